Background: an optimization exercise with open tools, aiming at small area, a short achievable clock period and few clock cycles per item. Do not read the settings as production practice. Only simulation tests tie the RTL to the original design; equivalence was not proved. The runs stand in the order in which they began. Some may have run side by side, so a run need not build on the results above it, and the first need not be the original design. Not every run is shown, and edits may drop behaviour that the tests do not exercise.

### config.mk
export PLATFORM = sky130hd
export DESIGN_NAME = aesha_keccak
export DESIGN_NICKNAME = aesha_keccak
export VERILOG_FILES = /design/flow/design.v
export SDC_FILE = /design/flow/constraint.sdc
export NUM_CORES = 4
export LEC_CHECK = 0
export CAP_MARGIN = 40
export CORE_MARGIN = 2
export CORE_UTILIZATION = 35
export PLACE_DENSITY = 0.5
export SLEW_MARGIN = 40
### constraint.sdc
create_clock -name core_clock -period 5.5 [get_ports {i_clk}]
set_input_delay 1.1000 -clock core_clock [delete_from_list [all_inputs] [get_ports {i_clk}]]
set_output_delay 1.1000 -clock core_clock [all_outputs]
set_load 0.01 [all_outputs]
### run.sh
#!/bin/bash
# synth_recipe.tcl (not shown) runs the flow's synth.tcl, then flattens the netlist and writes it again
# the make line also repeats each setting of config.mk as NAME=value (left out here)
make -C /OpenROAD-flow-scripts/flow DESIGN_CONFIG=/design/flow/config.mk WORK_HOME=/design/flow/orfs CLKGATE_MAP_FILE= SYNTH_SCRIPT=/design/flow/synth_recipe.tcl finish
### design.v
module rot(input  logic [63:0] i_lane,
           input  logic [5:0 ] i_r,
           output logic [63:0] o_lane
           );
    always_comb begin
        o_lane = (i_lane << i_r) | (i_lane >> (64 - i_r));
    end
endmodule
module rc (input [4:0] t, output logic [63:0] rct);
	always_comb begin
		case (t)
			5'b00000: rct = 64'h0000000000000001;
			5'b00001: rct = 64'h0000000000008082;
			5'b00010: rct = 64'h800000000000808A;
			5'b00011: rct = 64'h8000000080008000;
			5'b00100: rct = 64'h000000000000808B;
			5'b00101: rct = 64'h0000000080000001;
			5'b00110: rct = 64'h8000000080008081;
			5'b00111: rct = 64'h8000000000008009;
			5'b01000: rct = 64'h000000000000008A;
			5'b01001: rct = 64'h0000000000000088;
			5'b01010: rct = 64'h0000000080008009;
			5'b01011: rct = 64'h000000008000000A;
			5'b01100: rct = 64'h000000008000808B;
			5'b01101: rct = 64'h800000000000008B;
			5'b01110: rct = 64'h8000000000008089;
			5'b01111: rct = 64'h8000000000008003;
			5'b10000: rct = 64'h8000000000008002;
			5'b10001: rct = 64'h8000000000000080;
			5'b10010: rct = 64'h000000000000800A;
			5'b10011: rct = 64'h800000008000000A;
			5'b10100: rct = 64'h8000000080008081;
			5'b10101: rct = 64'h8000000000008080;
			5'b10110: rct = 64'h0000000080000001;
			5'b10111: rct = 64'h8000000080008008;
			default: rct = 64'h0;
		endcase
	end
endmodule
module round_counter_k(input  logic       i_clk, i_reset, i_aes_or_keccak,
                       output logic [4:0] o_round
                      );
    always_ff @(posedge i_clk, negedge i_reset) begin
        if (!i_reset)              o_round <= 0;
        else if (o_round == 24)    o_round <= 0; 
        else if (i_aes_or_keccak)  o_round <= 0;
        else                       o_round <= o_round + 1; 
    end
endmodule
module xor_32_bits (
    input  wire  [0:4][31:0] i_data,
    output logic [31:0] o_data
);
    assign o_data[31:16] = i_data[0][31:16] ^ i_data[1][31:16] ^ i_data[2][31:16] ^ i_data[3][31:16] ^ i_data[4][31:16];
    assign o_data[15:0 ] = i_data[0][15:0 ] ^ i_data[1][15:0 ] ^ i_data[2][15:0 ] ^ i_data[3][15:0 ] ^ i_data[4][15:0 ];
endmodule
module n (
    input  wire  [0:3][0:4][31:0] A_in,
    input  wire  [0:4][31:0] i_K_col_5,
    output logic [0:3][31:0] C,
    output logic [31:0] C_5
);
    xor_32_bits xor1(.i_data(A_in[0]),    .o_data(C[0]));
    xor_32_bits xor2(.i_data(A_in[1]),    .o_data(C[1]));
    xor_32_bits xor3(.i_data(A_in[2]),    .o_data(C[2]));
    xor_32_bits xor4(.i_data(A_in[3]),    .o_data(C[3]));
    xor_32_bits xor5(.i_data(i_K_col_5),  .o_data(C_5));
endmodule
module xor_padding(input  wire  [0:3][31:0] i_data,
                   input  wire  [31:0] i_K_col_5,
                   input  wire  [0:4][31:0] i_C_shifted,
                   output logic [0:3][0:4][31:0] o_data,
                   output logic [0:4][31:0] o_K_col_5
                  );
    assign o_data[0][0] = i_data[0];
    assign o_data[0][1] = i_C_shifted[2];
    assign o_data[0][2] = 32'b0;
    assign o_data[0][3] = 32'b0;
    assign o_data[0][4] = 32'b0;
    assign o_data[1][0] = 32'b0;
    assign o_data[1][1] = 32'b0;
    assign o_data[1][2] = i_data[1];
    assign o_data[1][3] = i_C_shifted[3];
    assign o_data[1][4] = 32'b0;
    assign o_data[2][0] = 32'b0;
    assign o_data[2][1] = 32'b0;
    assign o_data[2][2] = 32'b0;
    assign o_data[2][3] = i_C_shifted[4];
    assign o_data[2][4] = i_data[2];
    assign o_data[3][0] = i_data[3];
    assign o_data[3][1] = i_C_shifted[0];
    assign o_data[3][2] = 32'b0;
    assign o_data[3][3] = 32'b0;
    assign o_data[3][4] = 32'b0;
    assign o_K_col_5[0] = i_C_shifted[1];
    assign o_K_col_5[1] = i_K_col_5;
    assign o_K_col_5[2] = 32'b0;
    assign o_K_col_5[3] = 32'b0;
    assign o_K_col_5[4] = 32'b0;
endmodule
module unified_xor_section(input  logic        i_aes_or_keccak,
                           input  wire  [0:3][0:4][31:0] i_A_1_state,
                           input  wire  [0:3][0:4][31:0] i_A_2_state,
                           input  wire  [0:4][0:4][31:0] i_K_state,
                           input  wire  [0:4][31:0] i_C_shifted,
                           output logic [0:4][31:0] o_C,
                           output logic [0:3][63:0] o_A_state,
                           output logic [0:4][31:0] D
                           );
logic [0:4][31:0] C;
logic [0:4][31:0] o_data;
logic [0:3][0:4][31:0] A_in_n_1;
logic [0:3][0:4][31:0] A_in_n_2;
logic [0:4][0:4][31:0] A_in_n_mid;
assign A_in_n_1 = (i_aes_or_keccak) ? i_A_1_state : i_K_state[0:3];
n n1(.A_in(A_in_n_1), .i_K_col_5(i_K_state[4]), .C(C[0:3]), .C_5(C[4]));
assign o_C[0] = C[0];
assign o_C[1] = C[1];
assign o_C[2] = C[2];
assign o_C[3] = C[3];
assign o_C[4] = C[4];
xor_padding xpad(.i_data(C[0:3]), .i_K_col_5(C[4]), .i_C_shifted(i_C_shifted), .o_data(A_in_n_mid[0:3]), .o_K_col_5(A_in_n_mid[4]));
assign A_in_n_2 = (i_aes_or_keccak) ? i_A_2_state : A_in_n_mid[0:3];
n n2(.A_in(A_in_n_2), .i_K_col_5(A_in_n_mid[4]), .C(o_data[0:3]), .C_5(o_data[4]));
   assign o_A_state[3] = (i_aes_or_keccak) ? {C[2]     , C[3]     } : 64'h0;
   assign o_A_state[2] = (i_aes_or_keccak) ? {C[0]     , C[1]     } : 64'h0;
   assign o_A_state[1] = (i_aes_or_keccak) ? {o_data[2], o_data[3]} : 64'h0;
   assign o_A_state[0] = (i_aes_or_keccak) ? {o_data[0], o_data[1]} : 64'h0;
   assign D[0] = (!i_aes_or_keccak) ? o_data[4] : 32'b0;
   assign D[1] = (!i_aes_or_keccak) ? o_data[0] : 32'b0;
   assign D[2] = (!i_aes_or_keccak) ? o_data[1] : 32'b0;
   assign D[3] = (!i_aes_or_keccak) ? o_data[2] : 32'b0;
   assign D[4] = (!i_aes_or_keccak) ? o_data[3] : 32'b0;
endmodule
module sixie (
  input  wire  [0:4][0:4][63:0] A_in,
  input  wire  [0:4][63:0] D,
  input  wire  [63:0] rc,
  output logic [0:4][0:4][63:0] A_out
);
localparam logic [149:0] rot_constants = {
    6'd0, 6'd36, 6'd3, 6'd41, 6'd18,
    6'd1, 6'd44, 6'd10, 6'd45, 6'd2,
    6'd62, 6'd6, 6'd43, 6'd15, 6'd61,
    6'd28, 6'd55, 6'd25, 6'd21, 6'd56,
    6'd27, 6'd20, 6'd39, 6'd8, 6'd14
};
genvar x, y;
generate
  for(x = 0; x < 5; x++) begin : gen_x
      for(y = 0; y < 5; y++) begin : gen_y
          logic [63:0] theta_3_0, theta_3_1, theta_3_2;
          logic [63:0] o_rot_0, o_rot_1, o_rot_2;
          assign theta_3_0 = A_in[(x + 3 * y) % 5][x] ^ D[(x + 3 * y) % 5];
          assign theta_3_1 = A_in[((x + 1) + 3 * y) % 5][(x + 1) % 5] ^ D[((x + 1) + 3 * y) % 5];
          assign theta_3_2 = A_in[((x + 2) + 3 * y) % 5][(x + 2) % 5] ^ D[((x + 2) + 3 * y) % 5];
          wire [5:0] rot_cons_0 = rot_constants[149 - 6 * (5 * ((x + 3 * y) % 5) + x) -: 6];
          wire [5:0] rot_cons_1 = rot_constants[149 - 6 * (5 * (((x + 1) + 3 * y) % 5) + (x + 1) % 5) -: 6];
          wire [5:0] rot_cons_2 = rot_constants[149 - 6 * (5 * (((x + 2) + 3 * y) % 5) + (x + 2) % 5) -: 6];
          rot rot0_ins(.i_lane(theta_3_0), .i_r(rot_cons_0), .o_lane(o_rot_0));
          rot rot1_ins(.i_lane(theta_3_1), .i_r(rot_cons_1), .o_lane(o_rot_1));
          rot rot2_ins(.i_lane(theta_3_2), .i_r(rot_cons_2), .o_lane(o_rot_2));
          wire [63:0] sixie_result = o_rot_0 ^ ((~o_rot_1) & o_rot_2);
          if (x == 0 && y == 0) begin : g_iota
              assign A_out[x][y] = sixie_result ^ rc;
          end
          else begin : g_pass
              assign A_out[x][y] = sixie_result;
          end
      end
  end
endgenerate
endmodule
module S_to_A (
	input  [1599:0] S,
	output [0:4][0:4][63:0] A
);
	assign A[0][0] = {S[1543:1536], S[1551:1544], S[1559:1552], S[1567:1560], S[1575:1568], S[1583:1576], S[1591:1584], S[1599:1592]};
	assign A[1][0] = {S[1479:1472], S[1487:1480], S[1495:1488], S[1503:1496], S[1511:1504], S[1519:1512], S[1527:1520], S[1535:1528]};
	assign A[2][0] = {S[1415:1408], S[1423:1416], S[1431:1424], S[1439:1432], S[1447:1440], S[1455:1448], S[1463:1456], S[1471:1464]};
	assign A[3][0] = {S[1351:1344], S[1359:1352], S[1367:1360], S[1375:1368], S[1383:1376], S[1391:1384], S[1399:1392], S[1407:1400]};
	assign A[4][0] = {S[1287:1280], S[1295:1288], S[1303:1296], S[1311:1304], S[1319:1312], S[1327:1320], S[1335:1328], S[1343:1336]};
	assign A[0][1] = {S[1223:1216], S[1231:1224], S[1239:1232], S[1247:1240], S[1255:1248], S[1263:1256], S[1271:1264], S[1279:1272]};
	assign A[1][1] = {S[1159:1152], S[1167:1160], S[1175:1168], S[1183:1176], S[1191:1184], S[1199:1192], S[1207:1200], S[1215:1208]};
	assign A[2][1] = {S[1095:1088], S[1103:1096], S[1111:1104], S[1119:1112], S[1127:1120], S[1135:1128], S[1143:1136], S[1151:1144]};
	assign A[3][1] = {S[1031:1024], S[1039:1032], S[1047:1040], S[1055:1048], S[1063:1056], S[1071:1064], S[1079:1072], S[1087:1080]};
	assign A[4][1] = {S[967:960]  , S[975:968]  , S[983:976]  , S[991:984]  , S[999:992]  , S[1007:1000], S[1015:1008], S[1023:1016]};
	assign A[0][2] = {S[903:896]  , S[911:904]  , S[919:912]  , S[927:920]  , S[935:928]  , S[943:936]  , S[951:944]  , S[959:952]  };
	assign A[1][2] = {S[839:832]  , S[847:840]  , S[855:848]  , S[863:856]  , S[871:864]  , S[879:872]  , S[887:880]  , S[895:888]  };
	assign A[2][2] = {S[775:768]  , S[783:776]  , S[791:784]  , S[799:792]  , S[807:800]  , S[815:808]  , S[823:816]  , S[831:824]  };
	assign A[3][2] = {S[711:704]  , S[719:712]  , S[727:720]  , S[735:728]  , S[743:736]  , S[751:744]  , S[759:752]  , S[767:760]  };
	assign A[4][2] = {S[647:640]  , S[655:648]  , S[663:656]  , S[671:664]  , S[679:672]  , S[687:680]  , S[695:688]  , S[703:696]  };
	assign A[0][3] = {S[583:576]  , S[591:584]  , S[599:592]  , S[607:600]  , S[615:608]  , S[623:616]  , S[631:624]  , S[639:632]  };
	assign A[1][3] = {S[519:512]  , S[527:520]  , S[535:528]  , S[543:536]  , S[551:544]  , S[559:552]  , S[567:560]  , S[575:568]  };
	assign A[2][3] = {S[455:448]  , S[463:456]  , S[471:464]  , S[479:472]  , S[487:480]  , S[495:488]  , S[503:496]  , S[511:504]  };
	assign A[3][3] = {S[391:384]  , S[399:392]  , S[407:400]  , S[415:408]  , S[423:416]  , S[431:424]  , S[439:432]  , S[447:440]  };
	assign A[4][3] = {S[327:320]  , S[335:328]  , S[343:336]  , S[351:344]  , S[359:352]  , S[367:360]  , S[375:368]  , S[383:376]  };
	assign A[0][4] = {S[263:256]  , S[271:264]  , S[279:272]  , S[287:280]  , S[295:288]  , S[303:296]  , S[311:304]  , S[319:312]  };
	assign A[1][4] = {S[199:192]  , S[207:200]  , S[215:208]  , S[223:216]  , S[231:224]  , S[239:232]  , S[247:240]  , S[255:248]  };
	assign A[2][4] = {S[135:128]  , S[143:136]  , S[151:144]  , S[159:152]  , S[167:160]  , S[175:168]  , S[183:176]  , S[191:184]  };
	assign A[3][4] = {S[71:64]    , S[79:72]    , S[87:80]    , S[95:88]    , S[103:96]   , S[111:104]  , S[119:112]  , S[127:120]  };
	assign A[4][4] = {S[7:0]      , S[15:8]     , S[23:16]    , S[31:24]    , S[39:32]    , S[47:40]    , S[55:48]    , S[63:56]    };
endmodule
module A_to_S (
	input  [0:4][0:4][63:0] A,
	output [1599:0] S
);
	assign {S[1543:1536], S[1551:1544], S[1559:1552], S[1567:1560], S[1575:1568], S[1583:1576], S[1591:1584], S[1599:1592]} = A[0][0];
	assign {S[1479:1472], S[1487:1480], S[1495:1488], S[1503:1496], S[1511:1504], S[1519:1512], S[1527:1520], S[1535:1528]} = A[1][0];
	assign {S[1415:1408], S[1423:1416], S[1431:1424], S[1439:1432], S[1447:1440], S[1455:1448], S[1463:1456], S[1471:1464]} = A[2][0];
	assign {S[1351:1344], S[1359:1352], S[1367:1360], S[1375:1368], S[1383:1376], S[1391:1384], S[1399:1392], S[1407:1400]} = A[3][0];
	assign {S[1287:1280], S[1295:1288], S[1303:1296], S[1311:1304], S[1319:1312], S[1327:1320], S[1335:1328], S[1343:1336]} = A[4][0];
	assign {S[1223:1216], S[1231:1224], S[1239:1232], S[1247:1240], S[1255:1248], S[1263:1256], S[1271:1264], S[1279:1272]} = A[0][1];
	assign {S[1159:1152], S[1167:1160], S[1175:1168], S[1183:1176], S[1191:1184], S[1199:1192], S[1207:1200], S[1215:1208]} = A[1][1];
	assign {S[1095:1088], S[1103:1096], S[1111:1104], S[1119:1112], S[1127:1120], S[1135:1128], S[1143:1136], S[1151:1144]} = A[2][1];
	assign {S[1031:1024], S[1039:1032], S[1047:1040], S[1055:1048], S[1063:1056], S[1071:1064], S[1079:1072], S[1087:1080]} = A[3][1];
	assign {S[967:960]  , S[975:968]  , S[983:976]  , S[991:984]  , S[999:992]  , S[1007:1000], S[1015:1008], S[1023:1016]} = A[4][1];
	assign {S[903:896]  , S[911:904]  , S[919:912]  , S[927:920]  , S[935:928]  , S[943:936]  , S[951:944]  , S[959:952]  } = A[0][2];
	assign {S[839:832]  , S[847:840]  , S[855:848]  , S[863:856]  , S[871:864]  , S[879:872]  , S[887:880]  , S[895:888]  } = A[1][2];
	assign {S[775:768]  , S[783:776]  , S[791:784]  , S[799:792]  , S[807:800]  , S[815:808]  , S[823:816]  , S[831:824]  } = A[2][2];
	assign {S[711:704]  , S[719:712]  , S[727:720]  , S[735:728]  , S[743:736]  , S[751:744]  , S[759:752]  , S[767:760]  } = A[3][2];
	assign {S[647:640]  , S[655:648]  , S[663:656]  , S[671:664]  , S[679:672]  , S[687:680]  , S[695:688]  , S[703:696]  } = A[4][2];
	assign {S[583:576]  , S[591:584]  , S[599:592]  , S[607:600]  , S[615:608]  , S[623:616]  , S[631:624]  , S[639:632]  } = A[0][3];
	assign {S[519:512]  , S[527:520]  , S[535:528]  , S[543:536]  , S[551:544]  , S[559:552]  , S[567:560]  , S[575:568]  } = A[1][3];
	assign {S[455:448]  , S[463:456]  , S[471:464]  , S[479:472]  , S[487:480]  , S[495:488]  , S[503:496]  , S[511:504]  } = A[2][3];
	assign {S[391:384]  , S[399:392]  , S[407:400]  , S[415:408]  , S[423:416]  , S[431:424]  , S[439:432]  , S[447:440]  } = A[3][3];
	assign {S[327:320]  , S[335:328]  , S[343:336]  , S[351:344]  , S[359:352]  , S[367:360]  , S[375:368]  , S[383:376]  } = A[4][3];
	assign {S[263:256]  , S[271:264]  , S[279:272]  , S[287:280]  , S[295:288]  , S[303:296]  , S[311:304]  , S[319:312]  } = A[0][4];
	assign {S[199:192]  , S[207:200]  , S[215:208]  , S[223:216]  , S[231:224]  , S[239:232]  , S[247:240]  , S[255:248]  } = A[1][4];
	assign {S[135:128]  , S[143:136]  , S[151:144]  , S[159:152]  , S[167:160]  , S[175:168]  , S[183:176]  , S[191:184]  } = A[2][4];
	assign {S[71:64]    , S[79:72]    , S[87:80]    , S[95:88]    , S[103:96]   , S[111:104]  , S[119:112]  , S[127:120]  } = A[3][4];
	assign {S[7:0]      , S[15:8]     , S[23:16]    , S[31:24]    , S[39:32]    , S[47:40]    , S[55:48]    , S[63:56]    } = A[4][4];
endmodule
module aesha_keccak(input  logic         i_clk,
                    input  logic         i_reset,    
                    input  logic         i_start,
                    input  logic [511:0] i_data,
                    output logic [511:0] o_data,
                    output logic         o_busy,
                    output logic         o_done
                   );
    logic         busy, done_k;
    logic [4:0]   round_k;
    logic [511:0] data_reg;
    logic [1599:0] S_in, S_out;
    logic [0:4][0:4][63:0] sha_in;
    logic [0:4][0:4][63:0] sha_in_sie;
    logic [0:1][0:4][0:4][31:0] sha_in_mid;
    logic [0:4][0:4][63:0] sha_mid_out;
    logic [0:4][0:4][63:0] sha_out;
    logic [63:0] round_constant;
    logic [0:1][0:4][31:0] D;
    logic [0:4][63:0] D_in;
    logic [0:3][0:4][31:0] A_zero;
    logic [0:1][0:3][63:0] A_unused;
    logic        ctrl_1;
    always_ff @(posedge i_clk or negedge i_reset) begin
        if (!i_reset)                  busy <= 1'b0;
        else if (!busy && i_start)     busy <= 1'b1;
        else if (busy && done_k)       busy <= 1'b0;
    end
    always_ff @(posedge i_clk) begin
        if (!busy && i_start) data_reg <= i_data;
    end
    round_counter_k round_counter_ins1(.i_clk(i_clk), .i_reset(i_reset), .i_aes_or_keccak(!busy), .o_round(round_k));
    assign ctrl_1 = (round_k == 0) ? 1'b0 : 1'b1;
    assign A_zero = '0;
    assign S_in = {data_reg, 8'h01, 48'h0, 8'h80, 1024'h0};
    S_to_A SA_ins(.S(S_in), .A(sha_in));
    always_comb begin
        for (int x = 0; x < 5; x++) begin
            for (int y = 0; y < 5; y++) begin
                sha_in_mid[0][x][y] = (ctrl_1 == 0) ? sha_in[x][y][63:32] : sha_out[x][y][63:32];
                sha_in_mid[1][x][y] = (ctrl_1 == 0) ? sha_in[x][y][31:0 ] : sha_out[x][y][31:0 ];
            end
        end
    end
    logic [0:4][63:0] C;
    logic [0:4][63:0] C_rot;
    logic [0:1][0:4][31:0] o_C;
    logic [0:1][0:4][31:0] i_C_shifted;
    assign C[0] = {o_C[0][0], o_C[1][0]};
    assign C[1] = {o_C[0][1], o_C[1][1]};
    assign C[2] = {o_C[0][2], o_C[1][2]};
    assign C[3] = {o_C[0][3], o_C[1][3]};
    assign C[4] = {o_C[0][4], o_C[1][4]};
    rot rot_ins0 (.i_lane(C[0]), .i_r(6'b1), .o_lane(C_rot[0]));
    rot rot_ins1 (.i_lane(C[1]), .i_r(6'b1), .o_lane(C_rot[1]));
    rot rot_ins2 (.i_lane(C[2]), .i_r(6'b1), .o_lane(C_rot[2]));
    rot rot_ins3 (.i_lane(C[3]), .i_r(6'b1), .o_lane(C_rot[3]));
    rot rot_ins4 (.i_lane(C[4]), .i_r(6'b1), .o_lane(C_rot[4]));
    always_comb begin
        for (int i = 0; i < 5; i++) begin
            i_C_shifted[0][i] = C_rot[i][63:32];
            i_C_shifted[1][i] = C_rot[i][31:0];
        end
    end
    unified_xor_section  uxs0_ins(.i_aes_or_keccak(1'b0),
                                  .i_A_1_state(A_zero),
                                  .i_A_2_state(A_zero),
                                  .i_K_state(sha_in_mid[0]),
                                  .i_C_shifted(i_C_shifted[0]),
                                  .o_C(o_C[0]),
                                  .o_A_state(A_unused[0]),
                                  .D(D[0])
                                 );
    unified_xor_section  uxs1_ins(.i_aes_or_keccak(1'b0),
                                  .i_A_1_state(A_zero),
                                  .i_A_2_state(A_zero),
                                  .i_K_state(sha_in_mid[1]),
                                  .i_C_shifted(i_C_shifted[1]),
                                  .o_C(o_C[1]),
                                  .o_A_state(A_unused[1]),
                                  .D(D[1])
                                 );
    rc rc_inst (.t(round_k), .rct(round_constant));
    assign D_in[0] = {D[0][0], D[1][0]};
    assign D_in[1] = {D[0][1], D[1][1]};
    assign D_in[2] = {D[0][2], D[1][2]};
    assign D_in[3] = {D[0][3], D[1][3]};
    assign D_in[4] = {D[0][4], D[1][4]};
    assign sha_in_sie = (round_k == 0) ? sha_in : sha_out;
    sixie sixie_ins(.A_in(sha_in_sie), .D(D_in), .rc(round_constant), .A_out(sha_mid_out));
    always_ff @(posedge i_clk, negedge i_reset) begin
        if (!i_reset) begin
            sha_out <= '0;
        end
        else if (round_k == 24 || !busy) begin
            sha_out <= '0;
        end
        else sha_out <= sha_mid_out;
    end
    A_to_S AS_ins(.A(sha_out), .S(S_out));
    assign done_k = busy && (round_k == 24);
    assign o_busy = busy;
    assign o_done = done_k;
    assign o_data = done_k ? S_out[1599:1088] : 512'h0;
endmodule
==> results of run 1 <==
==> stage by stage <==
step	worst slack [ns]	hold WS, ns	cell area [sq um]	std cells	util
6_report	0.0797	0.604	180000	22000	0.443
2_1_floorplan	-3.69	0.541	143000	14300	-
3_3_place_gp	0.598	0.573	167000	21200	0.412
4_1_cts	0.0225	0.0430	179000	21700	0.441
3_5_place_dp	0.383	0.579	169000	21200	0.417
5_1_grt	0.000556	0.643	179000	21700	0.442
==> cells by family (layout without fill, tap and decap cells) <==
family          count (synthesis)  in the layout
xor+xnor                     4683           4683
simple gates                 4124           4124
compound gates               2614           2614
flops                        2118           2118
buf+inv                       504           2521
mux                           216            216
fa+ha+maj                       7              7
other cells                     0            264
==> worst max-delay path by stage <==
stage                        to  slack [ns]  cells past startpoint                          start
finish              o_data[148]        0.08                     10  round_counter_ins1.o_round[1]
global route        o_data[409]      0.0006                     10  round_counter_ins1.o_round[1]
CTS                 o_data[111]        0.02                     10  round_counter_ins1.o_round[1]
detailed placement  o_data[148]        0.38                     10  round_counter_ins1.o_round[1]
global placement    o_data[471]        0.60                      9  round_counter_ins1.o_round[1]
floorplan           data_reg[0]       -3.69                      1                        i_start
==> cell usage after synthesis (2+ instances only) <==
library cell / number
xnor2_1: 3262
nor2_1: 1629
dfrtp_1: 1606
a21oi_1: 1573
xor2_1: 854
a21o_1: 602
and2_1: 574
and3_1: 541
nor3_1: 540
edfxtp_1: 512
clkbuf_1: 454
xnor3_1: 344
o21ai_0: 284
or3_1: 277
nand2_1: 237
xnor2_2: 211
nand2b_1: 196
mux2_2: 184
o21ai_1: 135
nor2b_1: 95
mux2i_1: 29
buf_1: 27
buf_2: 18
nand3_1: 18
nor3b_1: 13
ha_1: 7
o21a_1: 7
xnor2_4: 6
inv_1: 5
xor3_2: 5
o21bai_1: 3
a211o_1: 2
mux2i_2: 2
o221ai_1: 2
==> placed cells by master, fill, tap and decap left out, drive strengths merged, types with 541 or more instances in the layout <==
master / count
clkdlybuf4s50: 1027
and3: 541
a21oi: 1573
buf: 959
dfrtp: 1606
a21o: 602
and2: 574
nor2: 1630
xnor2: 3479
xor2: 854
==> timing repair <==
| item | 4_1_cts | 5_1_grt |
|---|---|---|
| gates resized for setup | 5 | 1 |
| cloned | 5 | 4 |
| endpoints found under the hold margin | 0 | 6 |
| endpoints found under the setup margin | 393 | 183 |
| setup buffers | 2 | 0 |
| hold buffers | 0 | 1 |
| pin swaps | 1 | 0 |
==> metal layers <==
layer	part of all wire	wire, um	vias to the layer above	track usage
li1	-	-	52000	-
met1	0.36	416000	67600	0.631
met2	0.38	436000	10500	0.709
met3	0.14	164000	2617	0.263
met4	0.12	138000	48	0.530
met5	0.00050	579	-	0
==> area by class of cell <==
cell class                      instances  area share
Multi-Input combinational cell      11600       0.491
Sequential cell                      2118       0.309
Timing Repair Buffer                 1995       0.106
Clock buffer                          395      0.0448
Tap cell                             5428      0.0377
Clock inverter                        126     0.00793
Antenna cell                          264     0.00367
Inverter                                5    0.000104
==> flow_metrics.env, run 1 <==
export IMPL_synth_top_area_cell="dfrtp_1"
export IMPL_period_share=0.986
export IMPL_synth_seq_area_share=0.390
export IMPL_synth_edff_count=512
export IMPL_cpPeakStageDelay_ns=0.54
export IMPL_start_util=0.351
export IMPL_synth_mux_area_frac=0.0169
export IMPL_firstDrtPassIters=8
export IMPL_die_area_sq_um=413000
export IMPL_io_buffers=1028
export IMPL_worst_setup_path_end_kind="output port"
export IMPL_grt_first_pass_wirelength_um=1400000
export IMPL_synth_distinct_cells=46
export IMPL_multiInputGateArea_sq_um=88400
export IMPL_vias=133000
export IMPL_die_h_um=642
export IMPL_register_area_sq_um=55600
export IMPL_slew_violations=0
export IMPL_setup_viol=0
export IMPL_synth_top_area_share=0.282
export IMPL_period_minus_slack_ns=5.42
export IMPL_worst_path_buf_inv=5
export IMPL_synth_area_top_cells="dfrtp_1 28%, xnor2_1 20%, edfxtp_1 11%"
export IMPL_overflow=0
export IMPL_synth_simple_area_share=0.143
export IMPL_hold_start="round_counter_ins1.o_round[0]"
export IMPL_synth_fa_ha_area_frac=0.000614
export IMPL_hold_end="round_counter_ins1.o_round[0]"
export IMPL_core_sq_um=406000
export IMPL_drtIter0Drc=22400
export IMPL_clock_fmax_mhz=184
export IMPL_synth_compound_area_share=0.103
export IMPL_grt_start_max_net_pins=150
export IMPL_synth_area_per_cell_sq_um=10.0
export IMPL_max_slew_margin=0.267
export IMPL_ys_flop_type="dfrtp_1"
export IMPL_synth_seq_cells=2118
export IMPL_drt_total_wl_um=1150000
export IMPL_worstHoldPathCells=1
export IMPL_worst_setup_path_start_kind="flop"
export IMPL_grt_pass1_vias=118000
export IMPL_cp_slowest_cell="clkdlybuf4s50_1"
export IMPL_clk_pin_slew_ns=0.06
export IMPL_rsz0062_at_grt="no"
export IMPL_ys_warnings_count=4
export IMPL_antenna_found_initial=230
export IMPL_status="complete, no violations"
export IMPL_fp_row_count=234
export IMPL_cap_violations=0
export IMPL_async_flop_share=0.758
export IMPL_io_pins=1029
export IMPL_reg2reg_to="sha_out[642]"
export IMPL_syn2layout_area_growth_pct=26.3
export IMPL_via_per_inst=6.04
export IMPL_place_congestion=1.16
export IMPL_synth_top_family_by_area="XOR/XNOR gates"
export IMPL_clock_path_buffers=4
export IMPL_path_delay_family="buffers and inverters"
export IMPL_cts_tree="yes"
export IMPL_final_layout_size_suffix_gt1_frac=0.145
export IMPL_remaining_drc_errors=0
export IMPL_fill_cells=39200
export IMPL_min_path_type="flop to flop"
export IMPL_synthCells=14300
export IMPL_cpMostUsedCell="buf_16"
export IMPL_skew_ns=0.0589
export IMPL_syn_area_sq_um=143000
export IMPL_dieWidth_um=642
export IMPL_hold_viol_final=0
export IMPL_largest_reg_flops=1600
export IMPL_clk_latency_ns=1.02
export IMPL_crit_required_ns=4.40
export IMPL_cts_htree_levels=5
export IMPL_worstSetupPathType="flop to output port"
export IMPL_ant_nets=0
export IMPL_arrival_ns=4.32
export IMPL_tightest_slew_ns=1.10
export IMPL_rr_worst_depth=11
export IMPL_synth_xor_area_share=0.333
export IMPL_reg2reg_from="round_counter_ins1.o_round[1]"
export IMPL_clockRootBuffer="clkbuf_16"
export IMPL_grtUsageTotal=0.542
export IMPL_synth_fp_nets=14800
export IMPL_cts_buffers=286
export IMPL_wire_per_inst_um=52.5
export IMPL_path_cells="inv_1 -> ha_1 -> nor2b_4 -> nand3_4 -> nor2_4 -> buf_12 -> buf_16 -> buf_16 -> and2_1 -> clkdlybuf4s50_1"
export IMPL_critPathMaxFanout=48
export IMPL_finalSetupTns_ns=0
export IMPL_numClockSinks=2118
export IMPL_dp_hpwl_um=1010000
export IMPL_layout_nets=16600
export IMPL_rrSetupSlack_ns=0.92
Testbench counts, summed over its fixed seeds: cycles 8,312, items 320.
Power of run 1 is not shown: default switching activity piles up to over one toggle a cycle in this logic, so the estimate is an artifact.
==> inputs of run 2 (changes only) <==
--- a/design.v
+++ b/design.v
@@ -239,100 +239,119 @@
                     output logic         o_busy,
                     output logic         o_done
                    );
-    logic         busy, done_k;
-    logic [4:0]   round_k;
-    logic [511:0] data_reg;
-    logic [1599:0] S_in, S_out;
-    logic [0:4][0:4][63:0] sha_in;
-    logic [0:4][0:4][63:0] sha_in_sie;
-    logic [0:1][0:4][0:4][31:0] sha_in_mid;
-    logic [0:4][0:4][63:0] sha_mid_out;
-    logic [0:4][0:4][63:0] sha_out;
-    logic [63:0] round_constant;
-    logic [0:1][0:4][31:0] D;
-    logic [0:4][63:0] D_in;
-    logic [0:3][0:4][31:0] A_zero;
-    logic [0:1][0:3][63:0] A_unused;
-    logic        ctrl_1;
+    localparam logic [149:0] ROT = {
+        6'd14, 6'd56, 6'd61, 6'd2,  6'd18,    
+        6'd8,  6'd21, 6'd15, 6'd45, 6'd41,    
+        6'd39, 6'd25, 6'd43, 6'd10, 6'd3,     
+        6'd20, 6'd55, 6'd6,  6'd44, 6'd36,    
+        6'd27, 6'd28, 6'd62, 6'd1,  6'd0      
+    };
+    logic        busy, done;
+    logic [4:0]  cnt;
+    logic        accept;
+    logic [24:0][63:0] a, a_in, a_nx;
+    logic [4:0][63:0]  c, d;
+    logic [24:0][63:0] b;
+    logic [63:0]       rc;
+    assign accept = i_start && !busy;
     always_ff @(posedge i_clk or negedge i_reset) begin
-        if (!i_reset)                  busy <= 1'b0;
-        else if (!busy && i_start)     busy <= 1'b1;
-        else if (busy && done_k)       busy <= 1'b0;
-    end
-    always_ff @(posedge i_clk) begin
-        if (!busy && i_start) data_reg <= i_data;
-    end
-    round_counter_k round_counter_ins1(.i_clk(i_clk), .i_reset(i_reset), .i_aes_or_keccak(!busy), .o_round(round_k));
-    assign ctrl_1 = (round_k == 0) ? 1'b0 : 1'b1;
-    assign A_zero = '0;
-    assign S_in = {data_reg, 8'h01, 48'h0, 8'h80, 1024'h0};
-    S_to_A SA_ins(.S(S_in), .A(sha_in));
-    always_comb begin
-        for (int x = 0; x < 5; x++) begin
-            for (int y = 0; y < 5; y++) begin
-                sha_in_mid[0][x][y] = (ctrl_1 == 0) ? sha_in[x][y][63:32] : sha_out[x][y][63:32];
-                sha_in_mid[1][x][y] = (ctrl_1 == 0) ? sha_in[x][y][31:0 ] : sha_out[x][y][31:0 ];
+        if (!i_reset) begin
+            busy <= 1'b0;
+            done <= 1'b0;
+            cnt  <= 5'd0;
+        end else begin
+            done <= busy && (cnt == 5'd23);
+            if (accept) begin
+                busy <= 1'b1;
+                cnt  <= 5'd0;
+            end else if (busy) begin
+                if (cnt == 5'd23) busy <= 1'b0;
+                cnt <= cnt + 5'd1;
             end
         end
     end
-    logic [0:4][63:0] C;
-    logic [0:4][63:0] C_rot;
-    logic [0:1][0:4][31:0] o_C;
-    logic [0:1][0:4][31:0] i_C_shifted;
-    assign C[0] = {o_C[0][0], o_C[1][0]};
-    assign C[1] = {o_C[0][1], o_C[1][1]};
-    assign C[2] = {o_C[0][2], o_C[1][2]};
-    assign C[3] = {o_C[0][3], o_C[1][3]};
-    assign C[4] = {o_C[0][4], o_C[1][4]};
-    rot rot_ins0 (.i_lane(C[0]), .i_r(6'b1), .o_lane(C_rot[0]));
-    rot rot_ins1 (.i_lane(C[1]), .i_r(6'b1), .o_lane(C_rot[1]));
-    rot rot_ins2 (.i_lane(C[2]), .i_r(6'b1), .o_lane(C_rot[2]));
-    rot rot_ins3 (.i_lane(C[3]), .i_r(6'b1), .o_lane(C_rot[3]));
-    rot rot_ins4 (.i_lane(C[4]), .i_r(6'b1), .o_lane(C_rot[4]));
-    always_comb begin
-        for (int i = 0; i < 5; i++) begin
-            i_C_shifted[0][i] = C_rot[i][63:32];
-            i_C_shifted[1][i] = C_rot[i][31:0];
+    genvar l, k, x, y;
+    generate
+        for (l = 0; l < 25; l++) begin : g_in
+            if (l < 8) begin : g_msg
+                for (k = 0; k < 8; k++) begin : g_byte
+                    assign a_in[l][8*k +: 8] = i_data[511 - 8*(8*l + k) -: 8];
+                end
+            end else if (l == 8) begin : g_pad
+                assign a_in[l] = 64'h8000000000000001;
+            end else begin : g_zero
+                assign a_in[l] = 64'h0;
+            end
         end
-    end
-    unified_xor_section  uxs0_ins(.i_aes_or_keccak(1'b0),
-                                  .i_A_1_state(A_zero),
-                                  .i_A_2_state(A_zero),
-                                  .i_K_state(sha_in_mid[0]),
-                                  .i_C_shifted(i_C_shifted[0]),
-                                  .o_C(o_C[0]),
-                                  .o_A_state(A_unused[0]),
-                                  .D(D[0])
-                                 );
-    unified_xor_section  uxs1_ins(.i_aes_or_keccak(1'b0),
-                                  .i_A_1_state(A_zero),
-                                  .i_A_2_state(A_zero),
-                                  .i_K_state(sha_in_mid[1]),
-                                  .i_C_shifted(i_C_shifted[1]),
-                                  .o_C(o_C[1]),
-                                  .o_A_state(A_unused[1]),
-                                  .D(D[1])
-                                 );
-    rc rc_inst (.t(round_k), .rct(round_constant));
-    assign D_in[0] = {D[0][0], D[1][0]};
-    assign D_in[1] = {D[0][1], D[1][1]};
-    assign D_in[2] = {D[0][2], D[1][2]};
-    assign D_in[3] = {D[0][3], D[1][3]};
-    assign D_in[4] = {D[0][4], D[1][4]};
-    assign sha_in_sie = (round_k == 0) ? sha_in : sha_out;
-    sixie sixie_ins(.A_in(sha_in_sie), .D(D_in), .rc(round_constant), .A_out(sha_mid_out));
-    always_ff @(posedge i_clk, negedge i_reset) begin
-        if (!i_reset) begin
-            sha_out <= '0;
+    endgenerate
+    generate
+        for (x = 0; x < 5; x++) begin : g_c
+            assign c[x] = a[x] ^ a[x+5] ^ a[x+10] ^ a[x+15] ^ a[x+20];
         end
-        else if (round_k == 24 || !busy) begin
-            sha_out <= '0;
+        for (x = 0; x < 5; x++) begin : g_d
+            assign d[x] = c[(x+4)%5] ^ {c[(x+1)%5][62:0], c[(x+1)%5][63]};
         end
-        else sha_out <= sha_mid_out;
+        for (x = 0; x < 5; x++) begin : g_rx
+            for (y = 0; y < 5; y++) begin : g_ry
+                localparam int R = ROT[6*(x+5*y) +: 6];
+                logic [63:0] t;
+                assign t = a[x+5*y] ^ d[x];
+                if (R == 0) begin : g_r0
+                    assign b[y + 5*((2*x+3*y)%5)] = t;
+                end else begin : g_rn
+                    assign b[y + 5*((2*x+3*y)%5)] = {t[63-R:0], t[63:64-R]};
+                end
+            end
+        end
+        for (x = 0; x < 5; x++) begin : g_chx
+            for (y = 0; y < 5; y++) begin : g_chy
+                if (x == 0 && y == 0) begin : g_iota
+                    assign a_nx[0] = b[0] ^ (~b[1] & b[2]) ^ rc;
+                end else begin : g_chi
+                    assign a_nx[x+5*y] = b[x+5*y] ^ (~b[(x+1)%5+5*y] & b[(x+2)%5+5*y]);
+                end
+            end
+        end
+    endgenerate
+    always_comb begin
+        case (cnt)
+            5'd0:  rc = 64'h0000000000000001;
+            5'd1:  rc = 64'h0000000000008082;
+            5'd2:  rc = 64'h800000000000808A;
+            5'd3:  rc = 64'h8000000080008000;
+            5'd4:  rc = 64'h000000000000808B;
+            5'd5:  rc = 64'h0000000080000001;
+            5'd6:  rc = 64'h8000000080008081;
+            5'd7:  rc = 64'h8000000000008009;
+            5'd8:  rc = 64'h000000000000008A;
+            5'd9:  rc = 64'h0000000000000088;
+            5'd10: rc = 64'h0000000080008009;
+            5'd11: rc = 64'h000000008000000A;
+            5'd12: rc = 64'h000000008000808B;
+            5'd13: rc = 64'h800000000000008B;
+            5'd14: rc = 64'h8000000000008089;
+            5'd15: rc = 64'h8000000000008003;
+            5'd16: rc = 64'h8000000000008002;
+            5'd17: rc = 64'h8000000000000080;
+            5'd18: rc = 64'h000000000000800A;
+            5'd19: rc = 64'h800000008000000A;
+            5'd20: rc = 64'h8000000080008081;
+            5'd21: rc = 64'h8000000000008080;
+            5'd22: rc = 64'h0000000080000001;
+            5'd23: rc = 64'h8000000080008008;
+            default: rc = 64'h0;
+        endcase
     end
-    A_to_S AS_ins(.A(sha_out), .S(S_out));
-    assign done_k = busy && (round_k == 24);
+    always_ff @(posedge i_clk) begin
+        a <= accept ? a_in : a_nx;
+    end
+    generate
+        for (l = 0; l < 8; l++) begin : g_out
+            for (k = 0; k < 8; k++) begin : g_obyte
+                assign o_data[511 - 8*(8*l + k) -: 8] = a[l][8*k +: 8];
+            end
+        end
+    endgenerate
     assign o_busy = busy;
-    assign o_done = done_k;
-    assign o_data = done_k ? S_out[1599:1088] : 512'h0;
+    assign o_done = done;
 endmodule
==> run 2 against run 1 <==
Against the previous run:
- flip-flop and latch count decreased by 511
- via count decreased by 35%
- first-iteration DRC count decreased by 47%
- cell count decreased by 27%
- core utilization decreased by 3.0 points
- hold slack got worse by 0.12 ns
- sequential share of layout area decreased by 8.7 points
- critical path type is now flop to flop
- highest routed layer unchanged
==> flow_metrics.env, run 2 <==
export IMPL_syn2layout_area_growth_pct=17.6
export IMPL_reg2reg_from="a[251]"
export IMPL_die_area_sq_um=359000
export IMPL_largest_reg_flops=1600
export IMPL_dp_hpwl_um=755000
export IMPL_grt_pass1_vias=80900
export IMPL_synth_fp_nets=10800
export IMPL_synth_edff_count=0
export IMPL_cpPeakStageDelay_ns=0.95
export IMPL_min_path_type="input port to async pin"
export IMPL_ys_top_cells_by_count="1856 x xnor2_1, 1848 x xnor3_1, 1600 x dfxtp_1"
export IMPL_drt_total_wl_um=861000
export IMPL_cts_setup_buffers=0
export IMPL_drtIter0Drc=11800
export IMPL_io_pins=1029
export IMPL_final_common_cell="xnor2_1"
export IMPL_pre_cts_slack_ns=1.52
export IMPL_synth_top_area_share=0.336
export IMPL_overflow=0
export IMPL_vias=86000
export IMPL_grt_busiest_layer="met2"
export IMPL_path_delay_family="XOR/XNOR gates"
export IMPL_antenna_found_initial=119
export IMPL_cts_buffers=217
export IMPL_grtUsageTotal=0.471
export IMPL_dieWidth_um=599
export IMPL_cp_slowest_cell="xnor3_1"
export IMPL_place_congestion=1.10
export IMPL_clockRootBuffer="clkbuf_16"
export IMPL_tightest_slew_ns=1.10
export IMPL_cts_htree_levels=4
export IMPL_period_share=0.714
export IMPL_final_layout_size_suffix_gt1_frac=0.101
export IMPL_use_met1=0.557
export IMPL_grt_start_max_net_pins=200
export IMPL_crit_required_ns=6.33
export IMPL_critPathMaxFanout=10
export IMPL_reg2reg_to="a[201]"
export IMPL_layout_nets=11500
export IMPL_die_h_um=599
export IMPL_layout_common_cells="1846 x xnor2_1, 1630 x xnor3_1, 1600 x dfxtp_1"
export IMPL_ctsResizeCount=0
export IMPL_clk_pin_slew_ns=0.06
export IMPL_period_minus_slack_ns=3.93
export IMPL_skew_ns=0.0539
export IMPL_synthCells=10300
export IMPL_clk_latency_ns=1.00
export IMPL_start_util=0.351
export IMPL_syn_area_sq_um=124000
export IMPL_use_met2=0.661
export IMPL_grt_first_pass_wirelength_um=1030000
export IMPL_post_route_cell_area_sq_um=146000
export IMPL_ys_warnings_count=1
export IMPL_worst_setup_path_end_kind="flop"
export IMPL_cpMostUsedCell="xnor3_1"
export IMPL_core_sq_um=352000
export IMPL_clock_fmax_mhz=254
export IMPL_finalSetupTns_ns=0
export IMPL_rr_worst_depth=6
export IMPL_register_area_sq_um=32200
export IMPL_firstDrtPassIters=5
export IMPL_arrival_ns=4.76
export IMPL_wire_per_inst_um=53.9
export IMPL_synth_seq_area_share=0.260
export IMPL_timing_critical_path_from="a[251]"
export IMPL_synth_area_top_cells="xnor3_1 34%, dfxtp_1 26%, xnor2_1 13%"
export IMPL_holdBufCountCts=0
export IMPL_fp_row_count=218
export IMPL_clock_path_buffers=4
export IMPL_status="complete, no violations"
export IMPL_synth_distinct_cells=41
export IMPL_rsz0062_at_grt="no"
export IMPL_setup_slack_ns=1.57
export IMPL_io_buffers=1028
export IMPL_cts_tree="yes"
export IMPL_synth_seq_cells=1607
export IMPL_worst_setup_path_start_kind="flop"
export IMPL_grtUsageMet3=0.162
export IMPL_remaining_drc_errors=0
export IMPL_via_per_inst=5.38
export IMPL_async_flop_share=0.00436
export IMPL_top_register="a"
export IMPL_cap_violations=0
export IMPL_synth_area_per_cell_sq_um=12.0
export IMPL_final_core_util=0.413
export IMPL_worstSetupPathType="flop to flop"
export IMPL_detailed_place_area_sq_um=137000
export IMPL_ys_flop_type="dfxtp_1"
export IMPL_fill_cells=33400
export IMPL_worst_path_buf_inv=0
export IMPL_ant_nets=0
export IMPL_rrSetupSlack_ns=1.57
export IMPL_synthMostInstantiatedCell="xnor2_1"
export IMPL_multiInputGateArea_sq_um=87600
export IMPL_hold_viol_final=0
export IMPL_slew_violations=0
export IMPL_numClockSinks=1607
export IMPL_synth_top_area_cell="xnor3_1"
export IMPL_max_slew_margin=0.264
export IMPL_path_cells="xnor3_1 -> xnor2_4 -> xnor3_1 -> nand2b_1 -> xnor2_2 -> o21ai_1"
export IMPL_setup_viol=0
-- run 2: changes by cell type after synthesis, moves of 512 or more --
cell,previous run,this run
nor3_1,540,1
dfxtp_1,0,1600
a21oi_1,1573,6
and3_1,541,0
edfxtp_1,512,0
nand2b_1,196,1396
buf_4,0,513
dfrtp_1,1606,7
a21o_1,602,0
xor2_1,854,72
xnor2_1,3262,1856
and2_1,574,1
xnor3_1,344,1848
-- run 2: cell families (layout without fill, tap and decap cells) --
family / Yosys count / count (layout) / synth area share
AO/OA/AOI/OAI: 532 / 532 / 0.0219
XOR/XNOR: 4170 / 4170 / 0.551
adder cells (fa/ha/maj): 6 / 6 / 0.000606
buffers and inverters: 756 / 1616 / 0.0385
flip-flops: 1607 / 1607 / 0.260
multiplexers: 8 / 8 / 0.000788
other: 0 / 91 / 0
AND/OR/NAND/NOR: 3220 / 3220 / 0.128
-- run 2: worst max-delay path by stage --
stage,endpoint,slack (ns),cells past startpoint
after floorplan,a[1000],2.67,7
after global placement,a[233],1.48,6
after detailed placement,a[362],1.52,7
after CTS,a[201],1.85,6
after global routing,a[525],1.89,6
final,a[201],1.57,6
-- run 2: area by class of cell --
| type | count | share of cell area |
|---|---|---|
| multi-input combinational | 7936 | 0.601 |
| sequential | 1607 | 0.221 |
| timing repair buffer | 1214 | 0.0825 |
| clock buffer | 311 | 0.0441 |
| tap | 4730 | 0.0406 |
| clock inverter | 87 | 0.00847 |
| antenna | 91 | 0.00156 |
| inverter | 4 | 0.000103 |
-- run 2: layer usage --
| layer | up-vias | share of wire | wire length [um] |
|---|---|---|---|
| li1 | 34600 | - | - |
| met1 | 44500 | 0.37 | 321000 |
| met2 | 5449 | 0.40 | 348000 |
| met3 | 1423 | 0.11 | 92700 |
| met4 | 40 | 0.12 | 99500 |
| met5 | - | 0.00075 | 650 |
-- run 2: stage by stage --
step / hold slack, ns / std cells
global route: 0.520 / 15900
global placement: 0.765 / 15500
finish: 0.487 / 16000
CTS: 0.491 / 15900
floorplan: 0.628 / 10300
detailed placement: 0.744 / 15500
Testbench counts for the RTL of run 2, summed over its fixed seeds: cycles 8,000, items 320.
Power of run 2 is left out for the same reason.
==> inputs of run 3 (changes only) <==
--- a/design.v
+++ b/design.v
@@ -284,31 +284,50 @@
             end
         end
     endgenerate
+    logic [4:0][63:0]  p01, p23, p0123;
+    logic [24:0][63:0] t;
+    logic [63:0]       ldv;
+    assign ldv = {64{accept}};
     generate
         for (x = 0; x < 5; x++) begin : g_c
-            assign c[x] = a[x] ^ a[x+5] ^ a[x+10] ^ a[x+15] ^ a[x+20];
+            kx2 u_p01  (.a(a[x]),     .b(a[x+5]),  .y(p01[x]));
+            kx2 u_p23  (.a(a[x+10]),  .b(a[x+15]), .y(p23[x]));
+            kx2 u_p0123(.a(p01[x]),   .b(p23[x]),  .y(p0123[x]));
+            kx2 u_c    (.a(p0123[x]), .b(a[x+20]), .y(c[x]));
         end
         for (x = 0; x < 5; x++) begin : g_d
-            assign d[x] = c[(x+4)%5] ^ {c[(x+1)%5][62:0], c[(x+1)%5][63]};
+            kx2 u_d(.a(c[(x+4)%5]), .b({c[(x+1)%5][62:0], c[(x+1)%5][63]}), .y(d[x]));
         end
         for (x = 0; x < 5; x++) begin : g_rx
             for (y = 0; y < 5; y++) begin : g_ry
                 localparam int R = ROT[6*(x+5*y) +: 6];
-                logic [63:0] t;
-                assign t = a[x+5*y] ^ d[x];
+                kx2 u_t(.a(a[x+5*y]), .b(d[x]), .y(t[x+5*y]));
                 if (R == 0) begin : g_r0
-                    assign b[y + 5*((2*x+3*y)%5)] = t;
+                    assign b[y + 5*((2*x+3*y)%5)] = t[x+5*y];
                 end else begin : g_rn
-                    assign b[y + 5*((2*x+3*y)%5)] = {t[63-R:0], t[63:64-R]};
+                    assign b[y + 5*((2*x+3*y)%5)] = {t[x+5*y][63-R:0], t[x+5*y][63:64-R]};
                 end
             end
         end
-        for (x = 0; x < 5; x++) begin : g_chx
-            for (y = 0; y < 5; y++) begin : g_chy
-                if (x == 0 && y == 0) begin : g_iota
-                    assign a_nx[0] = b[0] ^ (~b[1] & b[2]) ^ rc;
-                end else begin : g_chi
-                    assign a_nx[x+5*y] = b[x+5*y] ^ (~b[(x+1)%5+5*y] & b[(x+2)%5+5*y]);
+        for (l = 0; l < 25; l++) begin : g_chi
+            logic [63:0] b0, nb, xn, x1;
+            if (l == 0) begin : g_iota
+                assign b0 = b[0] ^ rc;
+            end else begin : g_pass
+                assign b0 = b[l];
+            end
+            kornb u_nb(.a(b[(l%5+2)%5 + 5*(l/5)]), .b(b[(l%5+1)%5 + 5*(l/5)]), .y(nb));
+            if (l < 8) begin : g_msg
+                kxn2 u_x (.a(b0), .b(nb), .y(x1));
+                kmux u_ld(.s(ldv), .a(x1), .b(a_in[l]), .y(a_nx[l]));
+            end else begin : g_clr
+                logic [63:0] z;
+                kx2  u_xn(.a(b0), .b(nb), .y(xn));
+                knor u_ld(.a(ldv), .b(xn), .y(z));
+                if (l == 8) begin : g_pad
+                    assign a_nx[l] = z | {accept, 62'h0, accept};
+                end else begin : g_zero
+                    assign a_nx[l] = z;
                 end
             end
         end
@@ -343,7 +362,7 @@
         endcase
     end
     always_ff @(posedge i_clk) begin
-        a <= accept ? a_in : a_nx;
+        a <= a_nx;
     end
     generate
         for (l = 0; l < 8; l++) begin : g_out
@@ -355,3 +374,20 @@
     assign o_busy = busy;
     assign o_done = done;
 endmodule
+module kx2(input  logic [63:0] a, b, output logic [63:0] y);
+    assign y = a ^ b;
+endmodule
+module kxn2(input  logic [63:0] a, b, output logic [63:0] y);
+    assign y = ~(a ^ b);
+endmodule
+module kornb(input  logic [63:0] a, b, output logic [63:0] y);
+    assign y = b | ~a;
+endmodule
+module knor(input  logic [63:0] a, b, output logic [63:0] y);
+    assign y = ~(a | b);
+endmodule
+module kmux(input  logic [63:0] s, a, b, output logic [63:0] y);
+    for (genvar i = 0; i < 64; i++) begin : g_bit
+        assign y[i] = s[i] ? b[i] : a[i];
+    end
+endmodule
--- a/config.mk
+++ b/config.mk
@@ -10,3 +10,4 @@
 export CORE_UTILIZATION = 35
 export PLACE_DENSITY = 0.5
 export SLEW_MARGIN = 40
+export SYNTH_HIERARCHICAL = 1
==> run 3 against run 2 <==
Against the previous run:
- non-clock buffer count up 260
- synthesized cell count down 0.84%
- wire length down 17%
- flip-flop and latch count unchanged
- sequential share of layout area up 2.6 points
- via count down 7.6%
- setup slack worse by 0.36 ns
- cell count down 3.7%
- largest cell class unchanged
==> flow_metrics.env, run 3 <==
export IMPL_status="complete, no violations"
export IMPL_worst_setup_path_end_kind="flop"
export IMPL_wire_per_inst_um=46.3
export IMPL_clock_path_buffers=4
export IMPL_synth_fp_nets=10700
export IMPL_io_buffers=1028
export IMPL_clockRootBuffer="clkbuf_16"
export IMPL_arrival_ns=5.07
export IMPL_async_flop_share=0.00436
export IMPL_clk_latency_ns=0.94
export IMPL_reg2reg_to="a[967]"
export IMPL_ctsResizeCount=0
export IMPL_rr_worst_depth=9
export IMPL_numClockSinks=1607
export IMPL_dr_wl_met3_um=77400
export IMPL_via_per_inst=5.16
export IMPL_max_slew_margin=0.289
export IMPL_reg2reg_from="a[701]"
export IMPL_die_area_sq_um=292000
export IMPL_critPathMaxFanout=5
export IMPL_overflow=0
export IMPL_rrSetupSlack_ns=1.21
export IMPL_synth_area_per_cell_sq_um=9.85
export IMPL_crit_required_ns=6.29
export IMPL_fp_row_count=196
export IMPL_syn_area_sq_um=101000
export IMPL_grt_start_max_net_pins=115
export IMPL_cap_violations=0
export IMPL_synthMostInstantiatedCell="xor2_1"
export IMPL_finalSetupTns_ns=0
export IMPL_grt_pass1_vias=76400
export IMPL_firstDrtPassIters=7
export IMPL_synthCells=10200
export IMPL_synth_distinct_cells=39
export IMPL_cpMostUsedCell="xor2_1"
export IMPL_synth_seq_area_share=0.320
export IMPL_path_delay_family="XOR/XNOR gates"
export IMPL_remaining_drc_errors=0
export IMPL_cpPeakStageDelay_ns=0.76
export IMPL_cts_tree="yes"
export IMPL_hold_viol_final=0
export IMPL_core_sq_um=285000
export IMPL_ys_warnings_count=7
export IMPL_setup_viol=0
export IMPL_ys_flop_type="dfxtp_1"
export IMPL_drt_met1_wl_um=281000
export IMPL_final_layout_size_suffix_gt1_frac=0.176
export IMPL_vias=79500
export IMPL_ant_nets=0
export IMPL_synth_area_top_cells="xor2_1 37%, dfxtp_1 32%, nand2b_1 10%"
export IMPL_cp_slowest_cell="xor2_1"
export IMPL_clock_fmax_mhz=233
export IMPL_rsz0062_at_grt="no"
export IMPL_grtUsageTotal=0.474
export IMPL_path_cells="xor2_1 -> xor2_1 -> xor2_1 -> xor2_1 -> buf_4 -> xor2_1 -> nand2b_1 -> xor2_1 -> nor2_1"
export IMPL_period_minus_slack_ns=4.29
export IMPL_tightest_slew_ns=1.06
export IMPL_fill_cells=27200
export IMPL_drtIter0Drc=10200
export IMPL_synth_top_area_share=0.374
export IMPL_clk_pin_slew_ns=0.06
export IMPL_holdBufCountCts=0
export IMPL_grt_first_pass_wirelength_um=872000
export IMPL_slew_violations=0
export IMPL_worstSetupPathType="flop to flop"
export IMPL_min_path_type="input port to async pin"
export IMPL_route_top_layer_used="met5"
export IMPL_start_util=0.352
export IMPL_dp_hpwl_um=636000
export IMPL_skew_ns=0.0401
export IMPL_io_pins=1029
export IMPL_largest_reg_flops=1600
export IMPL_synth_top_area_cell="xor2_1"
export IMPL_cts_htree_levels=4
export IMPL_place_congestion=1.12
export IMPL_die_h_um=540
export IMPL_worst_path_buf_inv=1
export IMPL_layout_common_cells="3577 x xor2_1, 1602 x nand2b_1, 1599 x dfxtp_1"
export IMPL_syn2layout_area_growth_pct=29.8
export IMPL_antenna_found_initial=88
export IMPL_wl_met2_um=285000
export IMPL_worst_setup_path_start_kind="flop"
export IMPL_dieWidth_um=540
export IMPL_synth_seq_cells=1607
export IMPL_layout_nets=11900
export IMPL_cts_setup_buffers=0
export IMPL_final_common_cell="xor2_1"
export IMPL_period_share=0.779
export IMPL_synth_edff_count=0
export IMPL_ys_top_cells_by_count="4291 x xor2_1, 1602 x nand2b_1, 1600 x dfxtp_1"
export IMPL_top_register="a"
export IMPL_drt_total_wl_um=713000
export IMPL_cts_buffers=210
==> run 3: cell types whose count changed after synthesis, moves of 6 or more <==
cell	delta
clkbuf_1	-237
mux2_4	+513
nand2_1	-572
nand2b_1	+206
nor2_1	-68
nor2b_1	-70
o21ai_0	+6
o21ai_1	-506
xnor2_1	-1338
xnor2_2	-81
xnor2_4	-241
xnor3_1	-1848
xor2_1	+4219
xor3_1	-67
==> run 3: cell families (layout without fill, tap and decap cells) <==
logic type | count (synthesis) | count (layout) | synth area share
AO/OA/AOI/OAI | 30 | 30 | 0.00197
XOR/XNOR | 4809 | 4809 | 0.419
buffers and inverters | 525 | 1868 | 0.0393
AND/OR/NAND/NOR | 2718 | 2718 | 0.142
adder cells (fa/ha/maj) | 8 | 8 | 0.000996
multiplexers | 515 | 515 | 0.0768
flip-flops | 1607 | 1607 | 0.320
other | 0 | 76 | 0
==> run 3: area by class of cell <==
class / count / area [sq um] / area share
tap: 3762 / 4710 / 0.0361
inverter: 6 / 26.3 / 0.000201
clock inverter: 99 / 1280 / 0.00978
clock buffer: 289 / 6050 / 0.0463
antenna: 76 / 190 / 0.00146
multi-input combinational: 8080 / 71900 / 0.551
sequential: 1607 / 32200 / 0.247
timing repair buffer: 1474 / 14100 / 0.108
==> run 3: Yosys stat by module (local to each module, per instance) <==
| module | copies in the design | area (sq um) |
|---|---|---|
| kxn2 | 8 | 561 |
| knor | 17 | 240 |
| kx2 | 67 | 561 |
| kmux | 8 | 961 |
| aesha_keccak | 1 | 36700 |
| kornb | 25 | 400 |
==> run 3: worst max path at each step <==
| stage | slack (ns) | to | from | cells past startpoint |
|---|---|---|---|---|
| 2_1_floorplan | -18.70 | a[0] | i_start | 3 |
| 4_1_cts | 1.35 | a[386] | a[341] | 8 |
| 3_3_place_gp | 0.11 | a[849] | a[328] | 7 |
| 6_report | 1.21 | a[967] | a[701] | 9 |
| 3_5_place_dp | 1.42 | a[386] | a[341] | 8 |
| 5_1_grt | 1.40 | a[481] | a[740] | 8 |
==> run 3: per-layer routing <==
metal | vias to the layer above | GRT usage
met1 | 40400 | 0.577
met2 | 4814 | 0.664
met5 | - | 0
met3 | 1278 | 0.175
met4 | 42 | 0.387
li1 | 32900 | -
==> run 3: per-stage QoR <==
stage                     setup WS, ns  utilization  hold slack [ns]  instances  area [sq um]
after floorplan                 -18.70            -            0.586      10200        101000
after global placement           0.109        0.410            0.578      14900        117000
after detailed placement          1.42        0.429            0.593      14900        123000
after CTS                         1.35        0.455            0.395      15300        130000
after global routing              1.40        0.457            0.468      15300        130000
final                             1.21        0.457            0.454      15400        131000
Testbench counts for the RTL of run 3, summed over its fixed seeds: cycles 8,000, items 320.
Power of run 3 is left out for the same reason.
==> inputs of run 4 (changes only) <==
--- a/config.mk
+++ b/config.mk
@@ -9,5 +9,6 @@
 export CORE_MARGIN = 2
 export CORE_UTILIZATION = 35
 export PLACE_DENSITY = 0.5
+export SETUP_SLACK_MARGIN = 2.0
 export SLEW_MARGIN = 40
 export SYNTH_HIERARCHICAL = 1
==> run 4 against run 3 <==
Against the previous run:
- clock skew is 0.0016 ns higher
- critical path type unchanged
- die area unchanged
- design area increased by 2.9%
- largest cell class unchanged
- wire length is 0.16% higher
- core utilization grew 1.3 points
- first-iteration DRC count increased by 3.6%
- via count grew 0.42%
- sequential share of layout area fell by 0.70 points
==> flow_metrics.env, run 4 <==
export IMPL_status="complete, no violations"
export IMPL_grt_first_pass_wirelength_um=874000
export IMPL_synth_seq_cells=1607
export IMPL_antenna_found_initial=79
export IMPL_synth_seq_area_share=0.320
export IMPL_drt_total_wl_um=714000
export IMPL_crit_required_ns=6.31
export IMPL_async_flop_share=0.00436
export IMPL_worst_path_buf_inv=0
export IMPL_min_path_type="input port to async pin"
export IMPL_grt_pass1_vias=76600
export IMPL_clock_path_buffers=4
export IMPL_layout_cells_non_filler=15400
export IMPL_via_per_inst=5.18
export IMPL_rr_worst_depth=8
export IMPL_cap_violations=0
export IMPL_final_common_cell="xor2_1"
export IMPL_cts_buffers=210
export IMPL_drtIter0Drc=10600
export IMPL_io_buffers=1028
export IMPL_cpPeakStageDelay_ns=0.73
export IMPL_finalSetupTns_ns=0
export IMPL_core_sq_um=285000
export IMPL_top_register="a"
export IMPL_dp_hpwl_um=636000
export IMPL_tightest_slew_ns=1.06
export IMPL_layout_nets=11900
export IMPL_clk_latency_ns=0.94
export IMPL_synthMostInstantiatedCell="xor2_1"
export IMPL_synth_top_area_cell="xor2_1"
export IMPL_overflow=0
export IMPL_synth_top_area_share=0.374
export IMPL_arrival_ns=4.57
export IMPL_skew_ns=0.0416
export IMPL_dieWidth_um=540
export IMPL_ys_warnings_count=7
export IMPL_clk_pin_slew_ns=0.07
export IMPL_io_pins=1029
export IMPL_wire_per_inst_um=46.3
export IMPL_grtUsageTotal=0.475
export IMPL_period_share=0.684
export IMPL_syn2layout_area_growth_pct=33.6
export IMPL_die_area_sq_um=292000
export IMPL_ant_nets=0
export IMPL_period_minus_slack_ns=3.76
export IMPL_firstDrtPassIters=6
export IMPL_clock_fmax_mhz=266
export IMPL_remaining_drc_errors=0
export IMPL_synth_distinct_cells=39
export IMPL_worstSetupPathType="flop to flop"
export IMPL_synth_edff_count=0
export IMPL_hold_viol_final=0
export IMPL_ys_top_cells_by_count="4291 x xor2_1, 1602 x nand2b_1, 1600 x dfxtp_1"
export IMPL_synth_fp_nets=10700
export IMPL_worst_setup_path_end_kind="flop"
export IMPL_rsz0062_at_grt="yes"
export IMPL_worst_path_stages=8
export IMPL_cts_tree="yes"
export IMPL_grt_start_max_net_pins=115
export IMPL_syn_area_sq_um=101000
export IMPL_path_delay_family="XOR/XNOR gates"
export IMPL_dp_cells=14900
export IMPL_final_layout_size_suffix_gt1_frac=0.205
export IMPL_worst_setup_path_start_kind="flop"
export IMPL_die_h_um=540
export IMPL_place_congestion=1.12
export IMPL_critPathMaxFanout=5
export IMPL_ys_flop_type="dfxtp_1"
export IMPL_start_util=0.352
export IMPL_fp_row_count=196
export IMPL_cp_slowest_cell="xor2_1"
export IMPL_slew_violations=0
export IMPL_synth_area_top_cells="xor2_1 37%, dfxtp_1 32%, nand2b_1 10%"
export IMPL_setup_viol=0
export IMPL_numClockSinks=1607
export IMPL_clockRootBuffer="clkbuf_16"
export IMPL_largest_reg_flops=1600
export IMPL_cpMostUsedCell="xor2_1"
export IMPL_path_cells="xor2_1 -> xor2_1 -> xor2_1 -> xor2_4 -> xor2_2 -> nand2b_1 -> xor2_1 -> nor2_1"
export IMPL_synthCells=10200
export IMPL_layout_common_cells="3277 x xor2_1, 1602 x nand2b_1, 1596 x dfxtp_1"
export IMPL_synth_area_per_cell_sq_um=9.85
export IMPL_vias=79800
export IMPL_max_slew_margin=0.296
export IMPL_cts_htree_levels=4
run 4: cell count changes in the layout (fill, tap and decap cells not counted), sizes merged:
cell | previous run | this run
buf | 446 | 458
dlygate4sd2 | 0 | 1
diode | 76 | 82
clkdlybuf4s50 | 1028 | 1027
run 4: metal layers:
layer  track usage  up-vias  part of all wire
li1              -    32700                 -
met1         0.591    40800              0.39
met2         0.664     5082              0.40
met3         0.157     1269              0.11
met4         0.392       22             0.098
met5             0        -           0.00023
run 4: cell type report:
class,count,area (sq um)
antenna,82,205
clock inverter,99,1280
tap,3762,4710
clock buffer,289,6050
timing repair buffer,1486,14400
inverter,6,26.3
fill,26800,151000
multi-input combinational,8080,75500
sequential,1607,32200
run 4: logic make-up (layout without fill, tap and decap cells):
| family | after synthesis | in the layout | share of synthesized area |
|---|---|---|---|
| xor+xnor | 4809 | 4809 | 0.419 |
| simple gates | 2718 | 2718 | 0.142 |
| flops | 1607 | 1607 | 0.320 |
| buf+inv | 525 | 1880 | 0.0393 |
| mux | 515 | 515 | 0.0768 |
| compound gates | 30 | 30 | 0.00197 |
| fa+ha+maj | 8 | 8 | 0.000996 |
| other cells | 0 | 82 | 0 |
run 4: final timing paths:
| path | startpoint | to | slack (ns) |
|---|---|---|---|
| worst max-delay path | a[1080] | a[1031] | 1.74 |
| worst min-delay path | i_reset | done | 0.46 |
| worst max register to register | a[1080] | a[1031] | 1.74 |
| worst min register to register | busy | cnt[1] | 0.61 |
| max in group asynchronous | i_reset | cnt[3] | 4.78 |
| min in group core_clock | busy | cnt[1] | 0.61 |
run 4: per-module statistics from Yosys (local to each module, per instance):
module | cells inside | area [sq um] | copies in the design | flip-flops and latches
knor | 64 | 240 | 17 | 0
kmux | 64 | 961 | 8 | 0
kornb | 64 | 400 | 25 | 0
kxn2 | 64 | 561 | 8 | 0
aesha_keccak | 2212 | 36700 | 1 | 1607
kx2 | 64 | 561 | 67 | 0
run 4: timing repair:
item | 4_1_cts | 5_1_grt
hold endpoints to repair | 0 | 0
pin swaps | 10 | 16
gates resized for setup | 288 | 170
setup buffers | 7 | 6
hold buffers | 0 | 0
setup endpoints to repair | 440 | 305
run 4: per-stage QoR:
step | hold WS (ns) | util | instance area [sq um] | setup slack (ns)
after global routing | 0.469 | 0.470 | 134000 | 1.89
final | 0.461 | 0.471 | 134000 | 1.74
after detailed placement | 0.593 | 0.429 | 123000 | 1.42
after floorplan | 0.586 | - | 101000 | -18.70
after CTS | 0.395 | 0.464 | 132000 | 1.80
after global placement | 0.578 | 0.410 | 117000 | 0.109
Power of run 4 is left out for the same reason.
==> inputs of run 5 (changes only) <==
--- a/design.v
+++ b/design.v
@@ -239,21 +239,15 @@
                     output logic         o_busy,
                     output logic         o_done
                    );
-    localparam logic [149:0] ROT = {
-        6'd14, 6'd56, 6'd61, 6'd2,  6'd18,    
-        6'd8,  6'd21, 6'd15, 6'd45, 6'd41,    
-        6'd39, 6'd25, 6'd43, 6'd10, 6'd3,     
-        6'd20, 6'd55, 6'd6,  6'd44, 6'd36,    
-        6'd27, 6'd28, 6'd62, 6'd1,  6'd0      
-    };
     logic        busy, done;
     logic [4:0]  cnt;
-    logic        accept;
+    logic        ld;
     logic [24:0][63:0] a, a_in, a_nx;
-    logic [4:0][63:0]  c, d;
-    logic [24:0][63:0] b;
+    logic [4:0][63:0]  p01, p23, p0123, c, d;
+    logic [24:0][63:0] t;       
+    logic [24:0][63:0] b;       
     logic [63:0]       rc;
-    assign accept = i_start && !busy;
+    logic [63:0]       ldv;
     always_ff @(posedge i_clk or negedge i_reset) begin
         if (!i_reset) begin
             busy <= 1'b0;
@@ -261,16 +255,18 @@
             cnt  <= 5'd0;
         end else begin
             done <= busy && (cnt == 5'd23);
-            if (accept) begin
-                busy <= 1'b1;
+            if (!busy) begin
+                busy <= i_start;
                 cnt  <= 5'd0;
-            end else if (busy) begin
+            end else begin
                 if (cnt == 5'd23) busy <= 1'b0;
                 cnt <= cnt + 5'd1;
             end
         end
     end
-    genvar l, k, x, y;
+    assign ld  = !busy;
+    assign ldv = {64{ld}};
+    genvar l, k;
     generate
         for (l = 0; l < 25; l++) begin : g_in
             if (l < 8) begin : g_msg
@@ -284,66 +280,171 @@
             end
         end
     endgenerate
-    logic [4:0][63:0]  p01, p23, p0123;
-    logic [24:0][63:0] t;
-    logic [63:0]       ldv;
-    assign ldv = {64{accept}};
-    generate
-        for (x = 0; x < 5; x++) begin : g_c
-            kx2 u_p01  (.a(a[x]),     .b(a[x+5]),  .y(p01[x]));
-            kx2 u_p23  (.a(a[x+10]),  .b(a[x+15]), .y(p23[x]));
-            kx2 u_p0123(.a(p01[x]),   .b(p23[x]),  .y(p0123[x]));
-            kx2 u_c    (.a(p0123[x]), .b(a[x+20]), .y(c[x]));
-        end
-        for (x = 0; x < 5; x++) begin : g_d
-            kx2 u_d(.a(c[(x+4)%5]), .b({c[(x+1)%5][62:0], c[(x+1)%5][63]}), .y(d[x]));
-        end
-        for (x = 0; x < 5; x++) begin : g_rx
-            for (y = 0; y < 5; y++) begin : g_ry
-                localparam int R = ROT[6*(x+5*y) +: 6];
-                kx2 u_t(.a(a[x+5*y]), .b(d[x]), .y(t[x+5*y]));
-                if (R == 0) begin : g_r0
-                    assign b[y + 5*((2*x+3*y)%5)] = t[x+5*y];
-                end else begin : g_rn
-                    assign b[y + 5*((2*x+3*y)%5)] = {t[x+5*y][63-R:0], t[x+5*y][63:64-R]};
-                end
-            end
-        end
-        for (l = 0; l < 25; l++) begin : g_chi
-            logic [63:0] b0, nb, xn, x1;
-            if (l == 0) begin : g_iota
-                assign b0 = b[0] ^ rc;
-            end else begin : g_pass
-                assign b0 = b[l];
-            end
-            kornb u_nb(.a(b[(l%5+2)%5 + 5*(l/5)]), .b(b[(l%5+1)%5 + 5*(l/5)]), .y(nb));
-            if (l < 8) begin : g_msg
-                kxn2 u_x (.a(b0), .b(nb), .y(x1));
-                kmux u_ld(.s(ldv), .a(x1), .b(a_in[l]), .y(a_nx[l]));
-            end else begin : g_clr
-                logic [63:0] z;
-                kx2  u_xn(.a(b0), .b(nb), .y(xn));
-                knor u_ld(.a(ldv), .b(xn), .y(z));
-                if (l == 8) begin : g_pad
-                    assign a_nx[l] = z | {accept, 62'h0, accept};
-                end else begin : g_zero
-                    assign a_nx[l] = z;
-                end
-            end
-        end
-    endgenerate
+    kx2 u_p01_0  (.a(a[0]), .b(a[5]), .y(p01[0]));
+    kx2 u_p23_0  (.a(a[10]), .b(a[15]), .y(p23[0]));
+    kx2 u_p0123_0(.a(p01[0]), .b(p23[0]), .y(p0123[0]));
+    kx2 u_c_0    (.a(p0123[0]), .b(a[20]), .y(c[0]));
+    kx2 u_p01_1  (.a(a[1]), .b(a[6]), .y(p01[1]));
+    kx2 u_p23_1  (.a(a[11]), .b(a[16]), .y(p23[1]));
+    kx2 u_p0123_1(.a(p01[1]), .b(p23[1]), .y(p0123[1]));
+    kx2 u_c_1    (.a(p0123[1]), .b(a[21]), .y(c[1]));
+    kx2 u_p01_2  (.a(a[2]), .b(a[7]), .y(p01[2]));
+    kx2 u_p23_2  (.a(a[12]), .b(a[17]), .y(p23[2]));
+    kx2 u_p0123_2(.a(p01[2]), .b(p23[2]), .y(p0123[2]));
+    kx2 u_c_2    (.a(p0123[2]), .b(a[22]), .y(c[2]));
+    kx2 u_p01_3  (.a(a[3]), .b(a[8]), .y(p01[3]));
+    kx2 u_p23_3  (.a(a[13]), .b(a[18]), .y(p23[3]));
+    kx2 u_p0123_3(.a(p01[3]), .b(p23[3]), .y(p0123[3]));
+    kx2 u_c_3    (.a(p0123[3]), .b(a[23]), .y(c[3]));
+    kx2 u_p01_4  (.a(a[4]), .b(a[9]), .y(p01[4]));
+    kx2 u_p23_4  (.a(a[14]), .b(a[19]), .y(p23[4]));
+    kx2 u_p0123_4(.a(p01[4]), .b(p23[4]), .y(p0123[4]));
+    kx2 u_c_4    (.a(p0123[4]), .b(a[24]), .y(c[4]));
+    kx2 u_d_0(.a(c[4]), .b({c[1][62:0], c[1][63]}), .y(d[0]));
+    kx2 u_d_1(.a(c[0]), .b({c[2][62:0], c[2][63]}), .y(d[1]));
+    kx2 u_d_2(.a(c[1]), .b({c[3][62:0], c[3][63]}), .y(d[2]));
+    kx2 u_d_3(.a(c[2]), .b({c[4][62:0], c[4][63]}), .y(d[3]));
+    kx2 u_d_4(.a(c[3]), .b({c[0][62:0], c[0][63]}), .y(d[4]));
+    kx2  u_t_0(.a(a[0]), .b(d[0]), .y(t[0]));
+    assign b[0] = t[0];
+    kxn2 u_t_5(.a(a[5]), .b(d[0]), .y(t[5]));
+    assign b[16] = {t[5][27:0], t[5][63:28]};
+    kx2  u_t_10(.a(a[10]), .b(d[0]), .y(t[10]));
+    assign b[7] = {t[10][60:0], t[10][63:61]};
+    kxn2 u_t_15(.a(a[15]), .b(d[0]), .y(t[15]));
+    assign b[23] = {t[15][22:0], t[15][63:23]};
+    kx2  u_t_20(.a(a[20]), .b(d[0]), .y(t[20]));
+    assign b[14] = {t[20][45:0], t[20][63:46]};
+    kx2  u_t_1(.a(a[1]), .b(d[1]), .y(t[1]));
+    assign b[10] = {t[1][62:0], t[1][63:63]};
+    kxn2 u_t_6(.a(a[6]), .b(d[1]), .y(t[6]));
+    assign b[1] = {t[6][19:0], t[6][63:20]};
+    kx2  u_t_11(.a(a[11]), .b(d[1]), .y(t[11]));
+    assign b[17] = {t[11][53:0], t[11][63:54]};
+    kxn2 u_t_16(.a(a[16]), .b(d[1]), .y(t[16]));
+    assign b[8] = {t[16][18:0], t[16][63:19]};
+    kx2  u_t_21(.a(a[21]), .b(d[1]), .y(t[21]));
+    assign b[24] = {t[21][61:0], t[21][63:62]};
+    kx2  u_t_2(.a(a[2]), .b(d[2]), .y(t[2]));
+    assign b[20] = {t[2][1:0], t[2][63:2]};
+    kxn2 u_t_7(.a(a[7]), .b(d[2]), .y(t[7]));
+    assign b[11] = {t[7][57:0], t[7][63:58]};
+    kx2  u_t_12(.a(a[12]), .b(d[2]), .y(t[12]));
+    assign b[2] = {t[12][20:0], t[12][63:21]};
+    kxn2 u_t_17(.a(a[17]), .b(d[2]), .y(t[17]));
+    assign b[18] = {t[17][48:0], t[17][63:49]};
+    kx2  u_t_22(.a(a[22]), .b(d[2]), .y(t[22]));
+    assign b[9] = {t[22][2:0], t[22][63:3]};
+    kx2  u_t_3(.a(a[3]), .b(d[3]), .y(t[3]));
+    assign b[5] = {t[3][35:0], t[3][63:36]};
+    kxn2 u_t_8(.a(a[8]), .b(d[3]), .y(t[8]));
+    assign b[21] = {t[8][8:0], t[8][63:9]};
+    kx2  u_t_13(.a(a[13]), .b(d[3]), .y(t[13]));
+    assign b[12] = {t[13][38:0], t[13][63:39]};
+    kxn2 u_t_18(.a(a[18]), .b(d[3]), .y(t[18]));
+    assign b[3] = {t[18][42:0], t[18][63:43]};
+    kx2  u_t_23(.a(a[23]), .b(d[3]), .y(t[23]));
+    assign b[19] = {t[23][7:0], t[23][63:8]};
+    kx2  u_t_4(.a(a[4]), .b(d[4]), .y(t[4]));
+    assign b[15] = {t[4][36:0], t[4][63:37]};
+    kxn2 u_t_9(.a(a[9]), .b(d[4]), .y(t[9]));
+    assign b[6] = {t[9][43:0], t[9][63:44]};
+    kx2  u_t_14(.a(a[14]), .b(d[4]), .y(t[14]));
+    assign b[22] = {t[14][24:0], t[14][63:25]};
+    kxn2 u_t_19(.a(a[19]), .b(d[4]), .y(t[19]));
+    assign b[13] = {t[19][55:0], t[19][63:56]};
+    kx2  u_t_24(.a(a[24]), .b(d[4]), .y(t[24]));
+    assign b[4] = {t[24][49:0], t[24][63:50]};
+    logic [63:0] b0;
+    assign b0 = b[0] ^ rc;
+    logic [63:0] g0; knand u_g0(.a(b[1]), .b(b[2]), .y(g0));
+    logic [63:0] z0; kxn2 u_z0(.a(b0), .b(g0), .y(z0));
+    kmux u_ld0(.s(ldv), .a(z0), .b(a_in[0]), .y(a_nx[0]));
+    logic [63:0] g1; knor  u_g1(.a(b[2]), .b(b[3]), .y(g1));
+    logic [63:0] z1; kxn2 u_z1(.a(b[1]), .b(g1), .y(z1));
+    kmux u_ld1(.s(ldv), .a(z1), .b(a_in[1]), .y(a_nx[1]));
+    logic [63:0] g2; knand u_g2(.a(b[3]), .b(b[4]), .y(g2));
+    logic [63:0] z2; kxn2 u_z2(.a(b[2]), .b(g2), .y(z2));
+    kmux u_ld2(.s(ldv), .a(z2), .b(a_in[2]), .y(a_nx[2]));
+    logic [63:0] g3; kornb u_g3(.a(b[0]), .b(b[4]), .y(g3));
+    logic [63:0] z3; kx2  u_z3(.a(b[3]), .b(g3), .y(z3));
+    kmux u_ld3(.s(ldv), .a(z3), .b(a_in[3]), .y(a_nx[3]));
+    logic [63:0] g4; knor  u_g4(.a(b[0]), .b(b[1]), .y(g4));
+    logic [63:0] z4; kx2  u_z4(.a(b[4]), .b(g4), .y(z4));
+    kmux u_ld4(.s(ldv), .a(z4), .b(a_in[4]), .y(a_nx[4]));
+    logic [63:0] g5; knand u_g5(.a(b[6]), .b(b[7]), .y(g5));
+    logic [63:0] z5; kxn2 u_z5(.a(b[5]), .b(g5), .y(z5));
+    kmux u_ld5(.s(ldv), .a(z5), .b(a_in[5]), .y(a_nx[5]));
+    logic [63:0] g6; knor  u_g6(.a(b[7]), .b(b[8]), .y(g6));
+    logic [63:0] z6; kxn2 u_z6(.a(b[6]), .b(g6), .y(z6));
+    kmux u_ld6(.s(ldv), .a(z6), .b(a_in[6]), .y(a_nx[6]));
+    logic [63:0] g7; knand u_g7(.a(b[8]), .b(b[9]), .y(g7));
+    logic [63:0] z7; kxn2 u_z7(.a(b[7]), .b(g7), .y(z7));
+    kmux u_ld7(.s(ldv), .a(z7), .b(a_in[7]), .y(a_nx[7]));
+    logic [63:0] g8; kornb u_g8(.a(b[5]), .b(b[9]), .y(g8));
+    logic [63:0] zn8; kxn2 u_z8(.a(b[8]), .b(g8), .y(zn8));
+    logic [63:0] y8; knor u_ld8(.a(ldv), .b(zn8), .y(y8));
+    assign a_nx[8] = y8 | {ld, 62'h0, ld};
+    logic [63:0] g9; knor  u_g9(.a(b[5]), .b(b[6]), .y(g9));
+    logic [63:0] zn9; kxn2 u_z9(.a(b[9]), .b(g9), .y(zn9));
+    knor u_ld9(.a(ldv), .b(zn9), .y(a_nx[9]));
+    logic [63:0] g10; knand u_g10(.a(b[11]), .b(b[12]), .y(g10));
+    logic [63:0] zn10; kx2  u_z10(.a(b[10]), .b(g10), .y(zn10));
+    knor u_ld10(.a(ldv), .b(zn10), .y(a_nx[10]));
+    logic [63:0] g11; knor  u_g11(.a(b[12]), .b(b[13]), .y(g11));
+    logic [63:0] zn11; kx2  u_z11(.a(b[11]), .b(g11), .y(zn11));
+    knor u_ld11(.a(ldv), .b(zn11), .y(a_nx[11]));
+    logic [63:0] g12; knand u_g12(.a(b[13]), .b(b[14]), .y(g12));
+    logic [63:0] zn12; kx2  u_z12(.a(b[12]), .b(g12), .y(zn12));
+    knor u_ld12(.a(ldv), .b(zn12), .y(a_nx[12]));
+    logic [63:0] g13; kornb u_g13(.a(b[10]), .b(b[14]), .y(g13));
+    logic [63:0] zn13; kxn2 u_z13(.a(b[13]), .b(g13), .y(zn13));
+    knor u_ld13(.a(ldv), .b(zn13), .y(a_nx[13]));
+    logic [63:0] g14; knor  u_g14(.a(b[10]), .b(b[11]), .y(g14));
+    logic [63:0] zn14; kxn2 u_z14(.a(b[14]), .b(g14), .y(zn14));
+    knor u_ld14(.a(ldv), .b(zn14), .y(a_nx[14]));
+    logic [63:0] g15; knand u_g15(.a(b[16]), .b(b[17]), .y(g15));
+    logic [63:0] zn15; kx2  u_z15(.a(b[15]), .b(g15), .y(zn15));
+    knor u_ld15(.a(ldv), .b(zn15), .y(a_nx[15]));
+    logic [63:0] g16; knor  u_g16(.a(b[17]), .b(b[18]), .y(g16));
+    logic [63:0] zn16; kx2  u_z16(.a(b[16]), .b(g16), .y(zn16));
+    knor u_ld16(.a(ldv), .b(zn16), .y(a_nx[16]));
+    logic [63:0] g17; knand u_g17(.a(b[18]), .b(b[19]), .y(g17));
+    logic [63:0] zn17; kx2  u_z17(.a(b[17]), .b(g17), .y(zn17));
+    knor u_ld17(.a(ldv), .b(zn17), .y(a_nx[17]));
+    logic [63:0] g18; kornb u_g18(.a(b[15]), .b(b[19]), .y(g18));
+    logic [63:0] zn18; kxn2 u_z18(.a(b[18]), .b(g18), .y(zn18));
+    knor u_ld18(.a(ldv), .b(zn18), .y(a_nx[18]));
+    logic [63:0] g19; knor  u_g19(.a(b[15]), .b(b[16]), .y(g19));
+    logic [63:0] zn19; kxn2 u_z19(.a(b[19]), .b(g19), .y(zn19));
+    knor u_ld19(.a(ldv), .b(zn19), .y(a_nx[19]));
+    logic [63:0] g20; knand u_g20(.a(b[21]), .b(b[22]), .y(g20));
+    logic [63:0] zn20; kx2  u_z20(.a(b[20]), .b(g20), .y(zn20));
+    knor u_ld20(.a(ldv), .b(zn20), .y(a_nx[20]));
+    logic [63:0] g21; knor  u_g21(.a(b[22]), .b(b[23]), .y(g21));
+    logic [63:0] zn21; kx2  u_z21(.a(b[21]), .b(g21), .y(zn21));
+    knor u_ld21(.a(ldv), .b(zn21), .y(a_nx[21]));
+    logic [63:0] g22; knand u_g22(.a(b[23]), .b(b[24]), .y(g22));
+    logic [63:0] zn22; kx2  u_z22(.a(b[22]), .b(g22), .y(zn22));
+    knor u_ld22(.a(ldv), .b(zn22), .y(a_nx[22]));
+    logic [63:0] g23; kornb u_g23(.a(b[20]), .b(b[24]), .y(g23));
+    logic [63:0] zn23; kxn2 u_z23(.a(b[23]), .b(g23), .y(zn23));
+    knor u_ld23(.a(ldv), .b(zn23), .y(a_nx[23]));
+    logic [63:0] g24; knor  u_g24(.a(b[20]), .b(b[21]), .y(g24));
+    logic [63:0] zn24; kxn2 u_z24(.a(b[24]), .b(g24), .y(zn24));
+    knor u_ld24(.a(ldv), .b(zn24), .y(a_nx[24]));
     always_comb begin
         case (cnt)
-            5'd0:  rc = 64'h0000000000000001;
-            5'd1:  rc = 64'h0000000000008082;
-            5'd2:  rc = 64'h800000000000808A;
-            5'd3:  rc = 64'h8000000080008000;
-            5'd4:  rc = 64'h000000000000808B;
-            5'd5:  rc = 64'h0000000080000001;
-            5'd6:  rc = 64'h8000000080008081;
-            5'd7:  rc = 64'h8000000000008009;
-            5'd8:  rc = 64'h000000000000008A;
-            5'd9:  rc = 64'h0000000000000088;
+            5'd0: rc = 64'h0000000000000001;
+            5'd1: rc = 64'h0000000000008082;
+            5'd2: rc = 64'h800000000000808A;
+            5'd3: rc = 64'h8000000080008000;
+            5'd4: rc = 64'h000000000000808B;
+            5'd5: rc = 64'h0000000080000001;
+            5'd6: rc = 64'h8000000080008081;
+            5'd7: rc = 64'h8000000000008009;
+            5'd8: rc = 64'h000000000000008A;
+            5'd9: rc = 64'h0000000000000088;
             5'd10: rc = 64'h0000000080008009;
             5'd11: rc = 64'h000000008000000A;
             5'd12: rc = 64'h000000008000808B;
@@ -380,12 +481,15 @@
 module kxn2(input  logic [63:0] a, b, output logic [63:0] y);
     assign y = ~(a ^ b);
 endmodule
-module kornb(input  logic [63:0] a, b, output logic [63:0] y);
-    assign y = b | ~a;
+module knand(input  logic [63:0] a, b, output logic [63:0] y);
+    assign y = ~(a & b);
 endmodule
 module knor(input  logic [63:0] a, b, output logic [63:0] y);
     assign y = ~(a | b);
 endmodule
+module kornb(input  logic [63:0] a, b, output logic [63:0] y);
+    assign y = b | ~a;
+endmodule
 module kmux(input  logic [63:0] s, a, b, output logic [63:0] y);
     for (genvar i = 0; i < 64; i++) begin : g_bit
         assign y[i] = s[i] ? b[i] : a[i];
--- a/config.mk
+++ b/config.mk
@@ -7,8 +7,8 @@
 export LEC_CHECK = 0
 export CAP_MARGIN = 40
 export CORE_MARGIN = 2
-export CORE_UTILIZATION = 35
-export PLACE_DENSITY = 0.5
+export CORE_UTILIZATION = 55
+export PLACE_DENSITY = 0.65
 export SETUP_SLACK_MARGIN = 2.0
 export SLEW_MARGIN = 40
 export SYNTH_HIERARCHICAL = 1
==> run 5 against run 4 <==
Against the previous run:
- still clean on timing, DRC and antenna
- cell count down 11%
- global-route usage up 15 points
- design area down 8.7%
- via count is 4.9% higher
- clock skew is 0.0071 ns higher
- die area down 38%
- register-to-register slack got worse by 0.32 ns
- synthesized area shrank 3.3%
- critical path depth up 1
- core utilization is 23 points higher
- highest routed layer unchanged
==> flow_metrics.env, run 5 <==
export IMPL_dp_hpwl_um=501000
export IMPL_antenna_found_initial=48
export IMPL_min_path_type="input port to async pin"
export IMPL_start_util=0.553
export IMPL_largest_reg_flops=1600
export IMPL_path_cells="xor2_1 -> xor2_1 -> xor2_1 -> xor2_1 -> buf_4 -> xor2_1 -> nand2b_1 -> xnor2_1 -> nor2_1"
export IMPL_reg2reg_to="a[1156]"
export IMPL_worst_setup_path_start_kind="flop"
export IMPL_clockRootBuffer="clkbuf_16"
export IMPL_grtUsageTotal=0.625
export IMPL_firstDrtPassIters=10
export IMPL_grt_first_pass_wirelength_um=734000
export IMPL_path_delay_family="XOR/XNOR gates"
export IMPL_clock_path_buffers=3
export IMPL_final_layout_size_suffix_gt1_frac=0.164
export IMPL_tightest_slew_ns=1.17
export IMPL_numClockSinks=1607
export IMPL_syn_area_sq_um=97300
export IMPL_period_share=0.742
export IMPL_io_buffers=1028
export IMPL_hold_viol_final=0
export IMPL_via_per_inst=6.11
export IMPL_syn2layout_area_growth_pct=26.1
export IMPL_rr_worst_depth=9
export IMPL_synth_seq_cells=1607
export IMPL_place_congestion=1.28
export IMPL_finalSetupTns_ns=0
export IMPL_setup_viol=0
export IMPL_slew_violations=0
export IMPL_critPathMaxFanout=5
export IMPL_cts_buffers=181
export IMPL_die_area_sq_um=180000
export IMPL_io_pins=1029
export IMPL_ys_flop_type="dfxtp_1"
export IMPL_cpMostUsedCell="xor2_1"
export IMPL_synth_edff_count=0
export IMPL_final_common_cell="xor2_1"
export IMPL_worst_path_buf_inv=1
export IMPL_crit_required_ns=6.24
export IMPL_drtIter0Drc=14100
export IMPL_synth_fp_nets=10700
export IMPL_clock_fmax_mhz=245
export IMPL_ys_warnings_count=7
export IMPL_remaining_drc_errors=0
export IMPL_synth_distinct_cells=35
export IMPL_dieWidth_um=425
export IMPL_fp_row_count=154
export IMPL_cts_htree_levels=4
export IMPL_reg2reg_from="a[233]"
export IMPL_arrival_ns=4.83
export IMPL_grt_pass1_vias=77400
export IMPL_core_sq_um=176000
export IMPL_cpPeakStageDelay_ns=0.77
export IMPL_timing_critical_path_from="a[233]"
export IMPL_rsz0062_at_grt="yes"
export IMPL_worstSetupPathType="flop to flop"
export IMPL_layout_nets=11700
export IMPL_cts_tree="yes"
export IMPL_synthMostInstantiatedCell="xor2_1"
export IMPL_clk_latency_ns=0.91
export IMPL_synth_top_area_cell="dfxtp_1"
export IMPL_skew_ns=0.0488
export IMPL_max_slew_margin=0.219
export IMPL_grt_start_max_net_pins=135
export IMPL_synthCells=10200
export IMPL_synth_seq_area_share=0.331
export IMPL_cap_violations=0
export IMPL_clk_pin_slew_ns=0.07
export IMPL_synth_top_area_share=0.329
export IMPL_synth_area_per_cell_sq_um=9.53
export IMPL_ys_top_cells_by_count="3269 x xor2_1, 1739 x nor2_1, 1600 x dfxtp_1"
export IMPL_async_flop_share=0.00436
export IMPL_worst_setup_path_end_kind="flop"
export IMPL_top_register="a"
export IMPL_status="complete, no violations"
export IMPL_cp_slowest_cell="xnor2_1"
export IMPL_synth_area_top_cells="dfxtp_1 33%, xor2_1 29%, xnor2_1 14%"
export IMPL_layout_common_cells="2719 x xor2_1, 1735 x nor2_1, 1599 x dfxtp_1"
export IMPL_die_h_um=425
export IMPL_period_minus_slack_ns=4.08
export IMPL_rrSetupSlack_ns=1.42
export IMPL_drt_total_wl_um=586000
export IMPL_ant_nets=0
export IMPL_wire_per_inst_um=42.7
export IMPL_overflow=0
export IMPL_vias=83800
-- run 5: cell count changes after synthesis, sizes merged, moves of 3 or more --
cell | before | now
nand2b | 1602 | 322
xnor2 | 518 | 1542
xor2 | 4291 | 3269
nor2 | 1093 | 1739
nand2 | 8 | 642
o21ai | 10 | 5
a21oi | 5 | 2
a22oi | 3 | 0
-- run 5: cells by family after synthesis --
logic type | Yosys count | share of synthesized area
mux | 517 | 0.0797
flops | 1607 | 0.331
compound gates | 16 | 0.00111
xor+xnor | 4811 | 0.433
fa+ha+maj | 8 | 0.00103
simple gates | 2721 | 0.114
buf+inv | 522 | 0.0401
-- run 5: area by class of cell --
type / instances / area, sq um
Multi-Input combinational cell: 8073 / 68500
Fill cell: 13400 / 53300
Sequential cell: 1607 / 32200
Timing Repair Buffer: 1294 / 12500
Clock buffer: 255 / 5300
Tap cell: 2340 / 2930
Clock inverter: 78 / 1060
Antenna cell: 49 / 123
Inverter: 5 / 22.5
-- run 5: worst max-delay path by stage --
| stage | slack [ns] | end | depth (start not counted) |
|---|---|---|---|
| after detailed placement | 1.66 | a[345] | 8 |
| after global placement | 1.17 | a[172] | 8 |
| after CTS | 1.93 | a[398] | 8 |
| after global routing | 1.78 | a[1584] | 9 |
| after floorplan | -17.97 | a[0] | 2 |
| final | 1.42 | a[1156] | 9 |
-- run 5: Yosys stat by module (local to each module, per instance) --
module | cells | flops+latches
aesha_keccak | 2202 | 1607
kmux | 64 | 0
knand | 64 | 0
knor | 64 | 0
kornb | 64 | 0
kx2 | 64 | 0
kxn2 | 64 | 0
-- run 5: stage by stage --
step	utilization	hold WS, ns	area, sq um	worst slack, ns	std cells
floorplan	-	0.546	97300	-17.97	10200
global placement	0.624	0.624	110000	1.17	13300
detailed placement	0.645	0.633	114000	1.66	13300
CTS	0.685	0.468	121000	1.93	13600
global route	0.697	0.516	123000	1.78	13700
finish	0.697	0.469	123000	1.42	13700
-- run 5: layer usage --
| layer | vias up | track usage | wire length (um) |
|---|---|---|---|
| met4 | 42 | 0.664 | 80600 |
| met5 | - | 0.0439 | 2320 |
| met3 | 2705 | 0.388 | 103000 |
| met2 | 7986 | 0.820 | 216000 |
| li1 | 32500 | - | - |
| met1 | 40500 | 0.648 | 184000 |
-- run 5: timing repair --
action | in CTS | in global routing
pin swaps | 0 | 8
setup buffers | 0 | 2
hold buffers | 0 | 0
setup endpoints to repair | 133 | 237
gates resized for setup | 79 | 142
Testbench counts for the RTL of run 5, summed over its fixed seeds: cycles 8,000, items 320.
Power of run 5 is left out for the same reason.
==> inputs of run 6 (changes only) <==
==> config.mk (replaced) <==
export PLATFORM = sky130hd
export DESIGN_NAME = aesha_keccak
export DESIGN_NICKNAME = aesha_keccak
export VERILOG_FILES = /design/flow/design.v
export SDC_FILE = /design/flow/constraint.sdc
export NUM_CORES = 4
export LEC_CHECK = 0
export CAP_MARGIN = 10
export CORE_MARGIN = 2
export CORE_UTILIZATION = 60
export CTS_BUF_LIST = sky130_fd_sc_hd__clkbuf_8
export CTS_CLUSTER_DIAMETER = 100
export CTS_CLUSTER_SIZE = 30
export PLACE_DENSITY = 0.7
export SETUP_SLACK_MARGIN = 2.3
export SLEW_MARGIN = 10
export SYNTH_HIERARCHICAL = 1
==> run 6 against run 5 <==
Against the previous run:
- the flow now stops in global routing (5_1_grt)
- synthesized area unchanged
- synthesized cell count unchanged
==> flow_metrics.env, run 6 <==
export IMPL_io_pins=1029
export IMPL_cts_buffers=61
export IMPL_lastStage="global routing (5_1_grt)"
export IMPL_status="stopped before the end"
export IMPL_ys_top_cells_by_count="3269 x xor2_1, 1739 x nor2_1, 1600 x dfxtp_1"
export IMPL_fp_row_count=147
export IMPL_synth_seq_area_share=0.331
export IMPL_start_util=0.605
export IMPL_ys_warnings_count=7
export IMPL_synth_top_area_share=0.329
export IMPL_synth_area_top_cells="dfxtp_1 33%, xor2_1 29%, xnor2_1 14%"
export IMPL_overflow=43
export IMPL_ys_flop_type="dfxtp_1"
export IMPL_crit_endpoint="a[1199]$_DFF_P_/D"
export IMPL_detailed_place_area_sq_um=109000
export IMPL_synth_fp_nets=10700
export IMPL_synth_top_area_cell="dfxtp_1"
export IMPL_numClockSinks=1607
export IMPL_dieWidth_um=407
export IMPL_clock_path_buffers=3
export IMPL_synth_edff_count=0
export IMPL_clockRootBuffer="clkbuf_8"
export IMPL_synth_area_per_cell_sq_um=9.53
export IMPL_worst_endpoint_kind="register input"
export IMPL_holdBufCountCts=0
export IMPL_place_congestion=1.34
export IMPL_synth_seq_cells=1607
export IMPL_synthMostInstantiatedCell="xor2_1"
export IMPL_tool_error="[ERROR GRT-0232] Routing congestion too high. Check the congestion heatmap in the GUI."
export IMPL_grtUsageTotal=0.716
export IMPL_grt_start_max_net_pins=139
export IMPL_dp_hpwl_um=480000
export IMPL_cts_htree_levels=2
export IMPL_io_buffers=1028
export IMPL_async_flop_share=0.00436
export IMPL_synthCells=10200
export IMPL_synth_distinct_cells=35
export IMPL_die_h_um=407
export IMPL_syn_area_sq_um=97300
-- run 6: cell counts after synthesis --
Identical to the previous run, type by type.
-- run 6: worst max-delay path by stage --
stage | from | endpoint | slack [ns]
global placement | a[237] | a[187] | 1.21
floorplan | busy | a[0] | -17.97
detailed placement | a[97] | a[421] | 1.53
CTS | a[347] | a[860] | 2.01
-- run 6: kinds of logic after synthesis --
| family | count (synthesis) | synth area share |
|---|---|---|
| and+or+nand+nor | 2721 | 0.114 |
| buffers and inverters | 522 | 0.0401 |
| AOI/OAI and AO/OA | 16 | 0.00111 |
| DFF | 1607 | 0.331 |
| adders and majority gates | 8 | 0.00103 |
| xor gates and xnor gates | 4811 | 0.433 |
| muxes | 517 | 0.0797 |
-- run 6: timing repair --
| action | CTS |
|---|---|
| resized for setup | 1031 |
| buffers inserted | 9 |
| cloned | 0 |
| pin swaps | 23 |
| endpoints found under the setup margin | 1234 |
-- run 6: metrics by stage --
stage | hold slack (ns) | cells | util | setup WS, ns
detailed placement | 0.604 | 13100 | 0.679 | 1.53
CTS | 0.363 | 13200 | 0.731 | 2.01
global placement | 0.601 | 13100 | 0.678 | 1.21
floorplan | 0.546 | 10200 | - | -17.97
-- run 6: per-module statistics from Yosys, one instance, submodules excluded --
module	cells	cell area, sq um	flip-flops and latches	copies in the design
aesha_keccak	2202	36600	1607	1
kmux	64	961	0	8
kx2	64	561	0	51
kxn2	64	561	0	24
kornb	64	400	0	5
knand	64	240	0	10
knor	64	240	0	27
-- run 6: per-layer routing --
layer / GRT overflow / track usage
met3: 0 / 0.556
met1: 0 / 0.718
met4: 16 / 0.703
met2: 27 / 0.886
met5: 0 / 0.282
==> inputs of run 7 (changes only) <==
==> flow/run.sh (new file) <==
#!/bin/bash
# The standard ORFS layout (standard.sh), with faster, smaller port buffers
# (buffer_ports -buffer_cell) and sizing not tied to cell footprints.
set -euo pipefail
bash standard.sh \
  "BUFFER_PORTS_ARGS=-buffer_cell sky130_fd_sc_hd__buf_2" \
  MATCH_CELL_FOOTPRINT=0 \
  finish > standard_sh.log 2>&1
==> standard.sh (new file) <==
#!/bin/bash
# synth_recipe.tcl (not shown) runs the flow's synth.tcl, then flattens the netlist and writes it again
# the make line also repeats each setting of config.mk as NAME=value (left out here)
make -C /OpenROAD-flow-scripts/flow DESIGN_CONFIG=/design/flow/config.mk WORK_HOME=/design/flow/orfs CLKGATE_MAP_FILE= SYNTH_SCRIPT=/design/flow/synth_recipe.tcl "${@:-finish}"
==> config.mk (replaced) <==
export PLATFORM = sky130hd
export DESIGN_NAME = aesha_keccak
export DESIGN_NICKNAME = aesha_keccak
export VERILOG_FILES = /design/flow/design.v
export SDC_FILE = /design/flow/constraint.sdc
export NUM_CORES = 4
export LEC_CHECK = 0
export CAP_MARGIN = 20
export CORE_MARGIN = 2
export CORE_UTILIZATION = 50
export CTS_BUF_LIST = sky130_fd_sc_hd__clkbuf_16
export CTS_CLUSTER_DIAMETER = 60
export CTS_CLUSTER_SIZE = 20
export PLACE_DENSITY = 0.6
export SETUP_SLACK_MARGIN = 2.5
export SLEW_MARGIN = 20
export SYNTH_HIERARCHICAL = 1
removed: run.sh
==> run 7 against run 6 <==
Against the previous run:
- now clean on timing, DRC and antenna
- synthesized cell count unchanged
- synthesized area unchanged
==> flow_metrics.env, run 7 <==
export IMPL_status="complete, no violations"
export IMPL_fp_row_count=161
export IMPL_vias=87600
export IMPL_final_layout_size_suffix_gt1_frac=0.384
export IMPL_core_sq_um=193000
export IMPL_cap_violations=0
export IMPL_synth_seq_cells=1607
export IMPL_cts_tree="yes"
export IMPL_reg2reg_to="a[349]"
export IMPL_hold_viol_final=0
export IMPL_clockRootBuffer="clkbuf_16"
export IMPL_worst_setup_path_end_kind="flop"
export IMPL_syn_area_sq_um=97300
export IMPL_period_minus_slack_ns=3.38
export IMPL_skew_ns=0.0456
export IMPL_holdBufCountCts=0
export IMPL_die_h_um=445
export IMPL_clk_pin_slew_ns=0.08
export IMPL_min_path_type="input port to async pin"
export IMPL_cts_buffers=159
export IMPL_start_util=0.504
export IMPL_rsz0062_at_grt="yes"
export IMPL_max_slew_margin=0.235
export IMPL_synth_edff_count=0
export IMPL_cpMostUsedCell="xor2_2"
export IMPL_slew_violations=0
export IMPL_ys_flop_type="dfxtp_1"
export IMPL_synth_area_top_cells="dfxtp_1 33%, xor2_1 29%, xnor2_1 14%"
export IMPL_rrSetupSlack_ns=2.12
export IMPL_top_register="a"
export IMPL_clock_fmax_mhz=296
export IMPL_ys_warnings_count=7
export IMPL_path_cells="xor2_1 -> xor2_1 -> xor2_2 -> xor2_2 -> buf_4 -> xor2_2 -> xnor2_1 -> mux2_4"
export IMPL_syn2layout_area_growth_pct=43.3
export IMPL_grt_first_pass_wirelength_um=776000
export IMPL_worstSetupPathType="flop to flop"
export IMPL_place_congestion=1.23
export IMPL_rr_worst_depth=8
export IMPL_synth_fp_nets=10700
export IMPL_layout_common_cells="1991 x xor2_1, 1712 x nor2_1, 1527 x dfxtp_1"
export IMPL_critPathMaxFanout=3
export IMPL_numClockSinks=1607
export IMPL_dp_hpwl_um=531000
export IMPL_overflow=0
export IMPL_clock_path_buffers=3
export IMPL_layout_nets=12400
export IMPL_crit_required_ns=6.29
export IMPL_drtIter0Drc=14000
export IMPL_grtUsageTotal=0.608
export IMPL_setup_viol=0
export IMPL_cts_htree_levels=4
export IMPL_clk_latency_ns=0.91
export IMPL_fill_cells=13600
export IMPL_synth_distinct_cells=35
export IMPL_synth_top_area_share=0.329
export IMPL_io_pins=1029
export IMPL_tightest_slew_ns=1.15
export IMPL_ant_nets=0
export IMPL_worst_setup_path_start_kind="flop"
export IMPL_io_buffers=1028
export IMPL_cp_slowest_cell="xor2_2"
export IMPL_synthMostInstantiatedCell="xor2_1"
export IMPL_wire_per_inst_um=43.3
export IMPL_drt_total_wl_um=634000
export IMPL_finalSetupTns_ns=0
export IMPL_synthCells=10200
export IMPL_ys_top_cells_by_count="3269 x xor2_1, 1739 x nor2_1, 1600 x dfxtp_1"
export IMPL_grt_pass1_vias=79200
export IMPL_firstDrtPassIters=9
export IMPL_via_per_inst=5.99
export IMPL_dieWidth_um=445
export IMPL_remaining_drc_errors=0
export IMPL_grt_start_max_net_pins=145
export IMPL_cpPeakStageDelay_ns=0.77
export IMPL_die_area_sq_um=198000
export IMPL_synth_area_per_cell_sq_um=9.53
export IMPL_period_share=0.615
export IMPL_arrival_ns=4.17
export IMPL_largest_reg_flops=1600
export IMPL_final_common_cell="xor2_1"
export IMPL_synth_seq_area_share=0.331
export IMPL_antenna_found_initial=53
export IMPL_reg2reg_from="a[1089]"
export IMPL_async_flop_share=0.00436
export IMPL_synth_top_area_cell="dfxtp_1"
## run 7: routing by layer
metal	up-vias	GRT usage	part of all wire
met1	42700	0.646	0.31
li1	33600	-	-
met4	30	0.637	0.14
met5	-	0.0327	0.0015
met3	2946	0.354	0.17
met2	8425	0.803	0.37
## run 7: logic make-up (layout without fill, tap and decap cells)
logic type / count (synthesis) / after routing / synth area share
AND/OR/NAND/NOR: 2721 / 2721 / 0.114
flip-flops: 1607 / 1607 / 0.331
other: 0 / 52 / 0
buffers and inverters: 522 / 2368 / 0.0401
XOR/XNOR: 4811 / 4811 / 0.433
multiplexers: 517 / 517 / 0.0797
AO/OA/AOI/OAI: 16 / 16 / 0.00111
adder cells (fa/ha/maj): 8 / 8 / 0.00103
## run 7: metrics by stage
stage	area, sq um	util	cells	hold WS, ns	setup WS [ns]
2_1_floorplan	97300	-	10200	0.546	-17.97
3_3_place_gp	105000	0.546	13600	0.629	0.854
3_5_place_dp	106000	0.548	13600	0.642	1.34
4_1_cts	130000	0.672	14100	0.0591	2.15
5_1_grt	139000	0.722	14600	0.0833	2.24
6_report	139000	0.722	14600	0.0620	2.12
## run 7: worst max-delay path by stage
stage            start  endpoint  slack, ns
2_1_floorplan     busy      a[0]     -17.97
3_3_place_gp    a[173]     a[66]       0.85
3_5_place_dp    a[358]    a[245]       1.34
4_1_cts         a[290]    a[357]       2.15
5_1_grt         a[129]    a[349]       2.24
6_report       a[1089]    a[349]       2.12
## run 7: per-module statistics from Yosys (local to each module, per instance)
module,flops+latches,cells,area (sq um)
kmux,0,64,961
aesha_keccak,1607,2202,36600
kxn2,0,64,561
knor,0,64,240
kx2,0,64,561
kornb,0,64,400
knand,0,64,240
## run 7: cell type report
| class | instances | area (sq um) | share of cell area |
|---|---|---|---|
| Antenna cell | 52 | 130 | 0.000933 |
| Clock buffer | 165 | 4130 | 0.0296 |
| Tap cell | 2526 | 3160 | 0.0227 |
| Clock inverter | 126 | 1210 | 0.00870 |
| Sequential cell | 1607 | 32300 | 0.232 |
| Inverter | 5 | 22.5 | 0.000162 |
| Multi-Input combinational cell | 8073 | 82700 | 0.593 |
| Timing Repair Buffer | 2072 | 15700 | 0.113 |
## run 7: timing repair
item	CTS	global route
gates resized for setup	1848	527
pin swaps	160	233
buffers inserted	259	465
hold endpoints to repair	0	0
endpoints found under the setup margin	1543	1176
## run 7: critical path, delay by kind of cell (launching register included)
kind	cells	cell delay [ns]
XOR/XNOR	6	2.22
buffers and inverters	1	0.21
flip-flops	1	0.50
multiplexers	1	0.32
Power of run 7 is left out for the same reason.
==> inputs of run 8 (changes only) <==
--- a/config.mk
+++ b/config.mk
@@ -12,6 +12,6 @@
 export CTS_CLUSTER_DIAMETER = 60
 export CTS_CLUSTER_SIZE = 20
 export PLACE_DENSITY = 0.6
-export SETUP_SLACK_MARGIN = 2.5
+export SETUP_SLACK_MARGIN = 2.0
 export SLEW_MARGIN = 20
 export SYNTH_HIERARCHICAL = 1
==> run 8 against run 7 <==
Against the previous run:
- hold slack better by 0.0071 ns
- design area is 17% lower
- setup slack got worse by 0.43 ns
- first-iteration DRC count decreased by 6.9%
- clock skew is 0.0044 ns higher
- flip-flop and latch count stayed put
- via count down 6.6%
- global-route usage is 1.6 points lower
- fmax down 11%
- still clean
- largest cell class unchanged
- cell count decreased by 5.0%
- wire length decreased by 4.2%
- critical path depth stayed put
==> flow_metrics.env, run 8 <==
export IMPL_status="complete, no violations"
export IMPL_syn2layout_area_growth_pct=18.8
export IMPL_io_pins=1029
export IMPL_synth_distinct_cells=35
export IMPL_layout_common_cells="2794 x xor2_1, 1735 x nor2_1, 1598 x dfxtp_1"
export IMPL_cpPeakStageDelay_ns=0.62
export IMPL_core_sq_um=193000
export IMPL_synth_seq_area_share=0.331
export IMPL_vias=81900
export IMPL_ys_flop_type="dfxtp_1"
export IMPL_numClockSinks=1607
export IMPL_clockRootBuffer="clkbuf_16"
export IMPL_skew_ns=0.0500
export IMPL_syn_area_sq_um=97300
export IMPL_reg2reg_from="a[87]"
export IMPL_min_path_type="input port to async pin"
export IMPL_synth_top_area_share=0.329
export IMPL_setup_viol=0
export IMPL_synth_area_top_cells="dfxtp_1 33%, xor2_1 29%, xnor2_1 14%"
export IMPL_path_cells="xor2_1 -> xor2_1 -> xor2_2 -> xor2_2 -> xor2_1 -> nand2_1 -> xnor2_1 -> mux2_4"
export IMPL_clk_pin_slew_ns=0.08
export IMPL_io_buffers=1028
export IMPL_largest_reg_flops=1600
export IMPL_critPathMaxFanout=5
export IMPL_synth_edff_count=0
export IMPL_clock_path_buffers=3
export IMPL_path_delay_family="XOR/XNOR gates"
export IMPL_ys_top_cells_by_count="3269 x xor2_1, 1739 x nor2_1, 1600 x dfxtp_1"
export IMPL_dp_hpwl_um=531000
export IMPL_cpMostUsedCell="xor2_1"
export IMPL_finalSetupTns_ns=0
export IMPL_place_congestion=1.23
export IMPL_cap_violations=0
export IMPL_cts_htree_levels=4
export IMPL_top_register="a"
export IMPL_async_flop_share=0.00436
export IMPL_synth_area_per_cell_sq_um=9.53
export IMPL_clock_fmax_mhz=262
export IMPL_rsz0062_at_grt="yes"
export IMPL_worst_setup_path_start_kind="flop"
export IMPL_via_per_inst=5.89
export IMPL_period_minus_slack_ns=3.81
export IMPL_dieWidth_um=445
export IMPL_tightest_slew_ns=1.41
export IMPL_synth_fp_nets=10700
export IMPL_remaining_drc_errors=0
export IMPL_final_common_cell="xor2_1"
export IMPL_crit_required_ns=6.27
export IMPL_fp_row_count=161
export IMPL_final_layout_size_suffix_gt1_frac=0.246
export IMPL_synth_seq_cells=1607
export IMPL_firstDrtPassIters=8
export IMPL_grt_pass1_vias=75700
export IMPL_timing_critical_path_from="a[87]"
export IMPL_drt_total_wl_um=607000
export IMPL_grt_first_pass_wirelength_um=756000
export IMPL_overflow=0
export IMPL_max_slew_margin=0.0529
export IMPL_cp_slowest_cell="xor2_2"
export IMPL_grtUsageTotal=0.592
export IMPL_synth_top_area_cell="dfxtp_1"
export IMPL_slew_violations=0
export IMPL_cts_tree="yes"
export IMPL_start_util=0.504
export IMPL_hold_viol_final=0
export IMPL_arrival_ns=4.59
export IMPL_grt_start_max_net_pins=145
export IMPL_antenna_found_initial=61
export IMPL_worst_path_buf_inv=0
export IMPL_synthCells=10200
export IMPL_worst_setup_path_end_kind="flop"
export IMPL_period_share=0.694
export IMPL_die_area_sq_um=198000
export IMPL_worstSetupPathType="flop to flop"
export IMPL_ant_nets=0
export IMPL_clk_latency_ns=0.89
export IMPL_cts_buffers=159
export IMPL_wire_per_inst_um=43.7
export IMPL_drtIter0Drc=13000
export IMPL_die_h_um=445
export IMPL_synthMostInstantiatedCell="xor2_1"
export IMPL_layout_nets=11700
export IMPL_ys_warnings_count=7
[run 8: changes by cell type in the layout (fill, tap and decap cells not counted), sizes merged]
cell	change
diode	-14
buf	-721
[run 8: cells by family (layout without fill, tap and decap cells)]
group                    count (synthesis)  in the layout  share of synthesized area
XOR/XNOR                              4811           4811                      0.433
AND/OR/NAND/NOR                       2721           2721                      0.114
flip-flops                            1607           1607                      0.331
buffers and inverters                  522           1647                     0.0401
multiplexers                           517            517                     0.0797
AO/OA/AOI/OAI                           16             16                    0.00111
adder cells (fa/ha/maj)                  8              8                    0.00103
other                                    0             38                          0
[run 8: timing repair]
item                                    CTS  global route
hold buffers                              0             0
pin swaps                                 0             4
resized for setup                       257           259
endpoints found under the setup margin  397           411
gates cloned                              0             0
buffers inserted                          0             2
hold endpoints to repair                  0             0
[run 8: path summary, 6_finish.rpt]
path | end | slack [ns] | cells after the start
worst min-delay path | busy | 0.07 | 1
worst max-delay path | a[468] | 1.69 | 8
worst max register to register | a[468] | 1.69 | 8
min in group core_clock | a[298] | 0.43 | 2
worst min register to register | cnt[0] | 0.67 | 1
max in group asynchronous | busy | 5.26 | 1
[run 8: layout make-up]
class,instances,area [sq um]
fill,16700,77500
inverter,5,22.5
antenna,38,95.1
tap,2526,3160
timing repair buffer,1351,7750
sequential,1607,32200
clock buffer,165,4130
clock inverter,126,1210
multi-input combinational,8073,66900
[run 8: per-module statistics from Yosys (local to each module, per instance)]
module        cells  flops+latches  times used  cell area, sq um
knand            64              0          10               240
kmux             64              0           8               961
kornb            64              0           5               400
aesha_keccak   2202           1607           1             36600
kx2              64              0          51               561
kxn2             64              0          24               561
knor             64              0          27               240
[run 8: through the flow]
stage / hold WS [ns] / cell area (sq um) / utilization / cells / setup WS, ns
3_5_place_dp: 0.642 / 106000 / 0.548 / 13600 / 1.34
4_1_cts: 0.0591 / 113000 / 0.586 / 13900 / 1.75
2_1_floorplan: 0.546 / 97300 / - / 10200 / -17.97
3_3_place_gp: 0.629 / 105000 / 0.546 / 13600 / 0.854
5_1_grt: 0.0836 / 115000 / 0.598 / 13900 / 1.89
6_report: 0.0690 / 116000 / 0.599 / 13900 / 1.69
[run 8: per-layer routing]
layer | GRT usage | part of all wire | routed length [um] | vias to the layer above
li1 | - | - | - | 32600
met2 | 0.788 | 0.38 | 228000 | 7141
met4 | 0.608 | 0.13 | 79300 | 32
met5 | 0.0212 | 0.0028 | 1690 | -
met3 | 0.312 | 0.16 | 95100 | 2125
met1 | 0.649 | 0.33 | 203000 | 39900
[run 8: worst register-to-register path, stage by stage (launching register included)]
cell and delay, ns:
dfxtp_1 0.49, xor2_1 0.48, xor2_1 0.28, xor2_2 0.60, xor2_2 0.62, xor2_1 0.63, nand2_1 0.15, xnor2_1 0.17
mux2_4 0.29
Power of run 8 is left out for the same reason.
==> inputs of run 9 (changes only) <==
--- a/config.mk
+++ b/config.mk
@@ -7,11 +7,11 @@
 export LEC_CHECK = 0
 export CAP_MARGIN = 20
 export CORE_MARGIN = 2
-export CORE_UTILIZATION = 50
+export CORE_UTILIZATION = 40
 export CTS_BUF_LIST = sky130_fd_sc_hd__clkbuf_16
 export CTS_CLUSTER_DIAMETER = 60
 export CTS_CLUSTER_SIZE = 20
-export PLACE_DENSITY = 0.6
+export PLACE_DENSITY = 0.5
 export SETUP_SLACK_MARGIN = 2.0
 export SLEW_MARGIN = 20
 export SYNTH_HIERARCHICAL = 1
==> run 9 against run 8 <==
Against the previous run:
- synthesized area unchanged
- clock skew decreased by 0.0094 ns
- register-to-register slack improved by 0.04 ns
- count of clock-buffer cells in the layout increased by 18
- design area increased by 4.0%
- synthesized cell count unchanged
- critical path type unchanged
- largest cell class unchanged
- highest routed layer unchanged
==> flow_metrics.env, run 9 <==
export IMPL_synth_top_area_share=0.329
export IMPL_grt_first_pass_wirelength_um=820000
export IMPL_critPathMaxFanout=5
export IMPL_synth_distinct_cells=35
export IMPL_top_register="a"
export IMPL_crit_required_ns=6.23
export IMPL_ys_flop_type="dfxtp_1"
export IMPL_layout_nets=11800
export IMPL_syn2layout_area_growth_pct=23.5
export IMPL_grtUsageTotal=0.520
export IMPL_clock_fmax_mhz=265
export IMPL_remaining_drc_errors=0
export IMPL_start_util=0.401
export IMPL_clock_path_buffers=3
export IMPL_grt_pass1_vias=75600
export IMPL_place_congestion=1.17
export IMPL_finalSetupTns_ns=0
export IMPL_final_common_cell="xor2_1"
export IMPL_synth_edff_count=0
export IMPL_synth_seq_area_share=0.331
export IMPL_vias=80900
export IMPL_core_sq_um=243000
export IMPL_io_pins=1029
export IMPL_io_buffers=1028
export IMPL_synth_fp_nets=10700
export IMPL_largest_reg_flops=1600
export IMPL_synth_seq_cells=1607
export IMPL_synth_area_top_cells="dfxtp_1 33%, xor2_1 29%, xnor2_1 14%"
export IMPL_async_flop_share=0.00436
export IMPL_synthCells=10200
export IMPL_period_minus_slack_ns=3.78
export IMPL_drt_total_wl_um=665000
export IMPL_tightest_slew_ns=1.34
export IMPL_holdBufCountCts=0
export IMPL_cts_buffers=177
export IMPL_setup_viol=0
export IMPL_die_area_sq_um=247000
export IMPL_overflow=0
export IMPL_cap_violations=0
export IMPL_wire_per_inst_um=45.3
export IMPL_post_route_cell_area_sq_um=120000
export IMPL_dieWidth_um=497
export IMPL_pre_cts_slack_ns=1.28
export IMPL_period_share=0.687
export IMPL_worst_setup_path_start_kind="flop"
export IMPL_clk_pin_slew_ns=0.08
export IMPL_cts_htree_levels=4
export IMPL_slew_violations=0
export IMPL_hold_viol_final=0
export IMPL_final_layout_size_suffix_gt1_frac=0.270
export IMPL_numClockSinks=1607
export IMPL_via_per_inst=5.51
export IMPL_ys_top_cells_by_count="3269 x xor2_1, 1739 x nor2_1, 1600 x dfxtp_1"
export IMPL_antenna_found_initial=56
export IMPL_min_path_type="input port to async pin"
export IMPL_max_slew_margin=0.100
export IMPL_status="complete, no violations"
export IMPL_clk_latency_ns=0.90
export IMPL_dp_hpwl_um=590000
export IMPL_synthMostInstantiatedCell="xor2_1"
export IMPL_syn_area_sq_um=97300
export IMPL_firstDrtPassIters=6
export IMPL_grt_start_max_net_pins=125
export IMPL_synth_top_area_cell="dfxtp_1"
export IMPL_layout_common_cells="2650 x xor2_1, 1732 x nor2_1, 1592 x dfxtp_1"
export IMPL_worstSetupPathType="flop to flop"
export IMPL_clockRootBuffer="clkbuf_16"
export IMPL_fp_row_count=181
export IMPL_skew_ns=0.0406
export IMPL_ys_warnings_count=7
export IMPL_setup_slack_ns=1.72
export IMPL_worst_setup_path_end_kind="flop"
export IMPL_drtIter0Drc=12100
export IMPL_synth_area_per_cell_sq_um=9.53
export IMPL_ant_nets=0
export IMPL_arrival_ns=4.51
export IMPL_detailed_place_area_sq_um=108000
export IMPL_die_h_um=497
export IMPL_cts_tree="yes"
export IMPL_rsz0062_at_grt="yes"
==> run 9: per-module statistics from Yosys (local to each module, per instance) <==
module	cells	cell area (sq um)	flip-flops and latches	copies in the design
knor	64	240	0	27
aesha_keccak	2202	36600	1607	1
knand	64	240	0	10
kx2	64	561	0	51
kxn2	64	561	0	24
kornb	64	400	0	5
kmux	64	961	0	8
==> run 9: cells by family (layout without fill, tap and decap cells) <==
group,after synthesis,in the layout,synth area share
flops,1607,1607,0.331
other cells,0,45,0
mux,517,517,0.0797
compound gates,16,16,0.00111
buf+inv,522,1763,0.0401
fa+ha+maj,8,8,0.00103
simple gates,2721,2721,0.114
xor+xnor,4811,4811,0.433
==> run 9: worst max-delay path, stage by stage, from the launching register on <==
cell and delay, ns:
dfxtp_1 0.49, xor2_1 0.26, xor2_1 0.19, xor2_1 0.75
xor2_2 0.43, xnor2_1 0.91, xor2_1 0.17, nor2_1 0.41
==> run 9: worst paths after layout <==
kind	slack, ns	to	from	cells past startpoint
worst max register to register	1.72	a[1028]	a[415]	7
worst min register to register	0.66	cnt[0]	cnt[0]	1
min in group core_clock	0.43	a[2]	i_data[506]	2
worst max-delay path	1.72	a[1028]	a[415]	7
max in group asynchronous	5.25	busy	i_reset	1
worst min-delay path	0.07	cnt[3]	i_reset	1
==> run 9: timing repair <==
item	CTS	global route
gates resized for setup	407	267
endpoints found under the setup margin	636	535
buffers inserted	0	5
pin swaps	5	11
==> run 9: per-layer routing <==
metal | vias to the layer above | part of all wire | track usage
met3 | 1534 | 0.13 | 0.204
li1 | 32800 | - | -
met4 | 18 | 0.11 | 0.482
met5 | - | 0.00046 | 0
met1 | 40600 | 0.37 | 0.626
met2 | 6006 | 0.39 | 0.701
==> run 9: final cells by class <==
type	count	area, sq um
clock inverters	143	1530
multi-input cells	8073	69100
clock buffers	183	4580
inverters	5	22.5
flip-flops and latches	1607	32200
repair buffers	1432	8550
well taps	3202	4010
fillers	22800	122000
diodes	45	113
==> run 9: metrics by stage <==
step,instances,util,hold slack (ns)
6_report,14700,0.495,0.0662
5_1_grt,14600,0.495,0.0684
4_1_cts,14600,0.485,0.0280
3_3_place_gp,14300,0.443,0.613
3_5_place_dp,14300,0.446,0.653
2_1_floorplan,10200,-,0.546
Power of run 9 is left out for the same reason.
==> inputs of run 10 (changes only) <==
--- a/design.v
+++ b/design.v
@@ -358,29 +358,37 @@
     logic [63:0] b0;
     assign b0 = b[0] ^ rc;
     logic [63:0] g0; knand u_g0(.a(b[1]), .b(b[2]), .y(g0));
-    logic [63:0] z0; kxn2 u_z0(.a(b0), .b(g0), .y(z0));
-    kmux u_ld0(.s(ldv), .a(z0), .b(a_in[0]), .y(a_nx[0]));
+    logic [63:0] zn0; kx2  u_z0(.a(b0), .b(g0), .y(zn0));
+    logic [63:0] y0; knor u_ldz0(.a(ldv), .b(zn0), .y(y0));
+    ka21o u_ld0(.a1(a_in[0]), .a2(ldv), .b1(y0), .y(a_nx[0]));
     logic [63:0] g1; knor  u_g1(.a(b[2]), .b(b[3]), .y(g1));
-    logic [63:0] z1; kxn2 u_z1(.a(b[1]), .b(g1), .y(z1));
-    kmux u_ld1(.s(ldv), .a(z1), .b(a_in[1]), .y(a_nx[1]));
+    logic [63:0] zn1; kx2  u_z1(.a(b[1]), .b(g1), .y(zn1));
+    logic [63:0] y1; knor u_ldz1(.a(ldv), .b(zn1), .y(y1));
+    ka21o u_ld1(.a1(a_in[1]), .a2(ldv), .b1(y1), .y(a_nx[1]));
     logic [63:0] g2; knand u_g2(.a(b[3]), .b(b[4]), .y(g2));
-    logic [63:0] z2; kxn2 u_z2(.a(b[2]), .b(g2), .y(z2));
-    kmux u_ld2(.s(ldv), .a(z2), .b(a_in[2]), .y(a_nx[2]));
+    logic [63:0] zn2; kx2  u_z2(.a(b[2]), .b(g2), .y(zn2));
+    logic [63:0] y2; knor u_ldz2(.a(ldv), .b(zn2), .y(y2));
+    ka21o u_ld2(.a1(a_in[2]), .a2(ldv), .b1(y2), .y(a_nx[2]));
     logic [63:0] g3; kornb u_g3(.a(b[0]), .b(b[4]), .y(g3));
-    logic [63:0] z3; kx2  u_z3(.a(b[3]), .b(g3), .y(z3));
-    kmux u_ld3(.s(ldv), .a(z3), .b(a_in[3]), .y(a_nx[3]));
+    logic [63:0] zn3; kxn2 u_z3(.a(b[3]), .b(g3), .y(zn3));
+    logic [63:0] y3; knor u_ldz3(.a(ldv), .b(zn3), .y(y3));
+    ka21o u_ld3(.a1(a_in[3]), .a2(ldv), .b1(y3), .y(a_nx[3]));
     logic [63:0] g4; knor  u_g4(.a(b[0]), .b(b[1]), .y(g4));
-    logic [63:0] z4; kx2  u_z4(.a(b[4]), .b(g4), .y(z4));
-    kmux u_ld4(.s(ldv), .a(z4), .b(a_in[4]), .y(a_nx[4]));
+    logic [63:0] zn4; kxn2 u_z4(.a(b[4]), .b(g4), .y(zn4));
+    logic [63:0] y4; knor u_ldz4(.a(ldv), .b(zn4), .y(y4));
+    ka21o u_ld4(.a1(a_in[4]), .a2(ldv), .b1(y4), .y(a_nx[4]));
     logic [63:0] g5; knand u_g5(.a(b[6]), .b(b[7]), .y(g5));
-    logic [63:0] z5; kxn2 u_z5(.a(b[5]), .b(g5), .y(z5));
-    kmux u_ld5(.s(ldv), .a(z5), .b(a_in[5]), .y(a_nx[5]));
+    logic [63:0] zn5; kx2  u_z5(.a(b[5]), .b(g5), .y(zn5));
+    logic [63:0] y5; knor u_ldz5(.a(ldv), .b(zn5), .y(y5));
+    ka21o u_ld5(.a1(a_in[5]), .a2(ldv), .b1(y5), .y(a_nx[5]));
     logic [63:0] g6; knor  u_g6(.a(b[7]), .b(b[8]), .y(g6));
-    logic [63:0] z6; kxn2 u_z6(.a(b[6]), .b(g6), .y(z6));
-    kmux u_ld6(.s(ldv), .a(z6), .b(a_in[6]), .y(a_nx[6]));
+    logic [63:0] zn6; kx2  u_z6(.a(b[6]), .b(g6), .y(zn6));
+    logic [63:0] y6; knor u_ldz6(.a(ldv), .b(zn6), .y(y6));
+    ka21o u_ld6(.a1(a_in[6]), .a2(ldv), .b1(y6), .y(a_nx[6]));
     logic [63:0] g7; knand u_g7(.a(b[8]), .b(b[9]), .y(g7));
-    logic [63:0] z7; kxn2 u_z7(.a(b[7]), .b(g7), .y(z7));
-    kmux u_ld7(.s(ldv), .a(z7), .b(a_in[7]), .y(a_nx[7]));
+    logic [63:0] zn7; kx2  u_z7(.a(b[7]), .b(g7), .y(zn7));
+    logic [63:0] y7; knor u_ldz7(.a(ldv), .b(zn7), .y(y7));
+    ka21o u_ld7(.a1(a_in[7]), .a2(ldv), .b1(y7), .y(a_nx[7]));
     logic [63:0] g8; kornb u_g8(.a(b[5]), .b(b[9]), .y(g8));
     logic [63:0] zn8; kxn2 u_z8(.a(b[8]), .b(g8), .y(zn8));
     logic [63:0] y8; knor u_ld8(.a(ldv), .b(zn8), .y(y8));
@@ -490,8 +498,6 @@
 module kornb(input  logic [63:0] a, b, output logic [63:0] y);
     assign y = b | ~a;
 endmodule
-module kmux(input  logic [63:0] s, a, b, output logic [63:0] y);
-    for (genvar i = 0; i < 64; i++) begin : g_bit
-        assign y[i] = s[i] ? b[i] : a[i];
-    end
+module ka21o(input  logic [63:0] a1, a2, b1, output logic [63:0] y);
+    assign y = (a1 & a2) | b1;
 endmodule
==> config.mk (replaced) <==
export PLATFORM = sky130hd
export DESIGN_NAME = aesha_keccak
export DESIGN_NICKNAME = aesha_keccak
export VERILOG_FILES = /design/flow/design.v
export SDC_FILE = /design/flow/constraint.sdc
export NUM_CORES = 4
export LEC_CHECK = 0
export CAP_MARGIN = 40
export CORE_MARGIN = 2
export CORE_UTILIZATION = 50
export CTS_BUF_LIST = sky130_fd_sc_hd__clkbuf_16
export CTS_CLUSTER_DIAMETER = 60
export CTS_CLUSTER_SIZE = 20
export GPL_ROUTABILITY_DRIVEN = 0
export PLACE_DENSITY = 0.6
export SETUP_SLACK_MARGIN = 2.0
export SLEW_MARGIN = 20
export SYNTH_HIERARCHICAL = 1
==> run 10 against run 9 <==
Against the previous run:
- now fails the layout checks on max-capacitance violations, max-slew violations
- via count rose by 8.4%
- synthesized cell count rose by 5.0%
- wire length fell by 15%
- non-clock buffer count rose by 231
- critical path type unchanged
- critical endpoint is now a[1044]
- largest cell class unchanged
- highest routed layer unchanged
==> flow_metrics.env, run 10 <==
export IMPL_status="failed layout checks"
export IMPL_so_faults="max-capacitance violations, max-slew violations"
export IMPL_fill_cells=17300
export IMPL_worstSetupPathType="flop to flop"
export IMPL_dieWidth_um=441
export IMPL_die_area_sq_um=194000
export IMPL_antenna_found_initial=36
export IMPL_tightest_slew_ns=1.51
export IMPL_final_common_cell="xor2_1"
export IMPL_final_layout_size_suffix_gt1_frac=0.177
export IMPL_setup_viol=0
export IMPL_layout_nets=12500
export IMPL_wire_per_inst_um=38.4
export IMPL_async_flop_share=0.00436
export IMPL_clock_fmax_mhz=223
export IMPL_ys_flop_type="dfxtp_1"
export IMPL_multiInputGateArea_sq_um=61200
export IMPL_slew_violations=3
export IMPL_synth_seq_area_share=0.338
export IMPL_io_pins=1029
export IMPL_hold_viol_final=0
export IMPL_cap_violations=1
export IMPL_drtIter0Drc=16000
export IMPL_reg2reg_to="a[1044]"
export IMPL_core_sq_um=190000
export IMPL_crit_required_ns=6.21
export IMPL_holdBufCountCts=0
export IMPL_top_register="a"
export IMPL_rrSetupSlack_ns=1.02
export IMPL_synth_top_area_cell="dfxtp_1"
export IMPL_fp_row_count=160
export IMPL_cts_htree_levels=4
export IMPL_synth_area_per_cell_sq_um=8.90
export IMPL_finalSetupTns_ns=0
export IMPL_synth_seq_cells=1607
export IMPL_synthMostInstantiatedCell="xor2_1"
export IMPL_synth_fp_nets=11200
export IMPL_clk_pin_slew_ns=0.08
export IMPL_min_path_type="input port to async pin"
export IMPL_rr_worst_depth=8
export IMPL_clockRootBuffer="clkbuf_16"
export IMPL_clock_path_buffers=3
export IMPL_max_slew_margin=-0.0120
export IMPL_grt_start_max_net_pins=160
export IMPL_grt_first_pass_wirelength_um=709000
export IMPL_ys_warnings_count=7
export IMPL_cts_tree="yes"
export IMPL_syn2layout_area_growth_pct=17.5
export IMPL_synth_top_area_share=0.336
export IMPL_synth_edff_count=0
export IMPL_synth_area_top_cells="dfxtp_1 34%, xor2_1 32%, xnor2_1 12%"
export IMPL_arrival_ns=5.19
export IMPL_period_share=0.815
export IMPL_timing_critical_path_from="a[709]"
export IMPL_period_minus_slack_ns=4.48
export IMPL_die_h_um=441
export IMPL_cp_endpoint="a[1044]"
export IMPL_vias=87700
export IMPL_worst_setup_path_end_kind="flop"
export IMPL_rsz0062_at_grt="yes"
export IMPL_ys_top_cells_by_count="3525 x xor2_1, 2251 x nor2_1, 1600 x dfxtp_1"
export IMPL_dp_hpwl_um=477000
export IMPL_critPathMaxFanout=5
export IMPL_io_buffers=1028
export IMPL_start_util=0.502
export IMPL_synth_distinct_cells=35
export IMPL_grt_pass1_vias=78200
export IMPL_synthCells=10700
export IMPL_drt_total_wl_um=564000
export IMPL_layout_common_cells="3365 x xor2_1, 2246 x nor2_1, 1600 x dfxtp_1"
export IMPL_syn_area_sq_um=95300
export IMPL_firstDrtPassIters=13
export IMPL_reg2reg_from="a[709]"
export IMPL_overflow=0
export IMPL_cts_buffers=143
export IMPL_numClockSinks=1607
export IMPL_grtUsageTotal=0.556
export IMPL_clk_latency_ns=0.91
export IMPL_via_per_inst=5.98
export IMPL_worst_setup_path_start_kind="flop"
export IMPL_register_area_sq_um=32200
export IMPL_largest_reg_flops=1600
export IMPL_remaining_drc_errors=0
export IMPL_ant_nets=0
export IMPL_skew_ns=0.0759
run 10: through the flow:
| stage | hold slack, ns | area [sq um] | utilization | setup slack (ns) | cells |
|---|---|---|---|---|---|
| after floorplan | 0.546 | 95400 | - | -15.25 | 10700 |
| after global placement | 0.631 | 102000 | 0.540 | 1.66 | 14000 |
| after detailed placement | 0.642 | 105000 | 0.555 | 1.83 | 14300 |
| after CTS | 0.0646 | 110000 | 0.581 | 1.90 | 14500 |
| after global routing | 0.0835 | 112000 | 0.590 | 1.41 | 14600 |
| final | 0.0673 | 112000 | 0.591 | 1.02 | 14700 |
run 10: layout make-up:
type	instances	area share
repair buffers	1663	0.0944
clock inverters	112	0.00964
multi-input cells	8585	0.546
diodes	38	0.000849
inverters	5	0.000201
clock buffers	149	0.0333
flip-flops and latches	1607	0.287
well taps	2511	0.0280
run 10: critical path: stages (launching register included):
cell     delay [ns]
dfxtp_1        0.40
xor2_1         0.37
xor2_1         0.22
xor2_1         1.17
xor2_1         0.65
xnor2_2        0.64
nor2_1         0.13
xor2_1         0.19
nor2_1         0.52
run 10: cell families (layout without fill, tap and decap cells):
family / Yosys count / count (layout) / share of synthesized area
compound gates: 528 / 528 / 0.0414
xor+xnor: 4811 / 4811 / 0.442
fa+ha+maj: 8 / 8 / 0.00105
buf+inv: 522 / 1929 / 0.0409
flops: 1607 / 1607 / 0.338
mux: 5 / 5 / 0.000669
other cells: 0 / 38 / 0
simple gates: 3233 / 3233 / 0.136
run 10: layer usage:
metal,part of all wire,vias up,wire length (um),GRT usage
met1,0.31,41800,177000,0.572
li1,-,35000,-,-
met5,0.0053,-,2970,0.0943
met3,0.18,2586,102000,0.365
met4,0.13,50,75900,0.570
met2,0.36,8259,205000,0.724
run 10: worst min-delay path by stage:
stage	slack, ns	startpoint	end	cells past startpoint
floorplan	0.55	busy	a[512]	1
global placement	0.63	cnt[0]	cnt[0]	1
detailed placement	0.64	cnt[0]	cnt[0]	1
CTS	0.06	i_reset	cnt[0]	1
global route	0.08	i_reset	cnt[1]	1
finish	0.07	i_reset	done	1
run 10: per-module statistics from Yosys (local to each module, per instance):
module        cell area (sq um)  copies in the design  cells inside  flops+latches
kornb                       400                     5            64              0
kxn2                        561                    20            64              0
aesha_keccak              36600                     1          2202           1607
knand                       240                    10            64              0
ka21o                       480                     8            64              0
knor                        240                    35            64              0
kx2                         561                    55            64              0
run 10: repair_timing:
action                                  4_1_cts  5_1_grt
pin swaps                                     0        2
gates resized for setup                      30       85
endpoints found under the setup margin       47      119
buffers inserted                              0        0
Testbench counts for the RTL of run 10, summed over its fixed seeds: cycles 8,000, items 320.
Power of run 10 is left out for the same reason.
==> inputs of run 11 (changes only) <==
--- a/config.mk
+++ b/config.mk
@@ -11,7 +11,6 @@
 export CTS_BUF_LIST = sky130_fd_sc_hd__clkbuf_16
 export CTS_CLUSTER_DIAMETER = 60
 export CTS_CLUSTER_SIZE = 20
-export GPL_ROUTABILITY_DRIVEN = 0
 export PLACE_DENSITY = 0.6
 export SETUP_SLACK_MARGIN = 2.0
 export SLEW_MARGIN = 20
==> run 11 against run 10 <==
Against the previous run:
- now clean on timing, DRC and antenna
- cell count is 1.1% higher
- highest routed layer unchanged
- wire length is 5.2% higher
- hold slack better by 0.020 ns
- largest cell class unchanged
- flip-flop and latch count stayed put
- synthesized cell count stayed put
- via count is 1.3% lower
- register-to-register slack better by 0.55 ns
- clock skew is 0.017 ns lower
- first-iteration DRC count is 14% lower
==> flow_metrics.env, run 11 <==
export IMPL_finalSetupTns_ns=0
export IMPL_ant_nets=0
export IMPL_start_util=0.502
export IMPL_synth_seq_area_share=0.338
export IMPL_crit_required_ns=6.20
export IMPL_use_met2=0.779
export IMPL_drtIter0Drc=13800
export IMPL_hold_viol_final=0
export IMPL_io_pins=1029
export IMPL_slew_violations=0
export IMPL_tightest_slew_ns=1.08
export IMPL_grt_start_max_net_pins=221
export IMPL_clock_path_buffers=3
export IMPL_synthMostInstantiatedCell="xor2_1"
export IMPL_drt_total_wl_um=593000
export IMPL_syn2layout_area_growth_pct=20.5
export IMPL_grtUsageTotal=0.588
export IMPL_fp_row_count=160
export IMPL_ys_top_cells_by_count="3525 x xor2_1, 2251 x nor2_1, 1600 x dfxtp_1"
export IMPL_synth_area_top_cells="dfxtp_1 34%, xor2_1 32%, xnor2_1 12%"
export IMPL_holdBufCountCts=0
export IMPL_top_register="a"
export IMPL_grt_first_pass_wirelength_um=741000
export IMPL_worst_setup_path_start_kind="flop"
export IMPL_clockRootBuffer="clkbuf_16"
export IMPL_max_slew_margin=0.273
export IMPL_use_met1=0.643
export IMPL_clk_latency_ns=0.89
export IMPL_arrival_ns=4.63
export IMPL_synth_area_per_cell_sq_um=8.90
export IMPL_ys_warnings_count=7
export IMPL_ys_flop_type="dfxtp_1"
export IMPL_synth_top_area_share=0.336
export IMPL_remaining_drc_errors=0
export IMPL_clk_pin_slew_ns=0.08
export IMPL_cts_buffers=159
export IMPL_setup_viol=0
export IMPL_firstDrtPassIters=7
export IMPL_rsz0062_at_grt="yes"
export IMPL_synth_fp_nets=11200
export IMPL_worst_setup_path_end_kind="flop"
export IMPL_largest_reg_flops=1600
export IMPL_grt_busiest_layer="met2"
export IMPL_period_minus_slack_ns=3.93
export IMPL_grt_pass1_vias=78200
export IMPL_period_share=0.715
export IMPL_synth_top_area_cell="dfxtp_1"
export IMPL_numClockSinks=1607
export IMPL_status="complete, no violations"
export IMPL_grtUsageMet3=0.321
export IMPL_core_sq_um=190000
export IMPL_antenna_found_initial=40
export IMPL_via_per_inst=5.84
export IMPL_layout_nets=12700
export IMPL_synthCells=10700
export IMPL_overflow=0
export IMPL_dieWidth_um=441
export IMPL_cts_tree="yes"
export IMPL_wire_per_inst_um=40.0
export IMPL_clock_fmax_mhz=254
export IMPL_skew_ns=0.0593
export IMPL_synth_edff_count=0
export IMPL_synth_distinct_cells=35
export IMPL_die_h_um=441
export IMPL_cap_violations=0
export IMPL_min_path_type="input port to async pin"
export IMPL_final_layout_size_suffix_gt1_frac=0.196
export IMPL_die_area_sq_um=194000
export IMPL_cts_htree_levels=4
export IMPL_vias=86500
export IMPL_worstSetupPathType="flop to flop"
export IMPL_place_congestion=1.24
export IMPL_critPathMaxFanout=5
export IMPL_io_buffers=1028
export IMPL_synth_seq_cells=1607
export IMPL_dp_hpwl_um=517000
export IMPL_syn_area_sq_um=95300
export IMPL_layout_common_cells="3315 x xor2_1, 2247 x nor2_1, 1599 x dfxtp_1"
export IMPL_async_flop_share=0.00436
export IMPL_final_common_cell="xor2_1"
## run 11: cell counts after synthesis
No cell type changed its count.
## run 11: worst paths after layout
path | start | endpoint | slack (ns) | cells past startpoint
setup / recovery | a[75] | a[1114] | 1.57 | 8
hold reg to reg | cnt[0] | cnt[0] | 0.66 | 1
max in group asynchronous | i_reset | busy | 5.23 | 1
hold / removal | i_reset | done | 0.09 | 1
min in group core_clock | i_data[259] | a[251] | 0.40 | 2
setup reg to reg | a[75] | a[1114] | 1.57 | 8
## run 11: worst max-delay path, cell delays in order (launching register included)
cell     delay, ns
dfxtp_1       0.43
xor2_1        0.34
xor2_1        0.23
xor2_1        0.78
xor2_2        0.38
xnor2_1       0.64
nand2_1       0.14
xor2_1        0.22
nor2_1        0.60
## run 11: cell type report
type | instances | area (sq um)
clock inverters | 129 | 1540
diodes | 32 | 80.1
well taps | 2511 | 3140
flip-flops and latches | 1607 | 32200
multi-input cells | 8585 | 61800
inverters | 5 | 22.5
clock buffers | 167 | 4180
repair buffers | 1791 | 11900
fillers | 17000 | 74900
## run 11: stage by stage
stage / std cells / util / hold slack (ns) / setup slack, ns / area, sq um
2_1_floorplan: 10700 / - / 0.546 / -15.25 / 95400
3_3_place_gp: 14100 / 0.547 / 0.618 / 0.940 / 104000
3_5_place_dp: 14400 / 0.567 / 0.638 / 1.68 / 108000
4_1_cts: 14700 / 0.599 / 0.0624 / 1.90 / 114000
5_1_grt: 14800 / 0.605 / 0.0892 / 1.87 / 115000
6_report: 14800 / 0.605 / 0.0869 / 1.57 / 115000
## run 11: metal layers
metal,part of all wire,routed length [um],up-vias
met5,0.0016,943,-
met4,0.13,76400,26
met3,0.16,94500,2066
met2,0.37,222000,7191
met1,0.34,199000,42000
li1,-,-,35300
## run 11: modules after synthesis (local to each module, per instance)
module        area [sq um]  times used  flip-flops and latches
aesha_keccak         36600           1                    1607
kornb                  400           5                       0
knand                  240          10                       0
kxn2                   561          20                       0
knor                   240          35                       0
ka21o                  480           8                       0
kx2                    561          55                       0
## run 11: cells by family (layout without fill, tap and decap cells)
logic type,count (synthesis),count (layout),synth area share
flops,1607,1607,0.338
simple gates,3233,3233,0.136
other cells,0,32,0
compound gates,528,528,0.0414
xor+xnor,4811,4811,0.442
fa+ha+maj,8,8,0.00105
buf+inv,522,2092,0.0409
mux,5,5,0.000669
## run 11: what timing repair did
action,in CTS,in global routing
pin swaps,0,1
setup endpoints to repair,75,105
buffers inserted,0,0
resized for setup,52,84
Power of run 11 is left out for the same reason.
==> inputs of run 12 (changes only) <==
--- a/config.mk
+++ b/config.mk
@@ -5,13 +5,13 @@
 export SDC_FILE = /design/flow/constraint.sdc
 export NUM_CORES = 4
 export LEC_CHECK = 0
-export CAP_MARGIN = 40
+export CAP_MARGIN = 30
 export CORE_MARGIN = 2
 export CORE_UTILIZATION = 50
 export CTS_BUF_LIST = sky130_fd_sc_hd__clkbuf_16
 export CTS_CLUSTER_DIAMETER = 60
 export CTS_CLUSTER_SIZE = 20
 export PLACE_DENSITY = 0.6
-export SETUP_SLACK_MARGIN = 2.0
+export SETUP_SLACK_MARGIN = 1.75
 export SLEW_MARGIN = 20
 export SYNTH_HIERARCHICAL = 1
==> run 12 against run 11 <==
Against the previous run:
- first-iteration DRC count rose by 2.1%
- clock skew fell by 0.012 ns
- synthesized cell count did not move
- sequential share of layout area rose by 0.71 points
- setup slack got worse by 0.14 ns
- design area fell by 2.5%
- highest routed layer unchanged
==> flow_metrics.env, run 12 <==
export IMPL_status="complete, no violations"
export IMPL_dieWidth_um=441
export IMPL_setup_viol=0
export IMPL_grtUsageTotal=0.587
export IMPL_async_flop_share=0.00436
export IMPL_synth_top_area_cell="dfxtp_1"
export IMPL_rsz0062_at_grt="yes"
export IMPL_clock_fmax_mhz=245
export IMPL_synthCells=10700
export IMPL_critPathMaxFanout=5
export IMPL_synth_seq_area_share=0.338
export IMPL_clk_latency_ns=0.87
export IMPL_grt_pass1_vias=76900
export IMPL_synth_mux_area_frac=0.000669
export IMPL_overflow=0
export IMPL_grt_first_pass_wirelength_um=737000
export IMPL_layout_common_cells="3406 x xor2_1, 2251 x nor2_1, 1599 x dfxtp_1"
export IMPL_hold_viol_final=0
export IMPL_clk_pin_slew_ns=0.08
export IMPL_min_path_type="input port to async pin"
export IMPL_via_per_inst=5.86
export IMPL_layout_nets=12400
export IMPL_period_minus_slack_ns=4.07
export IMPL_cts_tree="yes"
export IMPL_die_h_um=441
export IMPL_synth_area_top_cells="dfxtp_1 34%, xor2_1 32%, xnor2_1 12%"
export IMPL_final_layout_size_suffix_gt1_frac=0.172
export IMPL_numClockSinks=1607
export IMPL_start_util=0.502
export IMPL_skew_ns=0.0469
export IMPL_synth_xor_area_share=0.442
export IMPL_synth_top_family_by_area="XOR/XNOR gates"
export IMPL_largest_reg_flops=1600
export IMPL_clockRootBuffer="clkbuf_16"
export IMPL_core_sq_um=190000
export IMPL_cts_htree_levels=4
export IMPL_arrival_ns=4.77
export IMPL_finalSetupTns_ns=0
export IMPL_synth_top_area_share=0.336
export IMPL_synth_distinct_cells=35
export IMPL_clock_path_buffers=3
export IMPL_synth_seq_cells=1607
export IMPL_synth_fa_ha_area_frac=0.00105
export IMPL_wire_per_inst_um=40.6
export IMPL_fill_cells=17100
export IMPL_ant_nets=0
export IMPL_cts_buffers=156
export IMPL_worst_setup_path_start_kind="flop"
export IMPL_register_area_sq_um=32200
export IMPL_io_pins=1029
export IMPL_ys_flop_type="dfxtp_1"
export IMPL_worst_setup_path_end_kind="flop"
export IMPL_multiInputGateArea_sq_um=61200
export IMPL_holdBufCountCts=0
export IMPL_ys_warnings_count=7
export IMPL_max_slew_margin=0.150
export IMPL_synth_edff_count=0
export IMPL_crit_required_ns=6.20
export IMPL_synth_compound_area_share=0.0414
export IMPL_synth_fp_nets=11200
export IMPL_cts_setup_buffers=0
export IMPL_antenna_found_initial=47
export IMPL_grt_start_max_net_pins=221
export IMPL_synth_simple_area_share=0.136
export IMPL_drtIter0Drc=14000
export IMPL_synthMostInstantiatedCell="xor2_1"
export IMPL_vias=85500
export IMPL_place_congestion=1.24
export IMPL_period_share=0.741
export IMPL_slew_violations=0
export IMPL_firstDrtPassIters=8
export IMPL_die_area_sq_um=194000
export IMPL_fp_row_count=160
export IMPL_cap_violations=0
export IMPL_ys_top_cells_by_count="3525 x xor2_1, 2251 x nor2_1, 1600 x dfxtp_1"
export IMPL_drt_total_wl_um=592000
export IMPL_io_buffers=1028
export IMPL_final_common_cell="xor2_1"
export IMPL_dp_hpwl_um=517000
export IMPL_top_register="a"
export IMPL_synth_area_per_cell_sq_um=8.90
export IMPL_remaining_drc_errors=0
export IMPL_worstSetupPathType="flop to flop"
export IMPL_tightest_slew_ns=1.27
export IMPL_syn2layout_area_growth_pct=17.5
export IMPL_syn_area_sq_um=95300
run 12: stage by stage:
stage / cell area (sq um) / std cells / util / hold WS, ns / setup slack (ns)
2_1_floorplan: 95400 / 10700 / - / 0.546 / -15.25
3_3_place_gp: 104000 / 14100 / 0.547 / 0.618 / 0.940
3_5_place_dp: 105000 / 14200 / 0.555 / 0.642 / 1.54
4_1_cts: 111000 / 14500 / 0.584 / 0.0656 / 1.70
5_1_grt: 112000 / 14600 / 0.590 / 0.0832 / 1.64
6_report: 112000 / 14600 / 0.590 / 0.0869 / 1.43
run 12: cell families (layout without fill, tap and decap cells):
group,Yosys count,in the layout
multiplexers,5,5
buffers and inverters,522,1848
adder cells (fa/ha/maj),8,8
XOR/XNOR,4811,4811
AND/OR/NAND/NOR,3233,3233
other,0,47
AO/OA/AOI/OAI,528,528
flip-flops,1607,1607
run 12: final cells by class:
| class | instances | share of cell area |
|---|---|---|
| inverter | 5 | 0.000201 |
| multi-input combinational | 8585 | 0.547 |
| sequential | 1607 | 0.287 |
| tap | 2511 | 0.0280 |
| clock inverter | 126 | 0.0125 |
| clock buffer | 167 | 0.0373 |
| antenna | 47 | 0.00105 |
| timing repair buffer | 1550 | 0.0869 |
run 12: modules after synthesis, one instance, submodules excluded:
module / copies in the design / cells
aesha_keccak: 1 / 2202
kx2: 55 / 64
kxn2: 20 / 64
ka21o: 8 / 64
kornb: 5 / 64
knand: 10 / 64
knor: 35 / 64
run 12: path summary, 6_finish.rpt:
| kind | slack [ns] | cells after the start | from | to |
|---|---|---|---|---|
| max | 1.43 | 9 | a[1006] | a[1016] |
| min in group core_clock | 0.42 | 2 | i_data[222] | a[294] |
| min reg2reg | 0.67 | 1 | cnt[0] | cnt[0] |
| min | 0.09 | 1 | i_reset | done |
| max in group asynchronous | 5.22 | 1 | i_reset | busy |
| max reg2reg | 1.43 | 9 | a[1006] | a[1016] |
run 12: critical path: stages (launching register included):
cell	delay, ns
dfxtp_1	0.65
xor2_1	0.22
xor2_1	0.43
xor2_1	0.42
xor2_1	0.19
buf_4	0.24
xor2_1	0.81
nand2_1	0.15
xor2_1	0.67
nor2_1	0.10
run 12: routing by layer:
layer  global-route usage  up-vias  part of all wire
li1                     -    34900                 -
met1                0.647    41600              0.34
met2                0.779     7027              0.38
met3                0.313     1961              0.16
met4                0.594       30              0.13
met5              0.00993        -            0.0012
run 12: repair_timing:
item,4_1_cts,5_1_grt
setup endpoints to repair,10,50
pin swaps,0,0
cloned,0,0
gates resized for setup,6,33
Power of run 12 is left out for the same reason.
==> inputs of run 13 (changes only) <==
--- a/config.mk
+++ b/config.mk
@@ -12,6 +12,6 @@
 export CTS_CLUSTER_DIAMETER = 60
 export CTS_CLUSTER_SIZE = 20
 export PLACE_DENSITY = 0.6
-export SETUP_SLACK_MARGIN = 1.75
+export SETUP_SLACK_MARGIN = 2.25
 export SLEW_MARGIN = 20
 export SYNTH_HIERARCHICAL = 1
==> run 13 against run 12 <==
Against the previous run:
- still clean
- core utilization rose by 4.3 points
- synthesized cell count did not move
- sequential share of layout area fell by 2.0 points
- via count rose by 0.50%
- count of clock-buffer cells in the layout did not move
- fmax rose by 11%
==> flow_metrics.env, run 13 <==
export IMPL_drt_total_wl_um=597000
export IMPL_cts_tree="yes"
export IMPL_async_flop_share=0.00436
export IMPL_largest_reg_flops=1600
export IMPL_max_slew_margin=0.196
export IMPL_dp_cells=14200
export IMPL_worst_setup_path_end_kind="flop"
export IMPL_start_util=0.502
export IMPL_core_sq_um=190000
export IMPL_clock_path_buffers=3
export IMPL_path_cells="xor2_1 -> xor2_1 -> xor2_1 -> xor2_1 -> xor2_1 -> nand2b_1 -> xnor2_1 -> nor2_1"
export IMPL_finalSetupTns_ns=0
export IMPL_worst_setup_path_start_kind="flop"
export IMPL_overflow=0
export IMPL_io_buffers=1028
export IMPL_drtIter0Drc=13800
export IMPL_synth_area_top_cells="dfxtp_1 34%, xor2_1 32%, xnor2_1 12%"
export IMPL_reg2reg_to="a[892]"
export IMPL_grt_first_pass_wirelength_um=742000
export IMPL_remaining_drc_errors=0
export IMPL_grt_start_max_net_pins=221
export IMPL_vias=85900
export IMPL_period_minus_slack_ns=3.66
export IMPL_critPathMaxFanout=5
export IMPL_cpPeakStageDelay_ns=0.86
export IMPL_worstSetupPathType="flop to flop"
export IMPL_grtUsageTotal=0.592
export IMPL_reg2reg_from="a[298]"
export IMPL_layout_nets=12400
export IMPL_final_common_cell="xor2_1"
export IMPL_cap_violations=0
export IMPL_cp_slowest_cell="xor2_1"
export IMPL_synth_distinct_cells=35
export IMPL_cts_buffers=156
export IMPL_arrival_ns=4.36
export IMPL_numClockSinks=1607
export IMPL_layout_common_cells="2749 x xor2_1, 2244 x nor2_1, 1593 x dfxtp_1"
export IMPL_ys_flop_type="dfxtp_1"
export IMPL_synthMostInstantiatedCell="xor2_1"
export IMPL_final_layout_size_suffix_gt1_frac=0.236
export IMPL_synth_fp_nets=11200
export IMPL_ant_nets=0
export IMPL_hold_viol_final=0
export IMPL_synth_area_per_cell_sq_um=8.90
export IMPL_io_pins=1029
export IMPL_cts_htree_levels=4
export IMPL_setup_viol=0
export IMPL_holdBufCountCts=0
export IMPL_antenna_found_initial=50
export IMPL_timing_critical_path_from="a[298]"
export IMPL_crit_required_ns=6.20
export IMPL_synth_seq_area_share=0.338
export IMPL_dp_hpwl_um=517000
export IMPL_syn_area_sq_um=95300
export IMPL_die_area_sq_um=194000
export IMPL_layout_cells_non_filler=14600
export IMPL_clk_pin_slew_ns=0.07
export IMPL_synth_seq_cells=1607
export IMPL_fp_row_count=160
export IMPL_status="complete, no violations"
export IMPL_clk_latency_ns=0.89
export IMPL_min_path_type="input port to async pin"
export IMPL_via_per_inst=5.88
export IMPL_synth_top_area_cell="dfxtp_1"
export IMPL_rsz0062_at_grt="yes"
export IMPL_clockRootBuffer="clkbuf_16"
export IMPL_synth_top_area_share=0.336
export IMPL_rr_worst_depth=8
export IMPL_hold_slack_ns=0.0860
export IMPL_wire_per_inst_um=40.9
export IMPL_synth_edff_count=0
export IMPL_tightest_slew_ns=1.20
export IMPL_dieWidth_um=441
export IMPL_skew_ns=0.0457
export IMPL_clock_fmax_mhz=273
export IMPL_ys_top_cells_by_count="3525 x xor2_1, 2251 x nor2_1, 1600 x dfxtp_1"
export IMPL_period_share=0.666
export IMPL_rrSetupSlack_ns=1.84
export IMPL_synthCells=10700
export IMPL_ys_warnings_count=7
export IMPL_cp_endpoint="a[892]"
export IMPL_place_congestion=1.24
export IMPL_slew_violations=0
export IMPL_grt_pass1_vias=77600
export IMPL_cpMostUsedCell="xor2_1"
export IMPL_top_register="a"
export IMPL_firstDrtPassIters=6
export IMPL_die_h_um=441
export IMPL_syn2layout_area_growth_pct=26.1
[run 13: final cells by class]
type,instances,area [sq um]
Antenna cell,44,110
Clock buffer,167,4180
Clock inverter,126,1400
Fill cell,16100,69500
Inverter,5,22.5
Multi-Input combinational cell,8585,69200
Sequential cell,1607,32200
Tap cell,2511,3140
Timing Repair Buffer,1554,9970
[run 13: cell families (layout without fill, tap and decap cells)]
kind of cell    after synthesis  in the layout  share of synthesized area
flops                      1607           1607                      0.338
fa+ha+maj                     8              8                    0.00105
mux                           5              5                   0.000669
simple gates               3233           3233                      0.136
xor+xnor                   4811           4811                      0.442
other cells                   0             44                          0
compound gates              528            528                     0.0414
buf+inv                     522           1852                     0.0409
[run 13: worst min path at each step]
stage	start	to	slack, ns
2_1_floorplan	busy	a[512]	0.55
3_3_place_gp	cnt[0]	cnt[0]	0.62
3_5_place_dp	cnt[0]	cnt[0]	0.64
4_1_cts	i_reset	done	0.07
5_1_grt	i_reset	done	0.09
6_report	i_reset	done	0.09
[run 13: stage by stage]
| stage | cell area, sq um | worst slack [ns] | utilization |
|---|---|---|---|
| after global placement | 104000 | 0.940 | 0.547 |
| final | 120000 | 1.84 | 0.634 |
| after detailed placement | 105000 | 1.54 | 0.555 |
| after CTS | 115000 | 2.03 | 0.605 |
| after floorplan | 95400 | -15.25 | - |
| after global routing | 120000 | 1.90 | 0.633 |
[run 13: timing repair]
item	in CTS	in global routing
pin swaps	9	39
setup endpoints to repair	696	792
buffers inserted	2	32
resized for setup	490	528
[run 13: routing by layer]
layer,up-vias,global-route usage,wire length (um),share of wire
li1,34400,-,-,-
met1,42100,0.646,197000,0.33
met2,7337,0.782,224000,0.38
met3,2132,0.324,97800,0.16
met4,24,0.603,76700,0.13
met5,-,0.0303,1180,0.0020
[run 13: worst max-delay path: cells and delay by family (launching register included)]
family	cells	cell delay [ns]
flip-flops	1	0.48
AND/OR/NAND/NOR	2	0.29
XOR/XNOR	6	2.71
[run 13: Yosys stat by module, one instance, submodules excluded]
module	cell area, sq um	cells inside	flip-flops and latches	times used
kornb	400	64	0	5
knor	240	64	0	35
ka21o	480	64	0	8
kx2	561	64	0	55
aesha_keccak	36600	2202	1607	1
kxn2	561	64	0	20
knand	240	64	0	10
Power of run 13 is left out for the same reason.
==> inputs of run 14 (changes only) <==
==> config.mk (replaced) <==
export PLATFORM = sky130hd
export DESIGN_NAME = aesha_keccak
export DESIGN_NICKNAME = aesha_keccak
export VERILOG_FILES = /design/flow/design.v
export SDC_FILE = /design/flow/constraint.sdc
export NUM_CORES = 4
export LEC_CHECK = 0
export CAP_MARGIN = 40
export CORE_MARGIN = 2
export CORE_UTILIZATION = 55
export CTS_BUF_LIST = sky130_fd_sc_hd__clkbuf_16
export CTS_CLUSTER_DIAMETER = 60
export CTS_CLUSTER_SIZE = 20
export PLACE_DENSITY = 0.65
export SETUP_SLACK_MARGIN = 2.0
export SLEW_MARGIN = 40
export SYNTH_HIERARCHICAL = 1
==> run 14 against run 13 <==
Against the previous run:
- cell count shrank 3.3%
- hold slack worse by 0.020 ns
- fmax fell by 6.4%
- critical endpoint is now a[1178]
- largest cell class unchanged
==> flow_metrics.env, run 14 <==
export IMPL_dp_cells=13800
export IMPL_period_share=0.711
export IMPL_synth_top_area_cell="dfxtp_1"
export IMPL_grt_start_max_net_pins=181
export IMPL_min_path_type="input port to async pin"
export IMPL_max_slew_margin=0.216
export IMPL_synth_seq_area_share=0.338
export IMPL_cp_slowest_cell="nor2_1"
export IMPL_path_delay_family="XOR/XNOR gates"
export IMPL_pre_cts_slack_ns=1.64
export IMPL_synth_edff_count=0
export IMPL_antenna_found_initial=36
export IMPL_core_sq_um=172000
export IMPL_overflow=0
export IMPL_cpMostUsedCell="xor2_1"
export IMPL_die_h_um=420
export IMPL_io_pins=1029
export IMPL_crit_required_ns=6.22
export IMPL_wire_per_inst_um=40.8
export IMPL_drt_total_wl_um=575000
export IMPL_synth_seq_cells=1607
export IMPL_remaining_drc_errors=0
export IMPL_cts_tree="yes"
export IMPL_rsz0062_at_grt="yes"
export IMPL_hold_viol_final=0
export IMPL_grtUsageTotal=0.628
export IMPL_holdBufCountCts=0
export IMPL_synthMostInstantiatedCell="xor2_1"
export IMPL_numClockSinks=1607
export IMPL_async_flop_share=0.00436
export IMPL_worst_path_buf_inv=0
export IMPL_synth_area_top_cells="dfxtp_1 34%, xor2_1 32%, xnor2_1 12%"
export IMPL_cap_violations=0
export IMPL_layout_nets=12200
export IMPL_worstSetupPathType="flop to flop"
export IMPL_clock_path_buffers=3
export IMPL_status="complete, no violations"
export IMPL_io_buffers=1028
export IMPL_synth_area_per_cell_sq_um=8.90
export IMPL_rr_worst_depth=8
export IMPL_fp_row_count=152
export IMPL_largest_reg_flops=1600
export IMPL_synthCells=10700
export IMPL_synth_distinct_cells=35
export IMPL_worst_setup_path_start_kind="flop"
export IMPL_final_common_cell="xor2_1"
export IMPL_layout_common_cells="2982 x xor2_1, 2251 x nor2_1, 1596 x dfxtp_1"
export IMPL_layout_cells_non_filler=14100
export IMPL_skew_ns=0.0432
export IMPL_hold_slack_ns=0.0665
export IMPL_finalSetupTns_ns=0
export IMPL_setup_slack_ns=1.59
export IMPL_clockRootBuffer="clkbuf_16"
export IMPL_slew_violations=0
export IMPL_dp_hpwl_um=494000
export IMPL_top_register="a"
export IMPL_ys_flop_type="dfxtp_1"
export IMPL_cpPeakStageDelay_ns=0.69
export IMPL_period_minus_slack_ns=3.91
export IMPL_ys_warnings_count=7
export IMPL_start_util=0.555
export IMPL_final_layout_size_suffix_gt1_frac=0.199
export IMPL_synth_top_area_share=0.336
export IMPL_grt_first_pass_wirelength_um=721000
export IMPL_arrival_ns=4.63
export IMPL_synth_fp_nets=11200
export IMPL_grt_pass1_vias=77700
export IMPL_firstDrtPassIters=10
export IMPL_tightest_slew_ns=1.17
export IMPL_syn_area_sq_um=95300
export IMPL_path_cells="xor2_1 -> xor2_1 -> xor2_1 -> xor2_2 -> xor2_1 -> nand2b_1 -> xnor2_1 -> nor2_1"
export IMPL_clk_latency_ns=0.90
export IMPL_drtIter0Drc=15100
export IMPL_worst_path_stages=8
export IMPL_critPathMaxFanout=5
export IMPL_vias=86100
export IMPL_cts_buffers=148
export IMPL_cts_htree_levels=4
export IMPL_clock_fmax_mhz=256
export IMPL_ys_top_cells_by_count="3525 x xor2_1, 2251 x nor2_1, 1600 x dfxtp_1"
export IMPL_syn2layout_area_growth_pct=20.4
export IMPL_place_congestion=1.28
export IMPL_ant_nets=0
export IMPL_via_per_inst=6.10
export IMPL_worst_setup_path_end_kind="flop"
export IMPL_clk_pin_slew_ns=0.08
export IMPL_die_area_sq_um=177000
export IMPL_dieWidth_um=420
export IMPL_setup_viol=0
-- run 14: cell counts after synthesis --
No cell type changed its count.
-- run 14: worst register-to-register path, cell delays in order (launching register included) --
cell	delay (ns)
dfxtp_1	0.66
xor2_1	0.25
xor2_1	0.22
xor2_1	0.49
xor2_2	0.48
xor2_1	0.58
nand2b_1	0.22
xnor2_1	0.17
nor2_1	0.69
-- run 14: kinds of logic (layout without fill, tap and decap cells) --
kind of cell | after synthesis | count (layout) | share of synthesized area
compound gates | 528 | 528 | 0.0414
xor+xnor | 4811 | 4811 | 0.442
fa+ha+maj | 8 | 8 | 0.00105
buf+inv | 522 | 1579 | 0.0409
flops | 1607 | 1607 | 0.338
mux | 5 | 5 | 0.000669
other cells | 0 | 30 | 0
simple gates | 3233 | 3233 | 0.136
-- run 14: through the flow --
stage / cell area, sq um / util
6_report: 115000 / 0.667
5_1_grt: 115000 / 0.667
2_1_floorplan: 95400 / -
4_1_cts: 113000 / 0.655
3_5_place_dp: 107000 / 0.621
3_3_place_gp: 103000 / 0.597
-- run 14: layout make-up --
cell class / instances / area [sq um]
clock inverters: 114 / 1230
inverters: 5 / 22.5
multi-input cells: 8585 / 66800
diodes: 30 / 75.1
well taps: 2310 / 2890
fillers: 14300 / 57200
clock buffers: 157 / 3930
flip-flops and latches: 1607 / 32200
repair buffers: 1303 / 7560
-- run 14: path summary, 6_finish.rpt --
path / startpoint / endpoint / slack, ns
setup / recovery: a[289] / a[1178] / 1.59
hold / removal: i_reset / cnt[1] / 0.07
setup reg to reg: a[289] / a[1178] / 1.59
hold reg to reg: cnt[0] / cnt[0] / 0.67
max in group asynchronous: i_reset / busy / 5.25
min in group core_clock: i_data[446] / a[70] / 0.39
-- run 14: modules after synthesis, one instance, submodules excluded --
module	flops+latches	times used
aesha_keccak	1607	1
ka21o	0	8
knand	0	10
knor	0	35
kornb	0	5
kx2	0	55
kxn2	0	20
-- run 14: routing by layer --
metal | track usage | part of all wire | vias up | wire [um]
li1 | - | - | 34000 | -
met1 | 0.646 | 0.32 | 41400 | 182000
met2 | 0.819 | 0.37 | 8009 | 211000
met3 | 0.407 | 0.18 | 2628 | 102000
met4 | 0.649 | 0.13 | 46 | 77300
met5 | 0.104 | 0.0055 | - | 3140
-- run 14: timing repair --
item	in CTS	in global routing
endpoints found under the hold margin	0	0
endpoints found under the setup margin	97	222
resized for setup	77	148
cloned	0	0
buffers inserted	0	4
pin swaps	0	9
Power of run 14 is left out for the same reason.
==> inputs of run 15 (changes only) <==
==> config.mk (replaced) <==
export PLATFORM = sky130hd
export DESIGN_NAME = aesha_keccak
export DESIGN_NICKNAME = aesha_keccak
export VERILOG_FILES = /design/flow/design.v
export SDC_FILE = /design/flow/constraint.sdc
export NUM_CORES = 4
export LEC_CHECK = 0
export CAP_MARGIN = 30
export CORE_MARGIN = 2
export CORE_UTILIZATION = 50
export CTS_BUF_LIST = sky130_fd_sc_hd__clkbuf_16
export CTS_CLUSTER_DIAMETER = 60
export CTS_CLUSTER_SIZE = 20
export PLACE_DENSITY = 0.6
export SETUP_SLACK_MARGIN = 2.0
export SLEW_MARGIN = 20
export SYNTH_HIERARCHICAL = 1
==> run 15 against run 14 <==
Against the previous run:
- synthesized area stayed put
- setup slack better by 0.12 ns
- via count is 0.63% lower
- synthesized cell count stayed put
==> flow_metrics.env, run 15 <==
export IMPL_syn_area_sq_um=95300
export IMPL_core_sq_um=190000
export IMPL_ys_warnings_count=7
export IMPL_slew_violations=0
export IMPL_clockRootBuffer="clkbuf_16"
export IMPL_grt_start_max_net_pins=221
export IMPL_layout_nets=12400
export IMPL_start_util=0.502
export IMPL_remaining_drc_errors=0
export IMPL_status="complete, no violations"
export IMPL_top_register="a"
export IMPL_reg2reg_from="a[318]"
export IMPL_worst_path_buf_inv=0
export IMPL_grtUsageTotal=0.589
export IMPL_place_congestion=1.24
export IMPL_rrSetupSlack_ns=1.70
export IMPL_max_slew_margin=0.125
export IMPL_tightest_slew_ns=1.30
export IMPL_period_share=0.690
export IMPL_skew_ns=0.0507
export IMPL_ys_flop_type="dfxtp_1"
export IMPL_ys_top_cells_by_count="3525 x xor2_1, 2251 x nor2_1, 1600 x dfxtp_1"
export IMPL_final_layout_size_suffix_gt1_frac=0.189
export IMPL_die_area_sq_um=194000
export IMPL_grt_pass1_vias=77200
export IMPL_finalSetupTns_ns=0
export IMPL_arrival_ns=4.55
export IMPL_period_minus_slack_ns=3.80
export IMPL_cp_slowest_cell="xnor2_1"
export IMPL_antenna_found_initial=50
export IMPL_cpPeakStageDelay_ns=0.91
export IMPL_cp_endpoint="a[994]"
export IMPL_final_common_cell="xor2_1"
export IMPL_via_per_inst=5.86
export IMPL_layout_cells_non_filler=14600
export IMPL_cts_tree="yes"
export IMPL_io_pins=1029
export IMPL_rsz0062_at_grt="yes"
export IMPL_path_delay_family="XOR/XNOR gates"
export IMPL_setup_viol=0
export IMPL_fill_cells=16900
export IMPL_clock_fmax_mhz=263
export IMPL_numClockSinks=1607
export IMPL_cts_htree_levels=4
export IMPL_crit_required_ns=6.25
export IMPL_clock_path_buffers=3
export IMPL_worst_path_stages=8
export IMPL_drt_total_wl_um=593000
export IMPL_synth_area_per_cell_sq_um=8.90
export IMPL_ant_nets=0
export IMPL_firstDrtPassIters=7
export IMPL_synth_fp_nets=11200
export IMPL_largest_reg_flops=1600
export IMPL_syn2layout_area_growth_pct=19.5
export IMPL_dp_cells=14200
export IMPL_critPathMaxFanout=5
export IMPL_drtIter0Drc=13300
export IMPL_reg2reg_to="a[994]"
export IMPL_cap_violations=0
export IMPL_synth_area_top_cells="dfxtp_1 34%, xor2_1 32%, xnor2_1 12%"
export IMPL_synthCells=10700
export IMPL_async_flop_share=0.00436
export IMPL_io_buffers=1028
export IMPL_worstSetupPathType="flop to flop"
export IMPL_fp_row_count=160
export IMPL_holdBufCountCts=0
export IMPL_layout_common_cells="3213 x xor2_1, 2250 x nor2_1, 1599 x dfxtp_1"
export IMPL_cpMostUsedCell="xor2_1"
export IMPL_dieWidth_um=441
export IMPL_synth_distinct_cells=35
export IMPL_cts_buffers=156
export IMPL_worst_setup_path_end_kind="flop"
export IMPL_vias=85600
export IMPL_dp_hpwl_um=517000
export IMPL_grt_first_pass_wirelength_um=739000
export IMPL_overflow=0
export IMPL_synth_top_area_cell="dfxtp_1"
export IMPL_path_cells="xor2_1 -> xor2_1 -> xor2_1 -> xor2_2 -> xnor2_1 -> nand2_1 -> xor2_1 -> nor2_1"
export IMPL_synth_top_area_share=0.336
export IMPL_synthMostInstantiatedCell="xor2_1"
export IMPL_hold_viol_final=0
export IMPL_synth_edff_count=0
export IMPL_clk_pin_slew_ns=0.08
export IMPL_rr_worst_depth=8
export IMPL_die_h_um=441
export IMPL_timing_critical_path_from="a[318]"
export IMPL_wire_per_inst_um=40.6
export IMPL_synth_seq_area_share=0.338
export IMPL_worst_setup_path_start_kind="flop"
export IMPL_synth_seq_cells=1607
export IMPL_clk_latency_ns=0.89
export IMPL_min_path_type="input port to async pin"
-- run 15: cell counts after synthesis --
No cell type changed its count.
-- run 15: layout make-up --
cell class | count | area, sq um | share of cell area
Multi-Input combinational cell | 8585 | 63100 | 0.554
Sequential cell | 1607 | 32200 | 0.283
Timing Repair Buffer | 1552 | 9760 | 0.0856
Clock buffer | 167 | 4180 | 0.0367
Tap cell | 2511 | 3140 | 0.0276
Clock inverter | 126 | 1400 | 0.0123
Antenna cell | 47 | 118 | 0.00103
Inverter | 5 | 22.5 | 0.000198
-- run 15: worst min-delay path by stage --
stage,to,cells past startpoint,start
2_1_floorplan,a[512],1,busy
3_3_place_gp,cnt[0],1,cnt[0]
3_5_place_dp,cnt[0],1,cnt[0]
4_1_cts,done,1,i_reset
5_1_grt,done,1,i_reset
6_report,done,1,i_reset
-- run 15: repair_timing --
item                                    in CTS  in global routing
gates resized for setup                    120                157
buffers inserted                             0                  2
endpoints found under the setup margin     187                235
pin swaps                                    1                  4
-- run 15: per-module statistics from Yosys, one instance, submodules excluded --
module,cell area [sq um],cells,times used,flip-flops and latches
kxn2,561,64,20,0
ka21o,480,64,8,0
aesha_keccak,36600,2202,1,1607
knor,240,64,35,0
kornb,400,64,5,0
knand,240,64,10,0
kx2,561,64,55,0
-- run 15: logic make-up (layout without fill, tap and decap cells) --
group	after synthesis	after routing	share of synthesized area
DFF	1607	1607	0.338
adders and majority gates	8	8	0.00105
AOI/OAI and AO/OA	528	528	0.0414
muxes	5	5	0.000669
buffers and inverters	522	1850	0.0409
and+or+nand+nor	3233	3233	0.136
other	0	47	0
xor gates and xnor gates	4811	4811	0.442
-- run 15: routing by layer --
layer	track usage	wire, um
met1	0.641	198000
met2	0.782	222000
met3	0.321	96000
met4	0.594	75700
met5	0.0385	1080
-- run 15: worst register-to-register path, stage by stage (launching register included) --
cell and delay [ns]:
dfxtp_1 0.50, xor2_1 0.21, xor2_1 0.21, xor2_1 0.77, xor2_2 0.38, xnor2_1 0.92
nand2_1 0.17, xor2_1 0.41, nor2_1 0.11
-- run 15: per-stage QoR --
stage / instance area (sq um) / hold WS, ns / worst slack [ns] / util
floorplan: 95400 / 0.546 / -15.25 / -
global placement: 104000 / 0.618 / 0.940 / 0.547
detailed placement: 105000 / 0.642 / 1.54 / 0.555
CTS: 112000 / 0.0656 / 1.79 / 0.589
global route: 114000 / 0.0796 / 1.81 / 0.600
finish: 114000 / 0.0804 / 1.70 / 0.600
Power of run 15 is left out for the same reason.
==> inputs of run 16 (changes only) <==
--- a/config.mk
+++ b/config.mk
@@ -11,7 +11,7 @@
 export CTS_BUF_LIST = sky130_fd_sc_hd__clkbuf_16
 export CTS_CLUSTER_DIAMETER = 60
 export CTS_CLUSTER_SIZE = 20
-export PLACE_DENSITY = 0.6
+export PLACE_DENSITY = 0.7
 export SETUP_SLACK_MARGIN = 2.0
 export SLEW_MARGIN = 20
 export SYNTH_HIERARCHICAL = 1
==> run 16 against run 15 <==
Against the previous run:
- critical path depth increased by 1
- register-to-register slack got worse by 0.09 ns
- critical path type unchanged
- synthesized cell count stayed put
- sequential share of layout area increased by 0.21 points
- wire length up 1.7%
==> flow_metrics.env, run 16 <==
export IMPL_status="complete, no violations"
export IMPL_layout_nets=12400
export IMPL_max_slew_margin=0.171
export IMPL_worst_setup_path_start_kind="flop"
export IMPL_core_sq_um=190000
export IMPL_synthCells=10700
export IMPL_ys_flop_type="dfxtp_1"
export IMPL_arrival_ns=4.64
export IMPL_crit_required_ns=6.26
export IMPL_final_common_cell="xor2_1"
export IMPL_synth_seq_cells=1607
export IMPL_largest_reg_flops=1600
export IMPL_cts_buffers=158
export IMPL_pre_cts_slack_ns=1.54
export IMPL_grt_pass1_vias=78600
export IMPL_min_path_type="input port to async pin"
export IMPL_slew_violations=0
export IMPL_via_per_inst=5.95
export IMPL_antenna_found_initial=46
export IMPL_layout_common_cells="3221 x xor2_1, 2246 x nor2_1, 1598 x dfxtp_1"
export IMPL_synth_area_top_cells="dfxtp_1 34%, xor2_1 32%, xnor2_1 12%"
export IMPL_top_register="a"
export IMPL_async_flop_share=0.00436
export IMPL_synth_seq_area_share=0.338
export IMPL_rsz0062_at_grt="yes"
export IMPL_critPathMaxFanout=3
export IMPL_clock_fmax_mhz=258
export IMPL_fp_row_count=160
export IMPL_grtUsageTotal=0.598
export IMPL_wire_per_inst_um=41.5
export IMPL_synth_area_per_cell_sq_um=8.90
export IMPL_synth_edff_count=0
export IMPL_synth_fp_nets=11200
export IMPL_clk_pin_slew_ns=0.08
export IMPL_setup_slack_ns=1.62
export IMPL_drt_total_wl_um=603000
export IMPL_dieWidth_um=441
export IMPL_clockRootBuffer="clkbuf_16"
export IMPL_grt_start_max_net_pins=174
export IMPL_period_share=0.706
export IMPL_final_layout_size_suffix_gt1_frac=0.186
export IMPL_die_area_sq_um=194000
export IMPL_skew_ns=0.0530
export IMPL_grt_first_pass_wirelength_um=752000
export IMPL_die_h_um=441
export IMPL_clock_path_buffers=3
export IMPL_holdBufCountCts=0
export IMPL_finalSetupTns_ns=0
export IMPL_ys_top_cells_by_count="3525 x xor2_1, 2251 x nor2_1, 1600 x dfxtp_1"
export IMPL_drtIter0Drc=13900
export IMPL_overflow=0
export IMPL_firstDrtPassIters=8
export IMPL_start_util=0.502
export IMPL_cts_htree_levels=4
export IMPL_synth_distinct_cells=35
export IMPL_place_congestion=1.25
export IMPL_ant_nets=0
export IMPL_io_buffers=1028
export IMPL_cap_violations=0
export IMPL_synthMostInstantiatedCell="xor2_1"
export IMPL_syn_area_sq_um=95300
export IMPL_io_pins=1029
export IMPL_setup_viol=0
export IMPL_synth_top_area_share=0.336
export IMPL_hold_viol_final=0
export IMPL_synth_top_area_cell="dfxtp_1"
export IMPL_remaining_drc_errors=0
export IMPL_ys_warnings_count=7
export IMPL_dp_hpwl_um=522000
export IMPL_syn2layout_area_growth_pct=18.6
export IMPL_period_minus_slack_ns=3.88
export IMPL_tightest_slew_ns=1.23
export IMPL_worstSetupPathType="flop to flop"
export IMPL_worst_setup_path_end_kind="flop"
export IMPL_cts_tree="yes"
export IMPL_numClockSinks=1607
export IMPL_clk_latency_ns=0.91
export IMPL_vias=86400
==> run 16: cell counts after synthesis <==
No cell type changed its count.
==> run 16: repair_timing <==
item,4_1_cts,5_1_grt
pin swaps,0,3
setup buffers,0,2
endpoints found under the setup margin,209,298
gates cloned,0,0
resized for setup,125,163
==> run 16: layout make-up <==
type / count / area [sq um]
well taps: 2511 / 3140
fillers: 16900 / 76700
clock inverters: 126 / 1280
inverters: 5 / 22.5
flip-flops and latches: 1607 / 32200
multi-input cells: 8585 / 63000
repair buffers: 1505 / 9230
clock buffers: 167 / 4180
diodes: 32 / 80.1
==> run 16: worst max-delay path, cell delays in order (launching register included) <==
cell and delay, ns:
dfxtp_1 0.50, xor2_1 0.20, xor2_1 0.20, xor2_1 0.73
xor2_1 0.59, xor2_1 0.76, buf_4 0.34, nor2_1 0.07
xor2_1 0.25, nor2_1 0.07
==> run 16: stage by stage <==
step                      area, sq um  hold WS (ns)  utilization  std cells
final                          113000        0.0659        0.596      14500
after floorplan                 95400         0.546            -      10700
after CTS                      111000        0.0437        0.586      14500
after global placement         103000         0.626        0.545      14000
after detailed placement       105000         0.653        0.552      14200
after global routing           113000        0.0580        0.596      14500
==> run 16: cell families after synthesis <==
group                      synth area share
xor gates and xnor gates              0.442
buffers and inverters                0.0409
DFF                                   0.338
adders and majority gates           0.00105
AOI/OAI and AO/OA                    0.0414
muxes                              0.000669
and+or+nand+nor                       0.136
==> run 16: layer usage <==
| layer | GRT usage | vias up | wire length, um |
|---|---|---|---|
| met5 | 0.0395 | - | 1340 |
| met4 | 0.611 | 26 | 78400 |
| met3 | 0.328 | 2324 | 98100 |
| met2 | 0.794 | 7526 | 225000 |
| met1 | 0.647 | 41900 | 200000 |
| li1 | - | 34600 | - |
==> run 16: worst paths after layout <==
check	end	depth (start not counted)	slack (ns)	startpoint
min in group core_clock	a[503]	2	0.38	i_data[15]
worst min register to register	cnt[0]	1	0.67	cnt[0]
worst min-delay path	done	1	0.07	i_reset
worst max-delay path	a[1084]	9	1.62	a[50]
worst max register to register	a[1084]	9	1.62	a[50]
max in group asynchronous	cnt[2]	1	5.19	i_reset
==> run 16: modules after synthesis, one instance, submodules excluded <==
module	flops+latches	copies in the design	cells inside
knor	0	35	64
kx2	0	55	64
kornb	0	5	64
aesha_keccak	1607	1	2202
ka21o	0	8	64
kxn2	0	20	64
knand	0	10	64
Power of run 16 is left out for the same reason.
==> inputs of run 17 (changes only) <==
--- a/config.mk
+++ b/config.mk
@@ -9,9 +9,9 @@
 export CORE_MARGIN = 2
 export CORE_UTILIZATION = 50
 export CTS_BUF_LIST = sky130_fd_sc_hd__clkbuf_16
-export CTS_CLUSTER_DIAMETER = 60
-export CTS_CLUSTER_SIZE = 20
-export PLACE_DENSITY = 0.7
+export CTS_CLUSTER_DIAMETER = 80
+export CTS_CLUSTER_SIZE = 28
+export PLACE_DENSITY = 0.6
 export SETUP_SLACK_MARGIN = 2.0
 export SLEW_MARGIN = 20
 export SYNTH_HIERARCHICAL = 1
==> run 17 against run 16 <==
Against the previous run:
- core utilization is 0.16 points lower
- wire length decreased by 2.0%
- global-route usage down 1.2 points
- design area fell by 0.26%
- setup slack better by 0.069 ns
- register-to-register slack better by 0.07 ns
- fmax up 1.8%
==> flow_metrics.env, run 17 <==
export IMPL_status="complete, no violations"
export IMPL_reg2reg_from="a[1279]"
export IMPL_rr_worst_depth=8
export IMPL_remaining_drc_errors=0
export IMPL_core_sq_um=190000
export IMPL_synth_distinct_cells=35
export IMPL_drt_total_wl_um=591000
export IMPL_drtIter0Drc=14000
export IMPL_cp_slowest_cell="xor2_1"
export IMPL_antenna_found_initial=52
export IMPL_start_util=0.502
export IMPL_clk_latency_ns=0.87
export IMPL_ys_top_cells_by_count="3525 x xor2_1, 2251 x nor2_1, 1600 x dfxtp_1"
export IMPL_syn_area_sq_um=95300
export IMPL_synth_fp_nets=11200
export IMPL_cpMostUsedCell="xor2_1"
export IMPL_synth_top_family_by_area="XOR/XNOR gates"
export IMPL_fill_cells=17000
export IMPL_reg2reg_to="a[995]"
export IMPL_via_per_inst=5.87
export IMPL_period_share=0.693
export IMPL_vias=85200
export IMPL_die_h_um=441
export IMPL_synth_area_per_cell_sq_um=8.90
export IMPL_worst_setup_path_start_kind="flop"
export IMPL_multiInputGateArea_sq_um=63200
export IMPL_rrSetupSlack_ns=1.69
export IMPL_skew_ns=0.0394
export IMPL_synthMostInstantiatedCell="xor2_1"
export IMPL_arrival_ns=4.53
export IMPL_synth_area_top_cells="dfxtp_1 34%, xor2_1 32%, xnor2_1 12%"
export IMPL_largest_reg_flops=1600
export IMPL_synth_top_area_cell="dfxtp_1"
export IMPL_critPathMaxFanout=5
export IMPL_synth_xor_area_share=0.442
export IMPL_io_pins=1029
export IMPL_clk_pin_slew_ns=0.10
export IMPL_synthCells=10700
export IMPL_die_area_sq_um=194000
export IMPL_grt_first_pass_wirelength_um=736000
export IMPL_hold_viol_final=0
export IMPL_timing_critical_path_from="a[1279]"
export IMPL_worstSetupPathType="flop to flop"
export IMPL_cp_endpoint="a[995]"
export IMPL_dp_hpwl_um=517000
export IMPL_crit_required_ns=6.22
export IMPL_firstDrtPassIters=6
export IMPL_synth_mux_area_frac=0.000669
export IMPL_setup_viol=0
export IMPL_synth_fa_ha_area_frac=0.00105
export IMPL_place_congestion=1.24
export IMPL_grtUsageTotal=0.586
export IMPL_synth_top_area_share=0.336
export IMPL_layout_common_cells="3203 x xor2_1, 2247 x nor2_1, 1599 x dfxtp_1"
export IMPL_cts_htree_levels=3
export IMPL_top_register="a"
export IMPL_final_common_cell="xor2_1"
export IMPL_rsz0062_at_grt="yes"
export IMPL_register_area_sq_um=32200
export IMPL_synth_seq_area_share=0.338
export IMPL_finalSetupTns_ns=0
export IMPL_ys_warnings_count=7
export IMPL_clockRootBuffer="clkbuf_16"
export IMPL_cap_violations=0
export IMPL_max_slew_margin=0.156
export IMPL_grt_pass1_vias=76600
export IMPL_cpPeakStageDelay_ns=0.71
export IMPL_overflow=0
export IMPL_final_layout_size_suffix_gt1_frac=0.186
export IMPL_tightest_slew_ns=1.26
export IMPL_layout_nets=12400
export IMPL_slew_violations=0
export IMPL_synth_seq_cells=1607
export IMPL_dieWidth_um=441
export IMPL_async_flop_share=0.00436
export IMPL_fp_row_count=160
export IMPL_holdBufCountCts=0
export IMPL_grt_start_max_net_pins=221
export IMPL_ys_flop_type="dfxtp_1"
export IMPL_synth_compound_area_share=0.0414
export IMPL_path_cells="xor2_1 -> xor2_1 -> xor2_1 -> xor2_2 -> xnor2_2 -> nand2_1 -> xor2_1 -> nor2_1"
export IMPL_clock_path_buffers=3
export IMPL_syn2layout_area_growth_pct=18.3
export IMPL_min_path_type="input port to async pin"
export IMPL_wire_per_inst_um=40.7
export IMPL_synth_edff_count=0
export IMPL_ant_nets=0
export IMPL_period_minus_slack_ns=3.81
export IMPL_cts_buffers=118
export IMPL_synth_simple_area_share=0.136
export IMPL_worst_setup_path_end_kind="flop"
export IMPL_io_buffers=1028
export IMPL_clock_fmax_mhz=262
export IMPL_numClockSinks=1607
export IMPL_cts_tree="yes"
## run 17: per-module statistics from Yosys (local to each module, per instance), excerpt
| module | cells inside | flip-flops and latches | times used |
|---|---|---|---|
| kxn2 | 64 | 0 | 20 |
| knand | 64 | 0 | 10 |
| kornb | 64 | 0 | 5 |
| ka21o | 64 | 0 | 8 |
| aesha_keccak | 2202 | 1607 | 1 |
| knor | 64 | 0 | 35 |
## run 17: cell type report
class	count	share of cell area
inverters	5	0.000200
multi-input cells	8585	0.560
repair buffers	1546	0.0858
clock buffers	121	0.0268
clock inverters	105	0.0127
diodes	51	0.00113
well taps	2511	0.0278
flip-flops and latches	1607	0.286
## run 17: stage by stage
stage	area, sq um	hold WS (ns)	util	setup slack (ns)	cells
floorplan	95400	0.546	-	-15.25	10700
global placement	104000	0.618	0.547	0.940	14100
detailed placement	105000	0.642	0.555	1.54	14200
CTS	111000	0.0634	0.583	1.76	14400
global route	113000	0.0706	0.594	1.86	14500
finish	113000	0.0619	0.594	1.69	14500
## run 17: cells by family (layout without fill, tap and decap cells)
group | Yosys count | count (layout)
other | 0 | 51
XOR/XNOR | 4811 | 4811
adder cells (fa/ha/maj) | 8 | 8
buffers and inverters | 522 | 1777
flip-flops | 1607 | 1607
multiplexers | 5 | 5
AND/OR/NAND/NOR | 3233 | 3233
AO/OA/AOI/OAI | 528 | 528
## run 17: what timing repair did
item                                    in CTS  in global routing
pin swaps                                    1                  2
buffers inserted                             0                  0
endpoints found under the setup margin     186                233
gates resized for setup                    123                163
## run 17: critical path, delay by kind of cell (launching register included)
kind,cells,cell delay (ns)
XOR/XNOR,6,2.94
flip-flops,1,0.43
AND/OR/NAND/NOR,2,0.29
## run 17: worst min-delay path by stage
stage	depth (start not counted)	to	slack, ns
floorplan	1	a[512]	0.55
global placement	1	cnt[0]	0.62
detailed placement	1	cnt[0]	0.64
CTS	1	done	0.06
global route	1	busy	0.07
finish	1	done	0.06
## run 17: routing by layer
metal  share of wire  vias to the layer above  GRT usage  wire, um
li1                -                    34600          -         -
met1            0.34                    41500      0.650    200000
met2            0.37                     7132      0.777    220000
met3            0.16                     1960      0.305     93300
met4            0.13                       20      0.591     76600
met5         0.00051                        -    0.00546       299
Power of run 17 is left out for the same reason.
==> inputs of run 18 (changes only) <==
--- a/config.mk
+++ b/config.mk
@@ -7,11 +7,11 @@
 export LEC_CHECK = 0
 export CAP_MARGIN = 30
 export CORE_MARGIN = 2
-export CORE_UTILIZATION = 50
+export CORE_UTILIZATION = 45
 export CTS_BUF_LIST = sky130_fd_sc_hd__clkbuf_16
 export CTS_CLUSTER_DIAMETER = 80
 export CTS_CLUSTER_SIZE = 28
-export PLACE_DENSITY = 0.6
-export SETUP_SLACK_MARGIN = 2.0
+export PLACE_DENSITY = 0.55
+export SETUP_SLACK_MARGIN = 2.1
 export SLEW_MARGIN = 20
 export SYNTH_HIERARCHICAL = 1
==> run 18 against run 17 <==
Against the previous run:
- now fails the layout checks on max-capacitance violations, max-slew violations
- hold slack improved by 0.0063 ns
- non-clock buffer count unchanged
- setup slack worse by 0.031 ns
- die area rose by 11%
- critical path type unchanged
- largest cell class unchanged
- sequential share of layout area down 1.0 points
- critical path depth stayed put
- clock skew rose by 0.0093 ns
- cell count up 2.0%
- register-to-register slack got worse by 0.03 ns
- flip-flop and latch count did not move
- via count barely moved
==> flow_metrics.env, run 18 <==
export IMPL_layout_nets=12400
export IMPL_hold_viol_final=0
export IMPL_via_per_inst=5.75
export IMPL_grtUsageTotal=0.566
export IMPL_cts_buffers=137
export IMPL_max_slew_margin=-0.0870
export IMPL_drtIter0Drc=13400
export IMPL_place_congestion=1.20
export IMPL_worst_setup_path_end_kind="flop"
export IMPL_timing_critical_path_from="a[239]"
export IMPL_reg2reg_from="a[239]"
export IMPL_final_layout_size_suffix_gt1_frac=0.216
export IMPL_fp_row_count=168
export IMPL_period_minus_slack_ns=3.85
export IMPL_dp_cells=14500
export IMPL_arrival_ns=4.51
export IMPL_synth_top_area_share=0.336
export IMPL_die_h_um=464
export IMPL_cap_violations=1
export IMPL_synth_top_family_by_area="XOR/XNOR gates"
export IMPL_rsz0062_at_grt="yes"
export IMPL_holdBufCountCts=0
export IMPL_synth_mux_area_frac=0.000669
export IMPL_period_share=0.699
export IMPL_synth_compound_area_share=0.0414
export IMPL_synthCells=10700
export IMPL_firstDrtPassIters=6
export IMPL_ant_nets=0
export IMPL_start_util=0.454
export IMPL_synth_simple_area_share=0.136
export IMPL_setup_viol=0
export IMPL_dp_hpwl_um=555000
export IMPL_status="failed layout checks"
export IMPL_layout_common_cells="2900 x xor2_1, 2242 x nor2_1, 1596 x dfxtp_1"
export IMPL_overflow=0
export IMPL_skew_ns=0.0487
export IMPL_top_register="a"
export IMPL_grt_start_max_net_pins=191
export IMPL_synth_xor_area_share=0.442
export IMPL_numClockSinks=1607
export IMPL_core_sq_um=210000
export IMPL_synth_distinct_cells=35
export IMPL_ys_warnings_count=7
export IMPL_synthMostInstantiatedCell="xor2_1"
export IMPL_crit_required_ns=6.16
export IMPL_synth_fa_ha_area_frac=0.00105
export IMPL_clock_fmax_mhz=260
export IMPL_so_faults="max-capacitance violations, max-slew violations"
export IMPL_synth_top_area_cell="dfxtp_1"
export IMPL_worstSetupPathType="flop to flop"
export IMPL_post_route_cell_area_sq_um=117000
export IMPL_synth_area_top_cells="dfxtp_1 34%, xor2_1 32%, xnor2_1 12%"
export IMPL_clk_pin_slew_ns=0.10
export IMPL_synth_seq_area_share=0.338
export IMPL_slew_violations=4
export IMPL_min_path_type="input port to async pin"
export IMPL_synth_fp_nets=11200
export IMPL_wire_per_inst_um=42.6
export IMPL_largest_reg_flops=1600
export IMPL_synth_area_per_cell_sq_um=8.90
export IMPL_syn_area_sq_um=95300
export IMPL_cts_tree="yes"
export IMPL_grt_pass1_vias=78000
export IMPL_clock_path_buffers=3
export IMPL_io_pins=1029
export IMPL_final_common_cell="xor2_1"
export IMPL_dieWidth_um=464
export IMPL_drt_total_wl_um=632000
export IMPL_async_flop_share=0.00436
export IMPL_layout_cells_non_filler=14800
export IMPL_cts_htree_levels=4
export IMPL_detailed_place_area_sq_um=106000
export IMPL_ys_flop_type="dfxtp_1"
export IMPL_antenna_found_initial=48
export IMPL_vias=85200
export IMPL_remaining_drc_errors=0
export IMPL_syn2layout_area_growth_pct=22.8
export IMPL_tightest_slew_ns=1.63
export IMPL_die_area_sq_um=216000
export IMPL_critPathMaxFanout=5
export IMPL_ys_top_cells_by_count="3525 x xor2_1, 2251 x nor2_1, 1600 x dfxtp_1"
export IMPL_worst_setup_path_start_kind="flop"
export IMPL_finalSetupTns_ns=0
export IMPL_io_buffers=1028
export IMPL_clk_latency_ns=0.87
export IMPL_synth_edff_count=0
export IMPL_grt_first_pass_wirelength_um=788000
export IMPL_clockRootBuffer="clkbuf_16"
export IMPL_synth_seq_cells=1607
-- run 18: cell counts after synthesis --
Identical to the previous run, type by type.
-- run 18: path summary, 6_finish.rpt --
kind	to	slack, ns	depth (start not counted)
setup / recovery	a[1087]	1.65	8
hold / removal	done	0.07	1
setup reg to reg	a[1087]	1.65	8
max in group asynchronous	busy	5.26	1
min in group core_clock	a[5]	0.43	2
hold reg to reg	cnt[0]	0.67	1
-- run 18: per-module statistics from Yosys, one instance, submodules excluded --
module / cells inside / cell area [sq um] / copies in the design
ka21o: 64 / 480 / 8
knand: 64 / 240 / 10
aesha_keccak: 2202 / 36600 / 1
kx2: 64 / 561 / 55
knor: 64 / 240 / 35
kxn2: 64 / 561 / 20
kornb: 64 / 400 / 5
-- run 18: cell families after synthesis --
family          count (synthesis)
xor+xnor                     4811
simple gates                 3233
flops                        1607
compound gates                528
buf+inv                       522
fa+ha+maj                       8
mux                             5
-- run 18: final cells by class --
cell class,count,area (sq um)
diodes,35,87.6
clock buffers,141,3530
clock inverters,103,1340
fillers,19200,93200
inverters,5,22.5
multi-input cells,8585,66700
flip-flops and latches,1607,32200
well taps,2805,3510
repair buffers,1546,9650
-- run 18: routing by layer --
layer	vias to the layer above	share of wire	wire [um]	global-route usage
met2	7047	0.38	238000	0.752
met4	22	0.12	78500	0.552
li1	34400	-	-	-
met5	-	0.00064	407	0
met1	41900	0.35	221000	0.660
met3	1891	0.15	94000	0.256
-- run 18: timing repair --
action / CTS / global route
pin swaps: 6 / 21
setup buffers: 3 / 9
endpoints found under the setup margin: 608 / 555
gates resized for setup: 406 / 304
-- run 18: stage by stage --
step	worst slack [ns]	hold slack, ns	util
final	1.65	0.0682	0.557
after global routing	1.65	0.0751	0.556
after CTS	1.87	0.0570	0.543
after detailed placement	1.44	0.663	0.504
after global placement	1.27	0.603	0.496
after floorplan	-15.25	0.546	-
-- run 18: worst max-delay path: stages, from the launching register on --
cell	delay, ns
dfxtp_1	0.53
xor2_1	0.23
xor2_1	0.24
xor2_1	0.67
xor2_2	0.33
xnor2_2	0.65
nor2_1	0.14
xor2_1	0.19
nor2_1	0.65
Power of run 18 is left out for the same reason.
==> inputs of run 19 (changes only) <==
--- a/config.mk
+++ b/config.mk
@@ -7,11 +7,12 @@
 export LEC_CHECK = 0
 export CAP_MARGIN = 30
 export CORE_MARGIN = 2
-export CORE_UTILIZATION = 45
+export CORE_UTILIZATION = 50
 export CTS_BUF_LIST = sky130_fd_sc_hd__clkbuf_16
 export CTS_CLUSTER_DIAMETER = 80
 export CTS_CLUSTER_SIZE = 28
-export PLACE_DENSITY = 0.55
-export SETUP_SLACK_MARGIN = 2.1
+export PLACE_DENSITY = 0.6
+export SETUP_SLACK_MARGIN = 2.0
 export SLEW_MARGIN = 20
 export SYNTH_HIERARCHICAL = 1
+export TNS_END_PERCENT = 50
==> run 19 against run 18 <==
Against the previous run:
- the run now finishes clean
- sequential share of layout area up 1.1 points
- synthesized area did not move
- global-route usage is 1.9 points higher
- setup slack got worse by 0.11 ns
- fmax fell by 2.7%
- synthesized cell count is the same
- critical path depth stayed put
- wire length fell by 6.6%
- non-clock buffer count rose by 8
- count of clock-buffer cells in the layout down 20
- core utilization is 3.5 points higher
- critical path type unchanged
- critical endpoint is now a[964]
==> flow_metrics.env, run 19 <==
export IMPL_layout_common_cells="3261 x xor2_1, 2247 x nor2_1, 1599 x dfxtp_1"
export IMPL_vias=85300
export IMPL_synth_top_area_share=0.336
export IMPL_synthCells=10700
export IMPL_rsz0062_at_grt="yes"
export IMPL_min_path_type="input port to async pin"
export IMPL_grt_first_pass_wirelength_um=735000
export IMPL_numClockSinks=1607
export IMPL_synthMostInstantiatedCell="xor2_1"
export IMPL_syn_area_sq_um=95300
export IMPL_drtIter0Drc=13600
export IMPL_grt_pass1_vias=76600
export IMPL_remaining_drc_errors=0
export IMPL_synth_top_area_cell="dfxtp_1"
export IMPL_grtUsageTotal=0.585
export IMPL_hold_viol_final=0
export IMPL_via_per_inst=5.86
export IMPL_synth_seq_cells=1607
export IMPL_clk_pin_slew_ns=0.10
export IMPL_worstSetupPathType="flop to flop"
export IMPL_cts_buffers=118
export IMPL_slew_violations=0
export IMPL_synth_area_top_cells="dfxtp_1 34%, xor2_1 32%, xnor2_1 12%"
export IMPL_clockRootBuffer="clkbuf_16"
export IMPL_syn2layout_area_growth_pct=17.8
export IMPL_wire_per_inst_um=40.6
export IMPL_place_congestion=1.24
export IMPL_clock_fmax_mhz=253
export IMPL_largest_reg_flops=1600
export IMPL_io_pins=1029
export IMPL_cap_violations=0
export IMPL_worst_setup_path_start_kind="flop"
export IMPL_dp_hpwl_um=517000
export IMPL_clk_latency_ns=0.87
export IMPL_status="complete, no violations"
export IMPL_ys_top_cells_by_count="3525 x xor2_1, 2251 x nor2_1, 1600 x dfxtp_1"
export IMPL_synth_distinct_cells=35
export IMPL_layout_nets=12400
export IMPL_final_layout_size_suffix_gt1_frac=0.181
export IMPL_arrival_ns=4.66
export IMPL_final_core_util=0.592
export IMPL_io_buffers=1028
export IMPL_period_share=0.718
export IMPL_start_util=0.502
export IMPL_setup_viol=0
export IMPL_ys_flop_type="dfxtp_1"
export IMPL_tightest_slew_ns=1.35
export IMPL_antenna_found_initial=51
export IMPL_synth_fp_nets=11200
export IMPL_max_slew_margin=0.101
export IMPL_overflow=0
export IMPL_clock_path_buffers=3
export IMPL_synth_edff_count=0
export IMPL_synth_area_per_cell_sq_um=8.90
export IMPL_die_area_sq_um=194000
export IMPL_fill_cells=17000
export IMPL_crit_required_ns=6.21
export IMPL_layout_cells_non_filler=14600
export IMPL_ant_nets=0
export IMPL_dp_cells=14200
export IMPL_skew_ns=0.0422
export IMPL_synth_seq_area_share=0.338
export IMPL_cts_tree="yes"
export IMPL_die_h_um=441
export IMPL_async_flop_share=0.00436
export IMPL_cts_htree_levels=3
export IMPL_ys_warnings_count=7
export IMPL_dieWidth_um=441
export IMPL_grt_start_max_net_pins=221
export IMPL_top_register="a"
export IMPL_worst_setup_path_end_kind="flop"
export IMPL_critPathMaxFanout=5
export IMPL_drt_total_wl_um=591000
export IMPL_final_common_cell="xor2_1"
export IMPL_firstDrtPassIters=6
export IMPL_core_sq_um=190000
export IMPL_finalSetupTns_ns=0
export IMPL_period_minus_slack_ns=3.95
export IMPL_fp_row_count=160
[run 19: changes by cell type in the layout (fill, tap and decap cells not counted), moves of 20 or more]
cell	before	now
xor2_2	512	232
inv_12	8	30
xnor2_1	1122	1165
diode_2	35	62
clkbuf_16	141	121
xnor2_2	145	116
xor2_4	113	32
xor2_1	2900	3261
[run 19: worst paths after layout]
kind | from | cells after the start | slack, ns | end
max | a[1248] | 8 | 1.55 | a[964]
min | i_reset | 1 | 0.07 | done
max reg2reg | a[1248] | 8 | 1.55 | a[964]
min reg2reg | cnt[0] | 1 | 0.67 | cnt[0]
max in group asynchronous | i_reset | 1 | 5.25 | busy
min in group core_clock | i_data[182] | 2 | 0.42 | a[334]
[run 19: what timing repair did]
| item | CTS | global route |
|---|---|---|
| resized for setup | 68 | 149 |
| buffers inserted | 0 | 1 |
| pin swaps | 1 | 1 |
| hold buffers | 0 | 0 |
| hold endpoints to repair | 0 | 0 |
| setup endpoints to repair | 186 | 304 |
[run 19: critical path: stages (launching register included)]
cell,delay [ns]
dfxtp_1,0.39
xor2_1,0.35
xor2_1,0.23
xor2_1,0.43
xor2_1,0.41
xnor2_1,0.99
nand2_1,0.16
xor2_1,0.69
nor2_1,0.14
[run 19: cells by family (layout without fill, tap and decap cells)]
logic type / count (synthesis) / count (layout) / share of synthesized area
other: 0 / 62 / 0
buffers and inverters: 522 / 1785 / 0.0409
XOR/XNOR: 4811 / 4811 / 0.442
AO/OA/AOI/OAI: 528 / 528 / 0.0414
AND/OR/NAND/NOR: 3233 / 3233 / 0.136
multiplexers: 5 / 5 / 0.000669
flip-flops: 1607 / 1607 / 0.338
adder cells (fa/ha/maj): 8 / 8 / 0.00105
[run 19: metrics by stage]
stage	setup WS, ns	hold WS [ns]	instance area, sq um
after floorplan	-15.25	0.546	95400
after global placement	0.940	0.618	104000
after detailed placement	1.54	0.642	105000
after CTS	1.76	0.0634	110000
after global routing	1.79	0.0729	112000
final	1.55	0.0732	112000
[run 19: final cells by class]
cell class	count	area [sq um]	area share
Inverter	5	22.5	0.000200
Multi-Input combinational cell	8585	62600	0.557
Tap cell	2511	3140	0.0280
Antenna cell	62	155	0.00138
Clock buffer	121	3030	0.0269
Sequential cell	1607	32200	0.287
Timing Repair Buffer	1554	9800	0.0872
Clock inverter	105	1430	0.0128
[run 19: routing by layer]
metal	vias to the layer above	routed length [um]	share of wire	GRT usage
met4	26	75700	0.13	0.592
met5	-	1050	0.0018	0.0228
met2	7182	221000	0.37	0.777
met1	41300	199000	0.34	0.647
li1	34700	-	-	-
met3	2014	93200	0.16	0.306
[run 19: per-module statistics from Yosys (local to each module, per instance)]
module	area (sq um)	flip-flops and latches
aesha_keccak	36600	1607
ka21o	480	0
knand	240	0
knor	240	0
kornb	400	0
kx2	561	0
kxn2	561	0
Power of run 19 is left out for the same reason.

## static timing again, ports no longer ideal
No port has a modelled driver above. Below, the same layouts with a new extraction and two added sets of constraints. Step 1 assumes that a clkbuf_16 drives the clock port and a buf_2 every other input. Step 2 times the ports against the registers' clock, not the clock port: input delays grow and output delays shrink by t, the midpoint of the rising clock arrivals with the driver on. Three values: ideal ports, drivers, drivers and shift; two values: the first two.
run | t (ns) | setup WS [ns] | worst hold slack (ns) | worst setup path at the end
run 1 | 1.127 | 0.080 / -0.052 / 0.925 | 0.604 / 0.508 / 0.604 | register to register
run 2 | 1.097 | 1.571 / 1.571 / 1.450 | 0.487 / 0.383 / 0.751 | input to register
run 3 | 1.035 | 1.213 / 1.213 / 1.213 | 0.454 / 0.407 / 0.609 | register to register
run 4 | 1.043 | 1.738 / 1.738 / 1.284 | 0.461 / 0.403 / 0.612 | input to register
run 5 | 0.992 | 1.417 / 1.417 / 1.417 | 0.469 / 0.389 / 0.662 | register to register
run 7 | 0.995 | 2.118 / 2.118 / 2.118 | 0.062 / -0.027 / 0.664 | register to register
run 8 | 0.974 | 1.685 / 1.685 / 1.685 | 0.069 / -0.015 / 0.670 | register to register
run 9 | 0.989 | 1.720 / 1.720 / 1.720 | 0.066 / -0.011 / 0.659 | register to register
run 10 | 0.982 | 1.020 / 1.020 / 1.020 | 0.067 / -0.024 / 0.647 | register to register
run 11 | 0.974 | 1.567 / 1.567 / 1.567 | 0.087 / 0.007 / 0.665 | register to register
run 12 | 0.950 | 1.427 / 1.427 / 1.427 | 0.087 / 0.020 / 0.668 | register to register
run 13 | 0.969 | 1.836 / 1.836 / 1.836 | 0.086 / 0.014 / 0.664 | register to register
run 14 | 0.980 | 1.587 / 1.587 / 1.587 | 0.067 / -0.014 / 0.674 | register to register
run 15 | 0.964 | 1.704 / 1.704 / 1.704 | 0.080 / 0.013 / 0.663 | register to register
run 16 | 0.984 | 1.617 / 1.617 / 1.617 | 0.066 / -0.011 / 0.673 | register to register
run 17 | 0.958 | 1.686 / 1.686 / 1.686 | 0.062 / -0.004 / 0.669 | register to register
run 18 | 0.953 | 1.655 / 1.655 / 1.655 | 0.068 / -0.015 / 0.672 | register to register
run 19 | 0.956 | 1.549 / 1.549 / 1.549 | 0.073 / 0.000 / 0.669 | register to register
For run 4, which loses most, drivers alone change the setup slack by 0.000 ns; drivers and shift together by -0.454 ns.
